From an optimization exercise on the open Yosys and OpenROAD flow, aimed at a short achievable clock period and few clock cycles; shortcuts taken in it are not production practice.
At most, simulation tests tie the RTL to the original design; equivalence was not proved.
The runs stand in the order in which they began. Some may have run side by side, so a run need not build on the results above it, and the first need not be the original design.
Some runs may be left out. An edit can pass the tests and still lose a function that they never use.
Only the layout flow was run in run 1; the RTL was not checked for function there.
Power and IR drop assume default switching activity.

==> design/flow/config.mk <==
export PLATFORM = sky130hd
export DESIGN_NAME = cpu
export DESIGN_NICKNAME = cpu
export VERILOG_FILES = /design/flow/design.v
export SDC_FILE = /design/flow/constraint.sdc
export NUM_CORES = 4
export LEC_CHECK = 0
export ABC_CLOCK_PERIOD_IN_PS = 3000
export CAP_MARGIN = 35
export CORE_MARGIN = 2
export CORE_UTILIZATION = 40
export SETUP_SLACK_MARGIN = 5.0
export SLEW_MARGIN = 35
==> design/flow/run.sh <==
#!/bin/bash
# synth_recipe.tcl (not shown) runs the flow's synth.tcl, then flattens the netlist and writes it again
# the make line also repeats each setting of config.mk as NAME=value (left out here)
make -C /OpenROAD-flow-scripts/flow DESIGN_CONFIG=/design/flow/config.mk WORK_HOME=/design/flow/orfs CLKGATE_MAP_FILE= SYNTH_SCRIPT=/design/flow/synth_recipe.tcl finish
==> design/flow/constraint.sdc <==
create_clock -name core_clock -period 8.5 [get_ports {clk}]
set_input_delay 1.7000 -clock core_clock [delete_from_list [all_inputs] [get_ports {clk}]]
set_output_delay 1.7000 -clock core_clock [all_outputs]
set_load 0.01 [all_outputs]
==> design/flow/design.v <==
typedef enum bit [6:0] {
	op_lui   = 7'b0110111,  
	op_auipc = 7'b0010111,  
	op_jal   = 7'b1101111,  
	op_jalr  = 7'b1100111,  
	op_br    = 7'b1100011,  
	op_load  = 7'b0000011,  
	op_store = 7'b0100011,  
	op_imm   = 7'b0010011,  
	op_reg   = 7'b0110011,  
	op_csr   = 7'b1110011   
} rv32i_opcode_e;
typedef logic [6:0] rv32i_opcode;
typedef enum bit [2:0] {
	beq  = 3'b000,
	bne  = 3'b001,
	blt  = 3'b100,
	bge  = 3'b101,
	bltu = 3'b110,
	bgeu = 3'b111
} branch_funct3_t_e;
typedef logic [2:0] branch_funct3_t;
typedef enum bit [2:0] {
	lb  = 3'b000,
	lh  = 3'b001,
	lw  = 3'b010,
	lbu = 3'b100,
	lhu = 3'b101
} load_funct3_t_e;
typedef logic [2:0] load_funct3_t;
typedef enum bit [2:0] {
	sb = 3'b000,
	sh = 3'b001,
	sw = 3'b010
} store_funct3_t_e;
typedef logic [2:0] store_funct3_t;
typedef enum bit [2:0] {
	add  = 3'b000,  
	sll  = 3'b001,
	slt  = 3'b010,
	sltu = 3'b011,
	axor = 3'b100,
	sr   = 3'b101,  
	aor  = 3'b110,
	aand = 3'b111
} arith_funct3_t_e;
typedef logic [2:0] arith_funct3_t;
typedef enum bit [2:0] {
	alu_add = 3'b000,
	alu_sll = 3'b001,
	alu_sra = 3'b010,
	alu_sub = 3'b011,
	alu_xor = 3'b100,
	alu_srl = 3'b101,
	alu_or  = 3'b110,
	alu_and = 3'b111
} alu_ops_e;
typedef logic [2:0] alu_ops;
typedef logic [31:0] rv32i_word;
typedef logic [4:0] rv32i_reg;
typedef logic [3:0] rv32i_mem_wmask;
typedef struct packed {
	rv32i_opcode opcode;
	logic [2:0] alumux_sel;
	logic [2:0] alumux2_sel;
	logic [1:0] exoutmux_sel;
	alu_ops aluop;
	branch_funct3_t cmpop;
	logic is_branch;
	logic is_jump;
	logic is_jalr;
	logic write_data;
	logic read_data;
	logic [3:0] write_mask;
	logic [2:0] load_type;
	logic wbmux_sel;
	logic load_regfile;
	logic instr_type_load;  
	logic instr_type_store;  
	logic forwarding_exempt;
} rv32i_control_word;
module mux2 #(parameter width = 32)
(
	input sel,
	input [width-1:0] a, b,
	output logic [width-1:0] f
);
always_comb
begin
	if (sel == 0)
		f = a;
	else
		f = b;
	end
endmodule
module mux4 #(parameter width = 32)
(
	input [1:0] sel,
	input [width-1:0] a, b, c, d,
	output logic [width-1:0] f
);
logic [width-1:0] out;
assign f = out;
always_comb
begin
	if (sel == 2'b00)
		out = a;
	else if (sel == 2'b01)
		out = b;
	else if (sel == 2'b10)
		out = c;
	else  
		out = d;
	end
endmodule
module mux8 #(parameter width = 32)
(
	input [2:0] sel,
	input [width-1:0] a, b, c, d, e, f, g, h,
	output logic [width-1:0] i
);
logic [width-1:0] out;
assign i = out;
always_comb
begin
	unique case (sel)
		3'b000  : out = a;
		3'b001  : out = b;
		3'b010  : out = c;
		3'b011  : out = d;
		3'b100  : out = e;
		3'b101  : out = f;
		3'b110  : out = g;
		default : out = h;  
	endcase
end
endmodule
module alu
(
    input alu_ops aluop,
    input [31:0] a, b,
    output logic [31:0] f
);
always_comb
begin
    case (aluop)
        alu_add:  f = a + b;
        alu_sll:  f = a << b[4:0];
        alu_sra:  f = $signed(a) >>> b[4:0];
        alu_sub:  f = a - b;
        alu_xor:  f = a ^ b;
        alu_srl:  f = a >> b[4:0];
        alu_or:   f = a | b;
        alu_and:  f = a & b;
    endcase
end
endmodule
module cmp
(
	input branch_funct3_t cmpop,
	input rv32i_word a, b,
	output logic enable
);
logic out;
assign enable = out;
always_comb
begin
	case(cmpop)
		beq: out = a == b;
		bne: out = a != b;
		blt: out = $signed(a) < $signed(b);
		bge: out = $signed(a) >= $signed(b);
		bltu: out = a < b;
		bgeu: out = a >= b;
		slt: out = $signed(a) < $signed(b);
		sltu: out = a < b;
		default: begin
			out = 1'b0;
			$display("Unrecognized cmp: ", cmpop);
		end
	endcase
end
endmodule
module control_rom (
	input rv32i_opcode opcode,
	input logic [2:0] funct3,
	input logic [6:0] funct7,
	output rv32i_control_word ctrl
);
logic bit30;
assign bit30 = funct7[5];
always_comb
begin
	ctrl.opcode = opcode;
	ctrl.load_regfile = 1'b0;
	ctrl.alumux_sel = 3'b000;
	ctrl.alumux2_sel = 3'b000;
	ctrl.exoutmux_sel = 2'b00;
	ctrl.aluop = alu_add;
	ctrl.cmpop = funct3;
	ctrl.is_branch = 1'b0;
	ctrl.is_jump = 1'b0;
	ctrl.is_jalr = 1'b0;
	ctrl.write_data = 1'b0;
	ctrl.read_data = 1'b0;
	ctrl.write_mask = 4'b1111;
	ctrl.load_type = 3'b000;
	ctrl.wbmux_sel = 1'b0;
	ctrl.instr_type_load = 1'b0;
	ctrl.instr_type_store = 1'b0;
	ctrl.forwarding_exempt = 1'b0;
	case(opcode)
		op_lui: begin
			ctrl.load_regfile = 1'b1;
			ctrl.alumux_sel = 3'd2;
			ctrl.alumux2_sel = 3'd1;
			ctrl.forwarding_exempt = 1'b1;
		end
		op_auipc: begin
			ctrl.load_regfile = 1'b1;
			ctrl.alumux_sel = 3'd1;
			ctrl.alumux2_sel = 3'd1;
			ctrl.forwarding_exempt = 1'b1;
		end
		op_jal: begin
			ctrl.is_jump = 1'b1;
			ctrl.exoutmux_sel = 2'b10;
			ctrl.load_regfile = 1'b1;
			ctrl.forwarding_exempt = 1'b1;
		end
		op_jalr: begin
			ctrl.is_jump = 1'b1;
			ctrl.is_jalr = 1'b1;
			ctrl.exoutmux_sel = 2'b10;
			ctrl.load_regfile = 1'b1;
		end
		op_br: begin
			ctrl.is_branch = 1;
		end
		op_load: begin
			ctrl.load_regfile = 1'b1;
			ctrl.read_data = 1'b1;
			ctrl.wbmux_sel = 1'b1;
			ctrl.instr_type_load = 1'b1;
			case(funct3)
				lw: begin
					ctrl.load_type = 3'b000;  
				end
				lhu: begin
					ctrl.load_type = 3'b001;  
				end
				lh: begin
					ctrl.load_type = 3'b010;  
				end
				lbu: begin
					ctrl.load_type = 3'b011;  
				end
				lb: begin
					ctrl.load_type = 3'b100;  
				end
				default: $display("Unrecognized load: ", funct3);
			endcase
		end
		op_store: begin
			ctrl.alumux2_sel = 3'd2;
			ctrl.write_data = 1'b1;
			ctrl.instr_type_store = 1'b1;
			case(funct3)
				sb: ctrl.write_mask = 4'b0001;
				sh: ctrl.write_mask = 4'b0011;
				sw: ctrl.write_mask = 4'b1111;
				default: $display("Unrecognized store: ", funct3);
			endcase
		end
		op_imm: begin
			ctrl.load_regfile = 1'b1;
			case(funct3)
				slt: ctrl.exoutmux_sel = 2'b01;
				sltu: ctrl.exoutmux_sel = 2'b01;
				sr: ctrl.aluop = bit30 ? alu_sra : alu_srl;
				default: ctrl.aluop = funct3;  
			endcase
		end
		op_reg: begin
			ctrl.load_regfile = 1'b1;
			ctrl.alumux2_sel = 3'd3;
			case(funct3)
				slt: ctrl.exoutmux_sel = 2'b01;
				sltu: ctrl.exoutmux_sel = 2'b01;
				sr: ctrl.aluop = bit30 ? alu_sra : alu_srl;
				add: ctrl.aluop = bit30 ? alu_sub : alu_add;
				default: ctrl.aluop = funct3;  
			endcase
		end
		op_csr: begin
		end
		default: begin
			ctrl = 0;  
		end
	endcase
end
endmodule
module regfile
(
    input clk,
    input load,
    input [31:0] in,
    input [4:0] src_a, src_b, dest,
    output logic [31:0] reg_a, reg_b
);
logic [31:0] data [32]  ;
always_ff @(posedge clk)
begin
    if (load && dest)
    begin
        data[dest] <= in;
    end
end
always_comb
begin
    if (src_a == 5'd0)  
        reg_a = 32'b0;
    else  
        reg_a = load & (dest == src_a) ? in : data[src_a];
    if (src_b == 5'd0)  
        reg_b = 32'b0;
    else  
        reg_b = load & (dest == src_b) ? in : data[src_b];
end
endmodule
module pipeline_register #(parameter width = 32, parameter [width-1:0] reset_value = {width{1'b0}})
(
    input clk,
    input rst,
    input stall,
    input clear,
    input [width-1:0] in,
    output logic [width-1:0] out
);
logic [width-1:0] data;
always_ff @(posedge clk)
begin
    if (rst)
    begin
        data <= reset_value;
    end
    else if (~stall)
    begin
        data <= clear ? {width{1'b0}} : in;
    end
end
always_comb
begin
    out = data;
end
endmodule
module data_forwarding_unit (
	input rv32i_control_word EX_ctrl,
	input rv32i_control_word MEM_ctrl,
	input rv32i_control_word WB_ctrl,
	input rv32i_word EX_ir,
	input rv32i_word MEM_ir,
	input rv32i_word WB_ir,
	output logic stall_EX,
	output logic [2:0] rs1_outmux_sel,
	output logic [2:0] rs2_outmux_sel,
	output logic wdatabmux_sel
);
logic [4:0] EX_rs1, EX_rs2;
logic [4:0] MEM_rs2, MEM_dr;
logic [4:0] WB_dr;
assign EX_rs1 = EX_ir[19:15];
assign EX_rs2 = EX_ir[24:20];
assign MEM_rs2 = MEM_ir[24:20];
assign MEM_dr = MEM_ir[11:7];
assign WB_dr = WB_ir[11:7];
logic is_MEMMEM;
logic stall_condition, stall_match_rs1, stall_match_rs2;
assign stall_condition = MEM_ctrl.load_regfile & MEM_ctrl.instr_type_load
	& ~(MEM_dr == 0) & ~EX_ctrl.forwarding_exempt; 
assign stall_match_rs1 = EX_rs1 == MEM_dr;
assign stall_match_rs2 = EX_rs2 == MEM_dr;
assign stall_EX = stall_condition & (stall_match_rs1 | stall_match_rs2);
logic exex_condition, exex_match_rs1, exex_match_rs2;
assign exex_condition = MEM_ctrl.load_regfile & ~MEM_ctrl.instr_type_load
	& ~(MEM_dr == 0) & ~EX_ctrl.forwarding_exempt; 
assign exex_match_rs1 = EX_rs1 == MEM_dr;  
assign exex_match_rs2 = EX_rs2 == MEM_dr;  
logic memex_condition, memex_match_rs1, memex_match_rs2;
assign memex_condition = WB_ctrl.load_regfile & ~(WB_dr == 0)
	& ~EX_ctrl.forwarding_exempt;
assign memex_match_rs1 = EX_rs1 == WB_dr;
assign memex_match_rs2 = EX_rs2 == WB_dr;
logic memmem_condition, memmem_match_rs1, memmem_match_rs2;
assign memmem_condition = WB_ctrl.load_regfile & WB_ctrl.instr_type_load
	& ~(WB_dr == 0) & MEM_ctrl.instr_type_store;
assign memmem_match_rs2 = MEM_rs2 == WB_dr;  
assign is_MEMMEM = memmem_condition & memmem_match_rs2;
always_comb
begin
	if (exex_condition & exex_match_rs1)
		rs1_outmux_sel = 2'b01;
	else if (memex_condition & memex_match_rs1)
		rs1_outmux_sel = 2'b10;
	else
		rs1_outmux_sel = 2'b00;
	if (exex_condition & exex_match_rs2)
		rs2_outmux_sel = 2'b01;
	else if (memex_condition & memex_match_rs2)
		rs2_outmux_sel = 2'b10;
	else
		rs2_outmux_sel = 2'b00;
end
assign wdatabmux_sel = is_MEMMEM;
endmodule
module cpu
(
    input clk,
    input rst,
    output logic read_a,
    output logic [31:0] address_a,
    input logic resp_a,
    input logic [31:0] rdata_a,
    output logic read_b,
    output logic write_b,
    output logic [3:0] wmask_b,
    output logic [31:0] address_b,
    output logic [31:0] wdata_b,
    input logic resp_b,
    input logic [31:0] rdata_b
);
localparam int BI = 5;           
localparam int BT = 4;           
localparam int NB = 1 << BI;
assign read_a = 1'b1;
logic [31:0] fpc;
logic        D_v;
logic [31:0] D_ir, D_pc;
logic        D_pt, D_phit;
logic [1:0]  D_pctr;
logic [31:0] D_ptgt;
logic        E_v;
logic [31:0] E_pc, E_pc4, E_a, E_b, E_sd, E_tgt, E_ptgt, E_jp0, E_jp1;
logic        E_pt, E_phit, E_tmatch;
logic [1:0]  E_pctr;
logic [4:0]  E_rd;
logic        E_wr, E_ld, E_st, E_br, E_jal, E_jalr;
logic        E_fAM, E_fAW, E_fBM, E_fBW, E_fSM, E_fSW, E_sdW;
logic        E_rAdd, E_rSub, E_rXor, E_rOr, E_rAnd, E_rSll, E_rSrl, E_rSra, E_rSlt, E_rSltu, E_rLink;
logic        E_cEq, E_cNe, E_cLt, E_cGe, E_cLtu, E_cGeu;
logic [3:0]  E_mask;
logic [4:0]  E_lt;               
logic        M_v;
logic [31:0] M_res, M_sd;
logic [4:0]  M_rd;
logic        M_wr, M_ld, M_st, M_sdW;
logic [3:0]  M_mask;
logic [4:0]  M_lt;
logic        W_v;
logic [31:0] W_res;
logic [4:0]  W_rd;
logic        W_wr;
logic [31:0] rf [32];
logic           bv   [NB];
logic [BT-1:0]  btag [NB];
logic [31:2]    btgt [NB];
logic [1:0]     bctr [NB];
logic freeze, stall_D, E_mis, D_redir;
logic [31:0] E_cpc, D_rtgt;
assign freeze = M_v & (M_ld | M_st) & ~resp_b;
assign address_a = fpc;
logic [BI-1:0] f_idx;
logic [BT-1:0] f_tag;
logic f_hit, f_pt;
logic [31:0] f_next, f_tgt;
assign f_idx = fpc[BI+1:2];
assign f_tag = fpc[BI+BT+1:BI+2];
assign f_hit = bv[f_idx] & (btag[f_idx] == f_tag);
assign f_pt  = f_hit & bctr[f_idx][1];
assign f_tgt = {btgt[f_idx], 2'b00};
assign f_next = f_pt ? f_tgt : fpc + 32'd4;
always_ff @(posedge clk) begin
    if (rst) begin
        fpc <= 32'd0;
    end else if (!freeze) begin
        if (E_mis)
            fpc <= E_cpc;
        else if (!stall_D) begin
            if (D_redir)
                fpc <= D_rtgt;
            else if (resp_a)
                fpc <= f_next;
        end
    end
end
always_ff @(posedge clk) begin
    if (rst) begin
        D_v <= 1'b0;
    end else if (!freeze) begin
        if (E_mis || (!stall_D && D_redir))
            D_v <= 1'b0;
        else if (!stall_D)
            D_v <= resp_a;
    end
    if (!freeze && !stall_D) begin
        D_ir   <= rdata_a;
        D_pc   <= fpc;
        D_pt   <= f_pt;
        D_phit <= f_hit;
        D_pctr <= bctr[f_idx];
        D_ptgt <= f_tgt;
    end
end
logic [6:0] d_op;
logic [2:0] d_f3;
logic [4:0] d_rd, d_rs1, d_rs2;
logic d_lui, d_auipc, d_jal, d_jalr, d_br, d_ld, d_st, d_opi, d_opr;
logic d_wr, d_useA, d_useB;
logic [31:0] d_immI, d_immS, d_immB, d_immU, d_immJ, d_imm;
assign d_op  = D_ir[6:0];
assign d_f3  = D_ir[14:12];
assign d_rd  = D_ir[11:7];
assign d_rs1 = D_ir[19:15];
assign d_rs2 = D_ir[24:20];
assign d_lui   = d_op == 7'b0110111;
assign d_auipc = d_op == 7'b0010111;
assign d_jal   = d_op == 7'b1101111;
assign d_jalr  = d_op == 7'b1100111;
assign d_br    = d_op == 7'b1100011;
assign d_ld    = d_op == 7'b0000011;
assign d_st    = d_op == 7'b0100011;
assign d_opi   = d_op == 7'b0010011;
assign d_opr   = d_op == 7'b0110011;
assign d_wr   = (d_lui | d_auipc | d_jal | d_jalr | d_ld | d_opi | d_opr) & (d_rd != 5'd0);
assign d_useA = (d_jalr | d_br | d_ld | d_st | d_opi | d_opr) & (d_rs1 != 5'd0);
assign d_useB = (d_br | d_opr) & (d_rs2 != 5'd0);
assign d_immI = {{21{D_ir[31]}}, D_ir[30:20]};
assign d_immS = {{21{D_ir[31]}}, D_ir[30:25], D_ir[11:7]};
assign d_immB = {{20{D_ir[31]}}, D_ir[7], D_ir[30:25], D_ir[11:8], 1'b0};
assign d_immU = {D_ir[31:12], 12'h000};
assign d_immJ = {{12{D_ir[31]}}, D_ir[19:12], D_ir[20], D_ir[30:21], 1'b0};
always_comb begin
    if (d_st) d_imm = d_immS;
    else if (d_lui | d_auipc) d_imm = d_immU;
    else d_imm = d_immI;
end
logic [31:0] d_rfa, d_rfb;
logic W_wrv;
assign W_wrv = W_v & W_wr;
assign d_rfa = (W_wrv && W_rd == d_rs1) ? W_res : rf[d_rs1];
assign d_rfb = (W_wrv && W_rd == d_rs2) ? W_res : rf[d_rs2];
logic E_wrv, M_wrv;
assign E_wrv = E_v & E_wr;
assign M_wrv = M_v & M_wr;
logic d_aE, d_aM, d_bE, d_bM;
assign d_aE = E_wrv && E_rd == d_rs1;
assign d_aM = M_wrv && M_rd == d_rs1;
assign d_bE = E_wrv && E_rd == d_rs2;
assign d_bM = M_wrv && M_rd == d_rs2;
assign stall_D = D_v & E_v & E_ld & ((d_useA & d_aE) | (d_useB & d_bE));
logic [31:0] d_btgt;    
assign d_btgt = D_pc + (d_jal ? d_immJ : d_immB);
assign D_rtgt = d_btgt;
assign D_redir = D_v & ~D_pt & (d_jal | (d_br & D_ir[31]));
always_ff @(posedge clk) begin
    if (rst) begin
        E_v <= 1'b0;
    end else if (!freeze) begin
        E_v <= D_v & ~stall_D & ~E_mis;
    end
    if (!freeze) begin
        E_pc   <= D_pc;
        E_pc4  <= D_pc + 32'd4;
        E_a    <= d_lui ? 32'd0 : d_auipc ? D_pc : (d_rs1 == 5'd0 ? 32'd0 : d_rfa);
        E_b    <= (d_br | d_opr) ? (d_rs2 == 5'd0 ? 32'd0 : d_rfb) : d_imm;
        E_sd   <= d_rs2 == 5'd0 ? 32'd0 : d_rfb;
        E_tgt  <= d_btgt;
        E_pt   <= D_pt | D_redir;
        E_ptgt <= D_redir ? d_btgt : D_ptgt;
        E_tmatch <= D_redir | (D_ptgt == d_btgt);
        E_jp0  <= D_ptgt - d_immI;
        E_jp1  <= D_ptgt - d_immI + 32'd1;
        E_phit <= D_phit;
        E_pctr <= D_pctr;
        E_rd   <= d_rd;
        E_wr   <= d_wr;
        E_ld   <= d_ld;
        E_st   <= d_st;
        E_br   <= d_br;
        E_jal  <= d_jal;
        E_jalr <= d_jalr;
        E_fAM  <= d_useA & d_aE;
        E_fAW  <= d_useA & ~d_aE & d_aM;
        E_fBM  <= d_useB & d_bE;
        E_fBW  <= d_useB & ~d_bE & d_bM;
        E_fSM  <= d_st & (d_rs2 != 5'd0) & d_bE & ~E_ld;
        E_fSW  <= d_st & (d_rs2 != 5'd0) & ~d_bE & d_bM;
        E_sdW  <= d_st & (d_rs2 != 5'd0) & d_bE & E_ld;
        E_rAdd <= d_lui | d_auipc | d_ld | d_st | ((d_opi | d_opr) & d_f3 == 3'b000 & ~(d_opr & D_ir[30]));
        E_rSub <= d_opr & d_f3 == 3'b000 & D_ir[30];
        E_rSll <= (d_opi | d_opr) & d_f3 == 3'b001;
        E_rSlt <= (d_opi | d_opr) & d_f3 == 3'b010;
        E_rSltu<= (d_opi | d_opr) & d_f3 == 3'b011;
        E_rXor <= (d_opi | d_opr) & d_f3 == 3'b100;
        E_rSrl <= (d_opi | d_opr) & d_f3 == 3'b101 & ~D_ir[30];
        E_rSra <= (d_opi | d_opr) & d_f3 == 3'b101 & D_ir[30];
        E_rOr  <= (d_opi | d_opr) & d_f3 == 3'b110;
        E_rAnd <= (d_opi | d_opr) & d_f3 == 3'b111;
        E_rLink<= d_jal | d_jalr;
        E_cEq  <= d_f3 == 3'b000;
        E_cNe  <= d_f3 == 3'b001;
        E_cLt  <= d_f3 == 3'b100;
        E_cGe  <= d_f3 == 3'b101;
        E_cLtu <= d_f3 == 3'b110;
        E_cGeu <= d_f3 == 3'b111;
        E_mask <= d_f3[1] ? 4'b1111 : d_f3[0] ? 4'b0011 : 4'b0001;
        E_lt   <= {d_f3 == 3'b000, d_f3 == 3'b100, d_f3 == 3'b001, d_f3 == 3'b101, d_f3[1]};
    end
end
logic [31:0] x_a, x_b, x_sd;
assign x_a  = ({32{E_fAM}} & M_res) | ({32{E_fAW}} & W_res) | ({32{~E_fAM & ~E_fAW}} & E_a);
assign x_b  = ({32{E_fBM}} & M_res) | ({32{E_fBW}} & W_res) | ({32{~E_fBM & ~E_fBW}} & E_b);
assign x_sd = ({32{E_fSM}} & M_res) | ({32{E_fSW}} & W_res) | ({32{~E_fSM & ~E_fSW}} & E_sd);
logic [31:0] x_sum, x_diff, x_sll, x_srl, x_sra, x_res;
logic x_eq, x_ltu, x_lt;
assign x_sum  = x_a + x_b;
assign x_diff = x_a - x_b;
assign x_sll  = x_a << x_b[4:0];
assign x_srl  = x_a >> x_b[4:0];
assign x_sra  = $signed(x_a) >>> x_b[4:0];
assign x_eq   = x_a == x_b;
assign x_ltu  = x_a < x_b;
assign x_lt   = (x_a[31] ^ x_b[31]) ? x_a[31] : x_ltu;
assign x_res = ({32{E_rAdd}} & x_sum)
             | ({32{E_rSub}} & x_diff)
             | ({32{E_rSll}} & x_sll)
             | ({32{E_rSrl}} & x_srl)
             | ({32{E_rSra}} & x_sra)
             | ({32{E_rXor}} & (x_a ^ x_b))
             | ({32{E_rOr}}  & (x_a | x_b))
             | ({32{E_rAnd}} & (x_a & x_b))
             | {31'd0, (E_rSlt & x_lt) | (E_rSltu & x_ltu)}
             | ({32{E_rLink}} & E_pc4);
logic x_cond, x_taken, x_tok;
assign x_cond = (E_cEq & x_eq) | (E_cNe & ~x_eq) | (E_cLt & x_lt) | (E_cGe & ~x_lt)
              | (E_cLtu & x_ltu) | (E_cGeu & ~x_ltu);
assign x_taken = E_jal | E_jalr | (E_br & x_cond);
assign x_tok = E_jalr ? ((x_a == E_jp0) | (x_a == E_jp1)) : E_tmatch;
assign E_mis = E_v & (E_pt ? (~x_taken | ~x_tok) : x_taken);
assign E_cpc = E_jalr ? {x_sum[31:1], 1'b0} : ((E_jal | (E_br & x_cond)) ? E_tgt : E_pc4);
logic [BI-1:0] e_idx;
logic [1:0] e_ctr;
assign e_idx = E_pc[BI+1:2];
always_comb begin
    if (!E_br)
        e_ctr = 2'b11;
    else if (!E_phit)
        e_ctr = 2'b11;
    else if (x_cond)
        e_ctr = (E_pctr == 2'b11) ? 2'b11 : E_pctr + 2'd1;
    else
        e_ctr = (E_pctr == 2'b00) ? 2'b00 : E_pctr - 2'd1;
end
always_ff @(posedge clk) begin
    for (int i = 0; i < NB; i++) begin
        if (rst)
            bv[i] <= 1'b0;
        else if (!freeze && E_v && (E_jal || E_jalr || (E_br && (x_cond || E_phit))) && e_idx == i[BI-1:0])
            bv[i] <= 1'b1;
        if (!freeze && E_v && (E_jal || E_jalr || (E_br && (x_cond || E_phit))) && e_idx == i[BI-1:0]) begin
            btag[i] <= E_pc[BI+BT+1:BI+2];
            btgt[i] <= E_jalr ? x_sum[31:2] : E_tgt[31:2];
            bctr[i] <= e_ctr;
        end
    end
end
always_ff @(posedge clk) begin
    if (rst) begin
        M_v <= 1'b0;
    end else if (!freeze) begin
        M_v <= E_v;
    end
    if (!freeze) begin
        M_res  <= x_res;
        M_sd   <= x_sd;
        M_rd   <= E_rd;
        M_wr   <= E_wr;
        M_ld   <= E_ld;
        M_st   <= E_st;
        M_sdW  <= E_sdW;
        M_mask <= E_mask;
        M_lt   <= E_lt;
    end
end
assign read_b    = M_v & M_ld;
assign write_b   = M_v & M_st;
assign address_b = M_res;
assign wmask_b   = M_mask;
assign wdata_b   = M_sdW ? W_res : M_sd;
logic [31:0] m_ld;
assign m_ld = ({32{M_lt[0]}} & rdata_b)
            | ({32{M_lt[1]}} & {16'd0, rdata_b[15:0]})
            | ({32{M_lt[2]}} & {{16{rdata_b[15]}}, rdata_b[15:0]})
            | ({32{M_lt[3]}} & {24'd0, rdata_b[7:0]})
            | ({32{M_lt[4]}} & {{24{rdata_b[7]}}, rdata_b[7:0]});
always_ff @(posedge clk) begin
    if (rst) begin
        W_v <= 1'b0;
    end else if (!freeze) begin
        W_v <= M_v;
    end
    if (!freeze) begin
        W_res <= M_ld ? m_ld : M_res;
        W_rd  <= M_rd;
        W_wr  <= M_wr;
    end
end
always_ff @(posedge clk) begin
    if (W_wrv)
        rf[W_rd] <= W_res;
end
endmodule
==> flow_metrics.env, run 1 <==
export IMPL_worstMarginPinSlew_ns=1.12
export IMPL_dieArea_mm2=0.324
export IMPL_fmax_ghz=0.189
export IMPL_final_cells=14000
export IMPL_cp_num_buf_inv=12
export IMPL_postRouteAntennaNets=0
export IMPL_path_cells="buf_4 -> clkbuf_16 -> a22o_1 -> a21oi_1 -> buf_4 -> inv_1 -> ha_4 -> nor4_4 -> and3_4 -> nand3_2 -> mux2i_4 -> o21ai_4 -> a211oi_4 -> buf_6 -> buf_12 -> buf_6 -> buf_6 -> nor4_4 -> buf_6 -> buf_6 -> and2_4 -> buf_12 -> buf_16"
export IMPL_rows=207
export IMPL_final_cell_mix="edfxtp_1, mux4_2, buf_4"
export IMPL_drtIter0Drc=17300
export IMPL_clkSinkCount=2745
export IMPL_hold_viol=0
export IMPL_clk_insertion_delay_late_ns=0.99
export IMPL_postCtsHoldBufs=0
export IMPL_initial_utilization=0.402
export IMPL_cp_top_family="buffers and inverters"
export IMPL_root_buffer="clkbuf_16"
export IMPL_grt_pass1_vias=90700
export IMPL_cp_start_kind="flip-flop"
export IMPL_drtPass1Iterations=13
export IMPL_synth_main_ff_cell="edfxtp_1"
export IMPL_worst_path_max_delay_cell="edfxtp_1"
export IMPL_synth_distinct_cells=110
export IMPL_worstHoldPathType="reg2reg"
export IMPL_dp_cells=12400
export IMPL_cp_end_kind="flip-flop"
export IMPL_status="timing/DRC/antenna clean"
export IMPL_syn_inst=8315
export IMPL_grtUsageTotal=0.342
export IMPL_period_share=0.622
export IMPL_ys_seq_elements=2745
export IMPL_core_mm2=0.318
export IMPL_syn_area_mm2=0.128
export IMPL_p_per_area_mw_per_mm2=222
export IMPL_gr_total_overflow=0
export IMPL_clkSlewWorstSetupHoldPaths_ns=0.06
export IMPL_post_dp_hpwl_um=326000
export IMPL_path_class="reg2reg"
export IMPL_fin_util=0.530
export IMPL_cts_inserted_buffers=301
export IMPL_grt_max_degree=153
export IMPL_yosys_warnings=5
export IMPL_setup_viol=0
export IMPL_fin_nets=9819
export IMPL_worstPathMaxFanout=12
export IMPL_slew_headroom=0.252
export IMPL_die_y_um=569
export IMPL_static_leakage_power_uw=0.0582
export IMPL_wl_um=587000
export IMPL_io_pins=171
export IMPL_drive_gt1_frac=0.357
export IMPL_avgSynthCellArea_um2=15.4
export IMPL_antenna_found_initial=32
export IMPL_ys_seq_area_frac=0.639
export IMPL_design_area_mm2=0.169
export IMPL_viasPerCell=6.89
export IMPL_final_common_cell="edfxtp_1"
export IMPL_area_growth_pct=31.9
export IMPL_htreeDepth=5
export IMPL_cp_data_arrival_time_ns=5.90
export IMPL_routed_via_count=96600
export IMPL_crit_path_max_incr_delay_ns=0.45
export IMPL_dieWidth_um=569
export IMPL_fin_crit_ns=5.28
export IMPL_grt_pass1_wl_um=765000
export IMPL_rsz0062_at_grt="yes"
export IMPL_drv_slew=0
export IMPL_cts_tree="done"
export IMPL_fin_skew_ns=0.133
export IMPL_vdd_drop_max_mv=0.188
export IMPL_cp_data_required_time_ns=9.12
export IMPL_gp_congestion=0.976
export IMPL_io_buffers=168
export IMPL_wl_per_cell_um=41.8
export IMPL_postPlaceCellArea_mm2=0.136
export IMPL_worst_hold_slack_ns=0.388
export IMPL_maxCapViolCount=0
export IMPL_synth_async_reset_ratio=0
export IMPL_synth_edff_count=2667
export IMPL_route_detailed_drc=0
export IMPL_path_common_cell="buf_6"
export IMPL_cts_buffer_depth=4
==> path summary, 6_finish.rpt <==
path | depth (start not counted) | slack (ns) | from | to
max | 23 | 3.22 | E_fAM | btgt[12][27]
min | 0 | 0.39 | E_lt[0] | M_lt[0]
max reg2reg | 23 | 3.22 | E_fAM | btgt[12][27]
min reg2reg | 0 | 0.39 | E_lt[0] | M_lt[0]
==> routing by layer <==
| metal | vias up | wire (um) | global-route usage | part of all wire |
|---|---|---|---|---|
| met5 | - | 643 | 0.0155 | 0.0011 |
| met4 | 26 | 51300 | 0.216 | 0.087 |
| met3 | 2193 | 82400 | 0.101 | 0.14 |
| met2 | 8907 | 252000 | 0.509 | 0.43 |
| met1 | 48900 | 201000 | 0.437 | 0.34 |
| li1 | 36600 | - | - | - |
==> cells in the mapped netlist (163+ instances only) <==
master,number,area [um2]
nor2_1,407,1530
a22oi_1,236,1770
clkbuf_1,426,1600
a21oi_1,302,1510
nand2_1,505,1900
o21ai_0,221,1110
a221oi_1,163,1430
mux4_2,643,14500
inv_1,201,754
xnor2_1,209,1830
a22o_1,213,1870
edfxtp_1,2667,80100
ha_1,165,2060
==> report_power, final <==
group	switching (uW)	internal, uW	leakage [uW]	total, uW
sequential	550	15700	0.0257	16200
clock	5800	7500	0.00473	13300
combinational	4670	3290	0.0278	7950
total	11000	26400	0.0582	37500
==> state kept, by name (all words and copies together), names as in the netlist, 11 cells and up, named ones only <==
register and cells:
fpc 32, W_res 32, E_a 32, E_pc 11
btgt 960, bctr 64, E_b 32, E_sd 32
rf 1024, btag 128, M_sd 32, D_pc 32
E_pc4 30, bv 32, E_jp1 32, E_tgt 31
D_ptgt 30, M_res 32, E_jp0 32, D_ir 32
==> repair_timing <==
item                                    4_1_cts  5_1_grt
gates resized for setup                    1949      476
gates cloned                                218       63
buffers inserted                            598      194
pin swaps                                   237      259
endpoints found under the setup margin     2982     2762
==> layout make-up <==
class,instances,area [um2]
inverter,207,848
tap,4180,5230
multi-input combinational,4817,49800
clock buffer,378,8050
sequential,2745,81800
timing repair buffer,1509,21200
clock inverter,169,1660
timing repair inverter,2,17.5
fill,25000,149000
antenna,21,52.6
==> metrics by stage <==
step | power (uW) | TNS (ns) | worst slack (ns)
3_3_place_gp | 21600 | 0 | 1.21
6_report | 37500 | 0 | 3.22
2_1_floorplan | 19100 | -808.29 | -0.725
5_1_grt | 38100 | 0 | 3.11
3_5_place_dp | 21600 | 0 | 1.23
4_1_cts | 36500 | 0 | 3.39
==> cells by family after synthesis <==
logic type,Yosys count,share of synthesized area
flops,2745,0.639
mux,877,0.132
simple gates,1537,0.0574
buf+inv,796,0.0246
other cells,1,0.0000293
xor+xnor,305,0.0214
compound gates,1885,0.109
fa+ha+maj,169,0.0167
==> inputs of run 2 (changes only) <==
--- a/design/flow/design.v
+++ b/design/flow/design.v
@@ -432,28 +432,62 @@
 localparam int BI = 5;           
 localparam int BT = 4;           
 localparam int NB = 1 << BI;
+localparam int BH = 13;          
 assign read_a = 1'b1;
+function automatic logic [31:0] ks_add(input logic [31:0] a, input logic [31:0] b, input logic cin);
+    logic [31:0] g, p, gg, pp;
+    g = a & b;
+    p = a ^ b;
+    gg = g;
+    gg[0] = g[0] | (p[0] & cin);
+    pp = p;
+    for (int l = 0; l < 5; l++) begin
+        for (int i = 31; i >= (1 << l); i--) begin
+            gg[i] = gg[i] | (pp[i] & gg[i - (1 << l)]);
+            pp[i] = pp[i] & pp[i - (1 << l)];
+        end
+    end
+    ks_add = p ^ {gg[30:0], cin};
+endfunction
+function automatic logic lt31(input logic [31:0] a, input logic [31:0] b);
+    logic [30:0] l, e;
+    l = ~a[30:0] & b[30:0];
+    e = ~(a[30:0] ^ b[30:0]);
+    for (int k = 0; k < 5; k++) begin
+        for (int i = 30; i >= (1 << k); i--) begin
+            l[i] = l[i] | (e[i] & l[i - (1 << k)]);
+            e[i] = e[i] & e[i - (1 << k)];
+        end
+    end
+    lt31 = l[30];
+endfunction
 logic [31:0] fpc;
 logic        D_v;
 logic [31:0] D_ir, D_pc;
 logic        D_pt, D_phit;
 logic [1:0]  D_pctr;
 logic [31:0] D_ptgt;
-logic        E_v;
-logic [31:0] E_pc, E_pc4, E_a, E_b, E_sd, E_tgt, E_ptgt, E_jp0, E_jp1;
-logic        E_pt, E_phit, E_tmatch;
+logic        D_bj;
+logic [31:0] D_immbj;
+logic        E_v, E_k;          
+logic [31:0] E_ptgt;
+logic [31:0] E_aa, E_ba;        
+logic [31:0] E_ax, E_bx;        
+logic [31:0] E_bn;              
+logic [31:0] E_pc, E_pc4, E_tgt, E_cT, E_cF, E_jp0, E_jp1;
+logic        E_phit, E_mT, E_mF, E_mJ, E_jv, E_mTt, E_mFt;
+logic        E_mTx, E_mFx;
 logic [1:0]  E_pctr;
 logic [4:0]  E_rd;
-logic        E_wr, E_ld, E_st, E_br, E_jal, E_jalr;
-logic        E_fAM, E_fAW, E_fBM, E_fBW, E_fSM, E_fSW, E_sdW;
+logic        E_wr, E_ld, E_st, E_br, E_jal, E_jalr, E_sdM;
 logic        E_rAdd, E_rSub, E_rXor, E_rOr, E_rAnd, E_rSll, E_rSrl, E_rSra, E_rSlt, E_rSltu, E_rLink;
 logic        E_cEq, E_cNe, E_cLt, E_cGe, E_cLtu, E_cGeu;
 logic [3:0]  E_mask;
 logic [4:0]  E_lt;               
 logic        M_v;
-logic [31:0] M_res, M_sd;
+logic [31:0] M_res, M_addr, M_sd, M_pc4;
 logic [4:0]  M_rd;
-logic        M_wr, M_ld, M_st, M_sdW;
+logic        M_wr, M_ld, M_st, M_rq, M_wq;
 logic [3:0]  M_mask;
 logic [4:0]  M_lt;
 logic        W_v;
@@ -463,47 +497,99 @@
 logic [31:0] rf [32];
 logic           bv   [NB];
 logic [BT-1:0]  btag [NB];
-logic [31:2]    btgt [NB];
+logic [BH:2]    btgt [NB];
 logic [1:0]     bctr [NB];
-logic freeze, stall_D, E_mis, D_redir;
+logic mstall, m_stl_r, stall_D, E_mis, D_redir;
 logic [31:0] E_cpc, D_rtgt;
-assign freeze = M_v & (M_ld | M_st) & ~resp_b;
+assign mstall = (M_rq | M_wq) & ~resp_b;
 assign address_a = fpc;
 logic [BI-1:0] f_idx;
 logic [BT-1:0] f_tag;
 logic f_hit, f_pt;
-logic [31:0] f_next, f_tgt;
+logic [31:0] f_tgt;
 assign f_idx = fpc[BI+1:2];
 assign f_tag = fpc[BI+BT+1:BI+2];
-assign f_hit = bv[f_idx] & (btag[f_idx] == f_tag);
-assign f_pt  = f_hit & bctr[f_idx][1];
-assign f_tgt = {btgt[f_idx], 2'b00};
-assign f_next = f_pt ? f_tgt : fpc + 32'd4;
+logic [NB-1:0] f_oh, f_hv, f_tv;
+always_comb begin
+    for (int i = 0; i < NB; i++) begin
+        f_oh[i] = f_idx == i[BI-1:0];
+        f_hv[i] = bv[i] & (btag[i] == f_tag);
+        f_tv[i] = f_hv[i] & bctr[i][1];
+    end
+end
+assign f_hit = |(f_oh & f_hv);
+assign f_pt  = |(f_oh & f_tv);
+assign f_tgt = {fpc[31:BH+1], btgt[f_idx], 2'b00};
+logic [31:0] f_pc4;
+assign f_pc4 = ks_add(fpc, 32'd4, 1'b0);
+logic f_h1, f_h2, f_dup;
+logic [31:0] f_norm, f_nT, f_nF, f_nJ;
+always_comb begin
+    if (f_h1)
+        f_norm = D_pc;
+    else if (f_h2 || stall_D)
+        f_norm = fpc;
+    else if (D_redir)
+        f_norm = D_rtgt;
+    else if (f_pt)
+        f_norm = f_tgt;
+    else
+        f_norm = f_pc4;
+end
+assign f_nT = E_mTx ? E_cT : f_norm;
+assign f_nF = E_mFx ? E_cF : f_norm;
+assign f_nJ = (E_mJ | ~x_jok) ? {x_sum[31:1], 1'b0} : f_norm;
 always_ff @(posedge clk) begin
-    if (rst) begin
+    if (rst)
         fpc <= 32'd0;
-    end else if (!freeze) begin
-        if (E_mis)
-            fpc <= E_cpc;
-        else if (!stall_D) begin
-            if (D_redir)
-                fpc <= D_rtgt;
-            else if (resp_a)
-                fpc <= f_next;
+    else if (m_stl_r)
+        fpc <= M_pc4;
+    else
+        fpc <= E_jvx ? f_nJ : x_cond ? f_nT : f_nF;
+end
+always_ff @(posedge clk) begin
+    if (rst) begin
+        m_stl_r <= 1'b0;
+        f_h1  <= 1'b0;
+        f_h2  <= 1'b0;
+        f_dup <= 1'b0;
+    end else begin
+        m_stl_r <= mstall;
+        if (mstall || m_stl_r || E_mis) begin
+            f_h1  <= 1'b0;
+            f_h2  <= 1'b0;
+            f_dup <= 1'b0;
+        end else if (f_h1) begin
+            f_h1  <= 1'b0;
+            f_h2  <= 1'b1;
+        end else if (f_h2) begin
+            f_h2  <= ~resp_a;
+            f_dup <= resp_a;
+        end else begin
+            f_h1  <= ~f_dup & ~stall_D & ~D_redir & ~resp_a;
+            f_dup <= f_dup & stall_D;
         end
     end
 end
+logic f_jal, f_br;
+assign f_jal = rdata_a[6:0] == 7'b1101111;
+assign f_br  = rdata_a[6:0] == 7'b1100011;
 always_ff @(posedge clk) begin
     if (rst) begin
         D_v <= 1'b0;
-    end else if (!freeze) begin
-        if (E_mis || (!stall_D && D_redir))
+    end else begin
+        if (mstall || m_stl_r || E_mis || f_h1)
             D_v <= 1'b0;
-        else if (!stall_D)
+        else if (f_h2)
             D_v <= resp_a;
+        else if (!stall_D)
+            D_v <= resp_a & ~D_redir & ~f_dup;
     end
-    if (!freeze && !stall_D) begin
+    if (!stall_D && !f_h1) begin
         D_ir   <= rdata_a;
+        D_bj   <= f_jal | (f_br & rdata_a[31]);
+        D_immbj <= f_jal ? {{12{rdata_a[31]}}, rdata_a[19:12], rdata_a[20], rdata_a[30:21], 1'b0}
+                         : {{20{rdata_a[31]}}, rdata_a[7], rdata_a[30:25], rdata_a[11:8], 1'b0};
         D_pc   <= fpc;
         D_pt   <= f_pt;
         D_phit <= f_hit;
@@ -534,6 +620,8 @@
 assign d_wr   = (d_lui | d_auipc | d_jal | d_jalr | d_ld | d_opi | d_opr) & (d_rd != 5'd0);
 assign d_useA = (d_jalr | d_br | d_ld | d_st | d_opi | d_opr) & (d_rs1 != 5'd0);
 assign d_useB = (d_br | d_opr) & (d_rs2 != 5'd0);
+logic d_useX;
+assign d_useX = (d_br | d_opr | d_st) & (d_rs2 != 5'd0);
 assign d_immI = {{21{D_ir[31]}}, D_ir[30:20]};
 assign d_immS = {{21{D_ir[31]}}, D_ir[30:25], D_ir[11:7]};
 assign d_immB = {{20{D_ir[31]}}, D_ir[7], D_ir[30:25], D_ir[11:8], 1'b0};
@@ -544,42 +632,64 @@
     else if (d_lui | d_auipc) d_imm = d_immU;
     else d_imm = d_immI;
 end
-logic [31:0] d_rfa, d_rfb;
-logic W_wrv;
-assign W_wrv = W_v & W_wr;
-assign d_rfa = (W_wrv && W_rd == d_rs1) ? W_res : rf[d_rs1];
-assign d_rfb = (W_wrv && W_rd == d_rs2) ? W_res : rf[d_rs2];
-logic E_wrv, M_wrv;
+logic [31:0] m_ld, m_val;
+logic E_wrv, M_wrv, W_wrv;
 assign E_wrv = E_v & E_wr;
 assign M_wrv = M_v & M_wr;
-logic d_aE, d_aM, d_bE, d_bM;
+assign W_wrv = W_v & W_wr;
+logic d_aE, d_aM, d_aW, d_bE, d_bM, d_bW;
 assign d_aE = E_wrv && E_rd == d_rs1;
 assign d_aM = M_wrv && M_rd == d_rs1;
+assign d_aW = W_wrv && W_rd == d_rs1;
 assign d_bE = E_wrv && E_rd == d_rs2;
 assign d_bM = M_wrv && M_rd == d_rs2;
+assign d_bW = W_wrv && W_rd == d_rs2;
+logic [31:0] d_ra, d_rb;    
+assign d_ra = (d_rs1 == 5'd0) ? 32'd0 : d_aM ? M_res : d_aW ? W_res : rf[d_rs1];
+assign d_rb = (d_rs2 == 5'd0) ? 32'd0 : d_bM ? M_res : d_bW ? W_res : rf[d_rs2];
+logic d_aL, d_bL;           
+assign d_aL = d_aM & M_ld & (d_rs1 != 5'd0);
+assign d_bL = d_bM & M_ld & (d_rs2 != 5'd0);
 assign stall_D = D_v & E_v & E_ld & ((d_useA & d_aE) | (d_useB & d_bE));
 logic [31:0] d_btgt;    
-assign d_btgt = D_pc + (d_jal ? d_immJ : d_immB);
+logic [31:0] d_pc4;
+assign d_pc4 = ks_add(D_pc, 32'd4, 1'b0);
+assign d_btgt = ks_add(D_pc, D_immbj, 1'b0);
 assign D_rtgt = d_btgt;
-assign D_redir = D_v & ~D_pt & (d_jal | (d_br & D_ir[31]));
+assign D_redir = D_v & ~D_pt & D_bj;
+logic [31:0] x_res;
+logic d_go, d_ptk;
+assign d_go  = D_v & ~stall_D;             
+assign d_ptk = D_pt | D_redir;             
 always_ff @(posedge clk) begin
     if (rst) begin
         E_v <= 1'b0;
-    end else if (!freeze) begin
-        E_v <= D_v & ~stall_D & ~E_mis;
+        E_k <= 1'b1;
+    end else begin
+        E_v <= d_go;
+        E_k <= E_mis | mstall;
     end
-    if (!freeze) begin
+    begin
+        E_aa   <= x_byp(d_useA & d_aE) | ((d_useA & d_aE) ? 32'd0 : (d_useA & d_aL) ? m_ld : d_lui ? 32'd0 : d_auipc ? D_pc : d_ra);
+        E_ax   <= x_byp(d_useA & d_aE) | ((d_useA & d_aE) ? 32'd0 : (d_useA & d_aL) ? m_ld : d_ra);
+        E_ba   <= x_byp(d_useB & d_bE) | ((d_useB & d_bE) ? 32'd0 : (d_useB & d_bL) ? m_ld : (d_br | d_opr) ? d_rb : d_imm);
+        E_bn   <= ~(x_byp(d_useB & d_bE) | ((d_useB & d_bE) ? 32'd0 : (d_useB & d_bL) ? m_ld : (d_br | d_opr) ? d_rb : d_imm));
+        E_bx   <= x_byp(d_useX & d_bE) | ((d_useX & d_bE) ? 32'd0 : (d_useX & d_bL) ? m_ld : (d_br | d_opr | d_st) ? d_rb : d_imm);
+        E_sdM  <= d_st & (d_rs2 != 5'd0) & d_bE & E_ld;
         E_pc   <= D_pc;
-        E_pc4  <= D_pc + 32'd4;
-        E_a    <= d_lui ? 32'd0 : d_auipc ? D_pc : (d_rs1 == 5'd0 ? 32'd0 : d_rfa);
-        E_b    <= (d_br | d_opr) ? (d_rs2 == 5'd0 ? 32'd0 : d_rfb) : d_imm;
-        E_sd   <= d_rs2 == 5'd0 ? 32'd0 : d_rfb;
+        E_pc4  <= d_pc4;
         E_tgt  <= d_btgt;
-        E_pt   <= D_pt | D_redir;
-        E_ptgt <= D_redir ? d_btgt : D_ptgt;
-        E_tmatch <= D_redir | (D_ptgt == d_btgt);
-        E_jp0  <= D_ptgt - d_immI;
-        E_jp1  <= D_ptgt - d_immI + 32'd1;
+        E_cT   <= (d_br | d_jal) ? d_btgt : d_pc4;
+        E_cF   <= d_jal ? d_btgt : d_pc4;
+        E_mT   <= d_go & ((d_br | d_jal) ? ~d_ptk : D_pt);
+        E_mF   <= d_go & (d_jal ? ~d_ptk : d_ptk);
+        E_mTt  <= d_go & (d_br | d_jal) & D_pt;
+        E_mFt  <= d_go & d_jal & D_pt;
+        E_mJ   <= ~D_pt;
+        E_jv   <= d_go & d_jalr;
+        E_jp0  <= ks_add(D_ptgt, ~d_immI, 1'b1);
+        E_jp1  <= ks_add({D_ptgt[31:1], 1'b1}, ~d_immI, 1'b1);
+        E_ptgt <= D_ptgt;
         E_phit <= D_phit;
         E_pctr <= D_pctr;
         E_rd   <= d_rd;
@@ -589,13 +699,6 @@
         E_br   <= d_br;
         E_jal  <= d_jal;
         E_jalr <= d_jalr;
-        E_fAM  <= d_useA & d_aE;
-        E_fAW  <= d_useA & ~d_aE & d_aM;
-        E_fBM  <= d_useB & d_bE;
-        E_fBW  <= d_useB & ~d_bE & d_bM;
-        E_fSM  <= d_st & (d_rs2 != 5'd0) & d_bE & ~E_ld;
-        E_fSW  <= d_st & (d_rs2 != 5'd0) & ~d_bE & d_bM;
-        E_sdW  <= d_st & (d_rs2 != 5'd0) & d_bE & E_ld;
         E_rAdd <= d_lui | d_auipc | d_ld | d_st | ((d_opi | d_opr) & d_f3 == 3'b000 & ~(d_opr & D_ir[30]));
         E_rSub <= d_opr & d_f3 == 3'b000 & D_ir[30];
         E_rSll <= (d_opi | d_opr) & d_f3 == 3'b001;
@@ -617,20 +720,32 @@
         E_lt   <= {d_f3 == 3'b000, d_f3 == 3'b100, d_f3 == 3'b001, d_f3 == 3'b101, d_f3[1]};
     end
 end
-logic [31:0] x_a, x_b, x_sd;
-assign x_a  = ({32{E_fAM}} & M_res) | ({32{E_fAW}} & W_res) | ({32{~E_fAM & ~E_fAW}} & E_a);
-assign x_b  = ({32{E_fBM}} & M_res) | ({32{E_fBW}} & W_res) | ({32{~E_fBM & ~E_fBW}} & E_b);
-assign x_sd = ({32{E_fSM}} & M_res) | ({32{E_fSW}} & W_res) | ({32{~E_fSM & ~E_fSW}} & E_sd);
-logic [31:0] x_sum, x_diff, x_sll, x_srl, x_sra, x_res;
-logic x_eq, x_ltu, x_lt;
-assign x_sum  = x_a + x_b;
-assign x_diff = x_a - x_b;
+logic [31:0] x_a, x_b;
+assign x_a = E_ax;
+assign x_b = E_bx;
+logic [31:0] x_sum, x_diff, x_sll, x_srl, x_sra;
+logic x_eq, x_ltu, x_lt, x_lt31;
+assign x_sum  = ks_add(E_aa, E_ba, 1'b0);
+assign x_diff = ks_add(E_ax, E_bn, 1'b1);
 assign x_sll  = x_a << x_b[4:0];
 assign x_srl  = x_a >> x_b[4:0];
 assign x_sra  = $signed(x_a) >>> x_b[4:0];
-assign x_eq   = x_a == x_b;
-assign x_ltu  = x_a < x_b;
-assign x_lt   = (x_a[31] ^ x_b[31]) ? x_a[31] : x_ltu;
+assign x_eq   = &(~(x_a ^ x_b));
+assign x_lt31 = lt31(x_a, x_b);
+assign x_ltu  = (~x_a[31] & x_b[31]) | (~(x_a[31] ^ x_b[31]) & x_lt31);
+assign x_lt   = (x_a[31] & ~x_b[31]) | (~(x_a[31] ^ x_b[31]) & x_lt31);
+function automatic logic [31:0] x_byp(input logic sel);
+    x_byp = ({32{sel & E_rAdd}} & x_sum)
+          | ({32{sel & E_rSub}} & x_diff)
+          | ({32{sel & E_rSll}} & x_sll)
+          | ({32{sel & E_rSrl}} & x_srl)
+          | ({32{sel & E_rSra}} & x_sra)
+          | ({32{sel & E_rXor}} & (x_a ^ x_b))
+          | ({32{sel & E_rOr}}  & (x_a | x_b))
+          | ({32{sel & E_rAnd}} & (x_a & x_b))
+          | {31'd0, sel & ((E_rSlt & x_lt) | (E_rSltu & x_ltu))}
+          | ({32{sel & E_rLink}} & E_pc4);
+endfunction
 assign x_res = ({32{E_rAdd}} & x_sum)
              | ({32{E_rSub}} & x_diff)
              | ({32{E_rSll}} & x_sll)
@@ -641,20 +756,26 @@
              | ({32{E_rAnd}} & (x_a & x_b))
              | {31'd0, (E_rSlt & x_lt) | (E_rSltu & x_ltu)}
              | ({32{E_rLink}} & E_pc4);
-logic x_cond, x_taken, x_tok;
+logic x_cond, x_jok;
 assign x_cond = (E_cEq & x_eq) | (E_cNe & ~x_eq) | (E_cLt & x_lt) | (E_cGe & ~x_lt)
               | (E_cLtu & x_ltu) | (E_cGeu & ~x_ltu);
-assign x_taken = E_jal | E_jalr | (E_br & x_cond);
-assign x_tok = E_jalr ? ((x_a == E_jp0) | (x_a == E_jp1)) : E_tmatch;
-assign E_mis = E_v & (E_pt ? (~x_taken | ~x_tok) : x_taken);
-assign E_cpc = E_jalr ? {x_sum[31:1], 1'b0} : ((E_jal | (E_br & x_cond)) ? E_tgt : E_pc4);
-logic [BI-1:0] e_idx;
-logic [1:0] e_ctr;
-assign e_idx = E_pc[BI+1:2];
+assign x_jok = (&(~(x_a ^ E_jp0))) | (&(~(x_a ^ E_jp1)));
+logic x_tok;
+assign x_tok = &(~(E_ptgt ^ E_tgt));
+logic E_jvx;
+assign E_mTx = ~E_k & (E_mT | (E_mTt & ~x_tok));
+assign E_mFx = ~E_k & (E_mF | (E_mFt & ~x_tok));
+assign E_jvx = ~E_k & E_jv;
+assign E_mis = E_jvx ? (E_mJ | ~x_jok) : (x_cond ? E_mTx : E_mFx);
+assign E_cpc = E_jalr ? {x_sum[31:1], 1'b0} : (x_cond ? E_cT : E_cF);
+logic          u_we;
+logic [BI-1:0] u_idx;
+logic [BT-1:0] u_tag;
+logic [BH:2]   u_tgt;
+logic [1:0]    u_ctr;
+logic [1:0]    e_ctr;
 always_comb begin
-    if (!E_br)
-        e_ctr = 2'b11;
-    else if (!E_phit)
+    if (!E_br || !E_phit)
         e_ctr = 2'b11;
     else if (x_cond)
         e_ctr = (E_pctr == 2'b11) ? 2'b11 : E_pctr + 2'd1;
@@ -662,58 +783,71 @@
         e_ctr = (E_pctr == 2'b00) ? 2'b00 : E_pctr - 2'd1;
 end
 always_ff @(posedge clk) begin
+    if (rst)
+        u_we <= 1'b0;
+    else
+        u_we <= ~mstall & E_v & ~E_k & (E_jal | E_jalr | E_br);
+    u_idx <= E_pc[BI+1:2];
+    u_tag <= E_pc[BI+BT+1:BI+2];
+    u_tgt <= E_jalr ? x_sum[BH:2] : E_tgt[BH:2];
+    u_ctr <= (E_br & ~E_phit & ~x_cond) ? 2'b01 : e_ctr;
+end
+always_ff @(posedge clk) begin
     for (int i = 0; i < NB; i++) begin
         if (rst)
             bv[i] <= 1'b0;
-        else if (!freeze && E_v && (E_jal || E_jalr || (E_br && (x_cond || E_phit))) && e_idx == i[BI-1:0])
+        else if (u_we && u_idx == i[BI-1:0])
             bv[i] <= 1'b1;
-        if (!freeze && E_v && (E_jal || E_jalr || (E_br && (x_cond || E_phit))) && e_idx == i[BI-1:0]) begin
-            btag[i] <= E_pc[BI+BT+1:BI+2];
-            btgt[i] <= E_jalr ? x_sum[31:2] : E_tgt[31:2];
-            bctr[i] <= e_ctr;
+        if (u_we && u_idx == i[BI-1:0]) begin
+            btag[i] <= u_tag;
+            btgt[i] <= u_tgt;
+            bctr[i] <= u_ctr;
         end
     end
 end
 always_ff @(posedge clk) begin
     if (rst) begin
-        M_v <= 1'b0;
-    end else if (!freeze) begin
-        M_v <= E_v;
+        M_v  <= 1'b0;
+        M_rq <= 1'b0;
+        M_wq <= 1'b0;
+    end else if (!mstall) begin
+        M_v  <= E_v & ~E_k;
+        M_rq <= E_v & ~E_k & E_ld;
+        M_wq <= E_v & ~E_k & E_st;
     end
-    if (!freeze) begin
+    if (!mstall) begin
+        M_pc4  <= E_pc4;
         M_res  <= x_res;
-        M_sd   <= x_sd;
+        M_addr <= x_sum;
+        M_sd   <= E_sdM ? m_ld : E_bx;    
         M_rd   <= E_rd;
         M_wr   <= E_wr;
         M_ld   <= E_ld;
         M_st   <= E_st;
-        M_sdW  <= E_sdW;
         M_mask <= E_mask;
         M_lt   <= E_lt;
     end
 end
-assign read_b    = M_v & M_ld;
-assign write_b   = M_v & M_st;
-assign address_b = M_res;
+assign read_b    = M_rq;
+assign write_b   = M_wq;
+assign address_b = M_addr;
 assign wmask_b   = M_mask;
-assign wdata_b   = M_sdW ? W_res : M_sd;
-logic [31:0] m_ld;
+assign wdata_b   = M_sd;
 assign m_ld = ({32{M_lt[0]}} & rdata_b)
             | ({32{M_lt[1]}} & {16'd0, rdata_b[15:0]})
             | ({32{M_lt[2]}} & {{16{rdata_b[15]}}, rdata_b[15:0]})
             | ({32{M_lt[3]}} & {24'd0, rdata_b[7:0]})
             | ({32{M_lt[4]}} & {{24{rdata_b[7]}}, rdata_b[7:0]});
+assign m_val = M_ld ? m_ld : M_res;
 always_ff @(posedge clk) begin
     if (rst) begin
         W_v <= 1'b0;
-    end else if (!freeze) begin
-        W_v <= M_v;
-    end
-    if (!freeze) begin
-        W_res <= M_ld ? m_ld : M_res;
-        W_rd  <= M_rd;
-        W_wr  <= M_wr;
+    end else begin
+        W_v <= M_v & ~mstall;
     end
+    W_res <= m_val;
+    W_rd  <= M_rd;
+    W_wr  <= M_wr;
 end
 always_ff @(posedge clk) begin
     if (W_wrv)
==> run 2 against run 1 <==
Worst hold slack got worse by 0.067 ns. Power is 2.4% lower. Worst setup slack better by 1.1 ns. Cell count decreased by 9.4%. Cell area is 19% lower. Clock-buffer cell count is 37 lower. Sequential cell count decreased by 333. Combinational power increased by 26%. Sequential share of layout area increased by 0.22 points. Largest cell class unchanged.
==> flow_metrics.env, run 2 <==
export IMPL_status="timing/DRC/antenna clean"
export IMPL_io_pins=171
export IMPL_synth_top_cell_by_area="edfxtp_1"
export IMPL_postRouteAntennaNets=0
export IMPL_multi_input_area_mm2=0.0477
export IMPL_path_cells="inv_4 -> ha_4 -> or4_4 -> or3_4 -> or2_4 -> nor2_4 -> buf_4 -> mux2i_1 -> nand4b_1 -> buf_4 -> a211o_4 -> buf_12 -> nand2_8 -> buf_4 -> o221ai_2 -> o211a_1 -> a311oi_1"
export IMPL_synth_top_cell_area_share=0.485
export IMPL_dp_cells=11900
export IMPL_ys_seq_area_frac=0.587
export IMPL_dieArea_mm2=0.288
export IMPL_num_fill_cells=24100
export IMPL_synth_common_cells="edfxtp_1, mux4_2, nor2_1"
export IMPL_root_buffer="clkbuf_16"
export IMPL_maxCapViolCount=0
export IMPL_cp_end_kind="flip-flop"
export IMPL_period_share=0.495
export IMPL_dieWidth_um=537
export IMPL_fin_skew_ns=0.0731
export IMPL_initial_utilization=0.402
export IMPL_synth_edff_count=1836
export IMPL_seq_area_mm2=0.0669
export IMPL_final_cell_mix="edfxtp_1, mux4_2, nor2_1"
export IMPL_cts_inserted_buffers=269
export IMPL_synth_main_ff_cell="edfxtp_1"
export IMPL_synth_distinct_cells=94
export IMPL_fin_nets=9012
export IMPL_cp_data_required_time_ns=9.25
export IMPL_rr_worst_depth=17
export IMPL_cp_start_kind="flip-flop"
export IMPL_fin_crit_ns=4.21
export IMPL_path_class="reg2reg"
export IMPL_fmax_ghz=0.238
export IMPL_routed_via_count=82600
export IMPL_drv_slew=0
export IMPL_grt_pass1_vias=78700
export IMPL_syn_inst=8224
export IMPL_gr_total_overflow=0
export IMPL_drtPass1Iterations=9
export IMPL_postCtsHoldBufs=0
export IMPL_grt_pass1_wl_um=632000
export IMPL_worstHoldPathType="reg2reg"
export IMPL_slew_headroom=0.287
export IMPL_static_leakage_power_uw=0.0480
export IMPL_largest_reg_flops=1024
export IMPL_clkSinkCount=2412
export IMPL_hold_viol=0
export IMPL_antenna_found_initial=61
export IMPL_area_growth_pct=20.8
export IMPL_yosysMostFrequentCell="edfxtp_1"
export IMPL_clkSlewWorstSetupHoldPaths_ns=0.07
export IMPL_cts_tree="done"
export IMPL_route_detailed_drc=0
export IMPL_regMostFlops="rf"
export IMPL_worstMarginPinSlew_ns=1.06
export IMPL_setup_viol=0
export IMPL_dp_slack_ns=3.19
export IMPL_yosys_warnings=5
export IMPL_cp_num_cells=17
export IMPL_cp_data_arrival_time_ns=4.96
export IMPL_setup_ws_ns=4.29
export IMPL_die_y_um=537
export IMPL_syn_area_mm2=0.114
export IMPL_grt_max_degree=66
export IMPL_cp_top_family="simple AND/OR/NAND/NOR gates"
export IMPL_ys_seq_elements=2412
export IMPL_tns_ns=0
export IMPL_gp_congestion=1.07
export IMPL_clk_insertion_delay_late_ns=0.92
export IMPL_final_cells=12700
export IMPL_synth_async_reset_ratio=0
export IMPL_rows=195
export IMPL_top_regs="rf: 1024 flops, btgt: 384 flops, btag: 128 flops"
export IMPL_path_common_cell="buf_4"
export IMPL_drive_gt1_frac=0.271
export IMPL_worstPathMaxFanout=7
export IMPL_p_per_area_mw_per_mm2=266
export IMPL_drtIter0Drc=12900
export IMPL_io_buffers=168
export IMPL_total_power_uw=36600
export IMPL_viasPerCell=6.49
export IMPL_synth_area_top_cells="edfxtp_1, mux4_2, dfxtp_1"
export IMPL_htreeDepth=5
export IMPL_worst_path_max_delay_cell="or4_4"
export IMPL_vdd_drop_max_mv=0.176
export IMPL_crit_path_max_incr_delay_ns=0.53
export IMPL_cts_buffer_depth=4
export IMPL_min_path_cells=0
export IMPL_post_dp_hpwl_um=301000
export IMPL_cp_num_buf_inv=5
export IMPL_grtUsageTotal=0.313
export IMPL_avgSynthCellArea_um2=13.8
export IMPL_final_common_cell="edfxtp_1"
export IMPL_wl_um=465000
export IMPL_wl_per_cell_um=36.5
export IMPL_rsz0062_at_grt="yes"
export IMPL_core_mm2=0.283
## run 2: cell count changes after synthesis, sizes merged, moves of 81 or more
cell    change
edfxtp    -831
dfxtp     +498
nand2      -81
nor2      +254
a22oi     -134
a22o      -148
a21oi     +185
## run 2: final timing paths
check	start	to	slack, ns
hold / removal	D_pctr[0]	E_pctr[0]	0.32
hold reg to reg	D_pctr[0]	E_pctr[0]	0.32
setup reg to reg	E_ax[23]	fpc[21]	4.29
setup / recovery	E_ax[23]	fpc[21]	4.29
## run 2: what timing repair did
item	in CTS	in global routing
buffers inserted	188	92
endpoints found under the setup margin	491	272
pin swaps	118	107
resized for setup	664	239
cloned	22	9
## run 2: power breakdown
| part | total, uW | internal [uW] | switching [uW] |
|---|---|---|---|
| logic | 10000 | 3870 | 6180 |
| clock network | 11700 | 6660 | 5030 |
| registers | 14800 | 13900 | 946 |
| total | 36600 | 24400 | 12200 |
## run 2: cell families (layout without fill, tap and decap cells)
family                     Yosys count  count (layout)  synth area share
and+or+nand+nor                   1817            1821            0.0752
other                                1              42         0.0000330
DFF                               2412            2412             0.587
xor gates and xnor gates           419             419            0.0323
AOI/OAI and AO/OA                 1621            1621            0.0945
adders and majority gates          232             232            0.0258
buffers and inverters              800            1502            0.0277
muxes                              922             922             0.158
## run 2: cell type report
class                      instances  area share
multi-input combinational       5017       0.348
antenna                           40    0.000729
clock buffer                     341      0.0525
sequential                      2412       0.487
tap                             3743      0.0341
timing repair inverter             1   0.0000547
timing repair buffer             788      0.0606
clock inverter                   149      0.0108
inverter                         223     0.00628
## run 2: through the flow
stage | util | hold slack, ns | instance area (um2)
floorplan | - | 0.310 | 114000
global route | 0.486 | 0.328 | 137000
detailed placement | 0.429 | 0.314 | 121000
finish | 0.486 | 0.320 | 137000
global placement | 0.428 | 0.313 | 121000
CTS | 0.477 | 0.324 | 135000
## run 2: worst reg2reg max path, delay by kind of cell, from the launching register on
| family | cells | cell delay [ns] |
|---|---|---|
| flops | 1 | 0.40 |
| fa+ha+maj | 1 | 0.21 |
| mux | 1 | 0.19 |
| buf+inv | 5 | 0.70 |
| compound gates | 4 | 0.93 |
| simple gates | 6 | 1.63 |
## run 2: per-layer routing
layer | share of wire | vias to the layer above | GRT usage | wire length, um
li1 | - | 33100 | - | -
met5 | 0.00038 | - | 0 | 178
met4 | 0.071 | 26 | 0.191 | 33100
met1 | 0.37 | 42200 | 0.419 | 174000
met2 | 0.43 | 5911 | 0.460 | 202000
met3 | 0.12 | 1282 | 0.0778 | 55700
Testbench counts for the RTL of run 2, summed over its fixed seeds: cycles 63,157.
==> inputs of run 3 (changes only) <==
--- a/design/flow/design.v
+++ b/design/flow/design.v
@@ -471,6 +471,7 @@
 logic [31:0] D_immbj;
 logic        E_v, E_k;          
 logic [31:0] E_ptgt;
+logic        E_tok;
 logic [31:0] E_aa, E_ba;        
 logic [31:0] E_ax, E_bx;        
 logic [31:0] E_bn;              
@@ -523,29 +524,29 @@
 logic [31:0] f_pc4;
 assign f_pc4 = ks_add(fpc, 32'd4, 1'b0);
 logic f_h1, f_h2, f_dup;
-logic [31:0] f_norm, f_nT, f_nF, f_nJ;
+logic [31:0] f_norm1, f_norm, f_cpc;
+logic f_blk, f_mis;
 always_comb begin
-    if (f_h1)
-        f_norm = D_pc;
+    if (m_stl_r)
+        f_norm1 = M_pc4;
+    else if (f_h1)
+        f_norm1 = D_pc;
     else if (f_h2 || stall_D)
-        f_norm = fpc;
+        f_norm1 = fpc;
     else if (D_redir)
-        f_norm = D_rtgt;
-    else if (f_pt)
-        f_norm = f_tgt;
+        f_norm1 = D_rtgt;
     else
-        f_norm = f_pc4;
+        f_norm1 = f_pc4;
 end
-assign f_nT = E_mTx ? E_cT : f_norm;
-assign f_nF = E_mFx ? E_cF : f_norm;
-assign f_nJ = (E_mJ | ~x_jok) ? {x_sum[31:1], 1'b0} : f_norm;
+assign f_blk  = m_stl_r | f_h1 | f_h2 | stall_D | D_redir;
+assign f_norm = (f_pt & ~f_blk) ? f_tgt : f_norm1;
+assign f_mis = E_mis & ~m_stl_r;
+assign f_cpc = E_jvx ? {x_sum[31:1], 1'b0} : x_cond ? E_cT : E_cF;
 always_ff @(posedge clk) begin
     if (rst)
         fpc <= 32'd0;
-    else if (m_stl_r)
-        fpc <= M_pc4;
     else
-        fpc <= E_jvx ? f_nJ : x_cond ? f_nT : f_nF;
+        fpc <= f_mis ? f_cpc : f_norm;
 end
 always_ff @(posedge clk) begin
     if (rst) begin
@@ -690,6 +691,7 @@
         E_jp0  <= ks_add(D_ptgt, ~d_immI, 1'b1);
         E_jp1  <= ks_add({D_ptgt[31:1], 1'b1}, ~d_immI, 1'b1);
         E_ptgt <= D_ptgt;
+        E_tok  <= D_ptgt == d_btgt;
         E_phit <= D_phit;
         E_pctr <= D_pctr;
         E_rd   <= d_rd;
@@ -761,7 +763,7 @@
               | (E_cLtu & x_ltu) | (E_cGeu & ~x_ltu);
 assign x_jok = (&(~(x_a ^ E_jp0))) | (&(~(x_a ^ E_jp1)));
 logic x_tok;
-assign x_tok = &(~(E_ptgt ^ E_tgt));
+assign x_tok = E_tok;
 logic E_jvx;
 assign E_mTx = ~E_k & (E_mT | (E_mTt & ~x_tok));
 assign E_mFx = ~E_k & (E_mF | (E_mFt & ~x_tok));
==> run 3 against run 2 <==
Still clean on timing, DRC and antenna. Largest power group unchanged. Non-clock buffer count fell by 39. Via count rose by 1.2%. Clock skew rose by 0.049 ns. Global-route usage rose by 0.064 points. Sequential power barely moved. Routed wire length rose by 1.8%. Critical path depth fell by 5. Critical path type unchanged. Highest routed layer unchanged. Clock-buffer cell count fell by 25. Die area rose by 0.62%.
==> flow_metrics.env, run 3 <==
export IMPL_status="timing/DRC/antenna clean"
export IMPL_worst_path_max_delay_cell="a211oi_1"
export IMPL_ys_seq_elements=2364
export IMPL_grt_pass1_wl_um=640000
export IMPL_clkSinkCount=2364
export IMPL_cts_tree="done"
export IMPL_drive_gt1_frac=0.273
export IMPL_synth_main_ff_cell="edfxtp_1"
export IMPL_cp_start_kind="flip-flop"
export IMPL_grt_most_used_layer="met2"
export IMPL_largest_reg_flops=1024
export IMPL_design_area_mm2=0.137
export IMPL_synth_top_cell_by_area="edfxtp_1"
export IMPL_worst_hold_slack_ns=0.324
export IMPL_avgSynthCellArea_um2=13.7
export IMPL_root_buffer="clkbuf_16"
export IMPL_cts_buffer_depth=4
export IMPL_grt_max_degree=91
export IMPL_path_class="reg2reg"
export IMPL_static_leakage_power_uw=0.0476
export IMPL_cp_data_required_time_ns=9.28
export IMPL_cp_data_arrival_time_ns=4.54
export IMPL_viasPerCell=6.55
export IMPL_dieWidth_um=539
export IMPL_fin_crit_ns=3.77
export IMPL_maxCapViolCount=0
export IMPL_num_fill_cells=24200
export IMPL_io_pins=171
export IMPL_io_buffers=168
export IMPL_slew_headroom=0.282
export IMPL_r2r_start="E_ax[31]"
export IMPL_hp_start="E_pc[2]"
export IMPL_wl_per_cell_um=37.1
export IMPL_cp_end_kind="flip-flop"
export IMPL_grtUsageMet2=0.473
export IMPL_rsz0062_at_grt="yes"
export IMPL_grt_util_met3=0.0649
export IMPL_hold_viol=0
export IMPL_initial_utilization=0.402
export IMPL_post_dp_hpwl_um=302000
export IMPL_startpoint="E_ax[31]"
export IMPL_clk_insertion_delay_late_ns=0.99
export IMPL_postRouteAntennaNets=0
export IMPL_ys_seq_area_frac=0.574
export IMPL_seq_area_mm2=0.0660
export IMPL_route_detailed_drc=0
export IMPL_top_regs="rf: 1024 flops, btgt: 384 flops, btag: 128 flops"
export IMPL_cts_inserted_buffers=243
export IMPL_fmax_ghz=0.266
export IMPL_fin_nets=9060
export IMPL_synth_async_reset_ratio=0
export IMPL_synth_top_cell_area_share=0.482
export IMPL_grtUsageTotal=0.314
export IMPL_fin_skew_ns=0.122
export IMPL_tns_ns=0
export IMPL_grt_use_met1=0.426
export IMPL_synth_area_top_cells="edfxtp_1, mux4_2, dfxtp_1"
export IMPL_worstHoldPathType="reg2reg"
export IMPL_synth_distinct_cells=109
export IMPL_setup_viol=0
export IMPL_area_growth_pct=20.2
export IMPL_antenna_found_initial=55
export IMPL_drtPass1Iterations=6
export IMPL_drv_slew=0
export IMPL_p_per_area_mw_per_mm2=259
export IMPL_postPlaceCellArea_mm2=0.122
export IMPL_syn_area_mm2=0.114
export IMPL_grt_pass1_vias=78500
export IMPL_final_cell_mix="edfxtp_1, mux4_2, nor2_1"
export IMPL_period_share=0.443
export IMPL_synth_edff_count=1836
export IMPL_total_power_uw=35600
export IMPL_vdd_drop_max_mv=0.191
export IMPL_wl_um=473000
export IMPL_syn_inst=8362
export IMPL_final_common_cell="edfxtp_1"
export IMPL_routed_via_count=83600
export IMPL_core_mm2=0.285
export IMPL_synth_common_cells="edfxtp_1, mux4_2, nor2_1"
export IMPL_path_cells="buf_4 -> ha_1 -> mux2_2 -> a211oi_1 -> o211ai_1 -> mux2i_4 -> buf_12 -> buf_16 -> mux2i_1 -> a311o_1 -> a222oi_1 -> a311oi_1"
export IMPL_htreeDepth=4
export IMPL_yosys_warnings=5
export IMPL_gr_total_overflow=0
export IMPL_drtIter0Drc=13300
export IMPL_multi_input_area_mm2=0.0491
export IMPL_fin_util=0.483
export IMPL_dieArea_mm2=0.290
export IMPL_crit_path_max_incr_delay_ns=0.46
export IMPL_worstMarginPinSlew_ns=1.07
export IMPL_regMostFlops="rf"
export IMPL_yosysMostFrequentCell="edfxtp_1"
export IMPL_die_y_um=539
export IMPL_rows=196
export IMPL_clkSlewWorstSetupHoldPaths_ns=0.06
export IMPL_gp_congestion=1.02
export IMPL_worstPathMaxFanout=19
==> run 3: changes by cell type after synthesis, moves of 21 or more <==
cell      delta
buf_2       +67
o21ai_0     +61
nand3_1     -56
buf_1       -54
dfxtp_1     -48
a221oi_1    +28
a211oi_1    +23
a22oi_1     -23
o22a_1      +23
nand2_1     +21
==> run 3: cell type report <==
cell class              instances  area share
multi-input cells            5178       0.357
inverters                     223     0.00632
repair buffers                749      0.0629
repair inverters                1   0.0000546
well taps                    3762      0.0342
flip-flops and latches       2364       0.480
clock buffers                 316      0.0489
diodes                         42    0.000764
clock inverters               130     0.00989
==> run 3: critical path: cells and delay by family (launching register included) <==
family                     cells  cell delay, ns
AOI/OAI and AO/OA              5            1.53
muxes                          3            0.65
adders and majority gates      1            0.35
buffers and inverters          3            0.73
DFF                            1            0.38
==> run 3: metrics by stage <==
stage / setup WS (ns) / instances
2_1_floorplan: 4.20 / 8363
3_3_place_gp: 2.92 / 11900
3_5_place_dp: 3.25 / 12000
4_1_cts: 4.83 / 12600
5_1_grt: 4.67 / 12700
6_report: 4.73 / 12800
==> run 3: repair_timing <==
item,4_1_cts,5_1_grt
setup endpoints to repair,462,202
buffers inserted,184,70
resized for setup,682,305
gates cloned,35,17
hold buffers,0,0
pin swaps,112,95
==> run 3: logic make-up (layout without fill, tap and decap cells) <==
| logic type | after synthesis | in the layout | synth area share |
|---|---|---|---|
| DFF | 2364 | 2364 | 0.574 |
| buffers and inverters | 824 | 1419 | 0.0297 |
| muxes | 920 | 920 | 0.157 |
| other | 1 | 44 | 0.0000328 |
| adders and majority gates | 232 | 232 | 0.0256 |
| AOI/OAI and AO/OA | 1806 | 1807 | 0.105 |
| and+or+nand+nor | 1776 | 1778 | 0.0728 |
| xor gates and xnor gates | 439 | 439 | 0.0347 |
==> run 3: worst paths after layout <==
kind | to | slack (ns) | cells after the start
setup reg to reg | fpc[0] | 4.73 | 12
hold reg to reg | u_idx[0] | 0.32 | 0
hold / removal | u_idx[0] | 0.32 | 0
setup / recovery | fpc[0] | 4.73 | 12
==> run 3: where the power goes <==
| group | internal [uW] | leakage, uW | switching [uW] |
|---|---|---|---|
| Clock | 6220 | 0.00393 | 4760 |
| Sequential | 13600 | 0.0214 | 1040 |
| Combinational | 3910 | 0.0223 | 6110 |
==> run 3: metal layers <==
layer | wire (um) | part of all wire
met3 | 50900 | 0.11
met4 | 30100 | 0.064
met5 | 195 | 0.00041
met1 | 181000 | 0.38
met2 | 211000 | 0.44
Testbench counts for the RTL of run 3, summed over its fixed seeds: cycles 63,157.
==> inputs of run 4 (changes only) <==
--- a/design/flow/design.v
+++ b/design/flow/design.v
@@ -471,10 +471,10 @@
 logic [31:0] D_immbj;
 logic        E_v, E_k;          
 logic [31:0] E_ptgt;
-logic        E_tok;
 logic [31:0] E_aa, E_ba;        
 logic [31:0] E_ax, E_bx;        
 logic [31:0] E_bn;              
+logic [4:0]  E_sa;              
 logic [31:0] E_pc, E_pc4, E_tgt, E_cT, E_cF, E_jp0, E_jp1;
 logic        E_phit, E_mT, E_mF, E_mJ, E_jv, E_mTt, E_mFt;
 logic        E_mTx, E_mFx;
@@ -524,29 +524,29 @@
 logic [31:0] f_pc4;
 assign f_pc4 = ks_add(fpc, 32'd4, 1'b0);
 logic f_h1, f_h2, f_dup;
-logic [31:0] f_norm1, f_norm, f_cpc;
-logic f_blk, f_mis;
+logic [31:0] f_norm, f_nT, f_nF, f_nJ;
 always_comb begin
-    if (m_stl_r)
-        f_norm1 = M_pc4;
-    else if (f_h1)
-        f_norm1 = D_pc;
+    if (f_h1)
+        f_norm = D_pc;
     else if (f_h2 || stall_D)
-        f_norm1 = fpc;
+        f_norm = fpc;
     else if (D_redir)
-        f_norm1 = D_rtgt;
+        f_norm = D_rtgt;
+    else if (f_pt)
+        f_norm = f_tgt;
     else
-        f_norm1 = f_pc4;
+        f_norm = f_pc4;
 end
-assign f_blk  = m_stl_r | f_h1 | f_h2 | stall_D | D_redir;
-assign f_norm = (f_pt & ~f_blk) ? f_tgt : f_norm1;
-assign f_mis = E_mis & ~m_stl_r;
-assign f_cpc = E_jvx ? {x_sum[31:1], 1'b0} : x_cond ? E_cT : E_cF;
+assign f_nT = E_mTx ? E_cT : f_norm;
+assign f_nF = E_mFx ? E_cF : f_norm;
+assign f_nJ = (E_mJ | ~x_jok) ? {x_sum[31:1], 1'b0} : f_norm;
 always_ff @(posedge clk) begin
     if (rst)
         fpc <= 32'd0;
+    else if (m_stl_r)
+        fpc <= M_pc4;
     else
-        fpc <= f_mis ? f_cpc : f_norm;
+        fpc <= E_jvx ? f_nJ : x_cond ? f_nT : f_nF;
 end
 always_ff @(posedge clk) begin
     if (rst) begin
@@ -676,6 +676,7 @@
         E_ba   <= x_byp(d_useB & d_bE) | ((d_useB & d_bE) ? 32'd0 : (d_useB & d_bL) ? m_ld : (d_br | d_opr) ? d_rb : d_imm);
         E_bn   <= ~(x_byp(d_useB & d_bE) | ((d_useB & d_bE) ? 32'd0 : (d_useB & d_bL) ? m_ld : (d_br | d_opr) ? d_rb : d_imm));
         E_bx   <= x_byp(d_useX & d_bE) | ((d_useX & d_bE) ? 32'd0 : (d_useX & d_bL) ? m_ld : (d_br | d_opr | d_st) ? d_rb : d_imm);
+        E_sa   <= x_byp(d_useB & d_bE) | ((d_useB & d_bE) ? 5'd0 : (d_useB & d_bL) ? m_ld[4:0] : d_opr ? d_rb[4:0] : d_imm[4:0]);
         E_sdM  <= d_st & (d_rs2 != 5'd0) & d_bE & E_ld;
         E_pc   <= D_pc;
         E_pc4  <= d_pc4;
@@ -691,7 +692,6 @@
         E_jp0  <= ks_add(D_ptgt, ~d_immI, 1'b1);
         E_jp1  <= ks_add({D_ptgt[31:1], 1'b1}, ~d_immI, 1'b1);
         E_ptgt <= D_ptgt;
-        E_tok  <= D_ptgt == d_btgt;
         E_phit <= D_phit;
         E_pctr <= D_pctr;
         E_rd   <= d_rd;
@@ -729,9 +729,9 @@
 logic x_eq, x_ltu, x_lt, x_lt31;
 assign x_sum  = ks_add(E_aa, E_ba, 1'b0);
 assign x_diff = ks_add(E_ax, E_bn, 1'b1);
-assign x_sll  = x_a << x_b[4:0];
-assign x_srl  = x_a >> x_b[4:0];
-assign x_sra  = $signed(x_a) >>> x_b[4:0];
+assign x_sll  = x_a << E_sa;
+assign x_srl  = x_a >> E_sa;
+assign x_sra  = $signed(x_a) >>> E_sa;
 assign x_eq   = &(~(x_a ^ x_b));
 assign x_lt31 = lt31(x_a, x_b);
 assign x_ltu  = (~x_a[31] & x_b[31]) | (~(x_a[31] ^ x_b[31]) & x_lt31);
@@ -763,7 +763,7 @@
               | (E_cLtu & x_ltu) | (E_cGeu & ~x_ltu);
 assign x_jok = (&(~(x_a ^ E_jp0))) | (&(~(x_a ^ E_jp1)));
 logic x_tok;
-assign x_tok = E_tok;
+assign x_tok = &(~(E_ptgt ^ E_tgt));
 logic E_jvx;
 assign E_mTx = ~E_k & (E_mT | (E_mTt & ~x_tok));
 assign E_mFx = ~E_k & (E_mF | (E_mFt & ~x_tok));
==> run 4 against run 3 <==
Global-route usage increased by 1.3 points. Die area fell by 0.15%. Power increased by 2.1%. First-iteration DRC count shrank 1.8%. Largest cell class unchanged.
==> flow_metrics.env, run 4 <==
export IMPL_wl_um=489000
export IMPL_path_cells="ha_4 -> fa_2 -> a211oi_4 -> o21ai_2 -> a2111oi_4 -> buf_6 -> nor3_4 -> or2_4 -> a21o_1 -> a21oi_4 -> xnor2_4 -> a221o_1 -> buf_6 -> a21oi_4 -> mux2i_4"
export IMPL_hold_viol=0
export IMPL_synth_edff_count=1836
export IMPL_drtIter0Drc=13100
export IMPL_fin_nets=9185
export IMPL_slew_headroom=0.281
export IMPL_synth_area_top_cells="edfxtp_1, mux4_2, dfxtp_1"
export IMPL_clk_insertion_delay_late_ns=0.93
export IMPL_num_fill_cells=24400
export IMPL_cp_data_required_time_ns=9.22
export IMPL_ys_seq_elements=2417
export IMPL_tns_ns=0
export IMPL_cts_tree="done"
export IMPL_grt_pass1_wl_um=659000
export IMPL_top_regs="rf: 1024 flops, btgt: 384 flops, btag: 128 flops"
export IMPL_cp_top_family="compound AO/OA/AOI/OAI gates"
export IMPL_status="timing/DRC/antenna clean"
export IMPL_grt_max_degree=70
export IMPL_synth_main_ff_cell="edfxtp_1"
export IMPL_avgSynthCellArea_um2=13.7
export IMPL_synth_top_cell_by_area="edfxtp_1"
export IMPL_worstHoldPathType="reg2reg"
export IMPL_startpoint="E_aa[0]"
export IMPL_grtUsageTotal=0.327
export IMPL_worstMarginPinSlew_ns=1.08
export IMPL_fin_crit_ns=3.91
export IMPL_postRouteAntennaNets=0
export IMPL_post_dp_hpwl_um=314000
export IMPL_viasPerCell=6.51
export IMPL_dieWidth_um=538
export IMPL_yosysMostFrequentCell="edfxtp_1"
export IMPL_gp_congestion=1.05
export IMPL_io_pins=171
export IMPL_ys_seq_area_frac=0.585
export IMPL_gr_total_overflow=0
export IMPL_r2r_start="E_aa[0]"
export IMPL_area_growth_pct=22.5
export IMPL_postCtsHoldBufs=0
export IMPL_path_class="reg2reg"
export IMPL_drive_gt1_frac=0.292
export IMPL_die_y_um=538
export IMPL_drv_slew=0
export IMPL_regMostFlops="rf"
export IMPL_vdd_drop_max_mv=0.185
export IMPL_hp_start="E_pc[4]"
export IMPL_clkSinkCount=2417
export IMPL_synth_top_cell_area_share=0.483
export IMPL_syn_area_mm2=0.114
export IMPL_worstPathMaxFanout=4
export IMPL_cp_data_arrival_time_ns=4.63
export IMPL_synth_distinct_cells=98
export IMPL_wl_per_cell_um=37.9
export IMPL_grt_pass1_vias=79700
export IMPL_period_share=0.460
export IMPL_cp_end_kind="flip-flop"
export IMPL_crit_path_max_incr_delay_ns=0.48
export IMPL_routed_via_count=83900
export IMPL_initial_utilization=0.401
export IMPL_core_mm2=0.284
export IMPL_drtPass1Iterations=8
export IMPL_min_path_cells=0
export IMPL_syn_inst=8313
export IMPL_rows=196
export IMPL_dieArea_mm2=0.290
export IMPL_setup_viol=0
export IMPL_static_leakage_power_uw=0.0490
export IMPL_io_buffers=168
export IMPL_fmax_ghz=0.256
export IMPL_largest_reg_flops=1024
export IMPL_synth_common_cells="edfxtp_1, mux4_2, nor2_1"
export IMPL_r2r_end="E_ba[16]"
export IMPL_synth_async_reset_ratio=0
export IMPL_p_per_area_mw_per_mm2=260
export IMPL_rr_worst_depth=15
export IMPL_antenna_found_initial=54
export IMPL_worst_path_max_delay_cell="mux2i_4"
export IMPL_cp_start_kind="flip-flop"
export IMPL_clkSlewWorstSetupHoldPaths_ns=0.06
export IMPL_rsz0062_at_grt="yes"
export IMPL_rrSetupSlack_ns=4.59
export IMPL_cts_inserted_buffers=273
export IMPL_route_detailed_drc=0
export IMPL_cp_num_buf_inv=2
export IMPL_total_power_uw=36300
export IMPL_whs_endpoint="u_idx[2]"
export IMPL_htreeDepth=5
export IMPL_maxCapViolCount=0
export IMPL_root_buffer="clkbuf_16"
export IMPL_final_cell_mix="edfxtp_1, mux4_2, nor2_1"
export IMPL_yosys_warnings=5
export IMPL_final_common_cell="edfxtp_1"
export IMPL_cts_buffer_depth=4
export IMPL_fin_skew_ns=0.0830
-- run 4: cell types whose count changed after synthesis, moves of 19 or more --
cell      before  now
a221oi_1     125   83
buf_1         56  114
a22o_1        84   57
nand3_1      114  188
nor2_1       656  624
buf_2         90   30
inv_1        218  242
o21ai_0      352  321
dfxtp_1      528  581
a22oi_1       79  123
o22a_1        33   14
-- run 4: timing repair --
action	in CTS	in global routing
cloned	30	12
buffers inserted	281	89
resized for setup	864	308
setup endpoints to repair	478	197
pin swaps	130	151
-- run 4: worst max path at each step --
stage	to	slack, ns	cells past startpoint
2_1_floorplan	M_addr[0]	4.20	2
6_report	E_ba[16]	4.59	15
3_5_place_dp	fpc[31]	2.87	14
4_1_cts	E_ba[16]	4.69	15
3_3_place_gp	fpc[8]	2.85	13
5_1_grt	fpc[7]	4.52	17
-- run 4: cells by family after synthesis --
logic type,Yosys count,synth area share
AND/OR/NAND/NOR,1836,0.0756
buffers and inverters,828,0.0293
AO/OA/AOI/OAI,1677,0.0966
XOR/XNOR,421,0.0323
adder cells (fa/ha/maj),231,0.0256
multiplexers,902,0.156
flip-flops,2417,0.585
other,1,0.0000328
-- run 4: layout make-up --
type / count / area [um2] / share of cell area
sequential: 2417 / 67100 / 0.480
multi-input combinational: 5069 / 48600 / 0.347
timing repair buffer: 875 / 9660 / 0.0691
clock buffer: 365 / 7570 / 0.0541
tap: 3762 / 4710 / 0.0336
clock inverter: 123 / 1140 / 0.00816
inverter: 249 / 1010 / 0.00724
antenna: 35 / 87.6 / 0.000626
timing repair inverter: 1 / 7.51 / 0.0000537
-- run 4: layer usage --
metal,share of wire,vias up,track usage
met5,0.00022,-,0
met4,0.065,14,0.184
met3,0.12,1169,0.0843
met2,0.43,5885,0.478
met1,0.38,43200,0.441
li1,-,33600,-
-- run 4: metrics by stage --
stage	util	hold WS, ns	cell area, um2	setup WS [ns]	cells
6_report	0.492	0.303	140000	4.59	12900
2_1_floorplan	-	0.310	115000	4.20	8314
3_3_place_gp	0.426	0.312	121000	2.85	11900
5_1_grt	0.492	0.324	140000	4.52	12900
4_1_cts	0.483	0.316	137000	4.69	12800
3_5_place_dp	0.429	0.312	122000	2.87	12000
-- run 4: report_power, final --
| group | internal, uW | leakage, uW | switching, uW | total, uW |
|---|---|---|---|---|
| clock | 6750 | 0.00427 | 5000 | 11800 |
| sequential | 13800 | 0.0220 | 1100 | 14900 |
| combinational | 3750 | 0.0228 | 5880 | 9630 |
-- run 4: worst register-to-register path: cells and delay by family, from the launching register on --
kind | cells | cell delay (ns)
AOI/OAI and AO/OA | 7 | 1.46
xor gates and xnor gates | 1 | 0.22
adders and majority gates | 2 | 0.55
buffers and inverters | 2 | 0.37
DFF | 1 | 0.33
muxes | 1 | 0.48
and+or+nand+nor | 2 | 0.33
Testbench counts for the RTL of run 4, summed over its fixed seeds: cycles 63,157.
==> inputs of run 5 (changes only) <==
--- a/design/flow/design.v
+++ b/design/flow/design.v
@@ -475,6 +475,8 @@
 logic [31:0] E_ax, E_bx;        
 logic [31:0] E_bn;              
 logic [4:0]  E_sa;              
+logic [31:0] E_ca, E_cb;        
+logic [31:0] E_la, E_lb;        
 logic [31:0] E_pc, E_pc4, E_tgt, E_cT, E_cF, E_jp0, E_jp1;
 logic        E_phit, E_mT, E_mF, E_mJ, E_jv, E_mTt, E_mFt;
 logic        E_mTx, E_mFx;
@@ -522,31 +524,35 @@
 assign f_pt  = |(f_oh & f_tv);
 assign f_tgt = {fpc[31:BH+1], btgt[f_idx], 2'b00};
 logic [31:0] f_pc4;
-assign f_pc4 = ks_add(fpc, 32'd4, 1'b0);
+assign f_pc4[1:0] = 2'b00;
+assign f_pc4[2] = ~fpc[2];
+for (genvar k = 3; k < 32; k++) begin : g_inc
+    assign f_pc4[k] = fpc[k] ^ (&fpc[k-1:2]);
+end
 logic f_h1, f_h2, f_dup;
-logic [31:0] f_norm, f_nT, f_nF, f_nJ;
+logic [31:0] f_norm1, f_norm, f_cpc;
+logic f_blk, f_mis;
 always_comb begin
-    if (f_h1)
-        f_norm = D_pc;
+    if (m_stl_r)
+        f_norm1 = M_pc4;
+    else if (f_h1)
+        f_norm1 = D_pc;
     else if (f_h2 || stall_D)
-        f_norm = fpc;
+        f_norm1 = fpc;
     else if (D_redir)
-        f_norm = D_rtgt;
-    else if (f_pt)
-        f_norm = f_tgt;
+        f_norm1 = D_rtgt;
     else
-        f_norm = f_pc4;
+        f_norm1 = f_pc4;
 end
-assign f_nT = E_mTx ? E_cT : f_norm;
-assign f_nF = E_mFx ? E_cF : f_norm;
-assign f_nJ = (E_mJ | ~x_jok) ? {x_sum[31:1], 1'b0} : f_norm;
+assign f_blk  = m_stl_r | f_h1 | f_h2 | stall_D | D_redir;
+assign f_norm = (f_pt & ~f_blk) ? f_tgt : f_norm1;
+assign f_mis = E_mis & ~m_stl_r;
+assign f_cpc = E_jvx ? {x_sum[31:1], 1'b0} : x_cond ? E_cT : E_cF;
 always_ff @(posedge clk) begin
     if (rst)
         fpc <= 32'd0;
-    else if (m_stl_r)
-        fpc <= M_pc4;
     else
-        fpc <= E_jvx ? f_nJ : x_cond ? f_nT : f_nF;
+        fpc <= f_mis ? f_cpc : f_norm;
 end
 always_ff @(posedge clk) begin
     if (rst) begin
@@ -622,6 +628,9 @@
 assign d_useA = (d_jalr | d_br | d_ld | d_st | d_opi | d_opr) & (d_rs1 != 5'd0);
 assign d_useB = (d_br | d_opr) & (d_rs2 != 5'd0);
 logic d_useX;
+logic d_cmpE, d_cmpL;    
+assign d_cmpE = (d_br & ~d_f3[2]) | d_jalr;
+assign d_cmpL = (d_br & d_f3[2]) | ((d_opi | d_opr) & (d_f3 == 3'b010 | d_f3 == 3'b011));
 assign d_useX = (d_br | d_opr | d_st) & (d_rs2 != 5'd0);
 assign d_immI = {{21{D_ir[31]}}, D_ir[30:20]};
 assign d_immS = {{21{D_ir[31]}}, D_ir[30:25], D_ir[11:7]};
@@ -677,6 +686,10 @@
         E_bn   <= ~(x_byp(d_useB & d_bE) | ((d_useB & d_bE) ? 32'd0 : (d_useB & d_bL) ? m_ld : (d_br | d_opr) ? d_rb : d_imm));
         E_bx   <= x_byp(d_useX & d_bE) | ((d_useX & d_bE) ? 32'd0 : (d_useX & d_bL) ? m_ld : (d_br | d_opr | d_st) ? d_rb : d_imm);
         E_sa   <= x_byp(d_useB & d_bE) | ((d_useB & d_bE) ? 5'd0 : (d_useB & d_bL) ? m_ld[4:0] : d_opr ? d_rb[4:0] : d_imm[4:0]);
+        E_ca   <= x_byp(d_cmpE & d_useA & d_aE) | ((~d_cmpE | (d_useA & d_aE)) ? 32'd0 : (d_useA & d_aL) ? m_ld : d_ra);
+        E_cb   <= x_byp(d_cmpE & d_useX & d_bE) | ((~d_cmpE | (d_useX & d_bE)) ? 32'd0 : (d_useX & d_bL) ? m_ld : (d_br | d_opr) ? d_rb : d_imm);
+        E_la   <= x_byp(d_cmpL & d_useA & d_aE) | ((~d_cmpL | (d_useA & d_aE)) ? 32'd0 : (d_useA & d_aL) ? m_ld : d_ra);
+        E_lb   <= x_byp(d_cmpL & d_useX & d_bE) | ((~d_cmpL | (d_useX & d_bE)) ? 32'd0 : (d_useX & d_bL) ? m_ld : (d_br | d_opr) ? d_rb : d_imm);
         E_sdM  <= d_st & (d_rs2 != 5'd0) & d_bE & E_ld;
         E_pc   <= D_pc;
         E_pc4  <= d_pc4;
@@ -732,10 +745,10 @@
 assign x_sll  = x_a << E_sa;
 assign x_srl  = x_a >> E_sa;
 assign x_sra  = $signed(x_a) >>> E_sa;
-assign x_eq   = &(~(x_a ^ x_b));
-assign x_lt31 = lt31(x_a, x_b);
-assign x_ltu  = (~x_a[31] & x_b[31]) | (~(x_a[31] ^ x_b[31]) & x_lt31);
-assign x_lt   = (x_a[31] & ~x_b[31]) | (~(x_a[31] ^ x_b[31]) & x_lt31);
+assign x_eq   = &(~(E_ca ^ E_cb));
+assign x_lt31 = lt31(E_la, E_lb);
+assign x_ltu  = (~E_la[31] & E_lb[31]) | (~(E_la[31] ^ E_lb[31]) & x_lt31);
+assign x_lt   = (E_la[31] & ~E_lb[31]) | (~(E_la[31] ^ E_lb[31]) & x_lt31);
 function automatic logic [31:0] x_byp(input logic sel);
     x_byp = ({32{sel & E_rAdd}} & x_sum)
           | ({32{sel & E_rSub}} & x_diff)
@@ -761,7 +774,7 @@
 logic x_cond, x_jok;
 assign x_cond = (E_cEq & x_eq) | (E_cNe & ~x_eq) | (E_cLt & x_lt) | (E_cGe & ~x_lt)
               | (E_cLtu & x_ltu) | (E_cGeu & ~x_ltu);
-assign x_jok = (&(~(x_a ^ E_jp0))) | (&(~(x_a ^ E_jp1)));
+assign x_jok = (&(~(E_ca ^ E_jp0))) | (&(~(E_ca ^ E_jp1)));
 logic x_tok;
 assign x_tok = &(~(E_ptgt ^ E_tgt));
 logic E_jvx;
==> run 5 against run 4 <==
Die area grew 4.4%. Sequential share of layout area is 0.29 points higher. Worst hold slack better by 0.0028 ns. Critical path type unchanged. Largest power group unchanged.
==> flow_metrics.env, run 5 <==
export IMPL_maxCapViolCount=0
export IMPL_gp_congestion=1.05
export IMPL_hp_start="E_pc[3]"
export IMPL_avgSynthCellArea_um2=13.5
export IMPL_grt_max_degree=84
export IMPL_final_cell_mix="edfxtp_1, mux4_2, nor2_1"
export IMPL_final_common_cell="edfxtp_1"
export IMPL_root_buffer="clkbuf_16"
export IMPL_dieWidth_um=550
export IMPL_synth_compound_area_frac=0.104
export IMPL_dieArea_mm2=0.302
export IMPL_p_per_area_mw_per_mm2=284
export IMPL_drtPass1Iterations=8
export IMPL_cp_data_arrival_time_ns=4.53
export IMPL_synth_common_cells="edfxtp_1, nor2_1, dfxtp_1"
export IMPL_routed_via_count=87600
export IMPL_worstPathMaxFanout=6
export IMPL_gr_total_overflow=0
export IMPL_synth_area_top_cells="edfxtp_1, mux4_2, dfxtp_1"
export IMPL_fin_nets=9657
export IMPL_fin_crit_ns=3.70
export IMPL_cts_tree="done"
export IMPL_largest_reg_flops=1024
export IMPL_htreeDepth=5
export IMPL_yosys_area_share_adder=0.0247
export IMPL_static_leakage_power_uw=0.0510
export IMPL_period_share=0.436
export IMPL_yosys_warnings=5
export IMPL_status="timing/DRC/antenna clean"
export IMPL_syn_area_mm2=0.119
export IMPL_slew_headroom=0.307
export IMPL_route_detailed_drc=0
export IMPL_initial_utilization=0.402
export IMPL_synth_top_cell_by_area="edfxtp_1"
export IMPL_core_mm2=0.297
export IMPL_setup_viol=0
export IMPL_synth_xor_area_frac=0.0325
export IMPL_ys_seq_elements=2545
export IMPL_rsz0062_at_grt="yes"
export IMPL_grtUsageTotal=0.311
export IMPL_path_cells="ha_1 -> or3_4 -> o211ai_1 -> a211o_4 -> nand4b_1 -> a221o_1 -> nand4_1 -> buf_4 -> buf_12 -> nand2_8 -> a32o_2 -> buf_12 -> or4_4 -> buf_12 -> o221ai_2"
export IMPL_postCtsHoldBufs=0
export IMPL_tns_ns=0
export IMPL_r2r_start="E_lb[6]"
export IMPL_cp_data_required_time_ns=9.33
export IMPL_synth_main_ff_cell="edfxtp_1"
export IMPL_antenna_found_initial=51
export IMPL_worstMarginPinSlew_ns=1.04
export IMPL_yosysMostFrequentCell="edfxtp_1"
export IMPL_hold_viol=0
export IMPL_synthSimpleGateAreaFrac=0.0769
export IMPL_synth_async_reset_ratio=0
export IMPL_cts_inserted_buffers=280
export IMPL_cp_start_kind="flip-flop"
export IMPL_synth_top_cell_area_share=0.462
export IMPL_rows=200
export IMPL_worstHoldPathType="reg2reg"
export IMPL_synthMuxAreaShare=0.149
export IMPL_vdd_drop_max_mv=0.184
export IMPL_synth_distinct_cells=104
export IMPL_path_common_cell="buf_12"
export IMPL_cp_end_kind="flip-flop"
export IMPL_path_class="reg2reg"
export IMPL_drive_gt1_frac=0.263
export IMPL_synth_top_family_by_area="multiplexers"
export IMPL_syn_inst=8861
export IMPL_io_buffers=168
export IMPL_top_regs="rf: 1024 flops, btgt: 384 flops, btag: 128 flops"
export IMPL_dp_cells=12700
export IMPL_grt_pass1_wl_um=660000
export IMPL_synth_edff_count=1836
export IMPL_die_y_um=550
export IMPL_drv_slew=0
export IMPL_fmax_ghz=0.270
export IMPL_clkSinkCount=2545
export IMPL_wl_per_cell_um=36.1
export IMPL_postRouteAntennaNets=0
export IMPL_fin_skew_ns=0.0779
export IMPL_crit_path_max_incr_delay_ns=0.58
export IMPL_final_cells=13600
export IMPL_area_growth_pct=20.9
export IMPL_viasPerCell=6.46
export IMPL_post_dp_hpwl_um=312000
export IMPL_ys_seq_area_frac=0.581
export IMPL_wl_um=489000
export IMPL_regMostFlops="rf"
export IMPL_worst_hold_slack_ns=0.305
export IMPL_clk_insertion_delay_late_ns=0.94
export IMPL_worst_path_max_delay_cell="or4_4"
export IMPL_io_pins=171
export IMPL_cts_buffer_depth=4
export IMPL_drtIter0Drc=14000
export IMPL_clkSlewWorstSetupHoldPaths_ns=0.06
export IMPL_startpoint="E_lb[6]"
export IMPL_grt_pass1_vias=82200
[run 5: changes by cell type in the layout (fill, tap and decap cells not counted), sizes merged, moves of 69 or more]
cell,before,now
a211oi,64,142
buf,684,591
dfxtp,581,709
inv,246,319
nand2,459,528
nor2,624,744
xor2,140,220
[run 5: metrics by stage]
stage	util	total power (uW)	instance area, um2	setup slack [ns]
after floorplan	-	21500	119000	4.92
after global placement	0.426	26300	126000	2.53
after detailed placement	0.428	26400	127000	3.49
after CTS	0.474	39900	141000	4.84
after global routing	0.486	41800	144000	4.74
final	0.486	40900	144000	4.80
[run 5: area by class of cell]
cell class | count | area [um2]
Timing Repair Buffer | 795 | 9010
Timing Repair inverter | 1 | 7.51
Multi-Input combinational cell | 5425 | 50100
Fill cell | 25600 | 153000
Sequential cell | 2545 | 69600
Inverter | 308 | 1170
Tap cell | 3939 | 4930
Clock buffer | 351 | 7600
Antenna cell | 29 | 72.6
Clock inverter | 158 | 1760
[run 5: final timing paths]
path | cells past startpoint | end | slack, ns
min | 0 | u_idx[1] | 0.31
max reg2reg | 15 | fpc[23] | 4.80
max | 15 | fpc[23] | 4.80
min reg2reg | 0 | u_idx[1] | 0.31
[run 5: per-layer routing]
metal | global-route usage | part of all wire | wire, um | vias to the layer above
li1 | - | - | - | 35400
met1 | 0.418 | 0.38 | 184000 | 44700
met2 | 0.464 | 0.44 | 215000 | 6284
met3 | 0.0672 | 0.11 | 56000 | 1213
met4 | 0.183 | 0.071 | 34700 | 16
met5 | 0 | 0.00022 | 110 | -
[run 5: logic make-up (layout without fill, tap and decap cells)]
kind of cell	Yosys count	count (layout)
DFF	2545	2545
and+or+nand+nor	1998	1998
AOI/OAI and AO/OA	1848	1849
muxes	900	900
buffers and inverters	893	1613
xor gates and xnor gates	443	443
adders and majority gates	233	233
other	1	31
[run 5: report_power, final]
part	switching (uW)	internal [uW]	total, uW
combinational	7380	4690	12100
clock	5240	7310	12500
sequential	1450	14800	16300
[run 5: what timing repair did]
action                                  CTS  global route
buffers inserted                        155           111
endpoints found under the setup margin  612           340
hold endpoints to repair                  0             0
pin swaps                                82           113
cloned                                   28            28
gates resized for setup                 643           382
[run 5: worst max-delay path: cells and delay by family, from the launching register on]
kind | cells | cell delay, ns
AO/OA/AOI/OAI | 5 | 1.09
adder cells (fa/ha/maj) | 1 | 0.24
buffers and inverters | 4 | 0.61
flip-flops | 1 | 0.34
AND/OR/NAND/NOR | 5 | 1.25
Testbench counts for the RTL of run 5, summed over its fixed seeds: cycles 63,157.
==> inputs of run 6 (changes only) <==
--- a/design/flow/design.v
+++ b/design/flow/design.v
@@ -429,7 +429,7 @@
     input logic resp_b,
     input logic [31:0] rdata_b
 );
-localparam int BI = 5;           
+localparam int BI = 4;           
 localparam int BT = 4;           
 localparam int NB = 1 << BI;
 localparam int BH = 13;          
==> run 6 against run 5 <==
Sequential share of layout area shrank 1.0 points. Via count decreased by 11%. Register-to-register slack gained 0.06 ns. Critical path depth is 14 lower. Largest power group unchanged.
==> flow_metrics.env, run 6 <==
export IMPL_status="timing/DRC/antenna clean"
export IMPL_yosys_warnings=5
export IMPL_synth_main_ff_cell="edfxtp_1"
export IMPL_ys_seq_elements=2239
export IMPL_antenna_found_initial=31
export IMPL_hold_viol=0
export IMPL_r2r_start="E_sa[3]"
export IMPL_clk_insertion_delay_late_ns=0.95
export IMPL_yosysMostFrequentCell="edfxtp_1"
export IMPL_drtIter0Drc=11100
export IMPL_fin_crit_ns=3.71
export IMPL_setup_viol=0
export IMPL_startpoint="M_sd[29]"
export IMPL_fin_util=0.479
export IMPL_dieArea_mm2=0.272
export IMPL_worstMarginPinSlew_ns=1.13
export IMPL_maxCapViolCount=0
export IMPL_grtUsageTotal=0.309
export IMPL_gr_total_overflow=0
export IMPL_synth_distinct_cells=108
export IMPL_rrSetupSlack_ns=4.86
export IMPL_synth_common_cells="edfxtp_1, nor2_1, dfxtp_1"
export IMPL_gp_congestion=1.02
export IMPL_num_fill_cells=23200
export IMPL_fin_nets=8789
export IMPL_synth_top_cell_area_share=0.433
export IMPL_synth_edff_count=1548
export IMPL_design_area_mm2=0.128
export IMPL_hp_start="E_pc[8]"
export IMPL_grt_max_degree=110
export IMPL_cp_data_required_time_ns=6.80
export IMPL_cp_num_buf_inv=1
export IMPL_root_buffer="clkbuf_16"
export IMPL_synth_area_top_cells="edfxtp_1, mux4_2, dfxtp_1"
export IMPL_ys_seq_area_frac=0.562
export IMPL_htreeDepth=4
export IMPL_vdd_drop_max_mv=0.194
export IMPL_setup_ws_ns=4.79
export IMPL_period_share=0.437
export IMPL_clkSinkCount=2239
export IMPL_post_dp_hpwl_um=287000
export IMPL_worstPathMaxFanout=6
export IMPL_path_class="reg2out"
export IMPL_die_y_um=522
export IMPL_postPlaceCellArea_mm2=0.113
export IMPL_worstHoldPathType="reg2reg"
export IMPL_final_cell_mix="edfxtp_1, nor2_1, mux4_2"
export IMPL_fmax_ghz=0.269
export IMPL_io_buffers=168
export IMPL_crit_path_max_incr_delay_ns=0.83
export IMPL_io_pins=171
export IMPL_wl_um=436000
export IMPL_postRouteAntennaNets=0
export IMPL_synth_top_cell_by_area="edfxtp_1"
export IMPL_wl_per_cell_um=35.5
export IMPL_static_leakage_power_uw=0.0454
export IMPL_core_mm2=0.267
export IMPL_cp_data_arrival_time_ns=2.01
export IMPL_viasPerCell=6.37
export IMPL_multi_input_area_mm2=0.0468
export IMPL_routed_via_count=78100
export IMPL_area_growth_pct=19.5
export IMPL_top_regs="rf: 1024 flops, btgt: 192 flops, btag: 64 flops"
export IMPL_drtPass1Iterations=7
export IMPL_dp_slack_ns=2.81
export IMPL_grt_pass1_vias=73900
export IMPL_syn_inst=8122
export IMPL_slew_headroom=0.243
export IMPL_avgSynthCellArea_um2=13.2
export IMPL_cts_buffer_depth=4
export IMPL_total_power_uw=33200
export IMPL_path_cells="buf_2"
export IMPL_cp_end_kind="output pin"
export IMPL_clkSlewWorstSetupHoldPaths_ns=0.07
export IMPL_postCtsHoldBufs=0
export IMPL_drive_gt1_frac=0.257
export IMPL_synth_async_reset_ratio=0
export IMPL_p_per_area_mw_per_mm2=259
export IMPL_grt_pass1_wl_um=591000
export IMPL_syn_area_mm2=0.107
export IMPL_rows=190
export IMPL_initial_utilization=0.401
export IMPL_drv_slew=0
export IMPL_tns_ns=0
export IMPL_final_common_cell="edfxtp_1"
export IMPL_dieWidth_um=522
export IMPL_rsz0062_at_grt="yes"
export IMPL_largest_reg_flops=1024
export IMPL_regMostFlops="rf"
export IMPL_cp_start_kind="flip-flop"
export IMPL_cts_inserted_buffers=241
export IMPL_cp_top_family="flip-flops"
export IMPL_fin_skew_ns=0.113
export IMPL_worst_path_max_delay_cell="edfxtp_1"
export IMPL_cts_tree="done"
export IMPL_route_detailed_drc=0
export IMPL_seq_area_mm2=0.0605
[run 6: cell count changes in the layout (fill, tap and decap cells not counted), moves of 32 or more]
cell and change:
edfxtp_1 -288, and2_1 -32, clkbuf_16 -46, xnor2_1 +53, nand3_1 -43, buf_4 -71, a21oi_1 +57, nor2_1 +65
a221oi_1 -45, xor2_1 -107, buf_6 -42, nor4_1 -36, a22o_1 -38, nand2_1 -40
[run 6: metrics by stage]
stage	std cells	hold WS [ns]
finish	12300	0.300
global route	12300	0.294
CTS	12100	0.272
detailed placement	11500	0.313
global placement	11500	0.316
floorplan	8123	0.310
[run 6: cell families after synthesis]
logic type | after synthesis | synth area share
XOR/XNOR | 400 | 0.0327
adder cells (fa/ha/maj) | 232 | 0.0273
buffers and inverters | 813 | 0.0325
other | 1 | 0.0000350
flip-flops | 2239 | 0.562
AND/OR/NAND/NOR | 1870 | 0.0783
AO/OA/AOI/OAI | 1665 | 0.100
multiplexers | 902 | 0.167
[run 6: report_power, final]
group | internal (uW) | switching (uW)
registers | 12700 | 1090
clock network | 6300 | 4510
logic | 3430 | 5120
total | 22500 | 10700
[run 6: what timing repair did]
action,in CTS,in global routing
endpoints found under the setup margin,661,303
resized for setup,605,315
setup buffers,96,110
gates cloned,30,22
pin swaps,46,115
[run 6: worst paths after layout]
path | end | depth (start not counted)
setup / recovery | wdata_b[29] | 1
hold / removal | u_tag[2] | 0
setup reg to reg | E_bx[4] | 8
hold reg to reg | u_tag[2] | 0
[run 6: final cells by class]
class	count	area share
Timing Repair inverter	1	0.0000586
Timing Repair Buffer	654	0.0571
Clock buffer	299	0.0504
Inverter	279	0.00839
Antenna cell	37	0.000722
Clock inverter	136	0.0119
Multi-Input combinational cell	5073	0.365
Sequential cell	2239	0.472
Tap cell	3552	0.0347
[run 6: metal layers]
metal  up-vias  global-route usage  routed length (um)
li1      32000                   -                   -
met1     40100               0.407              165000
met2      4998               0.479              198000
met3       997              0.0593               43000
met4         8               0.174               30100
met5         -                   0                 258
Testbench counts for the RTL of run 6, summed over its fixed seeds: cycles 63,291.
==> inputs of run 7 (changes only) <==
--- a/design/flow/design.v
+++ b/design/flow/design.v
@@ -545,7 +545,14 @@
         f_norm1 = f_pc4;
 end
 assign f_blk  = m_stl_r | f_h1 | f_h2 | stall_D | D_redir;
-assign f_norm = (f_pt & ~f_blk) ? f_tgt : f_norm1;
+logic        f_bb, f_fr;
+logic [12:0] f_lo;
+logic [31:0] f_btgt;
+assign f_bb    = (rdata_a[6:0] == 7'b1100011) & rdata_a[31];
+assign f_lo    = fpc[12:0] + {rdata_a[31], rdata_a[7], rdata_a[30:25], rdata_a[11:8], 1'b0};
+assign f_btgt  = {fpc[31:13], f_lo[12:0]};
+assign f_fr    = f_bb & ~f_pt & ~f_dup;
+assign f_norm  = f_blk ? f_norm1 : f_dup ? (D_pt ? D_ptgt : f_pc4) : f_pt ? f_tgt : f_fr ? f_btgt : f_pc4;
 assign f_mis = E_mis & ~m_stl_r;
 assign f_cpc = E_jvx ? {x_sum[31:1], 1'b0} : x_cond ? E_cT : E_cF;
 always_ff @(posedge clk) begin
@@ -598,10 +605,10 @@
         D_immbj <= f_jal ? {{12{rdata_a[31]}}, rdata_a[19:12], rdata_a[20], rdata_a[30:21], 1'b0}
                          : {{20{rdata_a[31]}}, rdata_a[7], rdata_a[30:25], rdata_a[11:8], 1'b0};
         D_pc   <= fpc;
-        D_pt   <= f_pt;
+        D_pt   <= f_pt | (f_fr & ~f_h2);
         D_phit <= f_hit;
         D_pctr <= bctr[f_idx];
-        D_ptgt <= f_tgt;
+        D_ptgt <= f_pt ? f_tgt : f_btgt;
     end
 end
 logic [6:0] d_op;
==> run 7 against run 6 <==
First-iteration DRC count rose by 15%. Cell area rose by 4.5%. Clock power barely moved. Sequential cell count rose by 4. Sequential share of layout area fell by 2.0 points. Non-clock buffer count rose by 225. Critical path depth rose by 14. Highest routed layer unchanged. Maximum frequency fell by 2.3%. Via count rose by 6.9%. Still clean.
==> flow_metrics.env, run 7 <==
export IMPL_ys_seq_elements=2243
export IMPL_period_share=0.447
export IMPL_clkSinkCount=2243
export IMPL_route_detailed_drc=0
export IMPL_synth_common_cells="edfxtp_1, nor2_1, mux4_2"
export IMPL_grtUsageTotal=0.325
export IMPL_cts_buffer_depth=4
export IMPL_maxCapViolCount=0
export IMPL_top_regs="rf: 1024 flops, btgt: 192 flops, btag: 64 flops"
export IMPL_worstPathMaxFanout=13
export IMPL_final_cell_mix="edfxtp_1, mux4_2, nor2_1"
export IMPL_post_dp_hpwl_um=302000
export IMPL_syn_inst=8427
export IMPL_postPlaceCellArea_mm2=0.116
export IMPL_p_per_area_mw_per_mm2=302
export IMPL_vdd_drop_max_mv=0.230
export IMPL_path_class="reg2reg"
export IMPL_tns_ns=0
export IMPL_clkSlewWorstSetupHoldPaths_ns=0.07
export IMPL_worstMarginPinSlew_ns=1.07
export IMPL_drtIter0Drc=12700
export IMPL_final_common_cell="edfxtp_1"
export IMPL_rows=191
export IMPL_drv_slew=0
export IMPL_synth_area_top_cells="edfxtp_1, mux4_2, dfxtp_1"
export IMPL_min_path_cells=0
export IMPL_static_leakage_power_uw=0.0481
export IMPL_cp_start_kind="flip-flop"
export IMPL_rsz0062_at_grt="yes"
export IMPL_gp_congestion=1.05
export IMPL_wl_um=469000
export IMPL_avgSynthCellArea_um2=12.9
export IMPL_fin_nets=9307
export IMPL_worstHoldPathType="reg2reg"
export IMPL_fin_util=0.495
export IMPL_multi_input_area_mm2=0.0498
export IMPL_num_fill_cells=23200
export IMPL_total_power_uw=40400
export IMPL_io_buffers=168
export IMPL_ys_seq_area_frac=0.554
export IMPL_cp_data_required_time_ns=9.26
export IMPL_cp_data_arrival_time_ns=4.56
export IMPL_grt_pass1_vias=78600
export IMPL_slew_headroom=0.287
export IMPL_cts_tree="done"
export IMPL_initial_utilization=0.402
export IMPL_dieArea_mm2=0.277
export IMPL_clk_insertion_delay_late_ns=0.95
export IMPL_syn_area_mm2=0.109
export IMPL_drive_gt1_frac=0.291
export IMPL_die_y_um=526
export IMPL_synth_top_cell_by_area="edfxtp_1"
export IMPL_root_buffer="clkbuf_16"
export IMPL_fin_crit_ns=3.80
export IMPL_yosysMostFrequentCell="edfxtp_1"
export IMPL_gr_total_overflow=0
export IMPL_cp_end_kind="flip-flop"
export IMPL_largest_reg_flops=1024
export IMPL_area_growth_pct=22.9
export IMPL_grt_max_degree=112
export IMPL_hold_viol=0
export IMPL_grt_pass1_wl_um=633000
export IMPL_routed_via_count=83500
export IMPL_dieWidth_um=526
export IMPL_rr_worst_depth=15
export IMPL_wl_per_cell_um=36.7
export IMPL_synth_async_reset_ratio=0
export IMPL_design_area_mm2=0.134
export IMPL_regMostFlops="rf"
export IMPL_htreeDepth=4
export IMPL_cts_inserted_buffers=245
export IMPL_io_pins=171
export IMPL_status="timing/DRC/antenna clean"
export IMPL_antenna_found_initial=44
export IMPL_postRouteAntennaNets=0
export IMPL_core_mm2=0.271
export IMPL_fin_skew_ns=0.116
export IMPL_yosys_warnings=5
export IMPL_synth_distinct_cells=94
export IMPL_drtPass1Iterations=8
export IMPL_viasPerCell=6.53
export IMPL_seq_area_mm2=0.0606
export IMPL_setup_viol=0
export IMPL_fmax_ghz=0.263
export IMPL_synth_top_cell_area_share=0.427
export IMPL_synth_main_ff_cell="edfxtp_1"
export IMPL_synth_edff_count=1550
run 7: cell count changes after synthesis, sizes merged, moves of 24 or more:
cell / change
nor2: -35
buf: -24
o21ai: +78
nand2: +72
xnor2: -60
xor2: +67
a21oi: -26
a22oi: -39
clkbuf: +59
run 7: cell type report:
type | count | area share
Timing Repair Buffer | 879 | 0.0726
Antenna cell | 19 | 0.000355
Inverter | 288 | 0.00834
Clock inverter | 138 | 0.0112
Sequential cell | 2243 | 0.453
Timing Repair inverter | 1 | 0.0000560
Tap cell | 3570 | 0.0333
Clock buffer | 311 | 0.0498
Multi-Input combinational cell | 5336 | 0.372
run 7: final timing paths:
check	from	to	slack (ns)
worst max-delay path	fpc[2]	fpc[8]	4.70
worst min-delay path	E_pc[4]	u_idx[2]	0.30
worst max register to register	fpc[2]	fpc[8]	4.70
worst min register to register	E_pc[4]	u_idx[2]	0.30
run 7: where the power goes:
group,leakage [uW],switching (uW),internal (uW)
Clock,0.00396,4610,6390
Sequential,0.0202,1590,13200
Combinational,0.0239,8880,5760
run 7: cells by family after synthesis:
logic type      synth area share
flops                      0.554
buf+inv                   0.0316
other cells            0.0000344
compound gates             0.105
simple gates              0.0816
fa+ha+maj                 0.0285
xor+xnor                  0.0327
mux                        0.166
run 7: critical path: stages (launching register included):
cell and delay, ns:
dfxtp_2 0.34, buf_12 0.15, clkinvlp_4 0.21, buf_12 0.20
ha_4 0.16, buf_8 0.15, nor3b_2 0.17, buf_4 0.23
a22o_1 0.27, a221oi_1 0.23, nand3_1 0.18, a211o_1 0.44
mux2i_1 0.29, o211ai_1 0.13, a32o_1 0.27, a31o_2 0.21
run 7: per-layer routing:
metal	up-vias	track usage	routed length, um
li1	33700	-	-
met2	6070	0.492	206000
met1	42400	0.420	172000
met5	-	0	100
met4	14	0.211	37700
met3	1387	0.0752	52700
run 7: what timing repair did:
action                                 4_1_cts  5_1_grt
endpoints found under the hold margin        0        0
buffers inserted                           238      136
pin swaps                                  115      191
hold buffers                                 0        0
gates cloned                                43       23
setup endpoints to repair                  623      304
resized for setup                          826      478
run 7: metrics by stage:
| step | std cells | hold WS (ns) | setup WS (ns) |
|---|---|---|---|
| finish | 12800 | 0.302 | 4.70 |
| global route | 12800 | 0.310 | 4.74 |
| CTS | 12600 | 0.305 | 4.73 |
| detailed placement | 11900 | 0.312 | 3.11 |
| global placement | 11900 | 0.311 | 1.84 |
| floorplan | 8428 | 0.310 | 4.66 |
Testbench counts for the RTL of run 7, summed over its fixed seeds: cycles 62,627.
==> inputs of run 8 (changes only) <==
--- a/design/flow/design.v
+++ b/design/flow/design.v
@@ -545,14 +545,7 @@
         f_norm1 = f_pc4;
 end
 assign f_blk  = m_stl_r | f_h1 | f_h2 | stall_D | D_redir;
-logic        f_bb, f_fr;
-logic [12:0] f_lo;
-logic [31:0] f_btgt;
-assign f_bb    = (rdata_a[6:0] == 7'b1100011) & rdata_a[31];
-assign f_lo    = fpc[12:0] + {rdata_a[31], rdata_a[7], rdata_a[30:25], rdata_a[11:8], 1'b0};
-assign f_btgt  = {fpc[31:13], f_lo[12:0]};
-assign f_fr    = f_bb & ~f_pt & ~f_dup;
-assign f_norm  = f_blk ? f_norm1 : f_dup ? (D_pt ? D_ptgt : f_pc4) : f_pt ? f_tgt : f_fr ? f_btgt : f_pc4;
+assign f_norm = f_blk ? f_norm1 : f_dup ? (D_pt ? D_ptgt : f_pc4) : f_pt ? f_tgt : f_pc4;
 assign f_mis = E_mis & ~m_stl_r;
 assign f_cpc = E_jvx ? {x_sum[31:1], 1'b0} : x_cond ? E_cT : E_cF;
 always_ff @(posedge clk) begin
@@ -605,10 +598,10 @@
         D_immbj <= f_jal ? {{12{rdata_a[31]}}, rdata_a[19:12], rdata_a[20], rdata_a[30:21], 1'b0}
                          : {{20{rdata_a[31]}}, rdata_a[7], rdata_a[30:25], rdata_a[11:8], 1'b0};
         D_pc   <= fpc;
-        D_pt   <= f_pt | (f_fr & ~f_h2);
+        D_pt   <= f_pt;
         D_phit <= f_hit;
         D_pctr <= bctr[f_idx];
-        D_ptgt <= f_pt ? f_tgt : f_btgt;
+        D_ptgt <= f_tgt;
     end
 end
 logic [6:0] d_op;
==> run 8 against run 7 <==
Area after synthesis shrank 0.98%. Synthesized cell count decreased by 1.7%. Cell area shrank 1.1%. Cell count down 1.2%. Utilization hardly changed. Sequential power grew 3%. Critical path type unchanged. Critical endpoint is now E_ba[22].
==> flow_metrics.env, run 8 <==
export IMPL_cp_start_kind="flip-flop"
export IMPL_syn_inst=8287
export IMPL_antenna_found_initial=29
export IMPL_fin_nets=9165
export IMPL_drtPass1Iterations=8
export IMPL_final_common_cell="edfxtp_1"
export IMPL_met2_length_um=205000
export IMPL_cp_data_required_time_ns=9.29
export IMPL_maxCapViolCount=0
export IMPL_regMostFlops="rf"
export IMPL_cts_tree="done"
export IMPL_post_dp_hpwl_um=294000
export IMPL_cp_data_arrival_time_ns=4.51
export IMPL_viasPerCell=6.39
export IMPL_synth_edff_count=1548
export IMPL_clk_insertion_delay_late_ns=0.93
export IMPL_p_per_area_mw_per_mm2=320
export IMPL_largest_reg_flops=1024
export IMPL_yosys_warnings=5
export IMPL_clkSinkCount=2239
export IMPL_root_buffer="clkbuf_16"
export IMPL_static_leakage_power_uw=0.0477
export IMPL_path_cells="buf_6 -> buf_6 -> clkbuf_16 -> mux4_2 -> mux2i_1 -> nor2_1 -> o21ai_0 -> o211ai_1 -> a221oi_2 -> buf_4 -> nand2_1 -> o21a_1 -> o21a_1"
export IMPL_path_class="reg2reg"
export IMPL_route_detailed_drc=0
export IMPL_fin_crit_ns=3.73
export IMPL_top_regs="rf: 1024 flops, btgt: 192 flops, btag: 64 flops"
export IMPL_cts_buffer_depth=4
export IMPL_grt_max_degree=74
export IMPL_gp_congestion=1.05
export IMPL_postRouteAntennaNets=0
export IMPL_dp_cells=11700
export IMPL_slew_headroom=0.311
export IMPL_status="timing/DRC/antenna clean"
export IMPL_fmax_ghz=0.268
export IMPL_cts_inserted_buffers=242
export IMPL_ys_seq_elements=2239
export IMPL_clkSlewWorstSetupHoldPaths_ns=0.07
export IMPL_dieWidth_um=524
export IMPL_wl_um=454000
export IMPL_hold_viol=0
export IMPL_worstPathMaxFanout=6
export IMPL_drive_gt1_frac=0.298
export IMPL_wirelength_met1_um=168000
export IMPL_crit_path_max_incr_delay_ns=0.51
export IMPL_die_y_um=524
export IMPL_grt_pass1_vias=76000
export IMPL_io_buffers=168
export IMPL_initial_utilization=0.403
export IMPL_vdd_drop_max_mv=0.197
export IMPL_synth_top_cell_by_area="edfxtp_1"
export IMPL_ys_seq_area_frac=0.559
export IMPL_area_growth_pct=22.7
export IMPL_final_cell_mix="edfxtp_1, mux4_2, nor2_1"
export IMPL_grt_pass1_wl_um=608000
export IMPL_gr_total_overflow=0
export IMPL_worst_hold_slack_ns=0.326
export IMPL_setup_viol=0
export IMPL_worstMarginPinSlew_ns=1.03
export IMPL_syn_area_mm2=0.108
export IMPL_wl_per_cell_um=35.9
export IMPL_synth_async_reset_ratio=0
export IMPL_worst_path_max_delay_cell="o21ai_0"
export IMPL_postCtsHoldBufs=0
export IMPL_dieArea_mm2=0.274
export IMPL_tns_ns=0
export IMPL_rows=190
export IMPL_cp_end_kind="flip-flop"
export IMPL_drtIter0Drc=11600
export IMPL_synth_distinct_cells=96
export IMPL_maxUsedRoutingLayer="met5"
export IMPL_fin_skew_ns=0.0759
export IMPL_rsz0062_at_grt="yes"
export IMPL_drv_slew=0
export IMPL_synth_area_top_cells="edfxtp_1, mux4_2, dfxtp_1"
export IMPL_routed_via_count=80700
export IMPL_synth_main_ff_cell="edfxtp_1"
export IMPL_io_pins=171
export IMPL_fin_util=0.494
export IMPL_met3WireLength_um=44700
export IMPL_worstHoldPathType="reg2reg"
export IMPL_synth_common_cells="edfxtp_1, nor2_1, mux4_2"
export IMPL_grtUsageTotal=0.318
export IMPL_core_mm2=0.268
export IMPL_final_cells=12600
export IMPL_synth_top_cell_area_share=0.430
export IMPL_num_fill_cells=23100
export IMPL_period_share=0.439
export IMPL_htreeDepth=4
export IMPL_yosysMostFrequentCell="edfxtp_1"
export IMPL_avgSynthCellArea_um2=13.0
[run 8: changes by cell type in the layout (fill, tap and decap cells not counted), sizes merged, moves of 14 or more]
cell,delta
a211oi,-26
o221ai,-16
inv,+16
a21o,+23
nor4,-22
nand3,-14
nor2,-40
o21ai,+26
xor2,-38
nand2,-16
a22oi,+14
xnor2,+38
clkinv,+22
[run 8: cells by family (layout without fill, tap and decap cells)]
group | Yosys count | after routing | share of synthesized area
adders and majority gates | 232 | 232 | 0.0272
AOI/OAI and AO/OA | 1733 | 1733 | 0.102
DFF | 2239 | 2239 | 0.559
other | 1 | 19 | 0.0000347
and+or+nand+nor | 1886 | 1888 | 0.0790
muxes | 934 | 934 | 0.168
buffers and inverters | 855 | 1629 | 0.0325
xor gates and xnor gates | 407 | 407 | 0.0330
[run 8: final timing paths]
kind	depth (start not counted)	end	startpoint	slack, ns
max	13	E_ba[22]	E_sa[0]	4.77
min	0	u_idx[2]	E_pc[4]	0.33
max reg2reg	13	E_ba[22]	E_sa[0]	4.77
min reg2reg	0	u_idx[2]	E_pc[4]	0.33
[run 8: per-layer routing]
metal	up-vias	GRT usage
met5	-	0
met4	20	0.198
met3	1311	0.0625
met2	5375	0.497
met1	41000	0.407
li1	32900	-
[run 8: worst max-delay path: cells and delay by family (launching register included)]
family                 cells  cell delay (ns)
multiplexers               2             0.78
AO/OA/AOI/OAI              5             1.55
AND/OR/NAND/NOR            2             0.22
buffers and inverters      4             0.63
flip-flops                 1             0.40
[run 8: repair_timing]
item	4_1_cts	5_1_grt
hold endpoints to repair	0	0
endpoints found under the setup margin	639	341
cloned	30	41
pin swaps	122	211
gates resized for setup	831	504
buffers inserted	209	164
[run 8: report_power, final]
group | switching (uW) | leakage (uW) | internal [uW]
sequential | 1800 | 0.0202 | 13400
combinational | 9870 | 0.0237 | 6830
clock | 4570 | 0.00379 | 5940
[run 8: cell type report]
type | instances | area, um2 | area share
Antenna cell | 17 | 42.5 | 0.000321
Sequential cell | 2239 | 60600 | 0.457
Multi-Input combinational cell | 5196 | 48700 | 0.368
Clock inverter | 141 | 1200 | 0.00906
Timing Repair inverter | 1 | 7.51 | 0.0000567
Timing Repair Buffer | 882 | 9870 | 0.0745
Tap cell | 3552 | 4440 | 0.0335
Inverter | 303 | 1170 | 0.00882
Clock buffer | 302 | 6510 | 0.0491
[run 8: stage by stage]
stage	area, um2	power (uW)	setup slack (ns)
3_3_place_gp	114000	28300	2.94
4_1_cts	128000	40600	4.82
5_1_grt	132000	43400	4.77
6_report	133000	42400	4.77
3_5_place_dp	115000	28400	3.18
2_1_floorplan	108000	22200	4.90
Testbench counts for the RTL of run 8, summed over its fixed seeds: cycles 63,291.
==> inputs of run 9 (changes only) <==
--- a/design/flow/design.v
+++ b/design/flow/design.v
@@ -429,7 +429,7 @@
     input logic resp_b,
     input logic [31:0] rdata_b
 );
-localparam int BI = 4;           
+localparam int BI = 5;           
 localparam int BT = 4;           
 localparam int NB = 1 << BI;
 localparam int BH = 13;          
==> run 9 against run 8 <==
First-iteration DRC count grew 18%. Clock power grew 19%. Power shrank 9.9%. Clock skew shrank 0.014 ns. Critical path depth shrank 1. Cell count grew 9.1%. Routed wire length grew 13%. Synthesized cell count grew 9.1%. Maximum frequency shrank 5.4%. Worst hold slack lost 0.00082 ns. Critical path type unchanged. Critical endpoint is now fpc[28].
==> flow_metrics.env, run 9 <==
export IMPL_status="timing/DRC/antenna clean"
export IMPL_worstMarginPinSlew_ns=1.00
export IMPL_rows=201
export IMPL_maxCapViolCount=0
export IMPL_path_common_cell="a211oi_2"
export IMPL_clk_insertion_delay_late_ns=0.93
export IMPL_root_buffer="clkbuf_16"
export IMPL_largest_reg_flops=1024
export IMPL_core_mm2=0.299
export IMPL_postRouteAntennaNets=0
export IMPL_hp_start="E_pc[5]"
export IMPL_rsz0062_at_grt="yes"
export IMPL_path_class="reg2reg"
export IMPL_synth_area_top_cells="edfxtp_1, mux4_2, dfxtp_1"
export IMPL_yosysMostFrequentCell="edfxtp_1"
export IMPL_vdd_drop_max_mv=0.153
export IMPL_drtIter0Drc=13800
export IMPL_synth_top_cell_area_share=0.460
export IMPL_tns_ns=0
export IMPL_routed_via_count=89700
export IMPL_path_cells="buf_4 -> ha_1 -> a211oi_2 -> o21ai_1 -> a211oi_2 -> nor3_2 -> o2111a_1 -> or2_2 -> a211oi_4 -> inv_1 -> o311ai_0 -> a311oi_1"
export IMPL_dieArea_mm2=0.304
export IMPL_worstPathMaxFanout=3
export IMPL_cts_buffer_depth=4
export IMPL_syn_area_mm2=0.120
export IMPL_avgSynthCellArea_um2=13.3
export IMPL_synth_edff_count=1836
export IMPL_ys_seq_elements=2545
export IMPL_drive_gt1_frac=0.272
export IMPL_gr_total_overflow=0
export IMPL_startpoint="D_pc[2]"
export IMPL_clkSlewWorstSetupHoldPaths_ns=0.06
export IMPL_fin_nets=9864
export IMPL_io_buffers=168
export IMPL_r2r_start="D_pc[2]"
export IMPL_cp_top_family="compound AO/OA/AOI/OAI gates"
export IMPL_cp_start_kind="flip-flop"
export IMPL_final_cell_mix="edfxtp_1, mux4_2, nor2_1"
export IMPL_drtPass1Iterations=7
export IMPL_setup_viol=0
export IMPL_hold_viol=0
export IMPL_die_y_um=552
export IMPL_io_pins=171
export IMPL_period_share=0.464
export IMPL_cp_num_buf_inv=2
export IMPL_synth_async_reset_ratio=0
export IMPL_slew_headroom=0.325
export IMPL_synth_main_ff_cell="edfxtp_1"
export IMPL_wl_per_cell_um=37.1
export IMPL_cp_data_arrival_time_ns=4.68
export IMPL_worstHoldPathType="reg2reg"
export IMPL_regMostFlops="rf"
export IMPL_final_common_cell="edfxtp_1"
export IMPL_synth_top_cell_by_area="edfxtp_1"
export IMPL_gp_congestion=1.07
export IMPL_post_dp_hpwl_um=331000
export IMPL_area_growth_pct=21.9
export IMPL_yosys_warnings=5
export IMPL_fin_skew_ns=0.0619
export IMPL_grt_max_degree=145
export IMPL_synth_distinct_cells=92
export IMPL_synth_common_cells="edfxtp_1, nor2_1, dfxtp_1"
export IMPL_cts_inserted_buffers=284
export IMPL_cp_data_required_time_ns=9.24
export IMPL_top_regs="rf: 1024 flops, btgt: 384 flops, btag: 128 flops"
export IMPL_initial_utilization=0.401
export IMPL_antenna_found_initial=52
export IMPL_drv_slew=0
export IMPL_static_leakage_power_uw=0.0511
export IMPL_viasPerCell=6.51
export IMPL_crit_path_max_incr_delay_ns=0.46
export IMPL_ys_seq_area_frac=0.578
export IMPL_cp_end_kind="flip-flop"
export IMPL_fin_crit_ns=3.94
export IMPL_fmax_ghz=0.254
export IMPL_grt_pass1_vias=84200
export IMPL_cts_tree="done"
export IMPL_htreeDepth=5
export IMPL_worst_hold_slack_ns=0.325
export IMPL_wl_um=511000
export IMPL_dieWidth_um=552
export IMPL_worst_path_max_delay_cell="edfxtp_1"
export IMPL_route_detailed_drc=0
export IMPL_clkSinkCount=2545
export IMPL_p_per_area_mw_per_mm2=261
export IMPL_grt_pass1_wl_um=688000
export IMPL_grtUsageTotal=0.325
export IMPL_syn_inst=9042
run 9: logic make-up (layout without fill, tap and decap cells):
logic type,after synthesis,in the layout,share of synthesized area
other,1,28,0.0000313
DFF,2545,2545,0.578
buffers and inverters,904,1654,0.0296
adders and majority gates,233,233,0.0246
xor gates and xnor gates,457,457,0.0334
muxes,906,906,0.150
and+or+nand+nor,2134,2137,0.0818
AOI/OAI and AO/OA,1862,1862,0.103
run 9: power breakdown:
part	internal (uW)	switching, uW	leakage [uW]
clock	7250	5260	0.00457
sequential	14500	1290	0.0229
combinational	3850	6040	0.0237
total	25600	12600	0.0511
run 9: final timing paths:
check,end,slack [ns],cells after the start
hold / removal,u_idx[3],0.33,0
setup reg to reg,fpc[28],4.56,12
hold reg to reg,u_idx[3],0.33,0
setup / recovery,fpc[28],4.56,12
run 9: routing by layer:
metal	track usage	routed length [um]	up-vias
met2	0.477	220000	6391
met3	0.0808	58600	1498
met1	0.432	192000	45700
met4	0.205	40300	24
met5	0	202	-
li1	-	-	36100
run 9: cell type report:
type / count / area (um2)
fillers: 25500 / 153000
flip-flops and latches: 2545 / 69600
multi-input cells: 5597 / 51700
repair buffers: 849 / 9480
clock buffers: 389 / 8170
well taps: 3958 / 4950
clock inverters: 130 / 1160
inverters: 284 / 1110
diodes: 26 / 65.1
repair inverters: 2 / 12.5
run 9: repair_timing:
action,4_1_cts,5_1_grt
endpoints found under the setup margin,620,384
pin swaps,118,128
buffers inserted,207,122
gates resized for setup,817,348
hold buffers,0,0
cloned,33,21
run 9: through the flow:
step / std cells / setup WS [ns] / area [um2] / util / power [uW]
after floorplan: 9043 / 4.98 / 120000 / - / 20000
after global placement: 12800 / 3.37 / 127000 / 0.426 / 24100
after detailed placement: 12900 / 3.35 / 128000 / 0.428 / 24200
after CTS: 13600 / 4.64 / 143000 / 0.479 / 37400
after global routing: 13800 / 4.47 / 146000 / 0.489 / 39000
final: 13800 / 4.56 / 146000 / 0.489 / 38200
Testbench counts for the RTL of run 9, summed over its fixed seeds: cycles 63,157.
==> inputs of run 10 (changes only) <==
--- a/design/flow/design.v
+++ b/design/flow/design.v
@@ -545,7 +545,14 @@
         f_norm1 = f_pc4;
 end
 assign f_blk  = m_stl_r | f_h1 | f_h2 | stall_D | D_redir;
-assign f_norm = f_blk ? f_norm1 : f_dup ? (D_pt ? D_ptgt : f_pc4) : f_pt ? f_tgt : f_pc4;
+logic        f_bb, f_fr;
+logic [12:0] f_lo;
+logic [31:0] f_btgt;
+assign f_bb    = (rdata_a[6:0] == 7'b1100011) & rdata_a[31];
+assign f_lo    = fpc[12:0] + {rdata_a[31], rdata_a[7], rdata_a[30:25], rdata_a[11:8], 1'b0};
+assign f_btgt  = {fpc[31:13], f_lo[12:0]};
+assign f_fr    = f_bb & ~f_pt & ~f_dup;
+assign f_norm  = f_blk ? f_norm1 : f_dup ? (D_pt ? D_ptgt : f_pc4) : f_pt ? f_tgt : f_fr ? f_btgt : f_pc4;
 assign f_mis = E_mis & ~m_stl_r;
 assign f_cpc = E_jvx ? {x_sum[31:1], 1'b0} : x_cond ? E_cT : E_cF;
 always_ff @(posedge clk) begin
@@ -598,10 +605,10 @@
         D_immbj <= f_jal ? {{12{rdata_a[31]}}, rdata_a[19:12], rdata_a[20], rdata_a[30:21], 1'b0}
                          : {{20{rdata_a[31]}}, rdata_a[7], rdata_a[30:25], rdata_a[11:8], 1'b0};
         D_pc   <= fpc;
-        D_pt   <= f_pt;
+        D_pt   <= f_pt | (f_fr & ~f_h2);
         D_phit <= f_hit;
         D_pctr <= bctr[f_idx];
-        D_ptgt <= f_tgt;
+        D_ptgt <= f_pt ? f_tgt : f_btgt;
     end
 end
 logic [6:0] d_op;
==> run 10 against run 9 <==
Still clean on timing, DRC and antenna. Die area up 0.52%. Sequential share of layout area down 0.77 points. Cell count up 1.5%. Worst setup slack better by 0.030 ns.
==> flow_metrics.env, run 10 <==
export IMPL_status="timing/DRC/antenna clean"
export IMPL_setup_ws_ns=4.59
export IMPL_p_int_uw=25400
export IMPL_final_common_cell="edfxtp_1"
export IMPL_path_class="reg2reg"
export IMPL_io_buffers=168
export IMPL_drv_slew=0
export IMPL_setup_viol=0
export IMPL_grt_most_used_layer="met2"
export IMPL_gr_total_overflow=0
export IMPL_antenna_found_initial=63
export IMPL_fin_skew_ns=0.0916
export IMPL_final_cell_mix="edfxtp_1, mux4_2, nor2_1"
export IMPL_synth_async_reset_ratio=0
export IMPL_regMostFlops="rf"
export IMPL_largest_reg_flops=1024
export IMPL_worst_path_max_delay_cell="a222oi_1"
export IMPL_grtUsageMet2=0.469
export IMPL_top_regs="rf: 1024 flops, btgt: 384 flops, btag: 128 flops"
export IMPL_yosysMostFrequentCell="edfxtp_1"
export IMPL_cp_data_arrival_time_ns=4.71
export IMPL_htreeDepth=5
export IMPL_avgSynthCellArea_um2=13.2
export IMPL_route_detailed_drc=0
export IMPL_dp_slack_ns=3.00
export IMPL_cp_end_kind="flip-flop"
export IMPL_syn_inst=9155
export IMPL_pwr_share_comb=0.260
export IMPL_rsz0062_at_grt="yes"
export IMPL_seq_area_mm2=0.0697
export IMPL_grt_pass1_vias=84900
export IMPL_design_area_mm2=0.149
export IMPL_hp_start="E_pc[2]"
export IMPL_slew_headroom=0.301
export IMPL_total_power_uw=37800
export IMPL_viasPerCell=6.46
export IMPL_tns_ns=0
export IMPL_ys_seq_elements=2549
export IMPL_synth_distinct_cells=95
export IMPL_die_y_um=553
export IMPL_vdd_drop_max_mv=0.194
export IMPL_num_fill_cells=25400
export IMPL_core_mm2=0.300
export IMPL_static_leakage_power_uw=0.0526
export IMPL_worst_hold_slack_ns=0.309
export IMPL_clk_insertion_delay_late_ns=0.94
export IMPL_worstHoldPathType="reg2reg"
export IMPL_cts_inserted_buffers=285
export IMPL_period_share=0.460
export IMPL_drtPass1Iterations=9
export IMPL_drtIter0Drc=14400
export IMPL_hold_viol=0
export IMPL_maxCapViolCount=0
export IMPL_post_dp_hpwl_um=323000
export IMPL_drive_gt1_frac=0.287
export IMPL_swShare=0.327
export IMPL_root_buffer="clkbuf_16"
export IMPL_power_clock_fraction=0.329
export IMPL_routed_via_count=90400
export IMPL_clkSinkCount=2549
export IMPL_power_switching_uw=12400
export IMPL_dieArea_mm2=0.306
export IMPL_grt_pass1_wl_um=677000
export IMPL_worstMarginPinSlew_ns=1.04
export IMPL_ys_seq_area_frac=0.576
export IMPL_clkSlewWorstSetupHoldPaths_ns=0.07
export IMPL_startpoint="fpc[2]"
export IMPL_grt_use_met1=0.416
export IMPL_wl_um=500000
export IMPL_grt_max_degree=113
export IMPL_crit_path_max_incr_delay_ns=0.71
export IMPL_cts_buffer_depth=4
export IMPL_synth_edff_count=1838
export IMPL_synth_top_cell_by_area="edfxtp_1"
export IMPL_p_per_area_mw_per_mm2=254
export IMPL_p_seq_frac=0.412
export IMPL_synth_area_top_cells="edfxtp_1, mux4_2, dfxtp_1"
export IMPL_dieWidth_um=553
export IMPL_r2r_start="fpc[2]"
export IMPL_initial_utilization=0.402
export IMPL_worstPathMaxFanout=8
export IMPL_postRouteAntennaNets=0
export IMPL_fin_nets=10100
export IMPL_syn_area_mm2=0.121
export IMPL_fmax_ghz=0.256
export IMPL_io_pins=171
export IMPL_multi_input_area_mm2=0.0523
export IMPL_grtUsageTotal=0.313
export IMPL_synth_top_cell_area_share=0.458
export IMPL_cp_data_required_time_ns=9.30
export IMPL_synth_common_cells="edfxtp_1, nor2_1, dfxtp_1"
export IMPL_path_cells="clkinvlp_4 -> ha_4 -> and4bb_2 -> buf_12 -> a222oi_1 -> nand2_1 -> a221oi_2 -> nand4_1 -> a211o_1 -> a211oi_2 -> a21oi_2 -> o32a_1 -> a41o_1"
export IMPL_cts_tree="done"
export IMPL_area_growth_pct=23.3
export IMPL_rows=201
export IMPL_synth_main_ff_cell="edfxtp_1"
export IMPL_wl_per_cell_um=35.7
export IMPL_cp_start_kind="flip-flop"
export IMPL_postPlaceCellArea_mm2=0.128
export IMPL_fin_crit_ns=3.91
export IMPL_gp_congestion=1.02
export IMPL_grt_util_met3=0.0731
export IMPL_yosys_warnings=5
[run 10: cell count changes after synthesis, moves of 17 or more]
cell	before	now
a211oi_1	79	107
a21o_1	90	73
a21oi_1	486	548
a31oi_1	65	43
buf_1	100	69
buf_2	40	58
buf_4	24	41
mux2i_1	153	175
nor2_1	743	812
nor3_1	166	119
o21a_1	55	29
o21ai_0	365	411
xnor2_1	327	308
xor2_1	130	170
[run 10: routing by layer]
metal / part of all wire / vias to the layer above / routed length, um
li1: - / 36600 / -
met1: 0.37 / 45900 / 186000
met2: 0.44 / 6614 / 219000
met3: 0.12 / 1336 / 59500
met4: 0.071 / 18 / 35300
met5: 0.00025 / - / 124
[run 10: kinds of logic (layout without fill, tap and decap cells)]
family / after synthesis / count (layout) / synth area share
xor+xnor: 478 / 478 / 0.0347
fa+ha+maj: 246 / 246 / 0.0258
buf+inv: 926 / 1774 / 0.0315
mux: 921 / 921 / 0.149
compound gates: 1902 / 1902 / 0.102
flops: 2549 / 2549 / 0.576
other cells: 1 / 31 / 0.0000311
simple gates: 2132 / 2134 / 0.0809
[run 10: final timing paths]
| path | endpoint | slack [ns] | cells after the start |
|---|---|---|---|
| max | fpc[7] | 4.59 | 13 |
| min reg2reg | u_idx[0] | 0.31 | 0 |
| min | u_idx[0] | 0.31 | 0 |
| max reg2reg | fpc[7] | 4.59 | 13 |
[run 10: through the flow]
step | std cells | utilization
2_1_floorplan | 9156 | -
3_3_place_gp | 12900 | 0.426
3_5_place_dp | 13000 | 0.428
4_1_cts | 13800 | 0.482
5_1_grt | 14000 | 0.496
6_report | 14000 | 0.496
[run 10: layout make-up]
| class | count | share of cell area |
|---|---|---|
| timing repair inverter | 1 | 0.0000505 |
| multi-input combinational | 5683 | 0.352 |
| inverter | 301 | 0.00790 |
| clock buffer | 355 | 0.0516 |
| sequential | 2549 | 0.468 |
| timing repair buffer | 952 | 0.0754 |
| tap | 3958 | 0.0333 |
| antenna | 29 | 0.000488 |
| clock inverter | 165 | 0.0110 |
[run 10: timing repair]
| item | in CTS | in global routing |
|---|---|---|
| pin swaps | 149 | 253 |
| setup buffers | 256 | 155 |
| hold buffers | 0 | 0 |
| setup endpoints to repair | 625 | 328 |
| gates resized for setup | 869 | 500 |
| gates cloned | 50 | 27 |
[run 10: power groups by stage]
stage	Combinational (uW)	Sequential (uW)	Clock (uW)
global placement	7650	15900	0
finish	9820	15600	12400
CTS	8910	15500	12500
global route	10100	15600	13000
floorplan	4460	15400	0
detailed placement	7750	15900	0
[run 10: worst max-delay path, delay by kind of cell, from the launching register on]
| kind | cells | cell delay, ns |
|---|---|---|
| compound gates | 7 | 2.07 |
| simple gates | 3 | 0.73 |
| flops | 1 | 0.41 |
| buf+inv | 2 | 0.32 |
| fa+ha+maj | 1 | 0.25 |
Testbench counts for the RTL of run 10, summed over its fixed seeds: cycles 62,627.
==> inputs of run 11 (changes only) <==
--- a/design/flow/design.v
+++ b/design/flow/design.v
@@ -429,7 +429,7 @@
     input logic resp_b,
     input logic [31:0] rdata_b
 );
-localparam int BI = 5;           
+localparam int BI = 4;           
 localparam int BT = 4;           
 localparam int NB = 1 << BI;
 localparam int BH = 13;          
@@ -474,7 +474,7 @@
 logic [31:0] E_aa, E_ba;        
 logic [31:0] E_ax, E_bx;        
 logic [31:0] E_bn;              
-logic [4:0]  E_sa;              
+logic [4:0]  E_sal, E_sar;      
 logic [31:0] E_ca, E_cb;        
 logic [31:0] E_la, E_lb;        
 logic [31:0] E_pc, E_pc4, E_tgt, E_cT, E_cF, E_jp0, E_jp1;
@@ -545,14 +545,7 @@
         f_norm1 = f_pc4;
 end
 assign f_blk  = m_stl_r | f_h1 | f_h2 | stall_D | D_redir;
-logic        f_bb, f_fr;
-logic [12:0] f_lo;
-logic [31:0] f_btgt;
-assign f_bb    = (rdata_a[6:0] == 7'b1100011) & rdata_a[31];
-assign f_lo    = fpc[12:0] + {rdata_a[31], rdata_a[7], rdata_a[30:25], rdata_a[11:8], 1'b0};
-assign f_btgt  = {fpc[31:13], f_lo[12:0]};
-assign f_fr    = f_bb & ~f_pt & ~f_dup;
-assign f_norm  = f_blk ? f_norm1 : f_dup ? (D_pt ? D_ptgt : f_pc4) : f_pt ? f_tgt : f_fr ? f_btgt : f_pc4;
+assign f_norm = f_blk ? f_norm1 : f_dup ? (D_pt ? D_ptgt : f_pc4) : f_pt ? f_tgt : f_pc4;
 assign f_mis = E_mis & ~m_stl_r;
 assign f_cpc = E_jvx ? {x_sum[31:1], 1'b0} : x_cond ? E_cT : E_cF;
 always_ff @(posedge clk) begin
@@ -605,10 +598,10 @@
         D_immbj <= f_jal ? {{12{rdata_a[31]}}, rdata_a[19:12], rdata_a[20], rdata_a[30:21], 1'b0}
                          : {{20{rdata_a[31]}}, rdata_a[7], rdata_a[30:25], rdata_a[11:8], 1'b0};
         D_pc   <= fpc;
-        D_pt   <= f_pt | (f_fr & ~f_h2);
+        D_pt   <= f_pt;
         D_phit <= f_hit;
         D_pctr <= bctr[f_idx];
-        D_ptgt <= f_pt ? f_tgt : f_btgt;
+        D_ptgt <= f_tgt;
     end
 end
 logic [6:0] d_op;
@@ -635,6 +628,9 @@
 assign d_useA = (d_jalr | d_br | d_ld | d_st | d_opi | d_opr) & (d_rs1 != 5'd0);
 assign d_useB = (d_br | d_opr) & (d_rs2 != 5'd0);
 logic d_useX;
+logic d_shl, d_shr;      
+assign d_shl = (d_opi | d_opr) & (d_f3 == 3'b001);
+assign d_shr = (d_opi | d_opr) & (d_f3 == 3'b101);
 logic d_cmpE, d_cmpL;    
 assign d_cmpE = (d_br & ~d_f3[2]) | d_jalr;
 assign d_cmpL = (d_br & d_f3[2]) | ((d_opi | d_opr) & (d_f3 == 3'b010 | d_f3 == 3'b011));
@@ -692,7 +688,8 @@
         E_ba   <= x_byp(d_useB & d_bE) | ((d_useB & d_bE) ? 32'd0 : (d_useB & d_bL) ? m_ld : (d_br | d_opr) ? d_rb : d_imm);
         E_bn   <= ~(x_byp(d_useB & d_bE) | ((d_useB & d_bE) ? 32'd0 : (d_useB & d_bL) ? m_ld : (d_br | d_opr) ? d_rb : d_imm));
         E_bx   <= x_byp(d_useX & d_bE) | ((d_useX & d_bE) ? 32'd0 : (d_useX & d_bL) ? m_ld : (d_br | d_opr | d_st) ? d_rb : d_imm);
-        E_sa   <= x_byp(d_useB & d_bE) | ((d_useB & d_bE) ? 5'd0 : (d_useB & d_bL) ? m_ld[4:0] : d_opr ? d_rb[4:0] : d_imm[4:0]);
+        E_sal  <= x_byp(d_shl & d_useB & d_bE) | ((~d_shl | (d_useB & d_bE)) ? 5'd0 : (d_useB & d_bL) ? m_ld[4:0] : d_opr ? d_rb[4:0] : d_imm[4:0]);
+        E_sar  <= x_byp(d_shr & d_useB & d_bE) | ((~d_shr | (d_useB & d_bE)) ? 5'd0 : (d_useB & d_bL) ? m_ld[4:0] : d_opr ? d_rb[4:0] : d_imm[4:0]);
         E_ca   <= x_byp(d_cmpE & d_useA & d_aE) | ((~d_cmpE | (d_useA & d_aE)) ? 32'd0 : (d_useA & d_aL) ? m_ld : d_ra);
         E_cb   <= x_byp(d_cmpE & d_useX & d_bE) | ((~d_cmpE | (d_useX & d_bE)) ? 32'd0 : (d_useX & d_bL) ? m_ld : (d_br | d_opr) ? d_rb : d_imm);
         E_la   <= x_byp(d_cmpL & d_useA & d_aE) | ((~d_cmpL | (d_useA & d_aE)) ? 32'd0 : (d_useA & d_aL) ? m_ld : d_ra);
@@ -749,9 +746,9 @@
 logic x_eq, x_ltu, x_lt, x_lt31;
 assign x_sum  = ks_add(E_aa, E_ba, 1'b0);
 assign x_diff = ks_add(E_ax, E_bn, 1'b1);
-assign x_sll  = x_a << E_sa;
-assign x_srl  = x_a >> E_sa;
-assign x_sra  = $signed(x_a) >>> E_sa;
+assign x_sll  = x_a << E_sal;
+assign x_srl  = x_a >> E_sar;
+assign x_sra  = $signed(x_a) >>> E_sar;
 assign x_eq   = &(~(E_ca ^ E_cb));
 assign x_lt31 = lt31(E_la, E_lb);
 assign x_ltu  = (~E_la[31] & E_lb[31]) | (~(E_la[31] ^ E_lb[31]) & x_lt31);
==> run 11 against run 10 <==
Critical endpoint is now fpc[21]. Highest routed layer unchanged. Worst setup slack improved by 0.10 ns. Clock skew rose by 0.019 ns. Sequential cell count is 305 lower. Still clean on timing, DRC and antenna. Critical path type unchanged.
==> flow_metrics.env, run 11 <==
export IMPL_status="timing/DRC/antenna clean"
export IMPL_top_regs="rf: 1024 flops, btgt: 192 flops, btag: 64 flops"
export IMPL_dieArea_mm2=0.274
export IMPL_worstMarginPinSlew_ns=1.06
export IMPL_largest_reg_flops=1024
export IMPL_gr_total_overflow=0
export IMPL_cp_start_kind="flip-flop"
export IMPL_grt_pass1_wl_um=634000
export IMPL_fin_skew_ns=0.110
export IMPL_grt_use_met1=0.421
export IMPL_synth_top_cell_area_share=0.431
export IMPL_core_mm2=0.268
export IMPL_fin_nets=9236
export IMPL_routed_via_count=81300
export IMPL_synth_distinct_cells=94
export IMPL_drtPass1Iterations=8
export IMPL_rsz0062_at_grt="yes"
export IMPL_initial_utilization=0.402
export IMPL_synth_top_cell_by_area="edfxtp_1"
export IMPL_synth_area_top_cells="edfxtp_1, mux4_2, dfxtp_1"
export IMPL_multi_input_area_mm2=0.0494
export IMPL_cp_end_kind="flip-flop"
export IMPL_worstPathMaxFanout=4
export IMPL_path_class="reg2reg"
export IMPL_htreeDepth=4
export IMPL_wl_per_cell_um=37.2
export IMPL_clk_insertion_delay_late_ns=0.99
export IMPL_fin_crit_ns=3.81
export IMPL_wl_um=474000
export IMPL_grtUsageTotal=0.334
export IMPL_tns_ns=0
export IMPL_antenna_found_initial=36
export IMPL_rows=190
export IMPL_synth_async_reset_ratio=0
export IMPL_regMostFlops="rf"
export IMPL_rr_worst_depth=14
export IMPL_dieWidth_um=523
export IMPL_yosys_warnings=5
export IMPL_postRouteAntennaNets=0
export IMPL_yosysMostFrequentCell="edfxtp_1"
export IMPL_final_common_cell="edfxtp_1"
export IMPL_viasPerCell=6.39
export IMPL_syn_area_mm2=0.108
export IMPL_setup_viol=0
export IMPL_p_per_area_mw_per_mm2=256
export IMPL_drtIter0Drc=11700
export IMPL_synth_common_cells="edfxtp_1, dfxtp_1, mux4_2"
export IMPL_area_growth_pct=24.4
export IMPL_final_cell_mix="edfxtp_1, mux4_2, dfxtp_1"
export IMPL_min_path_cells=0
export IMPL_syn_inst=8331
export IMPL_ys_seq_elements=2244
export IMPL_cts_inserted_buffers=241
export IMPL_gp_congestion=1.03
export IMPL_pwr_share_comb=0.272
export IMPL_seq_area_mm2=0.0606
export IMPL_clkSinkCount=2244
export IMPL_drive_gt1_frac=0.303
export IMPL_cts_buffer_depth=4
export IMPL_cts_tree="done"
export IMPL_drv_slew=0
export IMPL_grtUsageMet2=0.516
export IMPL_maxCapViolCount=0
export IMPL_synth_main_ff_cell="edfxtp_1"
export IMPL_static_leakage_power_uw=0.0484
export IMPL_hold_viol=0
export IMPL_power_switching_uw=11400
export IMPL_post_dp_hpwl_um=307000
export IMPL_period_share=0.448
export IMPL_p_seq_frac=0.405
export IMPL_total_power_uw=34300
export IMPL_die_y_um=523
export IMPL_fmax_ghz=0.263
export IMPL_swShare=0.331
export IMPL_p_int_uw=23000
export IMPL_ys_seq_area_frac=0.560
export IMPL_power_clock_fraction=0.324
export IMPL_num_fill_cells=22900
export IMPL_route_detailed_drc=0
export IMPL_cp_data_required_time_ns=9.32
export IMPL_worstHoldPathType="reg2reg"
export IMPL_grt_most_used_layer="met2"
export IMPL_grt_util_met3=0.0659
export IMPL_avgSynthCellArea_um2=13.0
export IMPL_grt_pass1_vias=76900
export IMPL_slew_headroom=0.294
export IMPL_fin_util=0.501
export IMPL_vdd_drop_max_mv=0.209
export IMPL_io_pins=171
export IMPL_io_buffers=168
export IMPL_clkSlewWorstSetupHoldPaths_ns=0.06
export IMPL_grt_max_degree=73
export IMPL_root_buffer="clkbuf_16"
export IMPL_synth_edff_count=1548
export IMPL_cp_data_arrival_time_ns=4.63
## run 11: kinds of logic after synthesis
family          share of synthesized area
flops                               0.560
simple gates                       0.0801
compound gates                      0.102
mux                                 0.166
buf+inv                            0.0321
xor+xnor                           0.0329
fa+ha+maj                          0.0272
other cells                     0.0000347
## run 11: layout make-up
cell class,instances,area share
clock inverters,161,0.0133
repair buffers,911,0.0759
multi-input cells,5229,0.368
well taps,3552,0.0331
inverters,307,0.00890
clock buffers,290,0.0483
repair inverters,2,0.0000932
flip-flops and latches,2244,0.452
diodes,27,0.000503
## run 11: timing repair
action,CTS,global route
cloned,45,26
hold buffers,0,0
resized for setup,955,525
pin swaps,127,228
setup endpoints to repair,627,315
buffers inserted,222,163
## run 11: per-layer routing
| layer | up-vias | share of wire |
|---|---|---|
| li1 | 33200 | - |
| met1 | 41500 | 0.37 |
| met2 | 5348 | 0.45 |
| met3 | 1276 | 0.097 |
| met4 | 16 | 0.088 |
| met5 | - | 0.00027 |
## run 11: power by group through the flow
stage               combinational, uW  sequential (uW)  clock, uW
finish                           9330            13900      11100
global route                     9600            13900      11600
CTS                              8480            13900      11200
detailed placement               7330            14100          0
global placement                 7250            14100          0
floorplan                        4150            13500          0
## run 11: critical path, stage by stage (launching register included)
cell and delay, ns:
edfxtp_1 0.57, ha_2 0.27, inv_2 0.04, fa_2 0.38
nor2b_4 0.24, o2111ai_4 0.16, a32oi_4 0.29, a21oi_2 0.11
o31a_1 0.34, buf_4 0.18, mux2i_4 0.20, a2111oi_0 0.13
or4_1 0.48, a21o_1 0.20, a21oi_1 0.12
## run 11: final timing paths
| check | slack [ns] | to | start |
|---|---|---|---|
| setup / recovery | 4.69 | fpc[21] | D_immbj[1] |
| hold / removal | 0.33 | u_idx[2] | E_pc[4] |
| setup reg to reg | 4.69 | fpc[21] | D_immbj[1] |
| hold reg to reg | 0.33 | u_idx[2] | E_pc[4] |
## run 11: through the flow
step / hold WS, ns / area [um2] / std cells / setup slack [ns]
floorplan: 0.310 / 108000 / 8332 / 4.95
global placement: 0.313 / 115000 / 11800 / 2.47
detailed placement: 0.312 / 115000 / 11800 / 3.07
CTS: 0.326 / 130000 / 12500 / 4.81
global route: 0.333 / 134000 / 12700 / 4.71
finish: 0.326 / 134000 / 12700 / 4.69
Testbench counts for the RTL of run 11, summed over its fixed seeds: cycles 63,291.
==> inputs of run 12 (changes only) <==
==> design/flow/design.v: back to that of run 8 <==
--- a/design/flow/config.mk
+++ b/design/flow/config.mk
@@ -8,6 +8,6 @@
 export ABC_CLOCK_PERIOD_IN_PS = 3000
 export CAP_MARGIN = 35
 export CORE_MARGIN = 2
-export CORE_UTILIZATION = 40
+export CORE_UTILIZATION = 50
 export SETUP_SLACK_MARGIN = 5.0
 export SLEW_MARGIN = 35
==> run 12 against run 11 <==
Sequential cell count decreased by 5. Critical path depth increased by 1. Clock-buffer cell count decreased by 1. Worst hold slack improved by 0.0033 ns. Cell area decreased by 1.3%. First-iteration DRC count decreased by 0.30%. Highest routed layer unchanged.
==> flow_metrics.env, run 12 <==
export IMPL_wl_um=453000
export IMPL_synthSimpleGateAreaFrac=0.0790
export IMPL_synth_main_ff_cell="edfxtp_1"
export IMPL_maxCapViolCount=0
export IMPL_period_share=0.432
export IMPL_tns_ns=0
export IMPL_fin_crit_ns=3.68
export IMPL_ys_seq_area_frac=0.559
export IMPL_rsz0062_at_grt="yes"
export IMPL_static_leakage_power_uw=0.0483
export IMPL_rows=170
export IMPL_drtIter0Drc=11700
export IMPL_largest_reg_flops=1024
export IMPL_whs_endpoint="u_idx[2]"
export IMPL_syn_inst=8287
export IMPL_fin_nets=9184
export IMPL_synth_area_top_cells="edfxtp_1, mux4_2, dfxtp_1"
export IMPL_syn_area_mm2=0.108
export IMPL_worstMarginPinSlew_ns=1.15
export IMPL_rrSetupSlack_ns=4.82
export IMPL_grt_max_degree=104
export IMPL_core_mm2=0.215
export IMPL_viasPerCell=6.77
export IMPL_synth_common_cells="edfxtp_1, nor2_1, mux4_2"
export IMPL_drv_slew=0
export IMPL_cts_inserted_buffers=234
export IMPL_root_buffer="clkbuf_16"
export IMPL_worstHoldPathType="reg2reg"
export IMPL_synth_top_cell_area_share=0.430
export IMPL_synth_top_family_by_area="multiplexers"
export IMPL_die_y_um=469
export IMPL_path_class="reg2reg"
export IMPL_htreeDepth=4
export IMPL_num_fill_cells=16300
export IMPL_area_growth_pct=22.7
export IMPL_slew_headroom=0.232
export IMPL_initial_utilization=0.503
export IMPL_io_pins=171
export IMPL_status="timing/DRC/antenna clean"
export IMPL_synth_top_cell_by_area="edfxtp_1"
export IMPL_gp_congestion=1.03
export IMPL_clk_insertion_delay_late_ns=0.90
export IMPL_hold_viol=0
export IMPL_route_detailed_drc=0
export IMPL_dieWidth_um=469
export IMPL_postRouteAntennaNets=0
export IMPL_cts_tree="done"
export IMPL_setup_viol=0
export IMPL_drive_gt1_frac=0.301
export IMPL_final_cell_mix="edfxtp_1, mux4_2, nor2_1"
export IMPL_vdd_drop_max_mv=0.238
export IMPL_min_path_cells=0
export IMPL_drtPass1Iterations=6
export IMPL_synth_compound_area_frac=0.102
export IMPL_ys_seq_elements=2239
export IMPL_synth_async_reset_ratio=0
export IMPL_worstPathMaxFanout=6
export IMPL_avgSynthCellArea_um2=13.0
export IMPL_cp_data_required_time_ns=9.25
export IMPL_wl_per_cell_um=37.9
export IMPL_routed_via_count=80900
export IMPL_grt_pass1_wl_um=611000
export IMPL_gr_total_overflow=0
export IMPL_synth_edff_count=1548
export IMPL_fin_skew_ns=0.0475
export IMPL_r2r_end="E_lb[11]"
export IMPL_clkSinkCount=2239
export IMPL_yosysMostFrequentCell="edfxtp_1"
export IMPL_clkSlewWorstSetupHoldPaths_ns=0.06
export IMPL_synthMuxAreaShare=0.168
export IMPL_synth_distinct_cells=96
export IMPL_dieArea_mm2=0.220
export IMPL_grtUsageTotal=0.402
export IMPL_grt_pass1_vias=76000
export IMPL_cts_buffer_depth=3
export IMPL_post_dp_hpwl_um=295000
export IMPL_final_common_cell="edfxtp_1"
export IMPL_total_power_uw=42500
export IMPL_yosys_warnings=5
export IMPL_synth_xor_area_frac=0.0330
export IMPL_cp_data_arrival_time_ns=4.42
export IMPL_postCtsHoldBufs=0
export IMPL_top_regs="rf: 1024 flops, btgt: 192 flops, btag: 64 flops"
export IMPL_cp_end_kind="flip-flop"
export IMPL_yosys_area_share_adder=0.0272
export IMPL_antenna_found_initial=23
export IMPL_fmax_ghz=0.272
export IMPL_io_buffers=168
export IMPL_rr_worst_depth=15
export IMPL_worst_hold_slack_ns=0.329
export IMPL_p_per_area_mw_per_mm2=321
export IMPL_regMostFlops="rf"
export IMPL_cp_start_kind="flip-flop"
export IMPL_hp_start="E_pc[4]"
run 12: cell types whose count changed in the layout (fill, tap and decap cells not counted), moves of 19 or more:
cell | before | now
a21oi_1 | 382 | 418
buf_4 | 465 | 487
buf_6 | 98 | 70
clkbuf_16 | 272 | 253
clkdlybuf4s50_1 | 78 | 97
dlygate4sd2_1 | 88 | 51
nand2_1 | 580 | 499
nor2_1 | 577 | 617
nor3_1 | 78 | 110
o21ai_0 | 301 | 274
run 12: repair_timing:
item	in CTS	in global routing
buffers inserted	243	171
gates cloned	37	19
setup endpoints to repair	576	334
resized for setup	838	544
pin swaps	131	223
run 12: final cells by class:
cell class / count / area [um2] / share of cell area
diodes: 20 / 50.0 / 0.000378
repair buffers: 907 / 10200 / 0.0773
clock buffers: 289 / 6230 / 0.0470
clock inverters: 153 / 1730 / 0.0130
well taps: 2838 / 3550 / 0.0268
inverters: 303 / 1170 / 0.00880
multi-input cells: 5196 / 49000 / 0.370
flip-flops and latches: 2239 / 60500 / 0.457
repair inverters: 3 / 20.0 / 0.000151
run 12: cells by family after synthesis:
family,Yosys count
other cells,1
buf+inv,855
flops,2239
mux,934
fa+ha+maj,232
xor+xnor,407
simple gates,1886
compound gates,1733
run 12: stage by stage:
step	utilization	worst slack [ns]	area (um2)	cells
6_report	0.617	4.82	132000	11900
5_1_grt	0.617	4.80	132000	11900
4_1_cts	0.597	4.80	128000	11700
3_5_place_dp	0.530	3.22	114000	11000
3_3_place_gp	0.529	2.72	113000	11000
2_1_floorplan	-	4.90	108000	8288
run 12: critical path, cell delays in order (launching register included):
cell and delay (ns):
dfxtp_4 0.36, buf_16 0.14, buf_12 0.12, buf_12 0.15
buf_16 0.14, mux4_2 0.50, mux4_2 0.53, mux2i_4 0.29
nand2_2 0.11, o211ai_1 0.22, a21o_1 0.22, o21a_1 0.15
nand2_1 0.06, and3_4 0.20, a21oi_4 0.25, nor2_1 0.07
run 12: worst max-delay path by stage:
stage               end      start  cells after the start
6_report       E_lb[11]  flip-flop                     15
4_1_cts        E_cb[10]  flip-flop                     14
2_1_floorplan      u_we     resp_b                      4
3_5_place_dp    E_ca[4]  flip-flop                     12
5_1_grt         E_ca[4]  flip-flop                     16
3_3_place_gp    E_ca[7]  flip-flop                     12
run 12: layer usage:
layer  track usage  wire, um  part of all wire  up-vias
met3        0.0784     46900              0.10     1286
met5             0        56           0.00012        -
met1         0.535    169000              0.37    41100
met2         0.611    201000              0.44     5507
met4         0.250     35700             0.079        8
li1              -         -                 -    33000
run 12: power by group:
part	switching (uW)	internal (uW)
registers	1770	13400
logic	9810	6790
clock network	4580	6130
Testbench counts for the RTL of run 12, summed over its fixed seeds: cycles 63,291.
==> inputs of run 13 (changes only) <==
--- a/design/flow/config.mk
+++ b/design/flow/config.mk
@@ -8,6 +8,6 @@
 export ABC_CLOCK_PERIOD_IN_PS = 3000
 export CAP_MARGIN = 35
 export CORE_MARGIN = 2
-export CORE_UTILIZATION = 50
+export CORE_UTILIZATION = 60
 export SETUP_SLACK_MARGIN = 5.0
 export SLEW_MARGIN = 35
==> run 13 against run 12 <==
First-iteration DRC count increased by 48%. Worst setup slack got worse by 0.43 ns. Still clean on timing, DRC and antenna. Critical path type unchanged. Die area decreased by 17%.
==> flow_metrics.env, run 13 <==
export IMPL_grt_max_degree=130
export IMPL_postPlaceCellArea_mm2=0.113
export IMPL_rr_worst_depth=17
export IMPL_tns_ns=0
export IMPL_routed_via_count=89200
export IMPL_design_area_mm2=0.132
export IMPL_postCtsHoldBufs=0
export IMPL_fmax_ghz=0.244
export IMPL_power_clock_fraction=0.248
export IMPL_power_switching_uw=16700
export IMPL_ys_seq_elements=2239
export IMPL_drtPass1Iterations=6
export IMPL_viasPerCell=7.79
export IMPL_drtIter0Drc=17200
export IMPL_area_growth_pct=21.8
export IMPL_route_detailed_drc=0
export IMPL_wl_per_cell_um=43.4
export IMPL_setup_viol=0
export IMPL_cp_data_required_time_ns=9.28
export IMPL_gp_congestion=1.03
export IMPL_period_share=0.483
export IMPL_cp_start_kind="flip-flop"
export IMPL_vdd_drop_max_mv=0.383
export IMPL_r2r_end="E_la[6]"
export IMPL_clkSinkCount=2239
export IMPL_fin_nets=9173
export IMPL_rsz0062_at_grt="yes"
export IMPL_wl_um=497000
export IMPL_yosysMostFrequentCell="edfxtp_1"
export IMPL_grt_pass1_wl_um=636000
export IMPL_syn_inst=8287
export IMPL_dieWidth_um=428
export IMPL_p_seq_frac=0.358
export IMPL_fin_crit_ns=4.10
export IMPL_pwr_share_comb=0.395
export IMPL_clk_insertion_delay_late_ns=0.94
export IMPL_synth_async_reset_ratio=0
export IMPL_ys_seq_area_frac=0.559
export IMPL_swShare=0.390
export IMPL_yosys_warnings=5
export IMPL_final_common_cell="edfxtp_1"
export IMPL_p_int_uw=26000
export IMPL_antenna_found_initial=48
export IMPL_synth_common_cells="edfxtp_1, nor2_1, mux4_2"
export IMPL_cp_end_kind="flip-flop"
export IMPL_synth_top_cell_area_share=0.430
export IMPL_cts_tree="done"
export IMPL_p_per_area_mw_per_mm2=325
export IMPL_critPathCapture="E_la[6]"
export IMPL_synth_area_top_cells="edfxtp_1, mux4_2, dfxtp_1"
export IMPL_final_cell_mix="edfxtp_1, mux4_2, nor2_1"
export IMPL_avgSynthCellArea_um2=13.0
export IMPL_cts_buffer_depth=3
export IMPL_gr_total_overflow=0
export IMPL_rrSetupSlack_ns=4.40
export IMPL_slew_headroom=0.184
export IMPL_grtUsageTotal=0.495
export IMPL_io_buffers=168
export IMPL_synth_top_cell_by_area="edfxtp_1"
export IMPL_worstMarginPinSlew_ns=1.22
export IMPL_initial_utilization=0.605
export IMPL_root_buffer="clkbuf_16"
export IMPL_synth_distinct_cells=96
export IMPL_htreeDepth=4
export IMPL_synth_main_ff_cell="edfxtp_1"
export IMPL_io_pins=171
export IMPL_postRouteAntennaNets=0
export IMPL_static_leakage_power_uw=0.0478
export IMPL_synth_edff_count=1548
export IMPL_top_regs="rf: 1024 flops, btgt: 192 flops, btag: 64 flops"
export IMPL_worstHoldPathType="reg2reg"
export IMPL_drive_gt1_frac=0.301
export IMPL_drv_slew=0
export IMPL_core_mm2=0.179
export IMPL_status="timing/DRC/antenna clean"
export IMPL_grt_pass1_vias=81200
export IMPL_die_y_um=428
export IMPL_hold_viol=0
export IMPL_total_power_uw=42700
export IMPL_dieArea_mm2=0.183
export IMPL_clkSlewWorstSetupHoldPaths_ns=0.08
export IMPL_path_class="reg2reg"
export IMPL_fin_skew_ns=0.0985
export IMPL_cts_inserted_buffers=219
export IMPL_largest_reg_flops=1024
export IMPL_maxCapViolCount=0
export IMPL_regMostFlops="rf"
export IMPL_post_dp_hpwl_um=278000
export IMPL_rows=155
export IMPL_worstPathMaxFanout=6
export IMPL_syn_area_mm2=0.108
export IMPL_cp_data_arrival_time_ns=4.88
==> run 13: worst min-delay path by stage <==
stage,end,depth (start not counted),from
after global routing,u_tag[2],0,E_pc[8]
after detailed placement,u_tag[3],0,E_pc[9]
after global placement,u_idx[0],0,E_pc[2]
final,u_tag[1],0,E_pc[7]
after floorplan,u_idx[0],0,E_pc[2]
after CTS,u_tag[3],0,E_pc[9]
==> run 13: layer usage <==
layer | vias up | global-route usage | share of wire
met3 | 3217 | 0.153 | 0.16
met5 | - | 0 | 0.00066
li1 | 32900 | - | -
met1 | 42800 | 0.615 | 0.31
met2 | 10200 | 0.723 | 0.41
met4 | 34 | 0.390 | 0.12
==> run 13: power groups by stage <==
stage / registers, uW / clock network, uW / logic (uW)
6_report: 15300 / 10600 / 16800
5_1_grt: 15300 / 10800 / 17100
4_1_cts: 15100 / 10200 / 14400
3_5_place_dp: 15400 / 0 / 12500
3_3_place_gp: 15400 / 0 / 12400
2_1_floorplan: 14400 / 0 / 7800
==> run 13: cells by family (layout without fill, tap and decap cells) <==
group / Yosys count / in the layout / share of synthesized area
flip-flops: 2239 / 2239 / 0.559
other: 1 / 34 / 0.0000347
AO/OA/AOI/OAI: 1733 / 1733 / 0.102
adder cells (fa/ha/maj): 232 / 232 / 0.0272
multiplexers: 934 / 934 / 0.168
AND/OR/NAND/NOR: 1886 / 1886 / 0.0790
XOR/XNOR: 407 / 407 / 0.0330
buffers and inverters: 855 / 1633 / 0.0325
==> run 13: worst max-delay path, cell delays in order, from the launching register on <==
cell and delay [ns]:
dfxtp_4 0.37, buf_12 0.13, clkbuf_16 0.15, buf_6 0.12
clkbuf_16 0.16, buf_12 0.13, buf_12 0.12, mux4_2 0.49
mux4_2 0.54, mux2i_4 0.51, a211oi_4 0.15, a21oi_2 0.18
nor3_2 0.08, a21oi_2 0.31, nor2_2 0.13, nor2_4 0.16
buf_12 0.17, nor2_4 0.05
==> run 13: per-stage QoR <==
stage	hold WS (ns)	setup WS, ns	util	cells
final	0.325	4.40	0.736	11500
after global routing	0.332	4.37	0.736	11400
after CTS	0.326	4.80	0.707	11200
after detailed placement	0.313	3.17	0.632	10500
after global placement	0.311	3.16	0.631	10500
after floorplan	0.310	4.90	-	8288
==> run 13: cell type report <==
cell class                 instances  area [um2]
timing repair inverter             2        15.0
multi-input combinational       5194       48900
antenna                           32        80.1
clock buffer                     302        6230
inverter                         303        1170
clock inverter                   112        1310
tap                             2355        2950
sequential                      2239       60600
fill                           10800       47100
timing repair buffer             914       10300
==> run 13: repair_timing <==
item / in CTS / in global routing
setup endpoints to repair: 600 / 351
buffers inserted: 202 / 211
gates cloned: 36 / 39
pin swaps: 145 / 215
resized for setup: 826 / 572

## re-timing with driven ports
In the flow no input, the clock included, has a driving cell. The finished layouts below were timed again as built, in two steps.
Step 1, drivers: a clkbuf_16 drives clk and a buf_2 each remaining input, both assumed.
Step 2, shift: input delay + t, output delay - t, t = (earliest + latest rising clock arrival at the registers) / 2. This alone moves slack from input paths to output paths.
Slacks: ideal ports / drivers / drivers and shift; pairs: ideal ports / drivers.
run | t (ns) | setup slack, ns | worst setup path at the end
run 1 | 1.026 | 3.217 / 3.217 / 3.217 | register to register
run 2 | 0.978 | 4.290 / 4.290 / 4.191 | input to register
run 3 | 1.012 | 4.735 / 4.735 / 4.110 | input to register
run 4 | 0.972 | 4.591 / 4.591 / 4.037 | input to register
run 5 | 0.994 | 4.797 / 4.797 / 4.133 | input to register
run 6 | 0.993 | 4.788 / 4.693 / 4.095 | input to register
run 7 | 0.984 | 4.700 / 4.700 / 3.989 | input to register
run 8 | 0.987 | 4.771 / 4.771 / 4.117 | input to register
run 9 | 0.998 | 4.560 / 4.560 / 4.209 | input to register
run 10 | 0.990 | 4.590 / 4.590 / 3.941 | input to register
run 11 | 1.020 | 4.693 / 4.693 / 4.053 | input to register
run 12 | 0.982 | 4.825 / 4.825 / 4.125 | input to register
run 13 | 0.989 | 4.397 / 4.397 / 4.101 | input to register
After both steps setup and hold are still met in every run listed. The setup slack of run 7, which loses most, moves by 0.000 ns with the drivers and by -0.711 ns with both steps.
